Background: an optimization exercise with open tools, aiming at small area and few clock cycles per item. Do not read the settings as production practice.
In this exercise RTL edits were held to simulation tests only and were not proved equivalent to the original.
Order is by start time. A run may have started before the one above it ended, and the first run may already hold edits.
Not every run is shown, and edits may drop behaviour that the tests do not exercise.
Power figures rest on the tool's default switching activity, not on a simulated workload.

==> design/flow/design.v <==
`timescale 1ns/1ps
module LCD_CTRL(clk, reset, datain, cmd, cmd_valid, dataout, output_valid, busy);
input           clk;
input           reset;
input   [7:0]   datain;
input   [2:0]   cmd;
input           cmd_valid;
output reg  [7:0]   dataout;
output reg         output_valid;
output reg         busy;
reg [7:0]buffer[107:0];
reg [8:0] x,y,addr;
reg [9:0] load_cnt;
reg [2:0] cmd_reg,state,cur,next; 
always @(*) begin
  case (cur)
    0:begin
      if(cmd_valid == 0)begin
        next = 0;
      end
      else begin
        next = 1;
      end
    end
    1:begin
      if((cmd_reg == 1||cmd_reg==2)&&load_cnt == 15)begin
        next = 0;
      end
      else begin
        next = 1;
      end
    end
    default: next = 0;
  endcase
end
always @(posedge clk or posedge reset) begin
    if(reset)begin
      x <= 4;
      y <= 3;
      load_cnt <= 0;
      output_valid <= 0;
      busy <= 0;
      cur <= 0;
      state <= 1;
    end
    else begin
      cur <= next;
      if(cur == 0)begin
        if (cmd_valid == 1) begin
          busy <= 1;
          cmd_reg <= cmd;
        end
        output_valid <= 0;
      end
      else begin
        case(cmd_reg)
        0:begin 
          load_cnt <= load_cnt + 1;
          buffer[load_cnt] <= datain;
          if(load_cnt == 107)begin
            load_cnt <= 0;
            cmd_reg <= 2;
          end
        end
        1:begin
          state <= 0;
          load_cnt <= load_cnt + 10'd1;
          output_valid <= 1'd1;
          dataout <= buffer[addr];
          if(load_cnt == 10'd1 || load_cnt == 2 ||load_cnt == 0||load_cnt == 6||load_cnt==4||load_cnt==5||load_cnt==8 || load_cnt == 9||load_cnt == 10||load_cnt == 12||load_cnt==13||load_cnt==14)begin
            x <= x + 1;
          end
          else if (load_cnt == 3||load_cnt == 7||load_cnt == 11) begin
            y <= y + 1;
            x <= x - 3;
          end
          else if (load_cnt == 15) begin
              load_cnt <= 10'd0;
              busy <= 1'd0;
              x <= x -3;
              y <= y -3;
          end  
        end
        2:begin
          x <= 4;
          y <= 3;
          state <= 1;
          load_cnt <= load_cnt + 1;
          output_valid <= 1'd1;
          if (load_cnt == 0) begin
            dataout <= buffer[13];
          end 
          else if(load_cnt == 1)begin
            dataout <= buffer[16];
          end
          else if(load_cnt == 2)begin
            dataout <= buffer[19];
          end
          else if(load_cnt == 3)begin
            dataout <= buffer[22];
          end
          else if(load_cnt == 4)begin
            dataout <= buffer[37];
          end
          else if(load_cnt == 5)begin
            dataout <= buffer[40];
          end
          else if(load_cnt == 6)begin
            dataout <= buffer[43];
          end
          else if(load_cnt == 7)begin
            dataout <= buffer[46];
          end
          else if(load_cnt == 8)begin
            dataout <= buffer[61];
          end
          else if(load_cnt == 9)begin
            dataout <= buffer[64];
          end
          else if(load_cnt == 10)begin
            dataout <= buffer[67];
          end
          else if(load_cnt == 11)begin
            dataout <= buffer[70];
          end
          else if(load_cnt == 12)begin
            dataout <= buffer[85];
          end
          else if(load_cnt == 13)begin
            dataout <= buffer[88];
          end
          else if(load_cnt == 14)begin
            dataout <= buffer[91];
          end
          else if(load_cnt == 15)begin
            dataout <= buffer[94];
            load_cnt <= 10'd0;
            busy <= 1'd0;
          end
        end
        3:begin
          if (state == 0) begin 
            if(x<8)begin
              x <= x+1;
            end
            cmd_reg <= 1;
          end
          else begin
            cmd_reg <= 2;
          end
        end
        4:begin
          if (state == 0) begin 
            if(x>0)begin
              x <= x-1;
            end
            cmd_reg <= 1;
          end
          else begin
            cmd_reg <= 2;
          end
        end
        5:begin
          if (state == 0) begin 
            if(y>0)begin
              y <= y-1;
            end
            cmd_reg <= 1;
          end
          else begin
            cmd_reg <= 2;
          end
        end
        6:begin
          if (state == 0) begin 
            if(y<5)begin
              y <= y+1;
            end
            cmd_reg <= 1;
          end
          else begin
            cmd_reg <= 2;
          end
        end
        endcase
      end
    end
end
always @(*) begin
  addr = y*12+x;
end
endmodule
==> design/flow/run.sh <==
#!/bin/bash
# synth_recipe.tcl (not shown) runs the flow's synth.tcl, then flattens the netlist and writes it again
# the make line also repeats each setting of config.mk as NAME=value (left out here)
make -C /OpenROAD-flow-scripts/flow DESIGN_CONFIG=/design/flow/config.mk WORK_HOME=/design/flow/orfs CLKGATE_MAP_FILE= SYNTH_SCRIPT=/design/flow/synth_recipe.tcl finish
==> design/flow/config.mk <==
export PLATFORM = sky130hd
export DESIGN_NAME = LCD_CTRL
export DESIGN_NICKNAME = LCD_CTRL
export VERILOG_FILES = /design/flow/design.v
export SDC_FILE = /design/flow/constraint.sdc
export NUM_CORES = 4
export LEC_CHECK = 0
export CAP_MARGIN = 20
export CORE_MARGIN = 2
export CORE_UTILIZATION = 40
export SLEW_MARGIN = 20
==> design/flow/constraint.sdc <==
create_clock -name core_clock -period 8.0 [get_ports {clk}]
set_input_delay 1.6000 -clock core_clock [delete_from_list [all_inputs] [get_ports {clk}]]
set_output_delay 1.6000 -clock core_clock [all_outputs]
set_load 0.01 [all_outputs]
==> summary.txt, run 1 <==
status=no timing/DRC/antenna violations; critical path type=reg -> reg; mux contribution to synthesized area=0.5555%; top cells by area, synth=edfxtp_1 68%, a22oi_1 4.2%, nor2_1 2.1%; Total GRT Usage=37.01%; Die X-Extent=314.3 um; DRT iter0 DRCs=5,745; Clk Latency, worst-skew pair=0.71 ns; setup bufs post-CTS=0; DRT Pass-1 Iters=13; vias=just under 30,000; PortBufs=23; Final Max Tran Viols=0; clk slew on worst S/H paths=0.06 ns; starting density of the core=40.48%; # H-tree levels=3; Synth async-reset ratio=3.528%; placer congestion estimate=around 1.1; Layout Nets=2,880; # clock sinks=about 910; Post-synth EDFFs=slightly below 900; Antenna Nets Post-Route=0; Clock Skew=around 0.069 ns; Syn Nets=2,844; CP startpoint=y[0]; hold buffer count at cts=0; pin count of the biggest net entering global routing=77; placed inst area=between 0.04 and 0.05 mm^2; antenna violations before repair=14; largest family of logic cells by synthesized area=compound AO/OA/AOI/OAI gates; Syn-to-layout area delta=13.97%; area of the core=0.09515 mm^2; worst path required time=between 8 and 9 ns; Yosys reg bits=907; GR Overflow Total=0; Clock Tree Buf Depth=3; Die ar.=0.09879 mm^2; IO Pins=24; Largest regs=buffer x864, load_cnt x10; clk root buf=clkbuf_16; Synth Area in XOR/XNOR=0.6334%; commonest non-fill, non-tap cell in the layout=edfxtp_1; crit path capture type=flop; syn_area_per_cell=13.74 um^2; critical-path maximum fanout=20; Design Area, Final=0.04390 mm^2; Unique masters post-synth=just under 90; vias in the first global route=roughly 28,000; post-CTS resize count=0; max FFs per register=roughly 860; # DRC=0; max_cap viols=0; startpoint types=flop; drt total wl=about 180,000 um; Yosys top cell area share=between 60% and 70%; yosys warns=2; FP Rows=113; total CTS buffers=96; Final Hold Fails=0; Largest Register=buffer; per-cell routed wire length=44.12 um; post-synthesis adder-cell area fraction=0.9160%; vias per cell=between 7 and 8; Hold Startpoint=output_valid; Netlist Area Pre-Place=0.03852 mm^2; fin util=46.14%; ys flop type=edfxtp_1; RSZ-0062 raised after global routing=false; Syn Inst Count=2,803; Slew HR=approximately 15%; Synth area leader=edfxtp_1; Worst Hold Class=reg -> reg; Max Clk Rate=150.1 MHz; layout cells sized above 1=12.60%; setup_tns=0 ns; Setup Viol. Count Final=0; die height=314.3 um; Seq/Total Area, Yosys=70.31%; Compound-Gate Fraction of Synth Area=15.50%; data arrival time of the critical path=about 7 ns; final period utilization=83.29%; Reg-to-Reg Start=y[0]; Synth Area in Simple Gates=9.475%; most frequent cells in the layout=875 x edfxtp_1, 215 x a22oi_1, 192 x nand2_1, 191 x nor2_1, 126 x buf_4; final worst path period need=6.663 ns; CTS tree=done; HPWL after detailed placement=roughly 130,000 um; Worst Tran Pin Value=1.262 ns; first-pass GRT wire length=246,400 um
## cell type report
class | count | area (um^2)
Antenna cell | 4 | 10.01
Clock buffer | 115 | 2516
Sequential cell | 907 | 27080
Clock inverter | 64 | 774.5
Tap cell | 1265 | 1583
Multi-Input combinational cell | 1655 | 10600
Inverter | 31 | 116.4
Fill cell | 8325 | 51250
Timing Repair Buffer | 148 | 1217
## logic make-up after synthesis
family	after synthesis
compound gates	824
xor+xnor	27
fa+ha+maj	27
buf+inv	241
flops	907
mux	19
simple gates	758
## layer usage
metal,global-route usage [%],share of wire (%),vias to the layer above
li1,-,-,11310
met4,16.70,5.8,16
met1,49.32,37,15030
met2,53.11,42,2664
met5,0,0.056,-
met3,14.72,15,510
## final timing paths
kind,slack (ns),endpoint,cells after the start
max,1.34,dataout[1],15
min,0.52,output_valid,2
max reg2reg,1.34,dataout[1],15
min reg2reg,0.52,output_valid,2
max in group asynchronous,6.20,y[0],3
min in group asynchronous,1.43,x[4],3
## critical path, cell delays in order, from the launching register on
cell and delay (ns):
dfstp_2 0.62, ha_1 0.36, inv_1 0.13, fa_1 0.56, inv_1 0.06, ha_1 0.50, xor2_4 0.62, buf_4 0.43
mux2_2 0.39, a22oi_1 0.52, nand3_1 0.20, o31ai_1 0.60, a21oi_1 0.13, or4_1 0.63, o31ai_1 0.47, o211ai_1 0.17
## metrics by stage
step	hold slack, ns	worst slack, ns	std cells
after floorplan	0.4772	3.859	2803
after global placement	0.5006	1.586	4001
after detailed placement	0.5087	1.552	4003
after CTS	0.5180	1.566	4182
after global routing	0.5299	1.342	4185
final	0.5207	1.337	4189
## synthesized netlist by cell type (8+ instances only)
cell	count
a22oi_1	215
inv_1	30
buf_2	49
nand2b_1	10
dfrtp_1	28
o21ai_0	99
nor4_1	13
a31oi_1	51
a21oi_1	119
o221ai_1	11
o211ai_1	21
nor3_1	46
nor2_1	216
a32oi_1	11
ha_1	25
and3_1	28
a221oi_1	57
xnor2_1	16
a41oi_1	8
xor2_1	10
a222oi_1	35
a21o_1	9
nand2_1	194
and3b_1	8
a221o_1	8
mux2_2	9
buf_1	15
o22ai_1	25
and2_1	25
clkbuf_1	140
o21a_1	8
a311oi_1	14
nor2b_1	19
a32o_1	8
o31ai_1	9
nand3_1	103
a211oi_1	16
mux2i_1	9
nand4_1	37
nand3b_1	12
edfxtp_1	875
a22o_1	34
Testbench counts, summed over its fixed seeds: cycles 19,247, commands 768.
Power of run 1 is left out: the tool's default activity adds up to more than one toggle a clock period on the data nets, which glitch-free logic cannot reach.
==> run 2, diff against run 1 <==
==> design/flow/design.v (replaced) <==
`timescale 1ns/1ps
module LCD_CTRL(clk, reset, datain, cmd, cmd_valid, dataout, output_valid, busy);
input           clk;
input           reset;
input   [7:0]   datain;
input   [2:0]   cmd;
input           cmd_valid;
output  [7:0]   dataout;
output          output_valid;
output reg      busy;
reg        ov;           
reg        ld;           
reg  [3:0] p;            
reg  [3:0] x;            
reg  [2:0] y;            
reg        fit;          
reg  [3:0] i;            
reg  [3:0] rsel;         
reg  [3:0] jsel;         
assign output_valid = ov;
wire [95:0] ring [0:8];
genvar r;
generate
  for (r = 0; r < 9; r = r + 1) begin : g_row
    reg [95:0] q;
    wire we = ld && (x == r);
    always @(posedge clk)
      q <= {(we ? datain : q[7:0]), q[95:8]};
    assign ring[r] = q;
  end
endgenerate
reg [95:0] rowq;
always @(*) begin
  case (rsel)
    4'd0: rowq = ring[0];
    4'd1: rowq = ring[1];
    4'd2: rowq = ring[2];
    4'd3: rowq = ring[3];
    4'd4: rowq = ring[4];
    4'd5: rowq = ring[5];
    4'd6: rowq = ring[6];
    4'd7: rowq = ring[7];
    default: rowq = ring[8];
  endcase
end
reg [7:0] pix;
always @(*) begin
  case (jsel)
    4'd0:  pix = rowq[7:0];
    4'd1:  pix = rowq[15:8];
    4'd2:  pix = rowq[23:16];
    4'd3:  pix = rowq[31:24];
    4'd4:  pix = rowq[39:32];
    4'd5:  pix = rowq[47:40];
    4'd6:  pix = rowq[55:48];
    4'd7:  pix = rowq[63:56];
    4'd8:  pix = rowq[71:64];
    4'd9:  pix = rowq[79:72];
    4'd10: pix = rowq[87:80];
    default: pix = rowq[95:88];
  endcase
end
assign dataout = pix;
wire accept = cmd_valid && !busy;
wire [3:0] p1 = (p == 4'd11) ? 4'd0 : p + 4'd1;
reg        nfit;
reg  [3:0] nx;
reg  [2:0] ny;
always @(*) begin
  nfit = fit; nx = x; ny = y;
  case (cmd)
    3'd1: nfit = 1'b0;
    3'd2: begin nfit = 1'b1; nx = 4'd4; ny = 3'd3; end
    3'd3: if (!fit && x != 4'd8) nx = x + 4'd1;
    3'd4: if (!fit && x != 4'd0) nx = x - 4'd1;
    3'd5: if (!fit && y != 3'd0) ny = y - 3'd1;
    3'd6: if (!fit && y != 3'd5) ny = y + 3'd1;
    default: ;
  endcase
end
wire [3:0] c0 = nfit ? 4'd1 : nx;
wire [4:0] d0 = {1'b0, c0} - {1'b0, p1};
wire [3:0] j0 = d0[4] ? d0[3:0] + 4'd12 : d0[3:0];
wire [3:0] jm4 = (jsel < 4'd4) ? jsel + 4'd8 : jsel - 4'd4;
wire [3:0] jp2 = (jsel >= 4'd10) ? jsel - 4'd10 : jsel + 4'd2;
wire fitcol = (p == 4'd1) || (p == 4'd4) || (p == 4'd7) || (p == 4'd10);
always @(posedge clk or posedge reset) begin
  if (reset) begin
    busy <= 1'b0;
    ov   <= 1'b0;
    ld   <= 1'b0;
  end else begin
    if (accept) begin
      busy <= 1'b1;
      if (cmd == 3'd0) begin
        ld <= 1'b1;
        ov <= 1'b0;
      end else begin
        ov <= 1'b1;
      end
    end else if (ld) begin
      ov <= x[0] && fitcol;
      if (x == 4'd8 && p == 4'd11) begin
        ld   <= 1'b0;
        busy <= 1'b0;
      end
    end else if (ov) begin
      if (i == 4'd14) busy <= 1'b0;
      if (i == 4'd15) ov <= 1'b0;
    end
  end
end
always @(posedge clk) begin
  p <= p1;
  if (accept) begin
    i <= 4'd0;
    if (cmd == 3'd0) begin
      p <= 4'd0;
      x <= 4'd0;
      jsel <= 4'd11;
    end else begin
      fit  <= nfit;
      x    <= nx;
      y    <= ny;
      rsel <= nfit ? 4'd1 : {1'b0, ny};
      jsel <= j0;
    end
  end else if (ld) begin
    rsel <= x;
    if (p == 4'd11) x <= x + 4'd1;
    if (x == 4'd8 && p == 4'd11) begin
      x <= 4'd4;
      y <= 3'd3;
      fit <= 1'b1;
    end
  end else begin
    i <= i + 4'd1;
    if (fit) begin
      jsel <= jp2;
      if (i[1:0] == 2'd3) rsel <= rsel + 4'd2;
    end else if (i[1:0] == 2'd3) begin
      jsel <= jm4;
      rsel <= rsel + 4'd1;
    end
  end
end
endmodule
==> run 2 against run 1 <==
Still clean on timing, DRC and antenna. Clock skew decreased by 0.050 ns. Flip-flop and latch count decreased by 16. Core utilization increased by 0.30 points. Critical path type is now reg -> out. Largest cell class unchanged.
==> summary.txt, run 2 <==
critical path depth=10 (-5); Syn-to-layout area delta=14.31%; met1 wire length=32,120 um (-53%); CP startpoint=rsel[0]; Syn Inst Count=2,219 (-21%); final worst path period need=6.461 ns (-0.2016 ns); RSZ-0062 raised after global routing=false; clk root buf=clkbuf_16; max_cap viols=0 (unchanged); FF-to-FF setup slack=3.86 ns (+2.52 ns); IO Pins=24 (unchanged); crit path capture type=output pin; GR Overflow Total=0 (unchanged); reg2reg path depth=15 (unchanged); hold buffer count at cts=0 (unchanged); Post-synth EDFFs=16 (-98%); vias per cell=5.819 (-17%); starting density of the core=40.62% (+0.14 points); Final Hold Fails=0 (unchanged); status=no timing/DRC/antenna violations; yosys warns=1 (-1); commonest non-fill, non-tap cell in the layout=dfxtp_1; Total GRT Usage=20.90% (-16 points); Clock Tree Buf Depth=3 (unchanged); Netlist Area Pre-Place=0.02685 mm^2 (-30%); area of the core=0.06610 mm^2 (-31%); Post-synth top cells=872 x dfxtp_1, 263 x a22oi_1, 128 x a21oi_1; vias=18,160 (-38%); Syn Nets=2,265 (-20%); setup_tns=0 ns (unchanged); CTS tree=done; Top cell by count, worst path=buf_4; # clock sinks=891 (-1.8%); Clock Skew=0.01853 ns (-0.05041 ns); RR Endpoint=jsel[2]; Worst VDD drop=0.3376 mV; Worst Tran Pin Value=1.215 ns (-0.04736 ns); Clk Latency, worst-skew pair=0.63 ns (-0.08 ns); PortBufs=23 (unchanged); critical path type=reg -> out; drt total wl=74,010 um (-60%); Max Clk Rate=154.8 MHz (+3.1%); WL met2=33,480 um (-57%); layout cells sized above 1=11.30% (-1.3 points); Leak Pwr=0.01139 uW; DRT iter0 DRCs=1,979 (-66%); CP cell instances=inv_1, ha_4, buf_4, buf_4, a22o_1, nor3_1, a311oi_1, a21oi_1, o211ai_1, clkdlybuf4s50_1; placer congestion estimate=0.8660 (-22%); DRT Pass-1 Iters=6 (-7); Antenna Nets Post-Route=0 (unchanged); ys flop type=dfxtp_1; most common cell in the netlist=dfxtp_1; data arrival time of the critical path=4.86 ns (-2.21 ns); Largest stage delay, worst path=0.76 ns (+0.13 ns); # DRC=0 (unchanged); Synth async-reset ratio=0.3367% (-3.2 points); critical-path maximum fanout=67 (+240%); startpoint types=flop; final period utilization=80.77% (-2.5 points); placed inst area=0.02771 mm^2 (-32%); Synth area leader=dfxtp_1; Yosys top cell area share=65.01% (-3.2 points); met3 wire length=5731 um (-80%); die height=263.1 um (-16%); clk slew on worst S/H paths=0.07 ns (about the same); Worst setup endpoint=dataout[2]; FP Rows=94 (-17%); worst path required time=6.40 ns (-2.01 ns); total CTS buffers=85 (-11%); Setup Viol. Count Final=0 (unchanged); most frequent cells in the layout=872 x dfxtp_1, 263 x a22oi_1, 128 x a21oi_1, 93 x nand2_1, 91 x clkbuf_16; pin count of the biggest net entering global routing=160 (+110%); first-pass GRT wire length=111,700 um (-55%); Max Used Layer=met4; Layout Nets=2,238 (-22%); Final Max Tran Viols=0 (unchanged); Slew HR=18.78% (+3.8 points); Die X-Extent=263.1 um (-16%); family with the most delay on the worst path=buffers and inverters; Unique masters post-synth=78 (-12%); Worst Hold Class=reg -> reg; Reg-to-Reg Start=x[0]; Die ar.=0.06922 mm^2 (-30%); WP buf/inv=4 (+1); Largest Register=g_row.q; setup bufs post-CTS=0 (unchanged); # H-tree levels=3 (unchanged); antenna violations before repair=2 (-12); top cells by area, synth=dfxtp_1 65%, a22oi_1 7.4%, mux2_2 3.2%; max FFs per register=864 (unchanged); syn_area_per_cell=12.10 um^2 (-12%); Cell Pwr Density=404.8 mW/mm^2; Yosys reg bits=891 (-1.8%); Crit-path slowest cell=buf_4; post-CTS resize count=0 (unchanged); Seq/Total Area, Yosys=67.08% (-3.2 points); HPWL after detailed placement=44,850 um (-65%); vias in the first global route=18,100 (-34%); per-cell routed wire length=23.71 um (-46%); Design Area, Final=0.03069 mm^2 (-30%)
run 2: changes by cell type after synthesis, moves of 21 or more:
cell	previous run	this run
a22oi_1	215	263
a31oi_1	51	11
and2_1	25	4
buf_2	49	73
clkbuf_1	140	48
dfrtp_1	28	3
dfxtp_1	0	872
edfxtp_1	875	16
mux2_2	9	76
nand2_1	194	93
nand3_1	103	52
nor2_1	216	53
o21ai_0	99	42
run 2: through the flow:
stage | power, uW | std cells | worst slack (ns) | util [%] | hold slack (ns)
after CTS | 12420 | 3119 | 1.490 | 46.41 | 0.3293
after global routing | 12890 | 3120 | 1.289 | 46.43 | 0.3392
final | 12430 | 3121 | 1.539 | 46.43 | 0.3284
after floorplan | 7078 | 2219 | 3.764 | - | 0.3230
after global placement | 8203 | 2968 | 2.249 | 41.91 | 0.3273
after detailed placement | 8248 | 2968 | 2.181 | 41.92 | 0.3292
run 2: cell type report:
type	instances	area [um^2]
Clock buffer	119	2522
Clock inverter	32	444.2
Inverter	27	101.3
Timing Repair Buffer	43	425.4
Antenna cell	1	2.502
Tap cell	864	1081
Fill cell	5914	35410
Multi-Input combinational cell	1144	8103
Sequential cell	891	18010
run 2: how the worst min path moves through the flow:
stage / from / to / slack, ns / depth (start not counted)
finish: g_row[1].q[32] / g_row[1].q[24] / 0.33 / 0
global route: g_row[4].q[60] / g_row[4].q[52] / 0.34 / 0
CTS: g_row[2].q[44] / g_row[2].q[36] / 0.33 / 0
detailed placement: g_row[8].q[64] / g_row[8].q[56] / 0.33 / 0
global placement: g_row[8].q[64] / g_row[8].q[56] / 0.33 / 0
floorplan: g_row[8].q[64] / g_row[8].q[56] / 0.32 / 0
run 2: per-layer routing:
layer / up-vias / GRT usage, %
li1: 8245 / -
met1: 8927 / 28.73
met2: 812 / 32.31
met3: 178 / 4.059
met4: 0 / 8.510
met5: - / 0
run 2: where the power goes:
| group | switching [uW] | total, uW | internal [uW] | leakage, uW |
|---|---|---|---|---|
| Combinational | 2210 | 3040 | 831 | 0.00266 |
| Sequential | 297 | 5180 | 4880 | 0.00727 |
| Clock | 1680 | 4210 | 2530 | 0.00146 |
| Total | 4190 | 12400 | 8240 | 0.0114 |
run 2: worst reg2reg max path, cell delays in order (launching register included):
cell,delay [ns]
edfxtp_1,0.59
inv_1,0.21
ha_1,0.33
and3b_1,0.27
or2_2,0.33
nor3_1,0.20
o21ai_0,0.10
o311a_1,0.14
and2_1,0.17
ha_1,0.21
fa_1,0.52
xnor2_1,0.26
o22a_1,0.19
nor2_1,0.04
a21oi_1,0.20
o22ai_1,0.13
run 2: cell families (layout without fill, tap and decap cells):
group	Yosys count	after routing	share of synthesized area [%]
AOI/OAI and AO/OA	682	682	18.24
xor gates and xnor gates	9	9	0.2935
adders and majority gates	32	32	1.519
buffers and inverters	184	221	3.038
DFF	891	891	67.08
muxes	84	84	3.486
other	0	1	0
and+or+nand+nor	337	337	6.342
Testbench counts for the RTL of run 2, summed over its fixed seeds: cycles 17,217, commands 768.
==> run 3, diff against run 2 <==
==> design/flow/design.v (replaced) <==
`timescale 1ns/1ps
module LCD_CTRL(clk, reset, datain, cmd, cmd_valid, dataout, output_valid, busy);
input           clk;
input           reset;
input   [7:0]   datain;
input   [2:0]   cmd;
input           cmd_valid;
output  [7:0]   dataout;
output          output_valid;
output reg      busy;
reg        ov;           
reg        ld;           
reg        wt;           
reg  [3:0] pa;           
reg  [3:0] pb;           
reg  [3:0] x;            
reg  [2:0] y;            
reg        fit;          
reg  [3:0] i;            
reg  [3:0] sa;           
reg  [2:0] sh;           
assign output_valid = ov;
reg [863:0] q;           
always @(posedge clk)
  q <= {(ld ? datain : q[7:0]), q[863:8]};
reg [95:0] rowq;
always @(*) begin
  case (sa)
    4'd0: rowq = q[95:0];
    4'd1: rowq = q[191:96];
    4'd2: rowq = q[287:192];
    4'd3: rowq = q[383:288];
    4'd4: rowq = q[479:384];
    4'd5: rowq = q[575:480];
    4'd6: rowq = q[671:576];
    4'd7: rowq = q[767:672];
    default: rowq = q[863:768];
  endcase
end
reg [7:0] pix;
always @(*) begin
  case (sh)
    3'd0: pix = rowq[7:0];
    3'd1: pix = rowq[23:16];
    3'd2: pix = rowq[39:32];
    3'd3: pix = rowq[55:48];
    3'd4: pix = rowq[71:64];
    default: pix = rowq[87:80];
  endcase
end
assign dataout = pix;
wire accept = cmd_valid && !busy;
reg        nfit;
reg  [3:0] nx;
reg  [2:0] ny;
always @(*) begin
  nfit = fit; nx = x; ny = y;
  case (cmd)
    3'd1: nfit = 1'b0;
    3'd2: begin nfit = 1'b1; nx = 4'd4; ny = 3'd3; end
    3'd3: if (!fit && x != 4'd8) nx = x + 4'd1;
    3'd4: if (!fit && x != 4'd0) nx = x - 4'd1;
    3'd5: if (!fit && y != 3'd0) ny = y - 3'd1;
    3'd6: if (!fit && y != 3'd5) ny = y + 3'd1;
    default: ;
  endcase
end
wire [3:0] r0 = nfit ? 4'd1 : {1'b0, ny};
wire [3:0] c0 = nfit ? 4'd1 : nx;
wire [4:0] nb = {1'b0, c0} - {1'b0, pb} - 5'd1;
wire [3:0] b0 = nb[4] ? nb[3:0] + 4'd12 : nb[3:0];
wire [4:0] na = {1'b0, r0} - {1'b0, pa} - {4'd0, nb[4]};
wire [3:0] a0 = na[4] ? na[3:0] + 4'd9 : na[3:0];
reg        da;
reg  [2:0] dh;
always @(*) begin
  if (fit) begin
    da = (i[1:0] == 2'd3);
    dh = 3'd1;                        
  end else begin
    da = 1'b0;
    dh = (i[1:0] == 2'd3) ? 3'd4 : 3'd0;    
  end
end
wire [3:0] hs = {1'b0, sh} + {1'b0, dh};
wire       hc = (hs >= 4'd6);
wire [2:0] h1 = hc ? hs[2:0] - 3'd6 : hs[2:0];
wire [3:0] as = sa + {3'd0, da} + {3'd0, hc};
wire [3:0] a1 = (as >= 4'd9) ? as - 4'd9 : as;
wire ph_end = (pa == 4'd8) && (pb == 4'd11);
always @(posedge clk or posedge reset) begin
  if (reset) begin
    busy <= 1'b0;
    ov   <= 1'b0;
    ld   <= 1'b0;
    wt   <= 1'b0;
  end else begin
    if (accept) begin
      busy <= 1'b1;
      if (cmd == 3'd0) begin
        ld <= 1'b1;
        ov <= 1'b0;
        wt <= 1'b0;
      end else begin
        ov <= !b0[0];
        wt <= b0[0];
      end
    end else if (ld) begin
      ov <= pa[0] && (pb == 4'd2 || pb == 4'd5 || pb == 4'd8 || pb == 4'd11);
      if (ph_end) begin
        ld   <= 1'b0;
        busy <= 1'b0;
      end
    end else if (wt) begin
      wt <= 1'b0;
      ov <= 1'b1;
    end else if (ov) begin
      if (i == 4'd14) busy <= 1'b0;
      if (i == 4'd15) ov <= 1'b0;
    end
  end
end
always @(posedge clk) begin
  if (accept && cmd == 3'd0) begin
    pa <= 4'd0;
    pb <= 4'd0;
  end else if (pb == 4'd11) begin
    pb <= 4'd0;
    pa <= (pa == 4'd8) ? 4'd0 : pa + 4'd1;
  end else begin
    pb <= pb + 4'd1;
  end
  if (accept) begin
    i <= 4'd0;
    if (cmd != 3'd0) begin
      fit <= nfit;
      x   <= nx;
      y   <= ny;
      sa  <= a0;
      sh  <= b0[3:1];
    end
  end else if (ld) begin
    sa <= 4'd8;
    sh <= 3'd5;
    if (ph_end) begin
      x <= 4'd4;
      y <= 3'd3;
      fit <= 1'b1;
    end
  end else if (!wt) begin
    i  <= i + 4'd1;
    sa <= a1;
    sh <= h1;
  end
end
endmodule
==> run 3 against run 2 <==
Wire length down 28%. Still clean. Clock-buffer cell count fell by 5. Critical path depth decreased by 1.
==> summary.txt, run 3 <==
placer congestion estimate=0.8204 (-5.3%); starting density of the core=40.59% (about the same); hold buffer count at cts=0 (unchanged); FILL cells=5,161 (-13%); antenna violations before repair=0 (-2); syn_area_per_cell=13.99 um^2 (+16%); Final Max Tran Viols=0 (unchanged); max FFs per register=864 (unchanged); Synth async-reset ratio=0.4469% (+0.11 points); Yosys top cell area share=72.93% (+7.9 points); GR Overflow Total=0 (unchanged); Syn Nets=1,765 (-22%); HPWL after detailed placement=34,070 um (-24%); Final Hold Fails=0 (unchanged); total CTS buffers=84 (-1.2%); Total GRT Usage=17.14% (-3.8 points); post-CTS resize count=0 (unchanged); final worst path period need=6.225 ns (-0.2361 ns); Die X-Extent=249.2 um (-5.3%); placed inst area=0.02500 mm^2 (-9.8%); Leak Pwr=0.01084 uW (-4.8%); startpoint types=flop; die height=249.2 um (-5.3%); commonest non-fill, non-tap cell in the layout=dfxtp_1; # clock sinks=895 (+0.45%); max_cap viols=0 (unchanged); # H-tree levels=3 (unchanged); Unique masters post-synth=74 (-5.1%); Design Area, Final=0.02795 mm^2 (-8.9%); Worst Hold Class=reg -> reg; final period utilization=77.81% (-3.0 points); worst path required time=6.40 ns (about the same); IO Pins=24 (unchanged); Yosys reg bits=895 (+0.45%); Syn Inst Count=1,719 (-23%); PortBufs=23 (unchanged); Cell Pwr Density=410.5 mW/mm^2 (+1.4%); clk slew on worst S/H paths=0.07 ns (about the same); critical path type=reg -> out; Clk Latency, worst-skew pair=0.65 ns (+0.02 ns); Layout Nets=1,824 (-18%); first-pass GRT wire length=81,070 um (-27%); data arrival time of the critical path=4.63 ns (-0.23 ns); Seq/Total Area, Yosys=75.22% (+8.1 points); top cells by area, synth=dfxtp_1 73%, mux2i_1 2.4%, mux4_2 2.2%; Post-synth EDFFs=15 (-1); hold depth=0 (unchanged); Max Clk Rate=160.6 MHz (+3.8%); clk root buf=clkbuf_16; DRT iter0 DRCs=1,049 (-47%); setup bufs post-CTS=0 (unchanged); vias per cell=5.021 (-14%); area of the core=0.05924 mm^2 (-10%); Setup Viol. Count Final=0 (unchanged); status=no timing/DRC/antenna violations; Worst VDD drop=0.1776 mV (-47%); Post-synth top cells=876 x dfxtp_1, 74 x nand2_1, 66 x nor2_1; crit path capture type=output pin; vias in the first global route=13,440 (-26%); total power=11,470 uW (-7.7%); Clock Tree Buf Depth=3 (unchanged); Syn-to-layout area delta=16.21%; yosys warns=1 (unchanged); Die ar.=0.06209 mm^2 (-10%); Largest Register=q; # DRC=0 (unchanged); vias=13,150 (-28%); layout cells sized above 1=12.58% (+1.3 points); Antenna Nets Post-Route=0 (unchanged); Synth area leader=dfxtp_1; most frequent cells in the layout=876 x dfxtp_1, 86 x clkbuf_16, 74 x nand2_1, 64 x nor2_1, 58 x mux2i_1; reg2reg path depth=21 (+6); Slew HR=29.38% (+11 points); Worst Tran Pin Value=1.055 ns (-0.1594 ns); DRT Pass-1 Iters=5 (-1); RSZ-0062 raised after global routing=false; FP Rows=89 (-5.3%); Hold Slack=0.3004 ns (-0.02794 ns); Netlist Area Pre-Place=0.02405 mm^2 (-10%); CTS tree=done; ys flop type=dfxtp_1; setup_tns=0 ns (unchanged); fin util=47.17% (+0.74 points); drt total wl=53,470 um (-28%); per-cell routed wire length=20.42 um (-14%); most common cell in the netlist=dfxtp_1; Clock Skew=0.02678 ns (+0.008253 ns); critical-path maximum fanout=35 (-48%); pin count of the biggest net entering global routing=45 (-72%)
-- run 3: cell count changes after synthesis, sizes merged, moves of 28 or more --
cell / delta
mux2i: +50
buf: -57
a21oi: -73
a22oi: -224
nand4: -28
mux2: -48
-- run 3: kinds of logic after synthesis --
kind of cell               after synthesis  share of synthesized area [%]
xor gates and xnor gates                21                         0.7649
buffers and inverters                  105                          2.347
DFF                                    895                          75.22
muxes                                  109                          5.895
AOI/OAI and AO/OA                      298                          8.741
adders and majority gates               32                          1.790
and+or+nand+nor                        259                          5.245
-- run 3: cell type report --
| cell class | instances | area (um^2) | share of cell area [%] |
|---|---|---|---|
| multi-input combinational | 719 | 5410 | 19.36 |
| clock buffer | 114 | 2407 | 8.614 |
| tap | 773 | 967.2 | 3.461 |
| clock inverter | 38 | 540.5 | 1.934 |
| antenna | 1 | 2.502 | 0.008955 |
| timing repair buffer | 48 | 417.9 | 1.495 |
| sequential | 895 | 18090 | 64.72 |
| inverter | 30 | 112.6 | 0.4030 |
-- run 3: metrics by stage --
step                setup WS [ns]  std cells
finish                      1.775       2618
global route                1.609       2617
CTS                         1.751       2617
detailed placement          1.302       2465
global placement            1.434       2465
floorplan                   2.489       1719
-- run 3: worst max-delay path, cell delays in order, from the launching register on --
cell	delay, ns
edfxtp_1	0.77
buf_4	0.47
nor2b_1	0.75
buf_4	0.33
a221oi_1	0.10
nor3_1	0.29
o21ai_0	0.11
and4b_1	0.19
o22ai_1	0.35
clkdlybuf4s50_1	0.62
-- run 3: final timing paths --
path	startpoint	to	slack, ns
worst max-delay path	sa[1]	dataout[3]	1.77
worst min-delay path	q[251]	q[243]	0.30
worst max register to register	x[0]	sa[3]	2.61
worst min register to register	q[251]	q[243]	0.30
max in group asynchronous	reset	ld	6.70
min in group asynchronous	reset	busy	1.15
-- run 3: report_power, final --
part           switching [uW]  leakage, uW  internal (uW)
clock                    1670      0.00144           2460
combinational            1390      0.00210            764
sequential                271      0.00730           4910
-- run 3: layer usage --
| layer | part of all wire [%] | global-route usage [%] | vias up |
|---|---|---|---|
| li1 | - | - | 6149 |
| met1 | 47 | 23.77 | 6497 |
| met2 | 45 | 26.88 | 404 |
| met3 | 5.6 | 3.459 | 96 |
| met4 | 2.5 | 5.594 | 0 |
| met5 | 0 | 0 | - |
Testbench counts for the RTL of run 3, summed over its fixed seeds: cycles 17,449, commands 768.
==> run 4, diff against run 3 <==
--- a/design/flow/config.mk
+++ b/design/flow/config.mk
@@ -7,5 +7,6 @@
 export LEC_CHECK = 0
 export CAP_MARGIN = 20
 export CORE_MARGIN = 2
-export CORE_UTILIZATION = 40
+export CORE_UTILIZATION = 60
+export CTS_BUF_LIST = sky130_fd_sc_hd__clkbuf_4 sky130_fd_sc_hd__clkbuf_2
 export SLEW_MARGIN = 20
==> run 4 against run 3 <==
Still clean on timing, DRC and antenna. Register-to-register slack got worse by 0.07 ns. Wire length is 0.80% lower. Hold slack got worse by 0.0055 ns. Design area decreased by 2.3%. Final cell count is 1.8% lower. Global-route usage up 8.9 points. Core utilization grew 22 points. Fmax grew 2.4%. Critical path depth down 1. Highest routed layer unchanged.
==> summary.txt, run 4 <==
status=no timing/DRC/antenna violations; most common cell in the netlist=dfxtp_1; RSZ-0062 raised after global routing=false; total CTS buffers=203 (+140%); Post-synth EDFFs=15 (unchanged); reg2reg path depth=21 (unchanged); setup ws final=1.921 ns (+0.1457 ns); ys flop type=dfxtp_1; Clk Latency, worst-skew pair=0.89 ns (+0.24 ns); first-pass GRT wire length=80,010 um (-1.3%); # DRC=0 (unchanged); Clock Skew=0.04312 ns (+0.01634 ns); Unique masters post-synth=74 (unchanged); post-CTS resize count=0 (unchanged); Worst Tran Pin Value=1.011 ns (-0.04455 ns); Worst Hold Class=reg -> reg; Seq/Total Area, Yosys=75.22% (unchanged); setup_tns=0 ns (unchanged); area of the core=0.03964 mm^2 (-33%); Setup Viol. Count Final=0 (unchanged); Total GRT Usage=26.00% (+8.9 points); Slew HR=31.90% (+2.5 points); CTS tree=done; Layout Nets=1,941 (+6.4%); # clock sinks=895 (unchanged); GR Overflow Total=0 (unchanged); placer congestion estimate=0.8170 (-0.41%); Synth async-reset ratio=0.4469% (unchanged); top cells by area, synth=dfxtp_1 73%, mux2i_1 2.4%, mux4_2 2.2%; IO Pins=24 (unchanged); syn_area_per_cell=13.99 um^2 (unchanged); PortBufs=23 (unchanged); data arrival time of the critical path=4.48 ns (-0.15 ns); HPWL after detailed placement=33,430 um (-1.9%); Final Hold Fails=0 (unchanged); max FFs per register=864 (unchanged); Yosys top cell area share=72.93% (unchanged); Hold EP=q[853]; per-cell routed wire length=20.62 um (+0.98%); commonest non-fill, non-tap cell in the layout=dfxtp_1; Netlist Area Pre-Place=0.02405 mm^2 (unchanged); crit path capture type=output pin; Reg-to-Reg Start=x[1]; Synth area leader=dfxtp_1; antenna violations before repair=1 (+1); Die ar.=0.04170 mm^2 (-33%); Syn-to-layout area delta=13.49%; final period utilization=75.99% (-1.8 points); Syn Nets=1,765 (unchanged); FILL cells=2,934 (-43%); Clock Tree Buf Depth=3 (unchanged); Post-synth top cells=876 x dfxtp_1, 74 x nand2_1, 66 x nor2_1; clk root buf=clkbuf_4; hold depth=0 (unchanged); Yosys reg bits=895 (unchanged); FF-to-FF setup slack=2.54 ns (-0.07 ns); critical-path maximum fanout=47 (+34%); most frequent cells in the layout=876 x dfxtp_1, 313 x clkbuf_4, 74 x nand2_1, 63 x nor2_1, 58 x mux2i_1; Syn Inst Count=1,719 (unchanged); Hold Startpoint=q[861]; RR Endpoint=sa[3]; max_cap viols=0 (unchanged); Antenna Nets Post-Route=0 (unchanged); drt total wl=53,040 um (-0.80%); pin count of the biggest net entering global routing=48 (+6.7%); Largest Register=q; starting density of the core=60.66% (+20 points); layout cells sized above 1=20.33% (+7.8 points); worst path required time=6.40 ns (about the same); Cell Pwr Density=395.9 mW/mm^2 (-3.5%); Worst VDD drop=0.2229 mV (+25%); Max Clk Rate=164.5 MHz (+2.4%); DRT iter0 DRCs=1,039 (-0.95%); FP Rows=73 (-18%); vias per cell=5.350 (+6.5%); final worst path period need=6.079 ns (-0.1457 ns); # H-tree levels=4 (+1); startpoint types=flop; hold buffer count at cts=0 (unchanged); vias=13,760 (+4.7%); critical path type=reg -> out; clk slew on worst S/H paths=0.07 ns (about the same); yosys warns=1 (unchanged); vias in the first global route=14,100 (+4.9%); Die X-Extent=204.2 um (-18%); setup bufs post-CTS=0 (unchanged); Final Max Tran Viols=0 (unchanged); die height=204.2 um (-18%); worst slack at placement=1.239 ns (-0.06268 ns); Leak Pwr=0.01095 uW (+1.0%); DRT Pass-1 Iters=5 (unchanged)
-- run 4: cell type report --
class | count | area (um^2) | area share [%]
Sequential cell | 895 | 18090 | 66.28
Multi-Input combinational cell | 719 | 5413 | 19.83
Clock buffer | 313 | 2350 | 8.610
Tap cell | 525 | 656.9 | 2.407
Timing Repair Buffer | 46 | 410.4 | 1.504
Clock inverter | 43 | 259.0 | 0.9490
Inverter | 30 | 112.6 | 0.4126
Antenna cell | 1 | 2.502 | 0.009169
-- run 4: worst max-delay path: stages (launching register included) --
cell             delay, ns
edfxtp_1              0.37
buf_4                 0.58
nor2b_1               0.78
a221o_1               0.29
a21oi_1               0.06
nor3_1                0.42
a2111oi_0             0.15
a21oi_1               0.30
clkdlybuf4s50_1       0.60
-- run 4: power by group --
part / internal (uW) / switching [uW] / total, uW
Clock: 1870 / 1620 / 3480
Sequential: 4910 / 249 / 5160
Combinational: 761 / 1400 / 2160
Total: 7540 / 3270 / 10800
-- run 4: metal layers --
metal	part of all wire (%)	vias up	GRT usage, %
met5	0	-	0
met4	1.7	0	8.282
li1	-	6505	-
met2	47	438	41.15
met3	6.4	64	7.908
met1	45	6752	34.33
-- run 4: worst max-delay path by stage --
stage,startpoint,to,slack [ns],depth (start not counted)
after floorplan,cmd[1],sa[3],2.49,19
after global placement,cmd[2],sa[3],1.47,19
after detailed placement,cmd[1],sa[3],1.24,19
after CTS,sa[1],dataout[3],1.56,8
after global routing,sa[2],dataout[7],1.65,8
final,sa[2],dataout[7],1.92,8
-- run 4: through the flow --
stage	total power [uW]	area (um^2)	util, %	hold WS [ns]	instances
3_5_place_dp	7385	24660	62.22	0.3121	2214
4_1_cts	10870	27270	68.80	0.3038	2570
3_3_place_gp	7349	24660	62.22	0.3095	2214
6_report	10810	27290	68.85	0.2950	2572
2_1_floorplan	6595	24050	-	0.3096	1719
5_1_grt	11330	27290	68.85	0.2885	2572
-- run 4: kinds of logic after synthesis --
logic type | synth area share, %
AOI/OAI and AO/OA | 8.741
xor gates and xnor gates | 0.7649
adders and majority gates | 1.790
buffers and inverters | 2.347
DFF | 75.22
muxes | 5.895
and+or+nand+nor | 5.245
==> run 5, diff against run 4 <==
--- a/design/flow/config.mk
+++ b/design/flow/config.mk
@@ -8,5 +8,6 @@
 export CAP_MARGIN = 20
 export CORE_MARGIN = 2
 export CORE_UTILIZATION = 60
-export CTS_BUF_LIST = sky130_fd_sc_hd__clkbuf_4 sky130_fd_sc_hd__clkbuf_2
+export CTS_CLUSTER_DIAMETER = 60
+export CTS_CLUSTER_SIZE = 20
 export SLEW_MARGIN = 20
==> run 5 against run 4 <==
Final cell count decreased by 11%. Via count decreased by 7.0%. Sequential power about the same. Largest cell class unchanged. Highest routed layer unchanged. Total power decreased by 8.4%. Hold slack improved by 0.013 ns. Synthesized area unchanged. Die area unchanged.
==> summary.txt, run 5 <==
reg2reg path depth=21 (unchanged); DRT Pass-1 Iters=7 (+2); Synth async-reset ratio=0.4469% (unchanged); Pint=6874 uW (-8.8%); Setup Viol. Count Final=0 (unchanged); family with the most delay on the worst path=adder cells; vias per cell=5.613 (+4.9%); Worst VDD drop=0.2410 mV (+8.1%); Antenna Nets Post-Route=0 (unchanged); drt total wl=51,290 um (-3.3%); clk slew on worst S/H paths=0.08 ns (about the same); die height=204.2 um (unchanged); FILL cells=2,968 (+1.2%); Synth area leader=dfxtp_1; setup_tns=0 ns (unchanged); clk root buf=clkbuf_16; area of the multi-input gates=0.005413 mm^2 (unchanged); Final Max Tran Viols=0 (unchanged); Netlist Area Pre-Place=0.02405 mm^2 (unchanged); Clk Latency, worst-skew pair=0.62 ns (-0.27 ns); placer congestion estimate=0.8170 (unchanged); post-CTS resize count=0 (unchanged); hold buffer count at cts=0 (unchanged); DRT iter0 DRCs=1,034 (-0.48%); placed inst area=0.02466 mm^2 (unchanged); Largest Register=q; pin count of the biggest net entering global routing=48 (unchanged); Die ar.=0.04170 mm^2 (unchanged); yosys warns=1 (unchanged); first-pass GRT wire length=76,880 um (-3.9%); FF-to-FF setup slack=2.54 ns (about the same); Worst Tran Pin Value=1.091 ns (+0.07966 ns); Sw Pwr=3019 uW (-7.6%); startpoint types=input pin; layout cells sized above 1=8.832% (-12 points); Top cell by count, worst path=fa_1; Design Area, Final=0.02611 mm^2 (-4.3%); vias in the first global route=12,760 (-9.5%); PortBufs=23 (unchanged); status=no timing/DRC/antenna violations; IO Pins=24 (unchanged); max FFs per register=864 (unchanged); Unique masters post-synth=74 (unchanged); Layout Nets=1,790 (-7.8%); Hold EP=q[471]; Yosys reg bits=895 (unchanged); setup bufs post-CTS=0 (unchanged); Cell Pwr Density=378.9 mW/mm^2 (-4.3%); setup ws final=1.728 ns (-0.1929 ns); Synth Area in Simple Gates=5.245% (unchanged); commonest non-fill, non-tap cell in the layout=dfxtp_1; Largest stage delay, worst path=0.90 ns (+0.12 ns); final worst path period need=6.272 ns (+0.1929 ns); Slew HR=27.30% (-4.6 points); hold depth=0 (unchanged); combinational share of power=21.6% (+1.6 points); Crit-path slowest cell=clkdlybuf4s50_1; Net Sw Frac=30.52% (+0.29 points); # clock sinks=895 (unchanged); Yosys top cell area share=72.93% (unchanged); FF/Latch Area=0.01809 mm^2 (unchanged); Cell Count Post-Placement=2,214 (unchanged); starting density of the core=60.66% (unchanged); RR Endpoint=sa[3]; # H-tree levels=2 (-2); Clock Skew=0.03140 ns (-0.01172 ns); Layout Cells excl Fill=2,280 (-11%); Worst Hold Class=reg -> reg; largest family of logic cells by synthesized area=compound AO/OA/AOI/OAI gates; RSZ-0062 raised after global routing=false; Syn Nets=1,765 (unchanged); CTS tree=done; Syn-to-layout area delta=8.585%; final period utilization=78.40% (+2.4 points); most common cell in the netlist=dfxtp_1; vias=12,800 (-7.0%); Post-synth EDFFs=15 (unchanged); Post-synth top cells=876 x dfxtp_1, 74 x nand2_1, 66 x nor2_1; Syn Inst Count=1,719 (unchanged); Reg-to-Reg Start=x[1]; Final Hold Fails=0 (unchanged); # DRC=0 (unchanged); worst path required time=8.34 ns (+1.94 ns); CP cell instances=clkdlybuf4s50_1, inv_1, o21a_1, o21ai_0, o311ai_0, nand2b_1, ha_1, fa_1, nand2_1, nand2b_1, a21o_1, fa_1, fa_1, nand2_1, a22o_1, a32oi_1, o221ai_1, xnor2_1, a21boi_1; HPWL after detailed placement=33,430 um (unchanged); worst slack at placement=1.239 ns (unchanged); Leak Pwr=0.01009 uW (-7.8%); syn_area_per_cell=13.99 um^2 (unchanged); data arrival time of the critical path=6.61 ns (+2.13 ns); Total GRT Usage=24.99% (-1.0 points); Clock Tree Buf Depth=3 (unchanged); critical-path maximum fanout=19 (-60%); crit path capture type=flop; Hold Startpoint=q[479]; area of the core=0.03964 mm^2 (unchanged); top cells by area, synth=dfxtp_1 73%, mux2i_1 2.4%, mux4_2 2.2%; per-cell routed wire length=22.50 um (+9.1%); antenna violations before repair=0 (-1); clock power share=26.2% (-6.0 points); Seq/Total Area, Yosys=75.22% (unchanged); Reg power frac=52.3% (+4.6 points); Compound-Gate Fraction of Synth Area=8.741% (unchanged); post-synthesis adder-cell area fraction=1.790% (unchanged); Antenna Cells=0 (-1); Synth Area in XOR/XNOR=0.7649% (unchanged); max_cap viols=0 (unchanged); mux contribution to synthesized area=5.895% (unchanged); Max Clk Rate=159.4 MHz (-3.1%); most frequent cells in the layout=876 x dfxtp_1, 74 x nand2_1, 63 x nor2_1, 58 x mux2i_1, 55 x a21oi_1; critical path type=in -> reg; Die X-Extent=204.2 um (unchanged); ys flop type=dfxtp_1; WP buf/inv=2 (unchanged); GR Overflow Total=0 (unchanged); FP Rows=73 (unchanged); total CTS buffers=53 (-74%)
run 5: area by class of cell:
| class | count | area share, % |
|---|---|---|
| flip-flops and latches | 895 | 69.27 |
| multi-input cells | 719 | 20.73 |
| clock buffers | 56 | 5.161 |
| well taps | 525 | 2.516 |
| repair buffers | 45 | 1.514 |
| inverters | 30 | 0.4313 |
| clock inverters | 10 | 0.3786 |
run 5: worst max-delay path by stage:
| stage | start | end | slack [ns] | cells past startpoint |
|---|---|---|---|---|
| after floorplan | cmd[1] | sa[3] | 2.49 | 19 |
| after global placement | cmd[2] | sa[3] | 1.47 | 19 |
| after CTS | cmd[1] | sa[3] | 1.86 | 19 |
| final | cmd[1] | sa[3] | 1.73 | 19 |
| after global routing | cmd[2] | sa[3] | 1.40 | 19 |
| after detailed placement | cmd[1] | sa[3] | 1.24 | 19 |
run 5: power by group through the flow:
| stage | clock (uW) | sequential, uW | combinational [uW] |
|---|---|---|---|
| final | 2590 | 5170 | 2130 |
| after global routing | 2800 | 5210 | 2280 |
| after CTS | 2630 | 5170 | 2120 |
| after detailed placement | 0 | 5270 | 2120 |
| after global placement | 0 | 5260 | 2090 |
| after floorplan | 0 | 5130 | 1470 |
run 5: logic make-up after synthesis:
| kind of cell | count (synthesis) |
|---|---|
| flip-flops | 895 |
| AO/OA/AOI/OAI | 298 |
| multiplexers | 109 |
| AND/OR/NAND/NOR | 259 |
| buffers and inverters | 105 |
| adder cells (fa/ha/maj) | 32 |
| XOR/XNOR | 21 |
run 5: stage by stage:
stage / hold slack, ns / util [%] / power (uW)
finish: 0.3081 / 65.87 / 9894
global route: 0.3119 / 65.87 / 10300
CTS: 0.3188 / 65.87 / 9925
detailed placement: 0.3121 / 62.22 / 7385
global placement: 0.3095 / 62.22 / 7349
floorplan: 0.3096 / - / 6595
run 5: per-layer routing:
metal	GRT usage (%)	vias to the layer above	share of wire, %
met5	0	-	0
met4	7.842	0	2.6
met1	35.19	6298	46
met3	4.129	94	5.6
met2	39.76	381	46
li1	-	6025	-
==> run 6, diff against run 5 <==
--- a/design/flow/design.v
+++ b/design/flow/design.v
@@ -17,36 +17,23 @@
 reg  [2:0] y;            
 reg        fit;          
 reg  [3:0] i;            
-reg  [3:0] sa;           
-reg  [2:0] sh;           
+reg  [8:0] ra;           
+reg  [5:0] hb;           
 assign output_valid = ov;
 reg [863:0] q;           
 always @(posedge clk)
   q <= {(ld ? datain : q[7:0]), q[863:8]};
-reg [95:0] rowq;
+reg [7:0] pix;
+reg [7:0] rowpix;
+integer ia, ih;
 always @(*) begin
-  case (sa)
-    4'd0: rowq = q[95:0];
-    4'd1: rowq = q[191:96];
-    4'd2: rowq = q[287:192];
-    4'd3: rowq = q[383:288];
-    4'd4: rowq = q[479:384];
-    4'd5: rowq = q[575:480];
-    4'd6: rowq = q[671:576];
-    4'd7: rowq = q[767:672];
-    default: rowq = q[863:768];
-  endcase
-end
-reg [7:0] pix;
-always @(*) begin
-  case (sh)
-    3'd0: pix = rowq[7:0];
-    3'd1: pix = rowq[23:16];
-    3'd2: pix = rowq[39:32];
-    3'd3: pix = rowq[55:48];
-    3'd4: pix = rowq[71:64];
-    default: pix = rowq[87:80];
-  endcase
+  pix = 8'd0;
+  for (ia = 0; ia < 9; ia = ia + 1) begin
+    rowpix = 8'd0;
+    for (ih = 0; ih < 6; ih = ih + 1)
+      rowpix = rowpix | ({8{hb[ih]}} & q[96*ia + 16*ih +: 8]);
+    pix = pix | ({8{ra[ia]}} & rowpix);
+  end
 end
 assign dataout = pix;
 wire accept = cmd_valid && !busy;
@@ -71,22 +58,13 @@
 wire [3:0] b0 = nb[4] ? nb[3:0] + 4'd12 : nb[3:0];
 wire [4:0] na = {1'b0, r0} - {1'b0, pa} - {4'd0, nb[4]};
 wire [3:0] a0 = na[4] ? na[3:0] + 4'd9 : na[3:0];
-reg        da;
-reg  [2:0] dh;
-always @(*) begin
-  if (fit) begin
-    da = (i[1:0] == 2'd3);
-    dh = 3'd1;                        
-  end else begin
-    da = 1'b0;
-    dh = (i[1:0] == 2'd3) ? 3'd4 : 3'd0;    
-  end
-end
-wire [3:0] hs = {1'b0, sh} + {1'b0, dh};
-wire       hc = (hs >= 4'd6);
-wire [2:0] h1 = hc ? hs[2:0] - 3'd6 : hs[2:0];
-wire [3:0] as = sa + {3'd0, da} + {3'd0, hc};
-wire [3:0] a1 = (as >= 4'd9) ? as - 4'd9 : as;
+wire rowch = (i[1:0] == 2'd3);
+wire hstep = fit | rowch;
+wire [5:0] hn = fit ? {hb[4:0], hb[5]} : {hb[1:0], hb[5:2]};
+wire hc = fit ? hb[5] : (hb[2] | hb[3] | hb[4] | hb[5]);
+wire [8:0] ra1 = {ra[7:0], ra[8]};
+wire [8:0] ra2 = {ra[6:0], ra[8:7]};
+wire [1:0] astep = (hstep ? {1'b0, hc} : 2'd0) + {1'b0, fit & rowch};
 wire ph_end = (pa == 4'd8) && (pb == 4'd11);
 always @(posedge clk or posedge reset) begin
   if (reset) begin
@@ -136,12 +114,12 @@
       fit <= nfit;
       x   <= nx;
       y   <= ny;
-      sa  <= a0;
-      sh  <= b0[3:1];
+      ra  <= 9'd1 << a0;
+      hb  <= 6'd1 << b0[3:1];
     end
   end else if (ld) begin
-    sa <= 4'd8;
-    sh <= 3'd5;
+    ra <= 9'b100000000;
+    hb <= 6'b100000;
     if (ph_end) begin
       x <= 4'd4;
       y <= 3'd3;
@@ -149,8 +127,9 @@
     end
   end else if (!wt) begin
     i  <= i + 4'd1;
-    sa <= a1;
-    sh <= h1;
+    if (hstep) hb <= hn;
+    if (astep == 2'd1) ra <= ra1;
+    else if (astep == 2'd2) ra <= ra2;
   end
 end
 endmodule
--- a/design/flow/config.mk
+++ b/design/flow/config.mk
@@ -8,6 +8,7 @@
 export CAP_MARGIN = 20
 export CORE_MARGIN = 2
 export CORE_UTILIZATION = 60
-export CTS_CLUSTER_DIAMETER = 60
-export CTS_CLUSTER_SIZE = 20
+export CTS_BUF_LIST = sky130_fd_sc_hd__clkbuf_16
+export CTS_CLUSTER_DIAMETER = 80
+export CTS_CLUSTER_SIZE = 36
 export SLEW_MARGIN = 20
==> run 6 against run 5 <==
Via count fell by 9.9%. Final cell count fell by 7.3%. Fmax fell by 1.5%. Design area fell by 5.9%. Global-route usage fell by 3.7 points. Synthesized cell count fell by 7.3%. Wire length fell by 18%. Total power fell by 9.7%. Highest routed layer unchanged.
==> summary.txt, run 6 <==
status=no timing/DRC/antenna violations; RSZ-0062 raised after global routing=false; Die ar.=0.03971 mm^2 (-4.8%); Syn Nets=1,633 (-7.5%); CTS tree=done; post-CTS resize count=0 (unchanged); Post-synth EDFFs=23 (+8); area of the core=0.03758 mm^2 (-5.2%); Worst Tran Pin Value=1.128 ns (+0.03709 ns); crit path capture type=flop; # DRC=0 (unchanged); GR Overflow Total=0 (unchanged); Worst Hold Class=reg -> reg; max_cap viols=0 (unchanged); Layout Nets=1,632 (-8.8%); Net Sw Frac=29.29% (-1.2 points); Max Clk Rate=157.0 MHz (-1.5%); PortBufs=23 (unchanged); setup bufs post-CTS=0 (unchanged); DRT Pass-1 Iters=6 (-1); layout cells sized above 1=4.741% (-4.1 points); antenna violations before repair=0 (unchanged); Pint=6320 uW (-8.1%); data arrival time of the critical path=6.72 ns (+0.11 ns); Leak Pwr=0.009558 uW (-5.3%); vias per cell=5.455 (-2.8%); die height=199.3 um (-2.4%); Worst VDD drop=0.2756 mV (+14%); Setup Viol. Count Final=0 (unchanged); ys flop type=dfxtp_1; pin count of the biggest net entering global routing=59 (+23%); critical-path maximum fanout=14 (-5); first-pass GRT wire length=65,180 um (-15%); Clk Latency, worst-skew pair=0.63 ns (about the same); top cells by area, synth=dfxtp_1 77%, a22oi_1 7.9%, edfxtp_1 3.0%; critical path type=in -> reg; placer congestion estimate=0.8192 (+0.27%); setup_tns=0 ns (unchanged); worst slack at placement=1.053 ns (-0.1859 ns); hold buffer count at cts=0 (unchanged); Largest Register=q; Syn Inst Count=1,593 (-7.3%); syn_area_per_cell=14.36 um^2 (+2.7%); Synth async-reset ratio=0.4430% (-0.0040 points); Total GRT Usage=21.32% (-3.7 points); Reg power frac=60.2% (+7.9 points); final period utilization=79.62% (+1.2 points); clk root buf=clkbuf_16; Antenna Cells=0 (unchanged); Yosys top cell area share=76.65% (+3.7 points); Clock Tree Buf Depth=3 (unchanged); drt total wl=41,970 um (-18%); Antenna Nets Post-Route=0 (unchanged); Cell Pwr Density=363.9 mW/mm^2 (-4.0%); clk slew on worst S/H paths=0.12 ns (+0.04 ns); # clock sinks=903 (+0.89%); total power=8938 uW (-9.7%); Slew HR=24.83% (-2.5 points); Largest regs=q x864, ra x9, hb x6; combinational share of power=16.4% (-5.2 points); startpoint types=input pin; Final Hold Fails=0 (unchanged); IO Pins=24 (unchanged); vias=11,530 (-9.9%); final worst path period need=6.370 ns (+0.09739 ns); per-cell routed wire length=19.85 um (-12%); most common cell in the netlist=dfxtp_1; setup ws final=1.630 ns (-0.09739 ns); Post-synth top cells=876 x dfxtp_1, 241 x a22oi_1, 85 x nand3_1; HPWL after detailed placement=23,380 um (-30%); Clock Skew=0.02213 ns (-0.009276 ns); commonest non-fill, non-tap cell in the layout=dfxtp_1; vias in the first global route=11,360 (-11%); Syn-to-layout area delta=7.361%; Yosys reg bits=903 (+0.89%); DRT iter0 DRCs=729 (-29%); yosys warns=1 (unchanged); Synth area leader=dfxtp_1; total CTS buffers=31 (-42%); # H-tree levels=1 (-1); FP Rows=71 (-2.7%); Hold Slack=0.3223 ns (+0.01421 ns); Die X-Extent=199.3 um (-2.4%); Netlist Area Pre-Place=0.02288 mm^2 (-4.9%); max FFs per register=864 (unchanged); most frequent cells in the layout=876 x dfxtp_1, 241 x a22oi_1, 85 x nand3_1, 31 x clkbuf_16, 30 x nor2_1; Final Max Tran Viols=0 (unchanged); worst path required time=8.35 ns (about the same); Seq/Total Area, Yosys=80.11% (+4.9 points); Unique masters post-synth=59 (-20%); starting density of the core=60.88% (+0.22 points); Sw Pwr=2618 uW (-13%); clock power share=23.4% (-2.8 points)
==> run 6: stage by stage <==
| step | utilization, % | cells | area, um^2 |
|---|---|---|---|
| after global routing | 65.36 | 2114 | 24560 |
| final | 65.36 | 2114 | 24560 |
| after CTS | 65.36 | 2114 | 24560 |
| after floorplan | - | 1593 | 22880 |
| after global placement | 62.79 | 2070 | 23600 |
| after detailed placement | 62.79 | 2070 | 23600 |
==> run 6: area by class of cell <==
class,count,area [um^2]
repair buffers,37,347.8
multi-input cells,591,4177
well taps,511,639.4
clock inverters,13,190.2
clock buffers,31,775.7
inverters,28,105.1
flip-flops and latches,903,18330
fillers,2814,13020
==> run 6: routing by layer <==
metal / wire, um / track usage, % / share of wire (%)
met1: 20880 / 31.93 / 50
met2: 18930 / 33.72 / 45
met3: 1531 / 2.633 / 3.6
met4: 633 / 4.008 / 1.5
met5: 0 / 0 / 0
==> run 6: power by group through the flow <==
stage / registers [uW] / clock network, uW / logic, uW
4_1_cts: 5380 / 2150 / 1490
3_5_place_dp: 5480 / 0 / 1480
5_1_grt: 5430 / 2300 / 1600
3_3_place_gp: 5470 / 0 / 1450
6_report: 5380 / 2090 / 1470
2_1_floorplan: 5220 / 0 / 1040
==> run 6: path summary, 6_finish.rpt <==
path | start | end | slack (ns) | cells after the start
max | cmd[0] | ra[1] | 1.63 | 20
min | q[46] | q[38] | 0.32 | 0
max reg2reg | x[0] | ra[1] | 2.59 | 23
min reg2reg | q[46] | q[38] | 0.32 | 0
max in group asynchronous | reset | wt | 6.69 | 2
min in group asynchronous | reset | ov | 1.16 | 2
==> run 6: worst max-delay path, stage by stage <==
cell and delay [ns]:
clkdlybuf4s50_1 0.67, nor2_1 0.33, nand2_1 0.12, nor3_1 0.28
mux2i_1 0.24, a21oi_1 0.09, or2_1 0.26, fa_1 0.44
nor2b_1 0.17, o21ai_0 0.09, nand2b_1 0.11, inv_1 0.06
fa_1 0.41, fa_1 0.43, and3b_1 0.22, o22ai_2 0.34
o31ai_1 0.18, xnor2_2 0.17, xnor2_2 0.35, o32ai_1 0.15
==> run 6: cells by family (layout without fill, tap and decap cells) <==
family	Yosys count	after routing	synth area share (%)
compound gates	331	331	10.69
xor+xnor	13	13	0.5633
fa+ha+maj	26	26	1.520
buf+inv	99	109	1.635
flops	903	903	80.11
mux	26	26	1.192
simple gates	195	195	4.293
Testbench counts for the RTL of run 6, summed over its fixed seeds: cycles 17,449, commands 768.
==> run 7, diff against run 6 <==
--- a/design/flow/config.mk
+++ b/design/flow/config.mk
@@ -8,7 +8,7 @@
 export CAP_MARGIN = 20
 export CORE_MARGIN = 2
 export CORE_UTILIZATION = 60
-export CTS_BUF_LIST = sky130_fd_sc_hd__clkbuf_16
-export CTS_CLUSTER_DIAMETER = 80
-export CTS_CLUSTER_SIZE = 36
+export CTS_BUF_LIST = sky130_fd_sc_hd__clkbuf_8
+export CTS_CLUSTER_DIAMETER = 60
+export CTS_CLUSTER_SIZE = 20
 export SLEW_MARGIN = 20
==> run 7 against run 6 <==
Design area down 0.69%. Fmax grew 0.64%. Total power shrank 2.2%. Flip-flop and latch count did not move. Global-route usage is 0.50 points higher. Core utilization is 0.45 points lower. Critical path type unchanged. Still clean. Hold slack improved by 0.0036 ns. Synthesized area stayed put. Via count increased by 0.53%. Clock skew is 0.0065 ns lower. Die area did not move. Worst setup slack improved by 0.040 ns.
==> summary.txt, run 7 <==
GR Overflow Total=0 (unchanged); most frequent cells in the layout=876 x dfxtp_1, 241 x a22oi_1, 85 x nand3_1, 53 x clkbuf_8; yosys warns=1 (unchanged); Crit-path slowest cell=clkdlybuf4s50_1; clock power share=21.6% (-1.8 points); Netlist Area Pre-Place=0.02288 mm^2 (unchanged); Clock Skew=0.01564 ns (-0.006485 ns); Leak Pwr=0.009507 uW (-0.53%); top cells by area, synth=dfxtp_1 77%, a22oi_1 7.9%, edfxtp_1 3.0%; Reg-to-Reg Start=x[0]; ys flop type=dfxtp_1; Slew HR=26.07% (+1.2 points); Syn-to-layout area delta=6.617%; IO Pins=24 (unchanged); post-CTS resize count=0 (unchanged); layout cells sized above 1=5.679% (+0.94 points); PortBufs=23 (unchanged); clk root buf=clkbuf_8; FP Rows=71 (unchanged); Unique masters post-synth=59 (unchanged); status=no timing/DRC/antenna violations; setup ws final=1.670 ns (+0.04021 ns); vias=11,590 (+0.53%); Clk Latency, worst-skew pair=0.67 ns (+0.04 ns); most common cell in the netlist=dfxtp_1; Syn Nets=1,633 (unchanged); Yosys reg bits=903 (unchanged); # clock sinks=903 (unchanged); DRT iter0 DRCs=769 (+5.5%); critical path type=in -> reg; crit path capture type=flop; Cell Pwr Density=358.2 mW/mm^2 (-1.5%); FILL cells=2,822 (+0.28%); Worst Tran Pin Value=1.109 ns (-0.01867 ns); startpoint types=input pin; Post-synth top cells=876 x dfxtp_1, 241 x a22oi_1, 85 x nand3_1; Reg power frac=61.6% (+1.4 points); area of the core=0.03758 mm^2 (unchanged); hold buffer count at cts=0 (unchanged); placer congestion estimate=0.8192 (unchanged); Seq/Total Area, Yosys=80.11% (unchanged); max_cap viols=0 (unchanged); vias in the first global route=11,610 (+2.2%); Sw Pwr=2609 uW (-0.33%); data arrival time of the critical path=6.73 ns (about the same); Max Clk Rate=158.0 MHz (+0.64%); setup_tns=0 ns (unchanged); Pint=6130 uW (-3.0%); HPWL after detailed placement=23,380 um (unchanged); clk slew on worst S/H paths=0.12 ns (about the same); Largest stage delay, worst path=0.66 ns (about the same); worst path required time=8.40 ns (+0.05 ns); critical-path maximum fanout=14 (unchanged); Final Max Tran Viols=0 (unchanged); total CTS buffers=52 (+68%); antenna violations before repair=0 (unchanged); # H-tree levels=2 (+1); FF-to-FF setup slack=2.59 ns (about the same); die height=199.3 um (unchanged); FF/Latch Area=0.01833 mm^2 (unchanged); Hold Startpoint=q[570]; first-pass GRT wire length=65,940 um (+1.2%); final worst path period need=6.330 ns (-0.04021 ns); Yosys top cell area share=76.65% (unchanged); Die ar.=0.03971 mm^2 (unchanged); per-cell routed wire length=19.95 um (+0.47%); area of the multi-input gates=0.004177 mm^2 (unchanged); Synth async-reset ratio=0.4430% (unchanged); pin count of the biggest net entering global routing=59 (unchanged); Hold Slack=0.3259 ns (+0.003642 ns); DRT Pass-1 Iters=7 (+1); Largest regs=q x864, ra x9, hb x6; vias per cell=5.440 (-0.27%); Antenna Nets Post-Route=0 (unchanged); # DRC=0 (unchanged); Worst VDD drop=0.2181 mV (-21%); starting density of the core=60.88% (unchanged); Die X-Extent=199.3 um (unchanged); max FFs per register=864 (unchanged); CP startpoint=cmd[0]; Largest Register=q; Total GRT Usage=21.83% (+0.50 points); Post-synth EDFFs=23 (unchanged); Clock Tree Buf Depth=3 (unchanged); Worst Hold Class=reg -> reg; setup bufs post-CTS=0 (unchanged); drt total wl=42,500 um (+1.3%); RSZ-0062 raised after global routing=false; Synth area leader=dfxtp_1; Top cell by count, worst path=fa_1; CP cell instances=clkdlybuf4s50_1, nor2_1, nand2_1, nor3_1, mux2i_1, a21oi_1, or2_1, fa_1, nor2b_1, o21ai_0, nand2b_1, inv_1, fa_1, fa_1, and3b_1, o22ai_2, o31ai_1, xnor2_2, xnor2_2, o32ai_1; Layout Nets=1,653 (+1.3%); Syn Inst Count=1,593 (unchanged); final period utilization=79.12% (-0.50 points); CTS tree=done; syn_area_per_cell=14.36 um^2 (unchanged); Antenna Cells=0 (unchanged); commonest non-fill, non-tap cell in the layout=dfxtp_1; Net Sw Frac=29.85% (+0.57 points); Setup Viol. Count Final=0 (unchanged); Final Hold Fails=0 (unchanged); worst slack at placement=1.053 ns (unchanged); combinational share of power=16.8% (+0.4 points)
-- run 7: changes by cell type in the layout (fill, tap and decap cells not counted), sizes merged --
cell and delta:
bufinv -2, clkbuf +22, clkinv -2, inv -1
-- run 7: power by group through the flow --
| stage | Sequential, uW | Clock [uW] | Combinational, uW |
|---|---|---|---|
| floorplan | 5220 | 0 | 1040 |
| CTS | 5380 | 1950 | 1490 |
| detailed placement | 5480 | 0 | 1480 |
| finish | 5380 | 1890 | 1470 |
| global placement | 5470 | 0 | 1450 |
| global route | 5430 | 2100 | 1600 |
-- run 7: final timing paths --
check | to | depth (start not counted)
max in group asynchronous | ld | 2
max | ra[4] | 20
min reg2reg | q[562] | 0
max reg2reg | ra[4] | 23
min | q[562] | 0
min in group asynchronous | busy | 2
-- run 7: kinds of logic after synthesis --
| group | synth area share, % |
|---|---|
| compound gates | 10.69 |
| xor+xnor | 0.5633 |
| fa+ha+maj | 1.520 |
| buf+inv | 1.635 |
| flops | 80.11 |
| mux | 1.192 |
| simple gates | 4.293 |
-- run 7: stage by stage --
step           util (%)  std cells  total power (uW)  cell area [um^2]
6_report          64.91       2131              8738             24390
5_1_grt           64.91       2131              9136             24390
4_1_cts           64.91       2131              8815             24390
3_5_place_dp      62.79       2070              6959             23600
3_3_place_gp      62.79       2070              6925             23600
2_1_floorplan         -       1593              6262             22880
-- run 7: metal layers --
layer  GRT usage (%)  wire length [um]
met5               0                 0
met4           7.214               937
met3           3.139              1682
met2           33.49             18820
met1           32.02             21070
-- run 7: layout make-up --
| cell class | count | area share [%] |
|---|---|---|
| flip-flops and latches | 903 | 75.14 |
| multi-input cells | 591 | 17.12 |
| clock buffers | 53 | 2.991 |
| well taps | 511 | 2.621 |
| repair buffers | 37 | 1.426 |
| inverters | 28 | 0.4309 |
| clock inverters | 8 | 0.2719 |
-- run 7: worst max-delay path, delay by kind of cell --
family                     cells  cell delay [ns]
muxes                          1             0.24
and+or+nand+nor                7             1.50
adders and majority gates      3             1.28
AOI/OAI and AO/OA              5             0.86
xor gates and xnor gates       2             0.52
buffers and inverters          2             0.72
==> run 8, diff against run 7 <==
==> design/flow/design.v (replaced) <==
`timescale 1ns/1ps
module LCD_CTRL(clk, reset, datain, cmd, cmd_valid, dataout, output_valid, busy);
input           clk;
input           reset;
input   [7:0]   datain;
input   [2:0]   cmd;
input           cmd_valid;
output  [7:0]   dataout;
output          output_valid;
output reg      busy;
reg        ov;           
reg        ld;           
reg  [3:0] pa;           
reg  [3:0] pb;           
reg  [3:0] x;            
reg  [2:0] y;            
reg        fit;          
reg  [3:0] i;            
reg  [8:0] ra;           
reg  [5:0] hb;           
assign output_valid = ov;
wire wt = busy & ~ov & ~ld;      
reg [863:0] q;           
always @(posedge clk)
  q <= {(ld ? datain : q[7:0]), q[863:8]};
reg [7:0] pix;
reg [7:0] rowpix;
integer ia, ih;
always @(*) begin
  pix = 8'd0;
  for (ia = 0; ia < 9; ia = ia + 1) begin
    rowpix = 8'd0;
    for (ih = 0; ih < 6; ih = ih + 1)
      rowpix = rowpix | ({8{hb[ih]}} & q[96*ia + 16*ih +: 8]);
    pix = pix | ({8{ra[ia]}} & rowpix);
  end
end
assign dataout = pix;
wire accept = cmd_valid & ~busy;
wire cload = (cmd == 3'd0);
wire c_r = (cmd == 3'd3), c_l = (cmd == 3'd4), c_u = (cmd == 3'd5), c_d = (cmd == 3'd6);
wire xinc = c_r & (x != 4'd8), xdec = c_l & (x != 4'd0);
wire yinc = c_d & (y != 3'd5), ydec = c_u & (y != 3'd0);
wire tofit = ~(c_r | c_l | c_u | c_d | (cmd == 3'd1));
wire nfit = tofit | (fit & (cmd != 3'd1));
wire [3:0] xs = x + {xdec, xdec, xdec, xinc | xdec};
wire [2:0] ys = y + {ydec, ydec, ydec | yinc};
wire [3:0] nx = (fit | tofit) ? 4'd4 : xs;
wire [2:0] ny = (fit | tofit) ? 3'd3 : ys;
wire [3:0] r0 = nfit ? 4'd1 : {1'b0, ny};
wire [3:0] c0 = nfit ? 4'd1 : nx;
wire [4:0] nb = {1'b0, c0} - {1'b0, pb} - 5'd1;
wire [3:0] b0 = nb[4] ? nb[3:0] + 4'd12 : nb[3:0];
wire [4:0] na = {1'b0, r0} - {1'b0, pa} - {4'd0, nb[4]};
wire [3:0] a0 = na[4] ? na[3:0] + 4'd9 : na[3:0];
wire rowch = (i[1:0] == 2'd3);
wire hstep = fit | rowch;
wire [5:0] hn = fit ? {hb[4:0], hb[5]} : {hb[1:0], hb[5:2]};
wire hc = fit ? hb[5] : ~(hb[0] | hb[1]);
wire a1 = hstep & (hc ^ (fit & rowch));
wire a2 = fit & rowch & hc;
wire ph_end = (pa == 4'd8) && (pb == 4'd11);
always @(posedge clk or posedge reset) begin
  if (reset) begin
    busy <= 1'b0;
    ov   <= 1'b0;
    ld   <= 1'b0;
  end else if (accept) begin
    busy <= 1'b1;
    ld   <= cload;
    ov   <= ~cload & ~b0[0];
  end else if (ld) begin
    ov <= pa[0] && (pb == 4'd2 || pb == 4'd5 || pb == 4'd8 || pb == 4'd11);
    if (ph_end) begin
      ld   <= 1'b0;
      busy <= 1'b0;
    end
  end else if (wt) begin
    ov <= 1'b1;
  end else if (ov) begin
    if (i == 4'd14) busy <= 1'b0;
    if (i == 4'd15) ov <= 1'b0;
  end
end
always @(posedge clk) begin
  if (accept && cload) begin
    pa <= 4'd0;
    pb <= 4'd0;
  end else if (pb == 4'd11) begin
    pb <= 4'd0;
    pa <= (pa == 4'd8) ? 4'd0 : pa + 4'd1;
  end else begin
    pb <= pb + 4'd1;
  end
  if (accept) begin
    i   <= 4'd0;
    fit <= nfit;
    x   <= nx;
    y   <= ny;
    ra  <= cload ? 9'b100000000 : 9'd1 << a0;
    hb  <= cload ? 6'b100000 : 6'd1 << b0[3:1];
  end else if (ov & ~ld) begin
    i <= i + 4'd1;
    if (hstep) hb <= hn;
    if (a1) ra <= {ra[7:0], ra[8]};
    else if (a2) ra <= {ra[6:0], ra[8:7]};
  end
end
endmodule
==> run 8 against run 7 <==
Design area fell by 0.43%. Wire length fell by 2.0%. Flip-flop and latch count fell by 1. Clock skew rose by 0.015 ns. Critical endpoint unchanged. Highest routed layer unchanged.
==> summary.txt, run 8 <==
post-CTS resize count=0 (unchanged); Syn Inst Count=1,554 (-2.4%); critical path type=in -> reg; Leak Pwr=0.009513 uW (about the same); startpoint types=input pin; total CTS buffers=53 (+1.9%); setup bufs post-CTS=0 (unchanged); final period utilization=84.31% (+5.2 points); # clock sinks=902 (-0.11%); Cell Pwr Density=371.4 mW/mm^2 (+3.7%); Hold Startpoint=q[812]; Antenna Nets Post-Route=0 (unchanged); commonest non-fill, non-tap cell in the layout=dfxtp_1; vias in the first global route=11,280 (-2.8%); Layout Nets=1,617 (-2.2%); antenna violations before repair=0 (unchanged); Syn-to-layout area delta=6.747%; Largest regs=q x864, ra x9, hb x6; vias=11,370 (-1.9%); Netlist Area Pre-Place=0.02275 mm^2 (-0.55%); Final Max Tran Viols=0 (unchanged); total power=9020 uW (+3.2%); Clock Skew=0.03029 ns (+0.01465 ns); Cell Count Post-Placement=2,033 (-1.8%); top cells by area, synth=dfxtp_1 77%, a22oi_1 7.9%, edfxtp_1 3.0%; ys flop type=dfxtp_1; GR Overflow Total=0 (unchanged); Hold Slack=0.3270 ns (+0.001003 ns); Post-synth top cells=876 x dfxtp_1, 240 x a22oi_1, 78 x nand3_1; per-cell routed wire length=19.84 um (-0.51%); Final Hold Fails=0 (unchanged); placer congestion estimate=0.8053 (-1.7%); clk root buf=clkbuf_8; worst path required time=8.50 ns (+0.10 ns); Synth async-reset ratio=0.3326% (-0.11 points); CTS tree=done; HPWL after detailed placement=22,900 um (-2.0%); first-pass GRT wire length=64,660 um (-1.9%); # DRC=0 (unchanged); IO Pins=24 (unchanged); Worst Tran Pin Value=0.9969 ns (-0.1120 ns); Yosys reg bits=902 (-0.11%); starting density of the core=60.69% (-0.19 points); yosys warns=1 (unchanged); die height=198.7 um (-0.27%); layout cells sized above 1=6.616% (+0.94 points); FP Rows=71 (unchanged); critical-path maximum fanout=10 (-4); Die ar.=0.03950 mm^2 (-0.54%); Worst VDD drop=0.2596 mV (+19%); DRT Pass-1 Iters=5 (-2); crit path capture type=flop; Synth area leader=dfxtp_1; Post-synth EDFFs=23 (unchanged); Clock Tree Buf Depth=3 (unchanged); Total GRT Usage=21.61% (-0.22 points); Slew HR=33.54% (+7.5 points); Reg-to-Reg Start=x[1]; most common cell in the netlist=dfxtp_1; DRT iter0 DRCs=552 (-28%); RSZ-0062 raised after global routing=false; Unique masters post-synth=67 (+14%); final worst path period need=6.745 ns (+0.4155 ns); Setup Viol. Count Final=0 (unchanged); data arrival time of the critical path=7.25 ns (+0.52 ns); Largest Register=q; # H-tree levels=2 (unchanged); drt total wl=41,630 um (-2.0%); clk slew on worst S/H paths=0.12 ns (about the same); Antenna Cells=0 (unchanged); pin count of the biggest net entering global routing=61 (+3.4%); vias per cell=5.418 (-0.40%); Layout Cells excl Fill=2,098 (-1.5%); most frequent cells in the layout=876 x dfxtp_1, 240 x a22oi_1, 78 x nand3_1, 55 x clkbuf_8, 32 x inv_1; fin util=64.79% (-0.12 points); max FFs per register=864 (unchanged); Syn Nets=1,593 (-2.4%); Max Clk Rate=148.3 MHz (-6.2%); Yosys top cell area share=77.07% (+0.42 points); CP startpoint=cmd[1]; Die X-Extent=198.7 um (-0.27%); Seq/Total Area, Yosys=80.44% (+0.33 points); hold buffer count at cts=0 (unchanged); max_cap viols=0 (unchanged); Clk Latency, worst-skew pair=0.67 ns (about the same); PortBufs=23 (unchanged); setup_tns=0 ns (unchanged); status=no timing/DRC/antenna violations; area of the core=0.03749 mm^2 (-0.24%); syn_area_per_cell=14.64 um^2 (+1.9%); Worst Hold Class=reg -> reg
==> run 8: cell count changes after synthesis, moves of 5 or more <==
cell      change
o22ai_1       -5
o21ai_0       -5
nor2_1        -7
nand2b_1      -5
and2_1        +5
nand3_1       -7
==> run 8: metrics by stage <==
stage / worst slack [ns] / area, um^2
detailed placement: 0.5973 / 23440
global route: 0.9237 / 24290
finish: 1.255 / 24290
global placement: 0.7556 / 23440
floorplan: 1.664 / 22750
CTS: 1.325 / 24280
==> run 8: path summary, 6_finish.rpt <==
check / cells past startpoint / slack (ns) / to
worst min-delay path: 0 / 0.33 / q[804]
min in group asynchronous: 2 / 1.14 / busy
worst max-delay path: 24 / 1.25 / ra[4]
max in group asynchronous: 2 / 6.72 / ov
worst max register to register: 23 / 1.99 / ra[4]
worst min register to register: 0 / 0.33 / q[804]
==> run 8: where the power goes <==
part	internal (uW)	switching, uW
Clock	643	1280
Sequential	4930	358
Combinational	620	1190
==> run 8: routing by layer <==
| layer | vias up | track usage, % | wire length (um) |
|---|---|---|---|
| li1 | 5491 | - | - |
| met4 | 0 | 6.993 | 1059 |
| met5 | - | 0 | 0 |
| met2 | 222 | 32.14 | 17800 |
| met3 | 67 | 4.340 | 1853 |
| met1 | 5587 | 31.81 | 20920 |
==> run 8: layout make-up <==
class,instances,area (um^2)
sequential,902,18300
fill,2842,13200
multi-input combinational,555,4063
clock buffer,55,757.0
tap,511,639.4
timing repair buffer,37,335.3
inverter,29,108.9
clock inverter,9,82.58
==> run 8: worst max-delay path, cell delays in order <==
cell and delay (ns):
clkdlybuf4s50_1 0.65, nor3b_1 0.15, and2_1 0.22, a41o_2 0.24, ha_1 0.20, ha_1 0.20, a21oi_1 0.14, xor2_1 0.16
nand2_1 0.08, and2_1 0.18, ha_1 0.34, nor2b_1 0.19, o21ai_0 0.10, nand2b_1 0.15, inv_1 0.07, fa_1 0.41
fa_1 0.62, inv_1 0.09, ha_1 0.23, nor3b_1 0.14, o21a_1 0.11, a221o_2 0.35, or3_1 0.40, o32ai_1 0.23
==> run 8: cell families (layout without fill, tap and decap cells) <==
logic type	count (synthesis)	in the layout	share of synthesized area, %
XOR/XNOR	18	18	0.6929
multiplexers	25	25	1.149
AND/OR/NAND/NOR	174	174	3.992
buffers and inverters	97	130	1.705
flip-flops	902	902	80.44
adder cells (fa/ha/maj)	25	25	1.507
AO/OA/AOI/OAI	313	313	10.51
Testbench counts for the RTL of run 8, summed over its fixed seeds: cycles 17,449, commands 768.
==> run 9, diff against run 8 <==
--- a/design/flow/config.mk
+++ b/design/flow/config.mk
@@ -8,7 +8,7 @@
 export CAP_MARGIN = 20
 export CORE_MARGIN = 2
 export CORE_UTILIZATION = 60
-export CTS_BUF_LIST = sky130_fd_sc_hd__clkbuf_8
-export CTS_CLUSTER_DIAMETER = 60
-export CTS_CLUSTER_SIZE = 20
+export CTS_BUF_LIST = sky130_fd_sc_hd__clkbuf_4
+export CTS_CLUSTER_DIAMETER = 40
+export CTS_CLUSTER_SIZE = 10
 export SLEW_MARGIN = 20
==> run 9 against run 8 <==
Still clean on timing, DRC and antenna. Via count is 2.0% higher. Global-route usage rose by 0.38 points. Hold slack worse by 0.031 ns. Non-clock buffer count is the same. Design area increased by 0.67%. Combinational power about the same. Final cell count rose by 3.3%. Clock power grew 7%. Largest power group unchanged. Highest routed layer unchanged.
==> summary.txt, run 9 <==
status=no timing/DRC/antenna violations; starting density of the core=60.69% (unchanged); Synth async-reset ratio=0.3326% (unchanged); Post-synth top cells=876 x dfxtp_1, 240 x a22oi_1, 78 x nand3_1; vias in the first global route=11,830 (+4.8%); Syn-to-layout area delta=7.462%; DRT Pass-1 Iters=6 (+1); WL met2=18,420 um (+3.5%); IO Pins=24 (unchanged); DRT iter0 DRCs=561 (+1.6%); FP Rows=71 (unchanged); vias=11,590 (+2.0%); met3 wire length=1832 um (-1.1%); ys flop type=dfxtp_1; total CTS buffers=105 (+98%); setup ws final=1.375 ns (+0.1204 ns); first-pass GRT wire length=65,910 um (+1.9%); clk slew on worst S/H paths=0.11 ns (about the same); top cells by area, synth=dfxtp_1 77%, a22oi_1 7.9%, edfxtp_1 3.0%; PortBufs=23 (unchanged); Reg power frac=57.8% (-0.9 points); Final Max Tran Viols=0 (unchanged); pin count of the biggest net entering global routing=61 (unchanged); Worst Hold Class=reg -> reg; area of the core=0.03749 mm^2 (unchanged); clk root buf=clkbuf_4; vias per cell=5.346 (-1.3%); Clock Skew=0.06199 ns (+0.03170 ns); Cell Pwr Density=374.2 mW/mm^2 (+0.76%); Sw Pwr=2869 uW (+1.6%); worst slack at placement=0.5973 ns (unchanged); Final Hold Fails=0 (unchanged); final period utilization=82.81% (-1.5 points); data arrival time of the critical path=7.25 ns (about the same); max_cap viols=0 (unchanged); Layout Cells excl Fill=2,168 (+3.3%); Yosys top cell area share=77.07% (unchanged); setup bufs post-CTS=0 (unchanged); Post-synth EDFFs=23 (unchanged); Worst VDD drop=0.2539 mV (-2.2%); Net Sw Frac=31.35% (+0.053 points); critical path type=in -> reg; # H-tree levels=3 (+1); reg2reg path depth=23 (unchanged); yosys warns=1 (unchanged); Slew HR=34.95% (+1.4 points); Unique masters post-synth=67 (unchanged); final worst path period need=6.625 ns (-0.1204 ns); placer congestion estimate=0.8053 (unchanged); Leak Pwr=0.009671 uW (+1.7%); Max Used Layer=met4; clock power share=22.4% (+1.1 points); Die X-Extent=198.7 um (unchanged); die height=198.7 um (unchanged); Clk Latency, worst-skew pair=0.83 ns (+0.16 ns); worst path required time=8.62 ns (+0.12 ns); per-cell routed wire length=19.43 um (-2.1%); Largest Register=q; Netlist Area Pre-Place=0.02275 mm^2 (unchanged); # DRC=0 (unchanged); RSZ-0062 raised after global routing=false; Seq/Total Area, Yosys=80.44% (unchanged); layout cells sized above 1=10.51% (+3.9 points); Setup Viol. Count Final=0 (unchanged); commonest non-fill, non-tap cell in the layout=dfxtp_1; setup_tns=0 ns (unchanged); GR Overflow Total=0 (unchanged); RR Endpoint=ra[4]; antenna violations before repair=1 (+1); Cell Count Post-Placement=2,033 (unchanged); HPWL after detailed placement=22,900 um (unchanged); # clock sinks=902 (unchanged); hold buffer count at cts=0 (unchanged); crit path capture type=flop; max FFs per register=864 (unchanged); Max Clk Rate=151.0 MHz (+1.8%); post-CTS resize count=0 (unchanged); Worst Tran Pin Value=0.9758 ns (-0.02115 ns); Die ar.=0.03950 mm^2 (unchanged); Pint=6281 uW (+1.4%); combinational share of power=19.8% (-0.2 points); Worst setup endpoint=ra[4]; Synth area leader=dfxtp_1; Largest regs=q x864, ra x9, hb x6; FF-to-FF setup slack=1.94 ns (-0.05 ns); met1 wire length=21,010 um (+0.43%); FILL cells=2,864 (+0.77%); startpoint types=input pin; Syn Nets=1,593 (unchanged); Total GRT Usage=21.99% (+0.38 points); most frequent cells in the layout=876 x dfxtp_1, 240 x a22oi_1, 119 x clkbuf_4, 78 x nand3_1, 29 x inv_1; Syn Inst Count=1,554 (unchanged); syn_area_per_cell=14.64 um^2 (unchanged); Reg-to-Reg Start=x[1]; drt total wl=42,130 um (+1.2%); most common cell in the netlist=dfxtp_1; CTS tree=done; Clock Tree Buf Depth=3 (unchanged); CP startpoint=cmd[1]; Antenna Nets Post-Route=0 (unchanged); Yosys reg bits=902 (unchanged); Layout Nets=1,669 (+3.2%); critical-path maximum fanout=10 (unchanged)
run 9: cell families after synthesis:
group           share of synthesized area (%)
flops                                   80.44
compound gates                          10.51
simple gates                            3.992
buf+inv                                 1.705
mux                                     1.149
fa+ha+maj                               1.507
xor+xnor                               0.6929
run 9: per-layer routing:
metal | up-vias | GRT usage [%]
li1 | 5657 | -
met1 | 5651 | 31.63
met2 | 222 | 32.82
met3 | 61 | 5.103
met4 | 0 | 7.573
met5 | - | 0
run 9: power by group through the flow:
stage                     Combinational (uW)  Sequential, uW  Clock, uW
after global routing                    1970            5330       2310
after floorplan                         1250            5150          0
final                                   1810            5290       2050
after detailed placement                1800            5390          0
after CTS                               1810            5290       2130
after global placement                  1780            5380          0
run 9: cell type report:
cell class                      instances  area [um^2]  area share, %
Sequential cell                       902        18300          74.85
Multi-Input combinational cell        555         4063          16.62
Clock buffer                          119        893.4          3.654
Tap cell                              511        639.4          2.615
Timing Repair Buffer                   37        335.3          1.371
Inverter                               29        108.9         0.4452
Clock inverter                         14        106.4         0.4350
Antenna cell                            1        2.502        0.01023
run 9: worst max-delay path, cell delays in order:
cell and delay (ns):
clkdlybuf4s50_1 0.65, nor3b_1 0.15, and2_1 0.22, a41o_2 0.24, ha_1 0.20, ha_1 0.20, a21oi_1 0.14, xor2_1 0.16
nand2_1 0.08, and2_1 0.18, ha_1 0.34, nor2b_1 0.19, o21ai_0 0.09, nand2b_1 0.15, inv_1 0.07, fa_1 0.41
fa_1 0.62, inv_1 0.09, ha_1 0.23, nor3b_1 0.14, o21a_1 0.11, a221o_2 0.35, or3_1 0.41, o32ai_1 0.23
run 9: per-stage QoR:
| stage | cell area, um^2 | hold slack [ns] | power [uW] | util [%] |
|---|---|---|---|---|
| CTS | 24440 | 0.2973 | 9232 | 65.20 |
| global route | 24450 | 0.3136 | 9616 | 65.22 |
| floorplan | 22750 | 0.3096 | 6403 | - |
| global placement | 23440 | 0.3096 | 7165 | 62.53 |
| detailed placement | 23440 | 0.3121 | 7193 | 62.53 |
| finish | 24450 | 0.2960 | 9150 | 65.22 |
run 9: worst min path at each step:
stage | start | to | slack [ns] | cells past startpoint
after CTS | q[88] | q[80] | 0.30 | 0
after floorplan | q[8] | q[0] | 0.31 | 0
after global placement | q[107] | q[99] | 0.31 | 0
after detailed placement | q[11] | q[3] | 0.31 | 0
after global routing | q[136] | q[128] | 0.31 | 0
final | q[271] | q[263] | 0.30 | 0
==> run 10, diff against run 9 <==
--- a/design/flow/design.v
+++ b/design/flow/design.v
@@ -24,15 +24,15 @@
 always @(posedge clk)
   q <= {(ld ? datain : q[7:0]), q[863:8]};
 reg [7:0] pix;
-reg [7:0] rowpix;
+reg [7:0] colpix;
 integer ia, ih;
 always @(*) begin
   pix = 8'd0;
-  for (ia = 0; ia < 9; ia = ia + 1) begin
-    rowpix = 8'd0;
-    for (ih = 0; ih < 6; ih = ih + 1)
-      rowpix = rowpix | ({8{hb[ih]}} & q[96*ia + 16*ih +: 8]);
-    pix = pix | ({8{ra[ia]}} & rowpix);
+  for (ih = 0; ih < 6; ih = ih + 1) begin
+    colpix = 8'd0;
+    for (ia = 0; ia < 9; ia = ia + 1)
+      colpix = colpix | ({8{ra[ia]}} & q[96*ia + 16*ih +: 8]);
+    pix = pix | ({8{hb[ih]}} & colpix);
   end
 end
 assign dataout = pix;
--- a/design/flow/config.mk
+++ b/design/flow/config.mk
@@ -8,7 +8,7 @@
 export CAP_MARGIN = 20
 export CORE_MARGIN = 2
 export CORE_UTILIZATION = 60
-export CTS_BUF_LIST = sky130_fd_sc_hd__clkbuf_4
-export CTS_CLUSTER_DIAMETER = 40
-export CTS_CLUSTER_SIZE = 10
+export CTS_BUF_LIST = sky130_fd_sc_hd__clkbuf_8
+export CTS_CLUSTER_DIAMETER = 60
+export CTS_CLUSTER_SIZE = 20
 export SLEW_MARGIN = 20
==> run 10 against run 9 <==
Still clean. Clock skew shrank 0.033 ns. Via count down 3.5%. Synthesized cell count fell by 3.0%. Global-route usage fell by 0.34 points. Combinational power down 17%. Worst setup slack better by 0.013 ns. Register-to-register slack improved by 0.22 ns. Die area shrank 0.69%. Design area is 1.5% lower. Hold slack better by 0.018 ns. Largest cell class unchanged. Highest routed layer unchanged.
==> summary.txt, run 10 <==
Post-synth EDFFs=23 (unchanged); Final Max Tran Viols=0 (unchanged); clk slew on worst S/H paths=0.12 ns (about the same); vias per cell=5.462 (+2.2%); startpoint types=input pin; RSZ-0062 raised after global routing=false; Clk Latency, worst-skew pair=0.69 ns (-0.14 ns); max_cap viols=0 (unchanged); data arrival time of the critical path=7.09 ns (-0.16 ns); PortBufs=23 (unchanged); placer congestion estimate=0.8050 (about the same); max FFs per register=864 (unchanged); Net Sw Frac=28.78% (-2.6 points); # clock sinks=902 (unchanged); Synth async-reset ratio=0.3326% (unchanged); antenna violations before repair=1 (unchanged); Layout Nets=1,567 (-6.1%); crit path capture type=flop; HPWL after detailed placement=25,300 um (+10%); syn_area_per_cell=14.99 um^2 (+2.4%); Reg power frac=62.0% (+4.2 points); Syn Nets=1,546 (-3.0%); hold buffer count at cts=0 (unchanged); Setup Viol. Count Final=0 (unchanged); IO Pins=24 (unchanged); Netlist Area Pre-Place=0.02259 mm^2 (-0.70%); critical-path maximum fanout=12 (+2); ys flop type=dfxtp_1; Yosys top cell area share=77.62% (+0.55 points); top cells by area, synth=dfxtp_1 78%, edfxtp_1 3.1%, a22oi_1 2.4%; Worst Tran Pin Value=0.9976 ns (+0.02180 ns); Largest Register=q; most common cell in the netlist=dfxtp_1; Total GRT Usage=21.65% (-0.34 points); worst slack at placement=0.7899 ns (+0.1926 ns); Worst Hold Class=reg -> reg; vias in the first global route=11,030 (-6.7%); Pint=6343 uW (+0.99%); clock power share=21.1% (-1.3 points); CTS tree=done; Antenna Cells=0 (-1); status=no timing/DRC/antenna violations; Cell Pwr Density=369.6 mW/mm^2 (-1.2%); clk root buf=clkbuf_8; worst path required time=8.48 ns (-0.14 ns); setup_tns=0 ns (unchanged); FP Rows=71 (unchanged); area of the core=0.03740 mm^2 (-0.24%); layout cells sized above 1=6.177% (-4.3 points); DRT Pass-1 Iters=8 (+2); post-CTS resize count=0 (unchanged); die height=198.1 um (-0.34%); Clock Skew=0.02854 ns (-0.03345 ns); total CTS buffers=52 (-50%); GR Overflow Total=0 (unchanged); drt total wl=41,700 um (-1.0%); pin count of the biggest net entering global routing=39 (-36%); # DRC=0 (unchanged); combinational share of power=16.9% (-2.9 points); per-cell routed wire length=20.35 um (+4.7%); most frequent cells in the layout=876 x dfxtp_1, 72 x a22oi_1, 60 x nand3_1, 52 x clkbuf_8; yosys warns=1 (unchanged); Max Clk Rate=151.2 MHz (+0.19%); Die X-Extent=198.1 um (-0.34%); setup bufs post-CTS=0 (unchanged); Leak Pwr=0.009525 uW (-1.5%); Clock Tree Buf Depth=3 (unchanged); Largest regs=q x864, ra x9, hb x6; Slew HR=33.42% (-1.5 points); final worst path period need=6.612 ns (-0.01261 ns); final period utilization=82.65% (-0.16 points); DRT iter0 DRCs=1,030 (+84%); Die ar.=0.03922 mm^2 (-0.69%); starting density of the core=60.41% (-0.28 points); Final Hold Fails=0 (unchanged); Yosys reg bits=902 (unchanged); commonest non-fill, non-tap cell in the layout=dfxtp_1; Unique masters post-synth=58 (-13%); setup ws final=1.388 ns (+0.01261 ns); vias=11,190 (-3.5%); Worst VDD drop=0.2424 mV (-4.5%); first-pass GRT wire length=63,540 um (-3.6%); Seq/Total Area, Yosys=81.01% (+0.57 points); Synth area leader=dfxtp_1; critical path type=in -> reg; Syn-to-layout area delta=6.646%; total power=8906 uW (-2.7%); Post-synth top cells=876 x dfxtp_1, 72 x a22oi_1, 60 x nand3_1; Sw Pwr=2563 uW (-11%); # H-tree levels=2 (-1); Antenna Nets Post-Route=0 (unchanged); Syn Inst Count=1,507 (-3.0%)
## run 10: power groups by stage
stage / logic (uW) / registers (uW) / clock network, uW
6_report: 1510 / 5520 / 1880
2_1_floorplan: 1130 / 5380 / 0
3_5_place_dp: 1500 / 5620 / 0
5_1_grt: 1650 / 5590 / 2110
3_3_place_gp: 1470 / 5610 / 0
4_1_cts: 1510 / 5520 / 1940
## run 10: logic make-up (layout without fill, tap and decap cells)
| group | after synthesis | count (layout) | share of synthesized area, % |
|---|---|---|---|
| flip-flops | 902 | 902 | 81.01 |
| AND/OR/NAND/NOR | 156 | 156 | 3.511 |
| buffers and inverters | 100 | 131 | 1.728 |
| multiplexers | 25 | 25 | 1.152 |
| XOR/XNOR | 18 | 18 | 0.8141 |
| adder cells (fa/ha/maj) | 25 | 25 | 1.517 |
| AO/OA/AOI/OAI | 281 | 281 | 10.27 |
## run 10: final cells by class
cell class                 count  area (um^2)
multi-input combinational    505         3900
clock inverter                12        92.59
tap                          511        639.4
timing repair buffer          36        327.8
inverter                      31        116.4
clock buffer                  52        715.7
fill                        2843        13310
sequential                   902        18300
## run 10: stage by stage
stage / instance area, um^2 / util (%) / cells / hold WS, ns
after floorplan: 22590 / - / 1507 / 0.3096
after global placement: 23290 / 62.26 / 1985 / 0.3096
after detailed placement: 23290 / 62.26 / 1985 / 0.3121
after CTS: 24090 / 64.42 / 2049 / 0.3189
after global routing: 24090 / 64.42 / 2049 / 0.3276
final: 24090 / 64.42 / 2049 / 0.3139
## run 10: final timing paths
check	from	end	slack, ns	cells after the start
setup reg to reg	x[1]	ra[6]	2.16	22
setup / recovery	cmd[1]	ra[6]	1.39	24
max in group asynchronous	reset	ld	6.79	2
hold / removal	q[861]	q[853]	0.31	0
hold reg to reg	q[861]	q[853]	0.31	0
min in group asynchronous	reset	busy	1.09	2
## run 10: critical path, stage by stage
cell and delay (ns):
clkdlybuf4s50_1 0.58, nor3b_1 0.41, o41ai_1 0.23, nand2_1 0.11, ha_1 0.19, ha_1 0.15, a21oi_1 0.05, xnor2_1 0.14
nand2b_1 0.15, and2b_2 0.21, ha_1 0.34, nand2b_1 0.12, nand2b_1 0.08, a21oi_1 0.08, fa_1 0.40, fa_1 0.51
inv_1 0.12, ha_1 0.19, or4b_2 0.59, o211ai_1 0.12, o211ai_1 0.20, nor2_1 0.14, inv_1 0.09, o32ai_1 0.30
## run 10: per-layer routing
layer  vias to the layer above  part of all wire [%]  global-route usage (%)
met5                         -                     0                       0
met4                         0                   2.7                   6.711
met3                        69                   5.7                   4.156
met2                       286                    44                   33.22
met1                      5463                    48                   31.27
li1                       5373                     -                       -
Testbench counts for the RTL of run 10, summed over its fixed seeds: cycles 17,449, commands 768.
==> run 11, diff against run 10 <==
--- a/design/flow/config.mk
+++ b/design/flow/config.mk
@@ -8,7 +8,7 @@
 export CAP_MARGIN = 20
 export CORE_MARGIN = 2
 export CORE_UTILIZATION = 60
-export CTS_BUF_LIST = sky130_fd_sc_hd__clkbuf_8
+export CTS_BUF_LIST = sky130_fd_sc_hd__clkbuf_16
 export CTS_CLUSTER_DIAMETER = 60
-export CTS_CLUSTER_SIZE = 20
+export CTS_CLUSTER_SIZE = 30
 export SLEW_MARGIN = 20
==> run 11 against run 10 <==
Synthesized cell count unchanged. Global-route usage increased by 0.081 points. Still clean. Die area unchanged. Critical endpoint is now ra[4]. Non-clock buffer count unchanged. Total power increased by 7.6%. Hold slack improved by 0.0075 ns. Clock-buffer cell count decreased by 10. Flip-flop and latch count unchanged. Highest routed layer unchanged. Synthesized area unchanged. Worst setup slack got worse by 0.093 ns. Design area increased by 2.5%. First-iteration DRC count decreased by 10%.
==> summary.txt, run 11 <==
vias per cell=5.468 (+0.11%); # DRC=0 (unchanged); hold depth=0 (unchanged); Final Max Tran Viols=0 (unchanged); Hold Slack=0.3214 ns (+0.007530 ns); pin count of the biggest net entering global routing=39 (unchanged); clk slew on worst S/H paths=0.10 ns (-0.02 ns); most frequent cells in the layout=876 x dfxtp_1, 72 x a22oi_1, 60 x nand3_1; Reg power frac=57.7% (-4.3 points); # H-tree levels=2 (unchanged); setup bufs post-CTS=0 (unchanged); FILL cells=2,779 (-2.3%); Yosys reg bits=902 (unchanged); hold buffer count at cts=0 (unchanged); mux contribution to synthesized area=1.152% (unchanged); worst path required time=8.39 ns (-0.09 ns); HPWL after detailed placement=25,300 um (unchanged); drt total wl=41,900 um (+0.47%); Yosys top cell area share=77.62% (unchanged); largest family of logic cells by synthesized area=compound AO/OA/AOI/OAI gates; Clk Latency, worst-skew pair=0.59 ns (-0.10 ns); die height=198.1 um (unchanged); Clock Tree Buf Depth=3 (unchanged); combinational share of power=15.8% (-1.1 points); Antenna Nets Post-Route=0 (unchanged); reg2reg path depth=22 (unchanged); commonest non-fill, non-tap cell in the layout=dfxtp_1; startpoint types=input pin; vias=11,220 (+0.26%); worst slack at placement=0.7899 ns (unchanged); Antenna Cells=0 (unchanged); Cell Pwr Density=388.0 mW/mm^2 (+5.0%); data arrival time of the critical path=7.10 ns (about the same); ys flop type=dfxtp_1; post-CTS resize count=0 (unchanged); Post-synth top cells=876 x dfxtp_1, 72 x a22oi_1, 60 x nand3_1; clock power share=26.5% (+5.4 points); per-cell routed wire length=20.42 um (+0.33%); most common cell in the netlist=dfxtp_1; final worst path period need=6.705 ns (+0.09323 ns); Max Clk Rate=149.1 MHz (-1.4%); DRT iter0 DRCs=924 (-10%); Seq/Total Area, Yosys=81.01% (unchanged); Die ar.=0.03922 mm^2 (unchanged); crit path capture type=flop; status=no timing/DRC/antenna violations; IO Pins=24 (unchanged); critical path type=in -> reg; layout cells sized above 1=6.360% (+0.18 points); placed inst area=0.02329 mm^2 (unchanged); critical-path maximum fanout=12 (unchanged); Netlist Area Pre-Place=0.02259 mm^2 (unchanged); first-pass GRT wire length=63,710 um (+0.28%); Synth Area in XOR/XNOR=0.8141% (unchanged); area of the core=0.03740 mm^2 (unchanged); placer congestion estimate=0.8050 (unchanged); final period utilization=83.82% (+1.2 points); Syn Nets=1,546 (unchanged); Layout Nets=1,556 (-0.70%); yosys warns=1 (unchanged); vias in the first global route=10,990 (-0.42%); Largest Register=q; FP Rows=71 (unchanged); # clock sinks=902 (unchanged); Total GRT Usage=21.73% (+0.081 points); Setup Viol. Count Final=0 (unchanged); Worst VDD drop=0.2976 mV (+23%); Synth Area in Simple Gates=3.511% (unchanged); max FFs per register=864 (unchanged); Worst Hold Class=reg -> reg; CTS tree=done; Syn-to-layout area delta=9.282%; post-synthesis adder-cell area fraction=1.517% (unchanged); Slew HR=33.29% (-0.14 points); syn_area_per_cell=14.99 um^2 (unchanged); total power=9580 uW (+7.6%); Sw Pwr=2703 uW (+5.5%); Synth area leader=dfxtp_1; Design Area, Final=0.02469 mm^2 (+2.5%); setup_tns=0 ns (unchanged); Pint=6877 uW (+8.4%); top cells by area, synth=dfxtp_1 78%, edfxtp_1 3.1%, a22oi_1 2.4%; Largest regs=q x864, ra x9, hb x6; setup ws final=1.295 ns (-0.09323 ns); Syn Inst Count=1,507 (unchanged); Unique masters post-synth=58 (unchanged); starting density of the core=60.41% (unchanged); Leak Pwr=0.009780 uW (+2.7%); max_cap viols=0 (unchanged); Clock Skew=0.01713 ns (-0.01142 ns); RSZ-0062 raised after global routing=false; Post-synth EDFFs=23 (unchanged); DRT Pass-1 Iters=7 (-1); Die X-Extent=198.1 um (unchanged); antenna violations before repair=1 (unchanged); clk root buf=clkbuf_16; Compound-Gate Fraction of Synth Area=10.27% (unchanged); Worst Tran Pin Value=1.001 ns (+0.003124 ns); Synth async-reset ratio=0.3326% (unchanged); Final Hold Fails=0 (unchanged); total CTS buffers=41 (-21%); GR Overflow Total=0 (unchanged); Net Sw Frac=28.22% (-0.56 points); PortBufs=23 (unchanged)
[run 11: final timing paths]
path	startpoint	to	slack, ns
min in group asynchronous	reset	ov	1.17
min reg2reg	q[861]	q[853]	0.32
max in group asynchronous	reset	busy	6.71
min	q[861]	q[853]	0.32
max	cmd[1]	ra[4]	1.29
max reg2reg	x[1]	ra[4]	2.16
[run 11: area by class of cell]
| class | count | area [um^2] | area share (%) |
|---|---|---|---|
| flip-flops and latches | 902 | 18300 | 74.13 |
| multi-input cells | 505 | 3900 | 15.80 |
| clock buffers | 42 | 1051 | 4.257 |
| well taps | 511 | 639.4 | 2.590 |
| clock inverters | 25 | 352.8 | 1.429 |
| repair buffers | 36 | 327.8 | 1.328 |
| inverters | 31 | 116.4 | 0.4713 |
[run 11: stage by stage]
| stage | instances | utilization [%] |
|---|---|---|
| after floorplan | 1507 | - |
| after global placement | 1985 | 62.26 |
| after detailed placement | 1985 | 62.26 |
| after CTS | 2052 | 66.02 |
| after global routing | 2052 | 66.02 |
| final | 2052 | 66.02 |
[run 11: power groups by stage]
stage	logic (uW)	registers, uW	clock network, uW
after floorplan	1130	5380	0
after global placement	1470	5610	0
after detailed placement	1500	5620	0
after CTS	1510	5530	2610
after global routing	1650	5590	2780
final	1510	5530	2540
[run 11: logic make-up after synthesis]
family	count (synthesis)
AOI/OAI and AO/OA	281
muxes	25
buffers and inverters	100
DFF	902
adders and majority gates	25
xor gates and xnor gates	18
and+or+nand+nor	156
[run 11: critical path, cell delays in order]
cell and delay [ns]:
clkdlybuf4s50_1 0.58, nor3b_1 0.41, o41ai_1 0.23, nand2_1 0.11, ha_1 0.19, ha_1 0.15, a21oi_1 0.05, xnor2_1 0.14
nand2b_1 0.15, and2b_2 0.21, ha_1 0.34, nand2b_1 0.11, nand2b_1 0.08, a21oi_1 0.08, fa_1 0.40, fa_1 0.51
inv_1 0.12, ha_1 0.19, or4b_2 0.59, o211ai_1 0.12, o211ai_1 0.20, nor2_1 0.14, inv_1 0.09, o32ai_1 0.30
[run 11: layer usage]
layer / share of wire [%] / wire length, um / GRT usage (%)
met3: 5.1 / 2127 / 3.866
met1: 48 / 20210 / 31.31
met4: 2.6 / 1107 / 6.488
met2: 44 / 18450 / 33.79
met5: 0 / 0 / 0
==> run 12, diff against run 11 <==
==> design/flow/flow/run.sh (new file) <==
#!/bin/bash
# The standard layout (standard.sh, all steps), with the input and
# output port buffers made from the smallest buffer cell.
export BUFFER_PORTS_ARGS="-buffer_cell sky130_fd_sc_hd__buf_1"
bash standard.sh > standard.log 2>&1
==> design/flow/standard.sh (new file) <==
#!/bin/bash
# synth_recipe.tcl (not shown) runs the flow's synth.tcl, then flattens the netlist and writes it again
# the make line also repeats each setting of config.mk as NAME=value (left out here)
make -C /OpenROAD-flow-scripts/flow DESIGN_CONFIG=/design/flow/config.mk WORK_HOME=/design/flow/orfs CLKGATE_MAP_FILE= SYNTH_SCRIPT=/design/flow/synth_recipe.tcl "${@:-finish}"
--- a/design/flow/config.mk
+++ b/design/flow/config.mk
@@ -8,7 +8,7 @@
 export CAP_MARGIN = 20
 export CORE_MARGIN = 2
 export CORE_UTILIZATION = 60
-export CTS_BUF_LIST = sky130_fd_sc_hd__clkbuf_16
+export CTS_BUF_LIST = sky130_fd_sc_hd__clkbuf_8
 export CTS_CLUSTER_DIAMETER = 60
-export CTS_CLUSTER_SIZE = 30
+export CTS_CLUSTER_SIZE = 20
 export SLEW_MARGIN = 20
removed: design/flow/run.sh
==> run 12 against run 11 <==
Wire length grew 0.25%. Register-to-register slack gained 0.05 ns. Combinational power shrank 5%. Fmax grew 7.3%. Critical endpoint unchanged. Die area is the same. Still clean on timing, DRC and antenna. Sequential power is essentially flat. Clock skew grew 0.0086 ns. Via count shrank 0.15%. Highest routed layer unchanged. Largest power group unchanged.
==> summary.txt, run 12 <==
hold buffer count at cts=0 (unchanged); RSZ-0062 raised after global routing=false; FILL cells=2,845 (+2.4%); vias=11,200 (-0.15%); startpoint types=input pin; yosys warns=1 (unchanged); vias in the first global route=11,290 (+2.8%); critical path type=in -> reg; Synth area leader=dfxtp_1; combinational share of power=16.3% (+0.5 points); worst path required time=8.51 ns (+0.12 ns); Synth async-reset ratio=0.3326% (unchanged); # clock sinks=902 (unchanged); Clock Skew=0.02572 ns (+0.008598 ns); Layout Nets=1,565 (+0.58%); Leak Pwr=0.009437 uW (-3.5%); final period utilization=78.10% (-5.7 points); Largest Register=q; most frequent cells in the layout=876 x dfxtp_1, 72 x a22oi_1, 60 x nand3_1, 51 x clkbuf_8; final worst path period need=6.248 ns (-0.4570 ns); max FFs per register=864 (unchanged); Total GRT Usage=22.10% (+0.37 points); Final Hold Fails=0 (unchanged); PortBufs=23 (unchanged); # DRC=0 (unchanged); Hold Slack=0.3194 ns (-0.002049 ns); data arrival time of the critical path=6.76 ns (-0.34 ns); # H-tree levels=2 (unchanged); Post-synth top cells=876 x dfxtp_1, 72 x a22oi_1, 60 x nand3_1; total CTS buffers=51 (+24%); setup bufs post-CTS=0 (unchanged); IO Pins=24 (unchanged); commonest non-fill, non-tap cell in the layout=dfxtp_1; status=no timing/DRC/antenna violations; pin count of the biggest net entering global routing=39 (unchanged); max_cap viols=0 (unchanged); Yosys reg bits=902 (unchanged); crit path capture type=flop; vias per cell=5.476 (+0.14%); Clk Latency, worst-skew pair=0.68 ns (+0.09 ns); HPWL after detailed placement=25,570 um (+1.0%); syn_area_per_cell=14.99 um^2 (unchanged); area of the multi-input gates=0.003900 mm^2 (unchanged); Pint=6270 uW (-8.8%); Net Sw Frac=28.82% (+0.60 points); Clock Tree Buf Depth=3 (unchanged); placer congestion estimate=0.8082 (+0.40%); Slew HR=29.60% (-3.7 points); Syn Nets=1,546 (unchanged); top cells by area, synth=dfxtp_1 78%, edfxtp_1 3.1%, a22oi_1 2.4%; DRT Pass-1 Iters=5 (-2); critical-path maximum fanout=9 (-3); area of the core=0.03740 mm^2 (unchanged); Antenna Nets Post-Route=0 (unchanged); Largest regs=q x864, ra x9, hb x6; Sw Pwr=2538 uW (-6.1%); clock power share=20.8% (-5.7 points); Seq/Total Area, Yosys=81.01% (unchanged); drt total wl=42,000 um (+0.25%); Unique masters post-synth=58 (unchanged); clk slew on worst S/H paths=0.12 ns (+0.02 ns); Syn-to-layout area delta=5.804%; Antenna Cells=0 (unchanged); FP Rows=71 (unchanged); post-CTS resize count=0 (unchanged); fin util=63.92% (-2.1 points); ys flop type=dfxtp_1; antenna violations before repair=1 (unchanged); most common cell in the netlist=dfxtp_1; Worst Hold Class=reg -> reg; Worst VDD drop=0.2693 mV (-9.5%); Post-synth EDFFs=23 (unchanged); die height=198.1 um (unchanged); total power=8808 uW (-8.1%); Die X-Extent=198.1 um (unchanged); Die ar.=0.03922 mm^2 (unchanged); Reg power frac=62.9% (+5.2 points); starting density of the core=60.41% (unchanged); Yosys top cell area share=77.62% (unchanged); Worst Tran Pin Value=1.055 ns (+0.05419 ns); DRT iter0 DRCs=935 (+1.2%); per-cell routed wire length=20.53 um (+0.54%); Setup Viol. Count Final=0 (unchanged); Cell Pwr Density=368.5 mW/mm^2 (-5.0%); layout cells sized above 1=5.863% (-0.50 points); Final Max Tran Viols=0 (unchanged); Syn Inst Count=1,507 (unchanged); clk root buf=clkbuf_8; GR Overflow Total=0 (unchanged); Max Clk Rate=160.0 MHz (+7.3%); CTS tree=done; first-pass GRT wire length=64,940 um (+1.9%); FF/Latch Area=0.01830 mm^2 (unchanged); Netlist Area Pre-Place=0.02259 mm^2 (unchanged); setup_tns=0 ns (unchanged)
[run 12: cell families after synthesis]
kind of cell / after synthesis / share of synthesized area (%)
AND/OR/NAND/NOR: 156 / 3.511
flip-flops: 902 / 81.01
XOR/XNOR: 18 / 0.8141
buffers and inverters: 100 / 1.728
AO/OA/AOI/OAI: 281 / 10.27
multiplexers: 25 / 1.152
adder cells (fa/ha/maj): 25 / 1.517
[run 12: final cells by class]
type / count / share of cell area, %
clock buffers: 51 / 2.936
clock inverters: 11 / 0.2826
inverters: 31 / 0.4868
multi-input cells: 505 / 16.32
flip-flops and latches: 902 / 76.57
well taps: 511 / 2.675
repair buffers: 35 / 0.7380
[run 12: path summary, 6_finish.rpt]
check | cells past startpoint | start | slack, ns | end
max in group asynchronous | 2 | reset | 7.12 | ov
worst min register to register | 0 | q[72] | 0.32 | q[64]
min in group asynchronous | 2 | reset | 0.75 | busy
worst max-delay path | 24 | cmd[2] | 1.75 | ra[4]
worst max register to register | 22 | x[1] | 2.21 | ra[4]
worst min-delay path | 0 | q[72] | 0.32 | q[64]
[run 12: worst max-delay path, stage by stage]
cell,delay (ns)
buf_1,0.23
nor3b_1,0.41
o41ai_1,0.24
nand2_1,0.10
ha_1,0.18
ha_1,0.16
a21oi_1,0.05
xnor2_1,0.14
nand2b_1,0.15
and2b_2,0.21
ha_1,0.33
nand2b_1,0.11
nand2b_1,0.09
a21oi_1,0.08
fa_1,0.42
fa_1,0.51
inv_1,0.12
ha_1,0.20
or4b_2,0.60
o211ai_1,0.12
o211ai_1,0.20
nor2_1,0.14
inv_1,0.09
o32ai_1,0.26
[run 12: stage by stage]
stage	std cells	setup slack [ns]	instance area, um^2
3_3_place_gp	1984	1.306	23130
6_report	2046	1.752	23900
4_1_cts	2046	1.874	23900
5_1_grt	2046	1.346	23900
2_1_floorplan	1507	1.774	22590
3_5_place_dp	1984	1.145	23130
[run 12: routing by layer]
layer	global-route usage, %	vias up	routed length, um
li1	-	5372	-
met1	31.77	5548	20390
met2	35.12	240	18990
met3	4.258	43	2034
met4	4.623	0	593
met5	0	-	0
[run 12: power groups by stage]
stage	Clock, uW	Sequential [uW]	Combinational (uW)
CTS	1900	5540	1440
detailed placement	0	5640	1430
finish	1830	5540	1440
global route	2060	5610	1600
floorplan	0	5380	1130
global placement	0	5630	1400
==> run 13, diff against run 12 <==
==> design/flow/config.mk (replaced) <==
export PLATFORM = sky130hd
export DESIGN_NAME = LCD_CTRL
export DESIGN_NICKNAME = LCD_CTRL
export VERILOG_FILES = /design/flow/design.v
export SDC_FILE = /design/flow/constraint.sdc
export NUM_CORES = 4
export LEC_CHECK = 0
export CAP_MARGIN = 5
export CORE_MARGIN = 2
export CORE_UTILIZATION = 60
export CTS_BUF_LIST = sky130_fd_sc_hd__clkbuf_8
export CTS_CLUSTER_DIAMETER = 60
export CTS_CLUSTER_SIZE = 19
export SLEW_MARGIN = 5
==> run 13 against run 12 <==
Global-route usage about the same. Core utilization rose by 0.12 points. Critical path depth unchanged. Fmax down 0.50%. Wire length increased by 0.40%. Clock-buffer cell count increased by 3. Final cell count is 0.15% higher. Sequential share of layout area shrank 0.15 points. Total power up 0.67%. Combinational power about the same. Critical path type unchanged. Critical endpoint is now ra[6]. Largest power group unchanged. Highest routed layer unchanged.
==> summary.txt, run 13 <==
IO Pins=24 (unchanged); FP Rows=71 (unchanged); vias per cell=5.490 (+0.25%); Synth async-reset ratio=0.3326% (unchanged); placer congestion estimate=0.8082 (unchanged); clk slew on worst S/H paths=0.11 ns (about the same); Syn Inst Count=1,507 (unchanged); Hold Startpoint=q[173]; Netlist Area Pre-Place=0.02259 mm^2 (unchanged); critical path type=in -> reg; ys flop type=dfxtp_1; max FFs per register=864 (unchanged); data arrival time of the critical path=6.77 ns (about the same); post-CTS resize count=0 (unchanged); Largest Register=q; DRT iter0 DRCs=951 (+1.7%); max_cap viols=0 (unchanged); area of the core=0.03740 mm^2 (unchanged); Slew HR=29.10% (-0.49 points); Final Hold Fails=0 (unchanged); Syn Nets=1,546 (unchanged); Die X-Extent=198.1 um (unchanged); final worst path period need=6.280 ns (+0.03157 ns); Total GRT Usage=22.11% (about the same); startpoint types=input pin; Worst VDD drop=0.2277 mV (-15%); Yosys top cell area share=77.62% (unchanged); # clock sinks=902 (unchanged); vias in the first global route=11,310 (+0.16%); Worst Hold Class=reg -> reg; starting density of the core=60.41% (unchanged); Post-synth top cells=876 x dfxtp_1, 72 x a22oi_1, 60 x nand3_1; Layout Nets=1,568 (+0.19%); commonest non-fill, non-tap cell in the layout=dfxtp_1; total CTS buffers=54 (+5.9%); HPWL after detailed placement=25,570 um (unchanged); Antenna Cells=0 (unchanged); critical-path maximum fanout=9 (unchanged); Clock Skew=0.01942 ns (-0.006302 ns); CTS tree=done; Leak Pwr=0.009456 uW (+0.20%); layout cells sized above 1=6.177% (+0.31 points); Setup Viol. Count Final=0 (unchanged); first-pass GRT wire length=64,940 um (unchanged); Seq/Total Area, Yosys=81.01% (unchanged); antenna violations before repair=0 (-1); Yosys reg bits=902 (unchanged); Post-synth EDFFs=23 (unchanged); Hold Slack=0.3159 ns (-0.003448 ns); die height=198.1 um (unchanged); drt total wl=42,170 um (+0.40%); Clk Latency, worst-skew pair=0.68 ns (about the same); per-cell routed wire length=20.58 um (+0.25%); hold depth=0 (unchanged); Die ar.=0.03922 mm^2 (unchanged); Synth area leader=dfxtp_1; Antenna Nets Post-Route=0 (unchanged); crit path capture type=flop; DRT Pass-1 Iters=6 (+1); setup bufs post-CTS=0 (unchanged); yosys warns=1 (unchanged); status=no timing/DRC/antenna violations; GR Overflow Total=0 (unchanged); Cell Pwr Density=370.2 mW/mm^2 (+0.47%); fin util=64.04% (+0.12 points); Worst Tran Pin Value=1.063 ns (+0.008554 ns); # H-tree levels=2 (unchanged); setup_tns=0 ns (unchanged); worst path required time=8.49 ns (-0.02 ns); PortBufs=23 (unchanged); Largest regs=q x864, ra x9, hb x6; syn_area_per_cell=14.99 um^2 (unchanged); Reg-to-Reg Start=x[1]; RSZ-0062 raised after global routing=false; most frequent cells in the layout=876 x dfxtp_1, 72 x a22oi_1, 60 x nand3_1, 54 x clkbuf_8; vias=11,250 (+0.40%); # DRC=0 (unchanged); Max Clk Rate=159.2 MHz (-0.50%); Unique masters post-synth=58 (unchanged); clk root buf=clkbuf_8; most common cell in the netlist=dfxtp_1; final period utilization=78.50% (+0.39 points); reg2reg path depth=22 (unchanged); Clock Tree Buf Depth=3 (unchanged); hold buffer count at cts=0 (unchanged); Final Max Tran Viols=0 (unchanged); top cells by area, synth=dfxtp_1 78%, edfxtp_1 3.1%, a22oi_1 2.4%; CP startpoint=cmd[2]; Syn-to-layout area delta=6.009%; pin count of the biggest net entering global routing=39 (unchanged)
[run 13: cell counts after synthesis]
Identical to the previous run, type by type.
[run 13: routing by layer]
metal	track usage [%]	up-vias	routed length [um]	part of all wire [%]
li1	-	5381	-	-
met1	31.73	5530	20100	48
met2	34.85	274	18900	45
met3	4.122	63	2397	5.7
met4	5.597	0	774	1.8
met5	0	-	0	0
[run 13: path summary, 6_finish.rpt]
kind                           to  slack [ns]
setup / recovery            ra[6]        1.72
max in group asynchronous      ov        7.13
setup reg to reg            ra[6]        2.20
min in group asynchronous    busy        0.74
hold / removal             q[165]        0.32
hold reg to reg            q[165]        0.32
[run 13: critical path: stages]
cell and delay (ns):
buf_1 0.24, nor3b_1 0.42, o41ai_1 0.24, nand2_1 0.10
ha_1 0.18, ha_1 0.16, a21oi_1 0.05, xnor2_1 0.14
nand2b_1 0.15, and2b_2 0.21, ha_1 0.33, nand2b_1 0.11
nand2b_1 0.10, a21oi_1 0.08, fa_1 0.42, fa_1 0.51
inv_1 0.12, ha_1 0.20, or4b_2 0.60, o211ai_1 0.12
o211ai_1 0.19, nor2_1 0.14, inv_1 0.09, o32ai_1 0.27
[run 13: final cells by class]
cell class,count,area (um^2)
clock buffers,54,743.2
well taps,511,639.4
flip-flops and latches,902,18300
multi-input cells,505,3900
repair buffers,35,176.4
clock inverters,11,72.57
fillers,2836,13450
inverters,31,116.4
[run 13: cell families (layout without fill, tap and decap cells)]
group,count (synthesis),in the layout,share of synthesized area (%)
DFF,902,902,81.01
AOI/OAI and AO/OA,281,281,10.27
and+or+nand+nor,156,156,3.511
buffers and inverters,100,131,1.728
adders and majority gates,25,25,1.517
muxes,25,25,1.152
xor gates and xnor gates,18,18,0.8141
[run 13: where the power goes]
group          switching, uW  internal [uW]
logic                    875            563
clock network           1260            625
registers                425           5120
[run 13: through the flow]
stage                     setup slack, ns  cells  total power [uW]  cell area (um^2)
after floorplan                     1.774   1507              6504             22590
after global placement              1.306   1984              7033             23130
after detailed placement            1.145   1984              7071             23130
after CTS                           1.845   2049              8940             23950
after global routing                1.307   2049              9313             23950
final                               1.720   2049              8867             23950
==> run 14, diff against run 13 <==
==> design/flow/config.mk (replaced) <==
export PLATFORM = sky130hd
export DESIGN_NAME = LCD_CTRL
export DESIGN_NICKNAME = LCD_CTRL
export VERILOG_FILES = /design/flow/design.v
export SDC_FILE = /design/flow/constraint.sdc
export NUM_CORES = 4
export LEC_CHECK = 0
export CAP_MARGIN = 20
export CORE_MARGIN = 2
export CORE_UTILIZATION = 60
export CTS_BUF_LIST = sky130_fd_sc_hd__clkbuf_8
export CTS_CLUSTER_DIAMETER = 45
export CTS_CLUSTER_SIZE = 20
export SLEW_MARGIN = 20
==> run 14 against run 13 <==
Via count up 1.3%. Register-to-register slack lost 0.02 ns. Worst setup slack about the same. Hold slack better by 0.0052 ns. Global-route usage increased by 0.14 points. Clock skew rose by 0.0064 ns. First-iteration DRC count is 5.5% lower. Critical path type unchanged. Largest power group unchanged.
==> summary.txt, run 14 <==
DRT Pass-1 Iters=6 (unchanged); Crit-path slowest cell=or4b_2; layout cells sized above 1=8.158% (+2.0 points); reg2reg path depth=22 (unchanged); FP Rows=71 (unchanged); total CTS buffers=60 (+11%); hold buffer count at cts=0 (unchanged); Setup Viol. Count Final=0 (unchanged); final worst path period need=6.280 ns (+0.0003700 ns); data arrival time of the critical path=6.76 ns (about the same); Die ar.=0.03922 mm^2 (unchanged); Max Clk Rate=159.2 MHz (about the same); startpoint types=input pin; placed inst area=0.02313 mm^2 (unchanged); Clk Latency, worst-skew pair=0.68 ns (about the same); Antenna Cells=0 (unchanged); most frequent cells in the layout=876 x dfxtp_1, 72 x a22oi_1, 65 x clkbuf_8, 60 x nand3_1; Syn Nets=1,546 (unchanged); DRT iter0 DRCs=899 (-5.5%); pin count of the biggest net entering global routing=39 (unchanged); setup bufs post-CTS=0 (unchanged); Syn Inst Count=1,507 (unchanged); clk slew on worst S/H paths=0.11 ns (about the same); Cell Pwr Density=383.7 mW/mm^2 (+3.6%); Largest stage delay, worst path=0.60 ns (about the same); Hold Slack=0.3211 ns (+0.005151 ns); setup ws final=1.720 ns (-0.0003700 ns); vias per cell=5.478 (-0.20%); most common cell in the netlist=dfxtp_1; Post-synth top cells=876 x dfxtp_1, 72 x a22oi_1, 60 x nand3_1; per-cell routed wire length=20.45 um (-0.64%); syn_area_per_cell=14.99 um^2 (unchanged); Yosys top cell area share=77.62% (unchanged); GR Overflow Total=0 (unchanged); post-CTS resize count=0 (unchanged); Worst Tran Pin Value=1.080 ns (+0.01659 ns); CP cell instances=buf_1, nor3b_1, o41ai_1, nand2_1, ha_1, ha_1, a21oi_1, xnor2_1, nand2b_1, and2b_2, ha_1, nand2b_1, nand2b_1, a21oi_1, fa_1, fa_1, inv_1, ha_1, or4b_2, o211ai_1, o211ai_1, nor2_1, inv_1, o32ai_1; Worst Hold Class=reg -> reg; Largest regs=q x864, ra x9, hb x6; Layout Nets=1,574 (+0.38%); setup_tns=0 ns (unchanged); critical-path maximum fanout=9 (unchanged); clk root buf=clkbuf_8; Die X-Extent=198.1 um (unchanged); Antenna Nets Post-Route=0 (unchanged); yosys warns=1 (unchanged); worst path required time=8.48 ns (about the same); top cells by area, synth=dfxtp_1 78%, edfxtp_1 3.1%, a22oi_1 2.4%; HPWL after detailed placement=25,570 um (unchanged); Seq/Total Area, Yosys=81.01% (unchanged); # DRC=0 (unchanged); drt total wl=42,540 um (+0.86%); area of the core=0.03740 mm^2 (unchanged); Synth area leader=dfxtp_1; max FFs per register=864 (unchanged); Unique masters post-synth=58 (unchanged); starting density of the core=60.41% (unchanged); # clock sinks=902 (unchanged); CTS tree=done; vias in the first global route=11,420 (+1.0%); Post-synth EDFFs=23 (unchanged); IO Pins=24 (unchanged); hold depth=0 (unchanged); Leak Pwr=0.009695 uW (+2.5%); max_cap viols=0 (unchanged); Yosys reg bits=902 (unchanged); Final Hold Fails=0 (unchanged); critical path type=in -> reg; Largest Register=q; # H-tree levels=2 (unchanged); worst slack at placement=1.145 ns (unchanged); final period utilization=78.50% (about the same); Syn-to-layout area delta=8.113%; FILL cells=2,789 (-1.7%); vias=11,400 (+1.3%); Netlist Area Pre-Place=0.02259 mm^2 (unchanged); Design Area, Final=0.02443 mm^2 (+2.0%); antenna violations before repair=0 (unchanged); status=no timing/DRC/antenna violations; Synth async-reset ratio=0.3326% (unchanged); Clock Tree Buf Depth=3 (unchanged); commonest non-fill, non-tap cell in the layout=dfxtp_1; Total GRT Usage=22.25% (+0.14 points); RSZ-0062 raised after global routing=false; Final Max Tran Viols=0 (unchanged); Clock Skew=0.02585 ns (+0.006433 ns); PortBufs=23 (unchanged); Top cell by count, worst path=ha_1; placer congestion estimate=0.8082 (unchanged); die height=198.1 um (unchanged); Worst VDD drop=0.2415 mV (+6.1%); ys flop type=dfxtp_1; crit path capture type=flop; Slew HR=28.00% (-1.1 points); first-pass GRT wire length=65,610 um (+1.0%)
-- run 14: kinds of logic (layout without fill, tap and decap cells) --
kind of cell,count (synthesis),count (layout),synth area share [%]
AO/OA/AOI/OAI,281,281,10.27
XOR/XNOR,18,18,0.8141
adder cells (fa/ha/maj),25,25,1.517
buffers and inverters,100,162,1.728
flip-flops,902,902,81.01
multiplexers,25,25,1.152
AND/OR/NAND/NOR,156,156,3.511
-- run 14: worst max-delay path, delay by kind of cell --
| family | cells | cell delay [ns] |
|---|---|---|
| and+or+nand+nor | 8 | 1.83 |
| AOI/OAI and AO/OA | 6 | 0.95 |
| adders and majority gates | 6 | 1.80 |
| xor gates and xnor gates | 1 | 0.14 |
| buffers and inverters | 3 | 0.43 |
-- run 14: layout make-up --
| class | count | area, um^2 | area share [%] |
|---|---|---|---|
| clock buffers | 65 | 894.6 | 3.663 |
| clock inverters | 31 | 396.6 | 1.624 |
| inverters | 31 | 116.4 | 0.4764 |
| multi-input cells | 505 | 3900 | 15.97 |
| flip-flops and latches | 902 | 18300 | 74.93 |
| well taps | 511 | 639.4 | 2.618 |
| repair buffers | 35 | 176.4 | 0.7223 |
-- run 14: final timing paths --
kind,end,slack (ns),start
max reg2reg,ra[4],2.18,x[1]
min reg2reg,q[37],0.32,q[45]
max in group asynchronous,ld,7.10,reset
max,ra[4],1.72,cmd[2]
min,q[37],0.32,q[45]
min in group asynchronous,busy,0.76,reset
-- run 14: per-layer routing --
| layer | routed length [um] | up-vias | track usage, % |
|---|---|---|---|
| met5 | 0 | - | 0 |
| met4 | 780 | 0 | 5.597 |
| met3 | 1996 | 55 | 3.986 |
| met2 | 19160 | 273 | 35.22 |
| met1 | 20600 | 5636 | 31.92 |
| li1 | - | 5431 | - |
-- run 14: power breakdown --
group          switching, uW  internal, uW
Clock                   1400           986
Sequential               429          5120
Combinational            879           563
-- run 14: through the flow --
step / std cells / total power [uW] / utilization (%)
final: 2080 / 9371 / 65.31
after global routing: 2080 / 9819 / 65.31
after CTS: 2080 / 9436 / 65.31
after detailed placement: 1984 / 7071 / 61.86
after global placement: 1984 / 7033 / 61.86
after floorplan: 1507 / 6504 / -
==> run 15, diff against run 14 <==
--- a/design/flow/config.mk
+++ b/design/flow/config.mk
@@ -7,8 +7,8 @@
 export LEC_CHECK = 0
 export CAP_MARGIN = 20
 export CORE_MARGIN = 2
-export CORE_UTILIZATION = 60
+export CORE_UTILIZATION = 70
 export CTS_BUF_LIST = sky130_fd_sc_hd__clkbuf_8
-export CTS_CLUSTER_DIAMETER = 45
+export CTS_CLUSTER_DIAMETER = 60
 export CTS_CLUSTER_SIZE = 20
 export SLEW_MARGIN = 20
==> run 15 against run 14 <==
Fmax grew 0.20%. Non-clock buffer count shrank 2. Clock power shrank 23%. Highest routed layer unchanged.
==> summary.txt, run 15 <==
Largest regs=q x864, ra x9, hb x6; die height=183.7 um (-7.3%); Clock Tree Buf Depth=3 (unchanged); setup bufs post-CTS=0 (unchanged); Post-synth EDFFs=23 (unchanged); first-pass GRT wire length=62,620 um (-4.6%); CTS tree=done; RSZ-0062 raised after global routing=false; data arrival time of the critical path=6.69 ns (-0.07 ns); max_cap viols=0 (unchanged); total CTS buffers=51 (-15%); Antenna Nets Post-Route=0 (unchanged); Max Clk Rate=159.5 MHz (+0.20%); Setup Viol. Count Final=0 (unchanged); final worst path period need=6.268 ns (-0.01226 ns); HPWL after detailed placement=25,090 um (-1.9%); Yosys reg bits=902 (unchanged); Crit-path slowest cell=or4b_2; clk root buf=clkbuf_8; Die ar.=0.03373 mm^2 (-14%); Pint=6294 uW (-5.6%); Slew HR=27.72% (-0.27 points); FF/Latch Area=0.01830 mm^2 (unchanged); family with the most delay on the worst path=adder cells; Netlist Area Pre-Place=0.02259 mm^2 (unchanged); ys flop type=dfxtp_1; Layout Nets=1,563 (-0.70%); vias per cell=5.822 (+6.3%); Post-synth top cells=876 x dfxtp_1, 72 x a22oi_1, 60 x nand3_1; per-cell routed wire length=20.95 um (+2.4%); Syn Inst Count=1,507 (unchanged); CP cell instances=buf_1, nor3b_1, o41ai_1, nand2_1, ha_1, ha_1, a21oi_1, xnor2_1, nand2b_1, and2b_2, ha_1, nand2b_1, nand2b_1, a21oi_1, fa_1, fa_1, inv_1, ha_1, or4b_2, o211ai_1, o211ai_1, nor2_1, inv_1, o32ai_1; clock power share=20.8% (-4.6 points); antenna violations before repair=0 (unchanged); Final Max Tran Viols=0 (unchanged); worst slack at placement=1.179 ns (+0.03422 ns); DRT Pass-1 Iters=6 (unchanged); crit path capture type=flop; Leak Pwr=0.009438 uW (-2.6%); commonest non-fill, non-tap cell in the layout=dfxtp_1; placer congestion estimate=0.8140 (+0.72%); IO Pins=24 (unchanged); max FFs per register=864 (unchanged); yosys warns=1 (unchanged); final period utilization=78.35% (-0.15 points); Largest Register=q; Yosys top cell area share=77.62% (unchanged); FILL cells=1,989 (-29%); Sw Pwr=2499 uW (-7.6%); Hold Startpoint=q[187]; setup ws final=1.732 ns (+0.01226 ns); Syn Nets=1,546 (unchanged); Unique masters post-synth=58 (unchanged); hold buffer count at cts=0 (unchanged); Cell Pwr Density=369.9 mW/mm^2 (-3.6%); worst path required time=8.42 ns (-0.06 ns); CP startpoint=cmd[2]; GR Overflow Total=0 (unchanged); Top cell by count, worst path=ha_1; layout cells sized above 1=5.813% (-2.3 points); Cell Count Post-Placement=1,873 (-5.6%); area of the multi-input gates=0.003900 mm^2 (unchanged); drt total wl=40,500 um (-4.8%); critical-path maximum fanout=9 (unchanged); Synth async-reset ratio=0.3326% (unchanged); DRT iter0 DRCs=1,062 (+18%); setup_tns=0 ns (unchanged); FP Rows=65 (-8.5%); pin count of the biggest net entering global routing=39 (unchanged); combinational share of power=15.8% (+0.4 points); startpoint types=input pin; clk slew on worst S/H paths=0.11 ns (about the same); # clock sinks=902 (unchanged); PortBufs=23 (unchanged); Reg power frac=63.4% (+4.2 points); Worst VDD drop=0.2530 mV (+4.8%); Clock Skew=0.02218 ns (-0.003671 ns); Syn-to-layout area delta=5.211%; Antenna Cells=0 (unchanged); most common cell in the netlist=dfxtp_1; Total GRT Usage=24.28% (+2.0 points); post-CTS resize count=0 (unchanged); Die X-Extent=183.7 um (-7.3%); syn_area_per_cell=14.99 um^2 (unchanged); vias=11,250 (-1.2%); most frequent cells in the layout=876 x dfxtp_1, 72 x a22oi_1, 60 x nand3_1, 54 x clkbuf_8; Final Hold Fails=0 (unchanged); Worst Tran Pin Value=1.084 ns (+0.004087 ns); Net Sw Frac=28.42% (-0.44 points); status=no timing/DRC/antenna violations; vias in the first global route=11,380 (-0.40%); area of the core=0.03164 mm^2 (-15%); Worst Hold Class=reg -> reg; critical path type=in -> reg; Layout Cells excl Fill=1,933 (-7.1%); Largest stage delay, worst path=0.59 ns (about the same); WP buf/inv=3 (unchanged); starting density of the core=71.41% (+11 points); Clk Latency, worst-skew pair=0.61 ns (-0.07 ns); # DRC=0 (unchanged); top cells by area, synth=dfxtp_1 78%, edfxtp_1 3.1%, a22oi_1 2.4%; Reg-to-Reg Start=x[1]; Synth area leader=dfxtp_1; Seq/Total Area, Yosys=81.01% (unchanged); # H-tree levels=2 (unchanged)
==> run 15: cell counts after synthesis <==
No cell type changed its count.
==> run 15: cells by family after synthesis <==
logic type                 Yosys count  share of synthesized area, %
AOI/OAI and AO/OA                  281                         10.27
xor gates and xnor gates            18                        0.8141
adders and majority gates           25                         1.517
buffers and inverters              100                         1.728
DFF                                902                         81.01
muxes                               25                         1.152
and+or+nand+nor                    156                         3.511
==> run 15: power groups by stage <==
stage	Sequential [uW]	Clock, uW	Combinational [uW]
2_1_floorplan	5380	0	1130
3_3_place_gp	5650	0	1330
3_5_place_dp	5670	0	1380
4_1_cts	5570	1870	1390
5_1_grt	5630	2030	1530
6_report	5570	1830	1390
==> run 15: cell type report <==
type                       instances  area share [%]
clock buffer                      54           3.127
clock inverter                     6          0.1842
inverter                          31          0.4895
multi-input combinational        505           16.41
sequential                       902           77.00
tap                              402           2.116
timing repair buffer              33          0.6790
==> run 15: worst paths after layout <==
kind	endpoint	slack, ns	depth (start not counted)
min in group asynchronous	busy	0.81	2
hold / removal	q[179]	0.33	0
setup / recovery	ra[6]	1.73	24
hold reg to reg	q[179]	0.33	0
max in group asynchronous	ld	7.06	2
setup reg to reg	ra[6]	2.26	22
==> run 15: routing by layer <==
layer | vias to the layer above | GRT usage [%] | wire length, um | share of wire, %
met5 | - | 0 | 0 | 0
met4 | 0 | 6.912 | 969 | 2.4
met3 | 61 | 3.170 | 1970 | 4.9
met2 | 305 | 39.14 | 18500 | 46
met1 | 5524 | 34.92 | 19060 | 47
li1 | 5363 | - | - | -
==> run 15: metrics by stage <==
step                      hold WS (ns)  util [%]  instance area, um^2  total power, uW
after floorplan                 0.3096         -                22590             6504
after global placement          0.3095     72.65                22980             6979
after detailed placement        0.3121     72.65                22980             7043
after CTS                       0.3188     75.14                23770             8824
after global routing            0.3361     75.14                23770             9187
final                           0.3278     75.14                23770             8793
==> run 16, diff against run 15 <==
==> design/flow/flow/run.sh (replaced) <==
#!/bin/bash
# The standard layout (standard.sh, all steps), with the input and
# output port buffers made from the smallest buffer cell and clock tree
# synthesis run without dummy loads.
export BUFFER_PORTS_ARGS="-buffer_cell sky130_fd_sc_hd__buf_1"
export CTS_ARGS="-sink_clustering_enable -repair_clock_nets -sink_clustering_size 20 -sink_clustering_max_diameter 60 -buf_list sky130_fd_sc_hd__clkbuf_8 -dont_use_dummy_load"
bash standard.sh > standard.log 2>&1
==> run 16 against run 15 <==
Flip-flop and latch count is the same. Still clean. Hold slack lost 0.024 ns. Fmax shrank 0.34%. Non-clock buffer count is the same. Critical path depth is the same. Wire length shrank 0.11%.
==> summary.txt, run 16 <==
fin util=74.87% (-0.27 points); hold depth=0 (unchanged); Max Used Layer=met4; Synth area leader=dfxtp_1; Yosys reg bits=902 (unchanged); DRT Pass-1 Iters=6 (unchanged); critical path type=in -> reg; HPWL after detailed placement=25,090 um (unchanged); worst path required time=8.38 ns (-0.04 ns); Post-synth EDFFs=23 (unchanged); ys flop type=dfxtp_1; CP cell instances=buf_1, nor3b_1, o41ai_1, nand2_1, ha_1, ha_1, a21oi_1, xnor2_1, nand2b_1, and2b_2, ha_1, nand2b_1, nand2b_1, a21oi_1, fa_1, fa_1, inv_1, ha_1, or4b_2, o211ai_1, o211ai_1, nor2_1, inv_1, o32ai_1; Synth async-reset ratio=0.3326% (unchanged); Largest Register=q; max_cap viols=0 (unchanged); FP Rows=65 (unchanged); most frequent cells in the layout=876 x dfxtp_1, 72 x a22oi_1, 60 x nand3_1, 51 x clkbuf_8; Cell Pwr Density=368.4 mW/mm^2 (-0.41%); final worst path period need=6.289 ns (+0.02142 ns); Hold Startpoint=q[541]; layout cells sized above 1=5.453% (-0.36 points); Worst VDD drop=0.2504 mV (-1.0%); crit path capture type=flop; FILL cells=2,000 (+0.55%); Unique masters post-synth=58 (unchanged); Antenna Nets Post-Route=0 (unchanged); FF-to-FF setup slack=2.31 ns (+0.05 ns); total CTS buffers=51 (unchanged); DRT iter0 DRCs=1,150 (+8.3%); IO Pins=24 (unchanged); per-cell routed wire length=21.02 um (+0.35%); Syn-to-layout area delta=4.835%; Die X-Extent=183.7 um (unchanged); syn_area_per_cell=14.99 um^2 (unchanged); placer congestion estimate=0.8140 (unchanged); Reg-to-Reg Start=x[1]; Layout Nets=1,563 (unchanged); die height=183.7 um (unchanged); final period utilization=78.62% (+0.27 points); # clock sinks=902 (unchanged); Clock Tree Buf Depth=3 (unchanged); Max Clk Rate=159.0 MHz (-0.34%); Final Max Tran Viols=0 (unchanged); vias in the first global route=11,380 (+0.044%); Largest regs=q x864, ra x9, hb x6; clk slew on worst S/H paths=0.11 ns (about the same); Crit-path slowest cell=or4b_2; max FFs per register=864 (unchanged); Clk Latency, worst-skew pair=0.61 ns (about the same); most common cell in the netlist=dfxtp_1; reg2reg path depth=22 (unchanged); starting density of the core=71.41% (unchanged); Yosys top cell area share=77.62% (unchanged); met3 wire length=1874 um (-4.9%); Antenna Cells=0 (unchanged); critical-path maximum fanout=9 (unchanged); WP buf/inv=3 (unchanged); Hold EP=q[533]; Worst Tran Pin Value=1.062 ns (-0.02208 ns); Top cell by count, worst path=ha_1; post-CTS resize count=0 (unchanged); data arrival time of the critical path=6.67 ns (-0.02 ns); vias=11,290 (+0.32%); area of the core=0.03164 mm^2 (unchanged); hold buffer count at cts=0 (unchanged); Clock Skew=0.04455 ns (+0.02237 ns); yosys warns=1 (unchanged); top cells by area, synth=dfxtp_1 78%, edfxtp_1 3.1%, a22oi_1 2.4%; Largest stage delay, worst path=0.59 ns (about the same); status=no timing/DRC/antenna violations; Setup Viol. Count Final=0 (unchanged); startpoint types=input pin; # H-tree levels=2 (unchanged); Worst Hold Class=reg -> reg; Leak Pwr=0.009384 uW (-0.58%); clk root buf=clkbuf_8; antenna violations before repair=0 (unchanged); pin count of the biggest net entering global routing=39 (unchanged); RR Endpoint=ra[6]; # DRC=0 (unchanged); Seq/Total Area, Yosys=81.01% (unchanged); Syn Nets=1,546 (unchanged); Post-synth top cells=876 x dfxtp_1, 72 x a22oi_1, 60 x nand3_1; family with the most delay on the worst path=adder cells; Slew HR=29.20% (+1.5 points); Syn Inst Count=1,507 (unchanged); first-pass GRT wire length=62,510 um (-0.19%); CTS tree=done; RSZ-0062 raised after global routing=false; commonest non-fill, non-tap cell in the layout=dfxtp_1; PortBufs=23 (unchanged); drt total wl=40,450 um (-0.11%); setup bufs post-CTS=0 (unchanged); setup_tns=0 ns (unchanged); Final Hold Fails=0 (unchanged); WL met2=18,540 um (+0.25%); GR Overflow Total=0 (unchanged); met1 wire length=19,090 um (+0.16%); Die ar.=0.03373 mm^2 (unchanged); Netlist Area Pre-Place=0.02259 mm^2 (unchanged); Total GRT Usage=24.24% (-0.031 points); vias per cell=5.867 (+0.79%)
run 16: cells by family after synthesis:
logic type	count (synthesis)	synth area share, %
DFF	902	81.01
buffers and inverters	100	1.728
AOI/OAI and AO/OA	281	10.27
and+or+nand+nor	156	3.511
adders and majority gates	25	1.517
xor gates and xnor gates	18	0.8141
muxes	25	1.152
run 16: cell type report:
cell class | count | area (um^2) | share of cell area, %
tap | 402 | 503.0 | 2.124
timing repair buffer | 33 | 161.4 | 0.6815
sequential | 902 | 18300 | 77.27
multi-input combinational | 505 | 3900 | 16.47
inverter | 31 | 116.4 | 0.4913
clock buffer | 51 | 701.9 | 2.964
run 16: worst reg2reg max path, delay by kind of cell, from the launching register on:
kind	cells	cell delay, ns
adders and majority gates	6	1.90
xor gates and xnor gates	1	0.07
DFF	1	0.45
buffers and inverters	2	0.20
AOI/OAI and AO/OA	6	1.54
and+or+nand+nor	7	1.38
run 16: through the flow:
step	cells	hold slack, ns	power [uW]	setup slack, ns	instance area [um^2]
after detailed placement	1873	0.3121	7043	1.179	22980
after global placement	1873	0.3095	6979	1.387	22980
after global routing	1924	0.3127	9115	1.369	23690
after CTS	1924	0.2870	8757	1.754	23690
after floorplan	1507	0.3096	6504	1.774	22590
final	1924	0.3034	8725	1.711	23690
run 16: where the power goes:
group / internal [uW] / switching, uW / total, uW
logic: 559 / 829 / 1390
clock network: 577 / 1190 / 1760
registers: 5120 / 455 / 5570
total: 6250 / 2470 / 8720
run 16: worst max path at each step:
stage	start	endpoint	cells after the start
4_1_cts	cmd[2]	ra[6]	24
3_3_place_gp	cmd[1]	ra[6]	24
2_1_floorplan	cmd[1]	ra[6]	24
6_report	cmd[2]	ra[6]	24
3_5_place_dp	cmd[2]	ra[6]	24
5_1_grt	cmd[1]	ra[4]	24
run 16: per-layer routing:
layer,track usage [%],vias up
li1,-,5353
met2,39.14,309
met5,0,-
met4,7.072,0
met3,3.090,58
met1,34.81,5569
==> run 17, diff against run 16 <==
--- a/design/flow/config.mk
+++ b/design/flow/config.mk
@@ -7,8 +7,9 @@
 export LEC_CHECK = 0
 export CAP_MARGIN = 20
 export CORE_MARGIN = 2
-export CORE_UTILIZATION = 70
+export CORE_UTILIZATION = 75
 export CTS_BUF_LIST = sky130_fd_sc_hd__clkbuf_8
 export CTS_CLUSTER_DIAMETER = 60
 export CTS_CLUSTER_SIZE = 20
+export GPL_TIMING_DRIVEN = 0
 export SLEW_MARGIN = 20
==> run 17 against run 16 <==
Design area grew 0.82%. Via count is 9.3% higher. First-iteration DRC count up 22%. Final cell count is 2.4% higher. Clock skew grew 0.041 ns. Clock power is 3% higher. Hold slack worse by 0.015 ns. Fmax fell by 3.7%.
==> summary.txt, run 17 <==
status=no timing/DRC/antenna violations; DRT Pass-1 Iters=5 (-1); final period utilization=81.68% (+3.1 points); starting density of the core=76.23% (+4.8 points); most common cell in the netlist=dfxtp_1; Max Clk Rate=153.0 MHz (-3.7%); WP buf/inv=4 (+1); Largest regs=q x864, ra x9, hb x6; Clock Tree Buf Depth=3 (unchanged); per-cell routed wire length=26.58 um (+26%); Net Sw Frac=30.51% (+2.2 points); Die X-Extent=177.6 um (-3.3%); PortBufs=22 (-4.3%); pin count of the biggest net entering global routing=21 (-46%); clock power share=20.0% (-0.2 points); Final Max Tran Viols=0 (unchanged); placer congestion estimate=0.8609 (+5.8%); Hold Slack=0.2883 ns (-0.01511 ns); Crit-path slowest cell=or4b_2; commonest non-fill, non-tap cell in the layout=dfxtp_1; most frequent cells in the layout=876 x dfxtp_1, 72 x a22oi_1, 60 x nand3_1, 59 x clkbuf_1, 52 x clkbuf_8; syn_area_per_cell=14.99 um^2 (unchanged); max FFs per register=864 (unchanged); post-CTS resize count=0 (unchanged); Synth area leader=dfxtp_1; Worst VDD drop=0.3029 mV (+21%); clk slew on worst S/H paths=0.12 ns (about the same); Antenna Cells=0 (unchanged); DRT iter0 DRCs=1,402 (+22%); data arrival time of the critical path=6.98 ns (+0.31 ns); setup_tns=0 ns (unchanged); Sw Pwr=2761 uW (+12%); Largest Register=q; Reg power frac=59.8% (-4.1 points); # clock sinks=902 (unchanged); antenna violations before repair=0 (unchanged); total power=9051 uW (+3.7%); # DRC=0 (unchanged); fin util=80.57% (+5.7 points); Leak Pwr=0.009436 uW (+0.56%); area of the core=0.02964 mm^2 (-6.3%); Syn-to-layout area delta=5.699%; Yosys top cell area share=77.62% (unchanged); CTS tree=done; die height=177.6 um (-3.3%); Post-synth top cells=876 x dfxtp_1, 72 x a22oi_1, 60 x nand3_1; FP Rows=63 (-3.1%); Clk Latency, worst-skew pair=0.64 ns (+0.03 ns); Die ar.=0.03153 mm^2 (-6.5%); startpoint types=input pin; final worst path period need=6.534 ns (+0.2450 ns); Synth async-reset ratio=0.3326% (unchanged); critical path type=in -> reg; Setup Viol. Count Final=0 (unchanged); vias in the first global route=12,270 (+7.8%); Top cell by count, worst path=ha_1; max_cap viols=0 (unchanged); Syn Nets=1,546 (unchanged); Clock Skew=0.08563 ns (+0.04108 ns); Unique masters post-synth=58 (unchanged); HPWL after detailed placement=33,820 um (+35%); Post-synth EDFFs=23 (unchanged); FILL cells=1,670 (-17%); Cell Count Post-Placement=1,919 (+2.5%); yosys warns=1 (unchanged); Worst Tran Pin Value=1.251 ns (+0.1889 ns); hold buffer count at cts=0 (unchanged); family with the most delay on the worst path=adder cells; vias=12,330 (+9.3%); IO Pins=24 (unchanged); Total GRT Usage=33.68% (+9.4 points); crit path capture type=flop; Layout Cells excl Fill=1,971 (+2.4%); Seq/Total Area, Yosys=81.01% (unchanged); Cell Pwr Density=379.0 mW/mm^2 (+2.9%); Final Hold Fails=0 (unchanged); GR Overflow Total=0 (unchanged); vias per cell=6.258 (+6.7%); total CTS buffers=52 (+2.0%); Largest stage delay, worst path=0.59 ns (about the same); setup bufs post-CTS=0 (unchanged); drt total wl=52,390 um (+30%); Worst Hold Class=reg -> reg; worst path required time=8.44 ns (+0.06 ns); # H-tree levels=2 (unchanged); Pint=6290 uW (+0.59%); Antenna Nets Post-Route=0 (unchanged); critical-path maximum fanout=10 (+1); top cells by area, synth=dfxtp_1 78%, edfxtp_1 3.1%, a22oi_1 2.4%; combinational share of power=20.1% (+4.2 points); Yosys reg bits=902 (unchanged); Slew HR=16.60% (-13 points); clk root buf=clkbuf_8; ys flop type=dfxtp_1; Syn Inst Count=1,507 (unchanged); layout cells sized above 1=4.870% (-0.58 points); first-pass GRT wire length=75,420 um (+21%); Layout Nets=1,622 (+3.8%); RSZ-0062 raised after global routing=false; Netlist Area Pre-Place=0.02259 mm^2 (unchanged)
==> run 17: final timing paths <==
kind	start	endpoint	slack [ns]	cells past startpoint
setup / recovery	cmd[1]	ra[4]	1.47	25
hold / removal	q[410]	q[402]	0.29	0
setup reg to reg	x[1]	ra[4]	2.11	22
hold reg to reg	q[410]	q[402]	0.29	0
max in group asynchronous	reset	ld	7.05	2
min in group asynchronous	reset	ov	0.83	2
==> run 17: power by group through the flow <==
stage	clock, uW	sequential, uW	combinational (uW)
detailed placement	0	5500	1760
CTS	1820	5400	1780
global placement	0	5470	1700
finish	1810	5410	1820
floorplan	0	5380	1130
global route	1980	5460	1930
==> run 17: stage by stage <==
step / instance area (um^2) / worst slack (ns)
global placement: 23160 / 1.143
floorplan: 22590 / 1.774
CTS: 23880 / 1.577
finish: 23880 / 1.466
global route: 23880 / 1.058
detailed placement: 23160 / 0.9369
==> run 17: final cells by class <==
type / count / area (um^2) / area share, %
Tap cell: 390 / 488.0 / 2.043
Sequential cell: 902 / 18300 / 76.64
Timing Repair Buffer: 22 / 82.58 / 0.3458
Multi-Input combinational cell: 505 / 3900 / 16.33
Inverter: 31 / 116.4 / 0.4873
Buffer: 69 / 275.3 / 1.153
Clock buffer: 52 / 715.7 / 2.997
==> run 17: kinds of logic (layout without fill, tap and decap cells) <==
logic type	after synthesis	count (layout)	share of synthesized area [%]
AOI/OAI and AO/OA	281	281	10.27
adders and majority gates	25	25	1.517
buffers and inverters	100	174	1.728
xor gates and xnor gates	18	18	0.8141
muxes	25	25	1.152
and+or+nand+nor	156	156	3.511
DFF	902	902	81.01
==> run 17: routing by layer <==
layer	track usage (%)	vias to the layer above	wire, um
li1	-	5473	-
met1	45.28	6093	21100
met2	54.62	635	24700
met3	7.198	133	4685
met4	11.89	0	1895
met5	0	-	0
==> run 17: worst reg2reg max path, cell delays in order, from the launching register on <==
cell and delay (ns):
edfxtp_1 0.46, o41ai_1 0.71, nand2_1 0.12, ha_1 0.25, ha_1 0.20, a21oi_1 0.18
xnor2_1 0.08, nand2b_1 0.15, and2b_2 0.21, ha_1 0.34, nand2b_1 0.11, nand2b_1 0.09
a21oi_1 0.10, fa_1 0.42, fa_1 0.52, inv_1 0.13, ha_1 0.20, or4b_2 0.59
o211ai_1 0.13, o211ai_1 0.22, nor2_1 0.16, inv_1 0.08, o32ai_1 0.34

port drivers added, routing unchanged:
How much do the figures lean on ideal ports? The routed layouts below were timed once more, with nothing changed but the port constraints.
Step 1 sets driving cells, clkbuf_16 on the clock port and buf_2 on the other inputs (assumed; they add their load-dependent delay and slew).
Step 2 moves the port delays by t, midway between the first and last clock arrival at a register: inputs arrive t later, outputs are due t later. That takes back most of the time a late clock gives input paths.
Three values: ideal ports, drivers, drivers and shift; two values: the first two.
run | t (ns) | setup slack, ns | worst setup path after step 2 | pins driven straight from the clock port
run 1 | 0.738 | 1.337 / 1.337 / 1.337 | register to register | 1
run 2 | 0.683 | 1.539 / 1.481 / 2.165 | register to output | 1
run 3 | 0.685 | 1.775 / 1.718 / 1.219 | input to register | 1
run 4 | 0.911 | 1.921 / 1.865 / 1.140 | input to register | 1
run 5 | 0.665 | 1.728 / 1.758 / 1.093 | input to register | 1
run 6 | 0.676 | 1.630 / 1.661 / 0.985 | input to register | 1
run 7 | 0.714 | 1.670 / 1.699 / 0.985 | input to register | 1
run 8 | 0.712 | 1.255 / 1.284 / 0.572 | input to register | 1
run 9 | 0.846 | 1.375 / 1.399 / 0.553 | input to register | 1
run 10 | 0.716 | 1.388 / 1.414 / 0.698 | input to register | 1
run 11 | 0.638 | 1.295 / 1.326 / 0.688 | input to register | 1
run 12 | 0.712 | 1.752 / 1.781 / 1.069 | input to register | 1
run 13 | 0.729 | 1.720 / 1.753 / 1.024 | input to register | 1
run 14 | 0.716 | 1.720 / 1.752 / 1.037 | input to register | 1
run 15 | 0.649 | 1.732 / 1.757 / 1.108 | input to register | 1
run 16 | 0.623 | 1.711 / 1.736 / 1.113 | input to register | 1
run 17 | 0.645 | 1.466 / 1.488 / 0.843 | input to register | 1
After both steps every run listed still meets setup and hold. For run 9, which loses most, drivers alone change the setup slack by +0.024 ns; drivers and shift together by -0.822 ns.
